This design comes from an exercise in tuning for a short achievable clock period and few clock cycles on the open sky130 flow, not from production work.
RTL that was checked went through simulation tests only; none was proved equivalent to the original.
Order is by start time. A run may have started before the one above it ended, and the first run may already hold edits.
Some runs may be left out. An edit can pass the tests and still lose a function that they never use.
For run 3, only the layout was checked, not whether the RTL still works.
Power is estimated from default activity; no workload was simulated.

$ cat flow/design.v
module FA(
    output f,cout,
    input x,y,cin
);
    assign f= x ^ y ^ cin;
    assign cout= (x & y) | (x & cin) | (y & cin);
endmodule
/*verilator lint_off UNOPTFLAT*/
module CLU4(
    output [4:1] c,
    input [4:1] p,g,
    input c0
);
    assign c[1]=g[1] | (p[1] & c0);
    genvar i;
    generate
        for (i=2;i<=4;i=i+1) begin
            assign c[i]=g[i] | (p[i] & c[i-1]);
        end
    endgenerate
endmodule
/*verilator lint_off PINMISSING*/
/*verilator lint_off UNOPTFLAT*/
module CLA4(
    output [3:0] f,
    output cout,
    input [3:0] x,y,
    input cin
);
    wire [4:1] p,g;
    wire [4:1] c;
    assign p=x|y;
    assign g=x&y;
    CLU4 gen(
        .c0(cin),
        .p(p),
        .g(g),
        .c(c)
    );
    genvar i;
    FA adder(
        .x(x[0]),
        .y(y[0]),
        .cin(cin),
        .f(f[0])
    );
    generate
        for (i=1;i<=3;i=i+1) begin
            FA adder(
                .x(x[i]),
                .y(y[i]),
                .cin(c[i]),
                .f(f[i])
            );
        end
    endgenerate
    assign cout = c[4];
endmodule
/*verilator lint_off PINMISSING*/
module CLA8(
    output [7:0] f,
    output cout,
    input [7:0] x,y,
    input cin
);
    wire cin2;
    wire [3:0] p,g;
    assign p=x[3:0] | y[3:0];
    assign g=x[3:0] & y[3:0];
    assign cin2=g[3] | (p[3]&g[2]) | (p[3]&p[2]&g[1]) | (p[3]&p[2]&p[1]&g[0]) | (p[3]&p[2]&p[1]&p[0]&cin);
    CLA4 adder_low(
        .x(x[3:0]),
        .y(y[3:0]),
        .cin(cin),
        .f(f[3:0])
    );
    CLA4 adder_high(
        .x(x[7:4]),
        .y(y[7:4]),
        .cin(cin2),
        .f(f[7:4]),
        .cout(cout)
    );
endmodule
module Adder32(
    output [31:0] result,
    output cout,
    input [31:0] x,y,
    input sub
);
    parameter t=32;
    wire [3:0] Gg,Pg;
    wire [7:0] p[3:0],g[3:0];
    wire [4:0] c;
    wire [3:0] cout_temp;
    genvar i;
    generate
        for (i=0;i<=3;i=i+1) begin
            assign p[i]=x[i*8+7:i*8] | y[i*8+7:i*8];
            assign g[i]=x[i*8+7:i*8] & y[i*8+7:i*8];
            assign Pg[i] = (p[i]==8'hff ? 1 : 0);
            assign Gg[i] = g[i][7] | (p[i][7] & g[i][6]) | (p[i][7] & p[i][6] & g[i][5]) | (p[i][7] & p[i][6] & p[i][5] & g[i][4]) 
            | (p[i][7] & p[i][6] & p[i][5] & p[i][4] & g[i][3]) | (p[i][7] & p[i][6] & p[i][5] & p[i][4] & p[i][3] & g[i][2]) | 
            (p[i][7] & p[i][6] & p[i][5] & p[i][4] & p[i][3] & p[i][2] & g[i][1]) | (p[i][7] & p[i][6] & p[i][5] & p[i][4] & p[i][3] & p[i][2] & p[i][1] & p[i][0] & g[i][0]);
        end
    endgenerate
    CLU4 gen(
        .p(Pg),
        .g(Gg),
        .c0(sub),
        .c(c[4:1])
    );
    assign c[0]=sub;
    wire [7:0] ff[3:0];
    generate
        for (i=0;i<=3;i=i+1) begin
            CLA8 adder8(
                .x(x[i*8+7:i*8]),
                .y(y[i*8+7:i*8]),
                .cin(c[i]),
                .cout(cout_temp[i]),
                .f(ff[i])
            );
        end
    endgenerate
    assign result = {ff[3], ff[2], ff[1], ff[0]};
    assign cout = cout_temp[3];
endmodule
module Adder32_p(
    output [31:0] f,
    output OF,SF,CF,ZF,
    output cout,
    input [31:0] x,y,
    input sub
);
    wire [31:0] tmp;
    assign tmp = (sub ? ~y : y);
    Adder32 adder32(
        .x(x),
        .y(tmp),
        .sub(sub),
        .cout(cout),
        .result(f)
    );
    assign OF = (!x[31] & !tmp[31] & f[31]) | (x[31] & tmp[31] & !f[31]);
    assign SF = f[31];
    assign ZF = (f == 32'h00000000 ? 1 : 0);
    assign CF = cout ^ sub;
endmodule
module barrelshift(
    input [31:0] din,
    input [4:0] shamt,
    input AL,
    input LR,
    output reg [31:0] dout
);
    wire sgn; assign sgn = (AL == 1) ? din[31] : 0;
    integer i;
    always @(*) begin
        if (LR == 0) begin  
            for (i = 0; i <= 31; i = i + 1) begin
                if (i >= shamt) dout[i] = din[i - {27'b0, shamt}]; else dout[i] = 0;
            end
        end
        else begin  
            for (i = 0; i <= 31; i= i + 1) begin
                if (i >= 32 - {27'b0, shamt}) dout[i] = sgn; else dout[i] = din[i + {27'b0, shamt}];
            end
        end
    end
endmodule
module mux8(
    input [31:0] a0, a1, a2, a3, a4, a5, a6, a7,
    input [2:0] s,
    output reg [31:0] result
);
    always @(*) begin
        case (s)
            3'b000: result = a0;
            3'b001: result = a1;
            3'b010: result = a2;
            3'b011: result = a3;
            3'b100: result = a4;
            3'b101: result = a5;
            3'b110: result = a6;
            3'b111: result = a7;
        endcase 
    end
endmodule
/*verilator lint_off CASEINCOMPLETE*/
module ALU_signal(
    input [3:0] aluctr,
    output SUBctr,
    output SFTctr,
    output ALctr,
    output reg [2:0] OPctr,
    output SIGctr
);
    assign SUBctr = (aluctr == 4'b0000) ? 0 : 1;
    assign SFTctr = (aluctr == 4'b0001) ? 0 : 1;
    assign ALctr  = (aluctr == 4'b1101) ? 1 : 0;
    assign SIGctr = (aluctr == 4'b0011) ? 0 : 1;
    always @(*) begin
        case(aluctr)
            4'b0000: OPctr = 3'b000;
            4'b0001: OPctr = 3'b100;
            4'b0010: OPctr = 3'b110;
            4'b0011: OPctr = 3'b110;
            4'b0100: OPctr = 3'b011;
            4'b0101: OPctr = 3'b100;
            4'b0110: OPctr = 3'b010;
            4'b0111: OPctr = 3'b001;
            4'b1000: OPctr = 3'b000;
            4'b1101: OPctr = 3'b100;
            4'b1111: OPctr = 3'b101;
            default: OPctr = 3'b000;
        endcase
    end
endmodule
module ALU_RV32(
    input [31:0] da, db,
    input [3:0] aluctr,
    output zero,
    output [31:0] result
);
    wire SUBctr, SFTctr, ALctr, SIGctr; wire [2:0] OPctr;
    ALU_signal sig_generator(
        .aluctr(aluctr),
        .SUBctr(SUBctr),
        .SFTctr(SFTctr),
        .ALctr(ALctr),
        .OPctr(OPctr),
        .SIGctr(SIGctr)
    );
    wire CF, OF, SF, comF, cout;
    wire [31:0] input0, input1, input2, input3, input4, input5, input6, input7;
    Adder32_p adder (
        .sub(SUBctr),
        .x(da),
        .y(db),
        .OF(OF), .SF(SF), .CF(CF), .ZF(zero),
        .f(input0),
        .cout(cout)
    );
    assign input1 = da & db;
    assign input2 = da | db;
    assign input3 = da ^ db;
    barrelshift shift(
        .din(da),
        .shamt(db[4:0]),
        .AL(ALctr),
        .LR(SFTctr),
        .dout(input4)
    );
    assign input5 = db;
    assign comF = (SIGctr == 1) ? (OF ^ SF) : CF;
    assign input6 = (comF == 1) ? 32'h00000001 : 32'h00000000;
    assign input7 = 0;
    mux8 selector (
        .a0(input0), .a1(input1), .a2(input2), .a3(input3),
        .a4(input4), .a5(input5), .a6(input6), .a7(input7),
        .s(OPctr),
        .result(result)
    );
endmodule
/*verilator lint_off CASEINCOMPLETE*/
module CtrSignal(
    input [4:0] op,
    input [2:0] func3,
    input func7,
    input ban,
    output reg [2:0] ExtOp,
    output reg [2:0] Branch,
    output reg [1:0] ALUBSrc,
    output reg [3:0] ALUctr,
    output reg [2:0] MemOp,
    output reg RegWr, MemtoReg, ALUASrc, MemWr
);
    always @(*) begin
        if (ban) begin
            ExtOp = 3'b000;
            Branch = 3'b000;
            ALUBSrc = 2'b00;
            ALUctr = 4'b0000;
            MemOp = 3'b000;
            RegWr = 0;
            MemtoReg = 0;
            ALUASrc = 0;
            MemWr = 0;
        end
        else begin
            ExtOp = 3'b110;
            Branch = 3'b000;
            ALUBSrc = 2'b00;
            ALUctr = 4'b0000;
            MemOp = 3'b000;
            RegWr = 0;
            MemtoReg = 0;
            ALUASrc = 0;
            MemWr = 0;
            case (op)
                5'b01101: begin 
                    ExtOp = 3'b001; RegWr = 1; MemtoReg = 0; MemWr = 0; ALUASrc = 0; ALUBSrc = 2'b01; 
                    Branch = 3'b000; MemOp = 3'b000; ALUctr = 4'b1111;
                end
                5'b00101: begin 
                    ExtOp = 3'b001; RegWr = 1; MemtoReg = 0; MemWr = 0; ALUASrc = 1; ALUBSrc = 2'b01;
                    Branch = 3'b000; MemOp = 3'b000; ALUctr = 4'b0000;
                end
                5'b00100: begin 
                    ExtOp = 3'b000; RegWr = 1; MemtoReg = 0; MemWr = 0; ALUASrc = 0; ALUBSrc = 2'b01;
                    Branch = 3'b000; MemOp = 3'b000;
                    if (func3 != 3'b101) ALUctr = {1'b0, func3}; else ALUctr = {func7, func3};
                end
                5'b01100: begin
                    ExtOp = 3'b101; RegWr = 1; MemtoReg = 0; MemWr = 0; ALUASrc = 0; ALUBSrc = 2'b00;
                    Branch = 3'b000; MemOp = 3'b000; ALUctr = {func7, func3};
                end
                5'b11011: begin 
                    ExtOp = 3'b100; RegWr = 1; MemtoReg = 0; MemWr = 0; ALUASrc = 1; ALUBSrc = 2'b10;
                    Branch = 3'b001; MemOp = 3'b000; ALUctr = 4'b0000;
                end
                5'b11001: begin
                    ExtOp = 3'b000; RegWr = 1; MemtoReg = 0; MemWr = 0; ALUASrc = 1; ALUBSrc = 2'b10;
                    Branch = 3'b010; MemOp = 3'b000; ALUctr = 4'b0000;
                end
                5'b11000: begin
                    ExtOp = 3'b011; RegWr = 0; MemtoReg = 0; MemWr = 0; ALUASrc = 0; ALUBSrc = 2'b00;
                    case (func3)
                        3'b000: Branch = 3'b100;
                        3'b001: Branch = 3'b101;
                        3'b100: Branch = 3'b110;
                        3'b101: Branch = 3'b111;
                        3'b110: Branch = 3'b110;
                        3'b111: Branch = 3'b111;
                    endcase
                    MemOp = 3'b000;
                    if (func3 == 3'b110 || func3 == 3'b111) ALUctr = 4'b0011; else ALUctr = 4'b0010;
                end
                5'b00000: begin
                    ExtOp = 3'b000; RegWr = 1; MemtoReg = 1; MemWr = 0; ALUASrc = 0; ALUBSrc = 2'b01;
                    Branch = 3'b000;
                    case (func3)
                        3'b000: MemOp = 3'b001;
                        3'b001: MemOp = 3'b010;
                        3'b010: MemOp = 3'b000;
                        3'b100: MemOp = 3'b101;
                        3'b101: MemOp = 3'b110;
                    endcase
                    ALUctr = 4'b0000;
                end
                5'b01000: begin
                    ExtOp = 3'b010; RegWr = 0; MemtoReg = 0; MemWr = 1; ALUASrc = 0; ALUBSrc = 2'b01;
                    Branch = 3'b000;
                    case (func3)
                        3'b000: MemOp = 3'b001;
                        3'b001: MemOp = 3'b010;
                        3'b010: MemOp = 3'b000;
                    endcase
                    ALUctr = 4'b0000;
                end
            endcase
        end
    end
endmodule
module InstrToImm(
	input [31:0] instr,
    input [2:0] ExtOp,
    output reg [31:0] imm,
    output reg reada,
    output reg readb,
    output reg protect
);
	always @(*) begin
		case(ExtOp)
			0: begin  
				imm = {{20{instr[31]}}, instr[31:20]};                               
				reada = 1; readb = 0; protect = 1;
			end
			1: begin  
				imm = {instr[31:12], 12'b0};
				reada = 0; readb = 0; protect = 1;
			end
			2: begin  
				imm = {{20{instr[31]}}, instr[31:25], instr[11:7]};                  
				reada = 1; readb = 1; protect = 0;
			end
			3: begin  
				imm = {{20{instr[31]}}, instr[7], instr[30:25], instr[11:8],1'b0};   
				reada = 1; readb = 1; protect = 0;
			end
			4: begin  
				imm = {{12{instr[31]}}, instr[19:12], instr[20], instr[30:21],1'b0}; 
				reada = 0; readb = 0; protect = 0;
			end
			5: begin  
				imm = 0;
				reada = 1; readb = 1; protect = 1;
			end
			default: begin
				imm = 0;
				reada = 0; readb = 0; protect = 0;
			end
		endcase
	end
endmodule
module Regfiles(
    input clk, flush,
    input reada, readb,
    input [4:0] ra,
    input [4:0] rb,
    input we,
    input [4:0] rw,
    input [31:0] busw,
    input protect,
    input [4:0] protectw,
    output reg [31:0] busa,
    output reg [31:0] busb,
    output reg conflict,
    output [31:0] x0 , x1 , x2 , x3 , x4 , x5 , x6 ,  x7,
    output [31:0] x8 , x9 , x10, x11, x12, x13, x14, x15,
    output [31:0] x16, x17, x18, x19, x20, x21, x22, x23,
    output [31:0] x24, x25, x26, x27, x28, x29, x30, x31
);
    reg [31:0] registers[31:0]; integer i;
    reg reg_status[31:0];
    always @(*) begin
        busa = (ra == 5'b00000) ? 32'h00000000 : registers[ra];
        busb = (rb == 5'b00000) ? 32'h00000000 : registers[rb];
    end
    wire write;
    assign write = (we == 1'b1 && rw != 5'b00000);
    always @(posedge clk) begin
        if (write) begin registers[rw] <= busw; reg_status[rw] <= 0; end
        if (flush) begin
            for (i = 0; i <= 31; i = i + 1)
                if (!(write && rw == i[4:0])) reg_status[i] <= 0;
            conflict <= 0;
        end
        else begin
            if (protect && ((!reada || reg_status[ra] == 0) && (!readb || reg_status[rb] == 0)) && reg_status[protectw] == 0 && (!write || (write && protectw != rw)) && protectw != 0) begin
                reg_status[protectw] <= 1;
            end
            conflict <= ((reada && reg_status[ra] == 1) || (readb && reg_status[rb] == 1) || (protect && protectw != 0 && reg_status[protectw] == 1)) ? 1 : 0;
        end
    end
    assign x0 = 32'h00000000; assign x1 = registers[1]; assign x2 = registers[2]; assign x3 = registers[3];
    assign x4 = registers[4]; assign x5 = registers[5]; assign x6 = registers[6]; assign x7 = registers[7];
    assign x8 = registers[8]; assign x9 = registers[9]; assign x10 = registers[10]; assign x11 = registers[11];
    assign x12 = registers[12]; assign x13 = registers[13]; assign x14 = registers[14]; assign x15 = registers[15];
    assign x16 = registers[16]; assign x17 = registers[17]; assign x18 = registers[18]; assign x19 = registers[19];
    assign x20 = registers[20]; assign x21 = registers[21]; assign x22 = registers[22]; assign x23 = registers[23];
    assign x24 = registers[24]; assign x25 = registers[25]; assign x26 = registers[26]; assign x27 = registers[27];
    assign x28 = registers[28]; assign x29 = registers[29]; assign x30 = registers[30]; assign x31 = registers[31];
endmodule
module IF(
    input clk, rst, flush, block,
    input [31:0] inputPC,
    output [31:0] imemaddr,
    input [31:0] imemdataout,
    output [31:0] currentPC,
    output [31:0] snPC,
    output [31:0] currentInstr,
    input in_valid,
    input out_ready,
    output out_valid,
    output in_ready
);
    reg [31:0] PC;
    reg reg_valid_r;
    wire cout, receive_flag, send_flag;
    always @(negedge clk) begin
        reg_valid_r <= 1;
        if (receive_flag) begin
            PC <= inputPC;
        end
    end
    Adder32 snpc_gen (
        .sub(0),
        .x(PC), .y(32'h00000004),
        .result(snPC),
        .cout(cout)
    );
    assign imemaddr = PC;
    assign currentPC = PC;
    assign currentInstr = imemdataout;
    assign send_flag = out_valid & out_ready;
    assign receive_flag = in_valid & in_ready;
    assign out_valid = reg_valid_r & (~block) & (~flush) & (~rst);
    assign in_ready = 1;
endmodule
module ID(
    input clk, flush, block,
    input [31:0] in_instr,
    input [31:0] in_PC,
    input in_RegWr,
    input [31:0] in_busw,
    input [4:0] in_rw,
    output [31:0] currentPC,
    output [31:0] imm,
    output [2:0] Branch,
    output [1:0] ALUBSrc,
    output [3:0] ALUctr,
    output [2:0] MemOp,
    output RegWr, MemtoReg, ALUASrc, MemWr,
    output [31:0] busa, busb,
    output [4:0] rw,
    output blk,
    output done,
    output [31:0] reg00,
    output [31:0] reg01,
    output [31:0] reg02,
    output [31:0] reg03,
    output [31:0] reg04,
    output [31:0] reg05,
    output [31:0] reg06,
    output [31:0] reg07,
    output [31:0] reg08,
    output [31:0] reg09,
    output [31:0] reg10,
    output [31:0] reg11,
    output [31:0] reg12,
    output [31:0] reg13,
    output [31:0] reg14,
    output [31:0] reg15,
    output [31:0] reg16,
    output [31:0] reg17,
    output [31:0] reg18,
    output [31:0] reg19,
    output [31:0] reg20,
    output [31:0] reg21,
    output [31:0] reg22,
    output [31:0] reg23,
    output [31:0] reg24,
    output [31:0] reg25,
    output [31:0] reg26,
    output [31:0] reg27,
    output [31:0] reg28,
    output [31:0] reg29,
    output [31:0] reg30,
    output [31:0] reg31,
    input in_valid,
    input out_ready,
    output out_valid,
    output in_ready
);
    reg reg_valid_r;
    reg [31:0] reg_instr, reg_PC;
    wire receive_flag, send_flag;
    always @(negedge clk) begin
        if (flush) reg_valid_r <= 0;
        else reg_valid_r <= (receive_flag || (reg_valid_r && !send_flag)) ? 1 : 0;
        if (receive_flag) begin
            reg_instr   <= in_instr;
            reg_PC      <= in_PC;
        end
    end
    wire [2:0] ExtOp;
    wire reada, readb, protect;
    CtrSignal CtrSignal(
        .op(reg_instr[6:2]),
        .func3(reg_instr[14:12]),
        .func7(reg_instr[30]),
		.ban(flush),
        .ExtOp(ExtOp),
        .Branch(Branch),
        .ALUBSrc(ALUBSrc),
        .ALUctr(ALUctr),
        .RegWr(RegWr),
        .MemtoReg(MemtoReg),
        .MemOp(MemOp),
        .ALUASrc(ALUASrc),
        .MemWr(MemWr)
    );
    InstrToImm InstrToImm(
        .instr(reg_instr),
        .ExtOp(ExtOp),
        .imm(imm),
        .reada(reada),
        .readb(readb),
        .protect(protect)
    );
    Regfiles Regfiles(
        .clk(clk), .flush(flush),
        .reada(reada), .readb(readb),
        .ra(reg_instr[19:15]),
        .rb(reg_instr[24:20]),
        .we(in_RegWr),
        .busw(in_busw),
        .rw(in_rw),
        .protect(protect & reg_valid_r),
        .protectw(reg_instr[11:7]),
        .busa(busa), .busb(busb),
        .conflict(blk),
        .x0(reg00),
        .x1(reg01),
        .x2(reg02),
        .x3(reg03),
        .x4(reg04),
        .x5(reg05),
        .x6(reg06),
        .x7(reg07),
        .x8(reg08),
        .x9(reg09),
        .x10(reg10),
        .x11(reg11),
        .x12(reg12),
        .x13(reg13),
        .x14(reg14),
        .x15(reg15),
        .x16(reg16),
        .x17(reg17),
        .x18(reg18),
        .x19(reg19),
        .x20(reg20),
        .x21(reg21),
        .x22(reg22),
        .x23(reg23),
        .x24(reg24),
        .x25(reg25),
        .x26(reg26),
        .x27(reg27),
        .x28(reg28),
        .x29(reg29),
        .x30(reg30),
        .x31(reg31)
    );
    assign currentPC = reg_PC;
    assign rw = reg_instr[11:7];
    assign done = (reg_instr == 32'hdead10cc) ? 1 : 0;
    assign send_flag = out_valid & out_ready;
    assign receive_flag = in_valid & in_ready;
    assign out_valid = reg_valid_r & (~block) & (~flush);
    assign in_ready = !reg_valid_r || (reg_valid_r && send_flag);
endmodule
module EX (
    input clk, flush,
    input [31:0] in_busa, in_busb,
    input [4:0] in_rw,
    input [31:0] in_PC,
    input [31:0] in_imm,
    input [2:0] in_Branch,
    input [1:0] in_ALUBSrc,
    input [3:0] in_ALUctr,
    input [2:0] in_MemOp,
    input in_RegWr, in_MemtoReg, in_ALUASrc, in_MemWr,
    input in_done,
    output zero,
    output [31:0] result,
    output [31:0] currentPC,
    output [31:0] imm,
    output [31:0] busa, busb,
    output [4:0] rw,
    output [2:0] Branch,
    output [2:0] MemOp,
    output RegWr, MemtoReg, MemWr,
    output done,
    input in_valid,
    input out_ready,
    output out_valid,
    output in_ready
);
    reg reg_valid_r;
    reg [31:0] reg_PC, reg_imm, reg_busa, reg_busb;
    reg [4:0] reg_rw;
    reg [2:0] reg_Branch;
    reg [1:0] reg_ALUBSrc;
    reg [3:0] reg_ALUctr;
    reg [2:0] reg_MemOp;
    reg reg_RegWr, reg_MemtoReg, reg_ALUASrc, reg_MemWr;
    reg reg_done;
    wire receive_flag, send_flag;
    always @(negedge clk) begin
        if (flush) reg_valid_r <= 0;
        else reg_valid_r <= (receive_flag || (reg_valid_r && !send_flag)) ? 1 : 0;
        if (receive_flag) begin
            reg_PC          <= in_PC;
            reg_imm         <= in_imm;
            reg_busa        <= in_busa;
            reg_busb        <= in_busb;
            reg_rw          <= in_rw;
            reg_Branch      <= in_Branch;
            reg_ALUBSrc     <= in_ALUBSrc;
            reg_ALUctr      <= in_ALUctr;
            reg_MemOp       <= in_MemOp;
            reg_RegWr       <= in_RegWr;
            reg_MemtoReg    <= in_MemtoReg;
            reg_ALUASrc     <= in_ALUASrc;
            reg_MemWr       <= in_MemWr;
            reg_done        <= in_done;
        end
    end
    wire [31:0] ALUa, ALUb;
    assign ALUa = (reg_ALUASrc == 1 ? reg_PC : reg_busa);
    assign ALUb = (reg_ALUBSrc == 2'b00) ? reg_busb : ((reg_ALUBSrc == 2'b01) ? reg_imm : 32'h00000004);
    ALU_RV32 ALU(
        .da(ALUa),
        .db(ALUb),
        .aluctr(reg_ALUctr),
        .result(result),
        .zero(zero)
    );
    assign currentPC = reg_PC;
    assign Branch = reg_Branch;
    assign MemOp = reg_MemOp;
    assign RegWr = reg_RegWr;
    assign MemtoReg = reg_MemtoReg;
    assign MemWr = reg_MemWr;
    assign imm = reg_imm;
    assign busa = reg_busa;
    assign busb = reg_busb;
    assign rw = reg_rw;
    assign done = reg_done;
    assign send_flag = out_valid & out_ready;
    assign receive_flag = in_valid & in_ready;
    assign out_valid = reg_valid_r & (~flush);
    assign in_ready = !reg_valid_r || (reg_valid_r && send_flag);
endmodule
/*verilator lint_off CASEINCOMPLETE*/
module JumpCtr(
    input [2:0] Branch,
    input result0,
    input zero,
    output reg NxtASrc,
    output reg NxtBSrc
);
    always@(*)
        case(Branch)
            3'b000: begin NxtASrc = 0; NxtBSrc = 0; end
            3'b001: begin NxtASrc = 0; NxtBSrc = 1; end
            3'b010: begin NxtASrc = 1; NxtBSrc = 1; end
            3'b100: begin NxtASrc = 0; NxtBSrc = zero; end
            3'b101: begin NxtASrc = 0; NxtBSrc = ~zero; end
            3'b110: begin NxtASrc = 0; NxtBSrc = result0; end
            3'b111: begin NxtASrc = 0; NxtBSrc = zero | (~result0); end
            default: begin NxtASrc = 0; NxtBSrc = 0; end
       endcase
endmodule
/*verilator lint_off PINMISSING*/
module NextAddr(
    input zero,
    input rst,
    input result0,
    input [2:0] Branch,
    input [31:0] imm,
    input [31:0] currentPC,
    input [31:0] busa,
    output [31:0] nextPC
);
    wire NxtASrc, NxtBSrc;
    JumpCtr jumper (
        .zero(zero),
        .result0(result0),
        .Branch(Branch),
        .NxtASrc(NxtASrc),
        .NxtBSrc(NxtBSrc)
    );
    wire [31:0] da, db;
    assign db = (NxtBSrc == 1) ? imm : 32'h00000004;
    assign da = (NxtASrc == 1) ? busa : currentPC;
    Adder32_p adder_jump (
        .x(da),
        .y(db),
        .sub(1'b0),
        .f(nextPC)
    );
endmodule
module M(
    input clk,
    input rst,
    output reg flush,
    input MemWr,
    input [2:0] MemOp,
    input [2:0] Branch,
    input done, 
    input zero,
    input [31:0] Di,
    input [31:0] ALUout,
    input [31:0] imm,
    input [31:0] currentPC,
    input [31:0] busa,
    input MemtoReg,
    input RegWr,
    input [4:0] Rd,
    output reg MemtoReg_o,
    output reg RegWr_o,
    output reg [4:0] Rd_o,
    output reg [31:0] ALUout_o,
	output reg [2:0] Branch_o,
	output reg zero_o,
    output reg done_o,
    output reg [31:0] PC_o,
	output [31:0] dmemaddr,
	input [31:0] dmemdataout,
	output [31:0] dmemdatain,
	output [2:0] dmemop,
	output dmemwe,
    output [31:0] Do,
    input in_valid,
    input out_ready,
    output in_ready,
    output out_valid,
    output [31:0] nextPC
);
    reg reg_valid_r;
    wire send_flag, receive_flag;
    assign send_flag = out_valid & out_ready;
    assign receive_flag = in_valid & in_ready;
    assign out_valid = reg_valid_r & (~rst);
    assign in_ready = !reg_valid_r || (reg_valid_r && send_flag);
    reg we;
    reg [2:0] MemOp_i;
    reg [31:0] Di_i;
    reg [2:0] Branch_i;
    reg [31:0] addr;
    reg zero_i;
    reg [31:0] imm_i;
    reg [31:0] currentPC_i;
    reg [31:0] busa_i;
    always@(negedge clk) begin
        if (rst) reg_valid_r <= 0;
        else reg_valid_r <= (receive_flag || (reg_valid_r && !send_flag)) ? 1 : 0;
        if (receive_flag) begin
            reg_valid_r <= 1'b1;
            MemtoReg_o <= MemtoReg;
            RegWr_o <= RegWr;
            Rd_o <= Rd;
            ALUout_o <= ALUout;
			Branch_o <= Branch;
            we <= MemWr;
            MemOp_i <= MemOp;
            Di_i <= Di;
            Branch_i <= Branch;
            addr <= ALUout;
            zero_i <= zero;
			zero_o <= zero;
            imm_i <= imm;
            currentPC_i <= currentPC;
            busa_i <= busa;
            done_o <= done;
            PC_o <= currentPC;
        end
        else Branch_o <= 0;
        if (rst) begin
            addr <= 32'h00000000;
            MemOp_i <= 3'b000;
        end
        flush <= (receive_flag && Branch != 3'b0) ? 1 : 0;
    end
	assign dmemaddr = addr;
	assign Do = dmemdataout;
	assign dmemdatain = Di_i;
	assign dmemop = MemOp_i;
	assign dmemwe = we & reg_valid_r;
    wire result0 = addr[0];
    NextAddr NextAddr (
		.zero(zero_i),
		.rst(flush),
		.result0(result0),
		.Branch(Branch_i),
		.imm(imm_i),
		.currentPC(currentPC_i),
		.busa(busa_i),
		.nextPC(nextPC)
	);
endmodule
module WB(
    input clk, rst, flush,
    input MemtoReg,
    input RegWr,
    input done,
    input [4:0] Rd,
    input [31:0] Do,
    input [31:0] ALUout,
    input [31:0] currentPC,
    output reg [31:0] Di,
    output reg WE,
    output reg [4:0] Rw,
    output reg wb,
    output reg done_o,
    output reg [31:0] PC_o,
    input in_valid,
    output in_ready
);
    reg reg_valid_r;
    wire receive_flag, send_flag;
    assign send_flag = 1;
    assign receive_flag = in_valid & in_ready;
    assign in_ready = 1'b1;
    always @(negedge clk) begin
        if (rst) reg_valid_r <= 1'b0;
        else reg_valid_r <= (receive_flag || (reg_valid_r && !send_flag)) ? 1 : 0;
        if (receive_flag) begin
            reg_valid_r <= 1'b1;
            Di <= (MemtoReg) ? Do : ALUout;
            WE <= RegWr & (~done);
            Rw <= Rd;
            wb <= 1'b1;
            done_o <= done;
            PC_o <= currentPC;
        end
        else begin
            WE <= 1'b0;
            wb <= 1'b0;
        end
    end
endmodule
module rv32is(
    input 	clk,
	input 	rst,
	output [31:0] imemaddr,		 
	input  [31:0] imemdataout,	 
	output [31:0] dmemaddr,		 
	input  [31:0] dmemdataout,	 
	output [31:0] dmemdatain,	 
	output [2:0] dmemop,		 
	output	dmemwe,				 
	output reg [31:0] dbg_pc,	 
	output done,				 
	output wb,					 
	output [31:0] reg00, reg01, reg02, reg03, reg04, reg05, reg06, reg07,
				  reg08, reg09, reg10, reg11, reg12, reg13, reg14, reg15,
				  reg16, reg17, reg18, reg19, reg20, reg21, reg22, reg23,
				  reg24, reg25, reg26, reg27, reg28, reg29, reg30, reg31
);
	wire flush, block;
	assign flush = rst | M_flush;
	wire [31:0] IF_PC, IF_snPC, IF_instr, inputPC;
	wire IF_valid, IF_ready;
	IF IF(
		.clk(clk), .rst(rst), .flush(flush), .block(block),
		.inputPC(inputPC),
		.imemaddr(imemaddr), .imemdataout(imemdataout),
		.currentPC(IF_PC), .snPC(IF_snPC), .currentInstr(IF_instr),
		.in_valid(1'b1),
		.in_ready(IF_ready),
		.out_valid(IF_valid),
		.out_ready(ID_ready)
	);
	wire PCselect = (M_Branch != 3'b0);
	assign inputPC = (rst ? 32'h80000000 : (block ? IF_PC : (PCselect ? M_nextPC : IF_snPC)));
	wire ID_valid, ID_ready;
	wire [31:0] ID_PC, ID_imm;
	wire [2:0] ID_Branch;
	wire [1:0] ID_ALUBSrc;
	wire [3:0] ID_ALUctr;
	wire [2:0] ID_MemOp;
	wire ID_RegWr, ID_MemtoReg, ID_ALUASrc, ID_MemWr;
	wire [31:0] ID_busa, ID_busb;
	wire [4:0] ID_rw;
	wire ID_done;
	ID ID(
		.clk(clk), .flush(flush | rst), .block(block),
		.in_instr(IF_instr), .in_PC(IF_PC),
		.in_RegWr(W_RegWr), .in_busw(W_busw), .in_rw(W_rw),
		.currentPC(ID_PC),
		.imm(ID_imm),
		.Branch(ID_Branch),
		.ALUBSrc(ID_ALUBSrc),
		.ALUctr(ID_ALUctr),
		.MemOp(ID_MemOp),
		.RegWr(ID_RegWr),
		.MemtoReg(ID_MemtoReg),
		.ALUASrc(ID_ALUASrc),
		.MemWr(ID_MemWr),
		.busa(ID_busa),
		.busb(ID_busb),
		.rw(ID_rw),
		.done(ID_done),
		.blk(block),
		.in_valid(IF_valid),
		.in_ready(ID_ready),
		.out_valid(ID_valid),
		.out_ready(EX_ready),
		.reg00(reg00), .reg01(reg01), .reg02(reg02), .reg03(reg03), .reg04(reg04), .reg05(reg05), .reg06(reg06), .reg07(reg07),
		.reg08(reg08), .reg09(reg09), .reg10(reg10), .reg11(reg11), .reg12(reg12), .reg13(reg13), .reg14(reg14), .reg15(reg15),
		.reg16(reg16), .reg17(reg17), .reg18(reg18), .reg19(reg19), .reg20(reg20), .reg21(reg21), .reg22(reg22), .reg23(reg23),
		.reg24(reg24), .reg25(reg25), .reg26(reg26), .reg27(reg27), .reg28(reg28), .reg29(reg29), .reg30(reg30), .reg31(reg31)
	);
	wire EX_valid, EX_ready;
	wire EX_zero, EX_done;
	wire [31:0] EX_PC, EX_result, EX_imm, EX_busa, EX_busb;
	wire [4:0] EX_rw;
	wire [2:0] EX_Branch, EX_MemOp;
	wire EX_RegWr, EX_MemtoReg, EX_MemWr;
	EX EX(
		.clk(clk), .flush(flush | rst),
		.in_busa(ID_busa),
		.in_busb(ID_busb),
		.in_rw(ID_rw),
		.in_PC(ID_PC),
		.in_imm(ID_imm),
		.in_Branch(ID_Branch),
		.in_ALUBSrc(ID_ALUBSrc),
		.in_ALUctr(ID_ALUctr),
		.in_MemOp(ID_MemOp),
		.in_RegWr(ID_RegWr),
		.in_MemtoReg(ID_MemtoReg),
		.in_ALUASrc(ID_ALUASrc),
		.in_MemWr(ID_MemWr),
		.in_done(ID_done),
		.zero(EX_zero),
		.busa(EX_busa),
		.busb(EX_busb),
		.result(EX_result),
		.currentPC(EX_PC),
		.Branch(EX_Branch),
		.MemOp(EX_MemOp),
		.RegWr(EX_RegWr),
		.MemtoReg(EX_MemtoReg),
		.MemWr(EX_MemWr),
		.imm(EX_imm),
		.rw(EX_rw),
		.done(EX_done),
		.in_valid(ID_valid),
		.in_ready(EX_ready),
		.out_valid(EX_valid),
		.out_ready(M_ready)
	);
	wire M_flush, M_valid, M_ready, M_done;
	wire M_MemToReg, M_RegWr, M_zero;
	wire [31:0] M_result;
	wire [4:0] M_rw;
	wire [31:0] M_Do, M_nextPC, M_PC;
	wire [2:0] M_Branch;
	M M(
		.clk(clk), .rst(rst), .flush(M_flush),
		.MemWr(EX_MemWr),
		.MemOp(EX_MemOp),
		.Branch(EX_Branch),
		.zero(EX_zero),
		.Di(EX_busb),
		.ALUout(EX_result),
		.imm(EX_imm),
		.currentPC(EX_PC),
		.busa(EX_busa),
		.MemtoReg(EX_MemtoReg),
		.RegWr(EX_RegWr),
		.Rd(EX_rw),
		.done(EX_done),
		.MemtoReg_o(M_MemToReg),
		.RegWr_o(M_RegWr),
		.Branch_o(M_Branch),
		.Rd_o(M_rw),
		.ALUout_o(M_result),
		.zero_o(M_zero),
		.Do(M_Do),
		.nextPC(M_nextPC),
		.done_o(M_done),
		.PC_o(M_PC),
		.dmemaddr(dmemaddr),
		.dmemdataout(dmemdataout),
		.dmemdatain(dmemdatain),
		.dmemop(dmemop),
		.dmemwe(dmemwe),
		.in_valid(EX_valid),
		.in_ready(M_ready),
		.out_valid(M_valid),
		.out_ready(W_ready)
	);
	wire W_ready, W_RegWr;
	wire [31:0] W_busw;
	wire [4:0] W_rw;
	WB WB(
		.clk(clk), .rst(rst), .flush(flush),
		.currentPC(M_PC),	
		.MemtoReg(M_MemToReg),
		.RegWr(M_RegWr),
		.done(M_done),
		.Rd(M_rw),
		.Do(M_Do),
		.ALUout(M_result),
		.Di(W_busw),
		.WE(W_RegWr),
		.Rw(W_rw),
		.wb(wb),
		.done_o(done),
		.PC_o(dbg_pc),
		.in_valid(M_valid),
		.in_ready(W_ready)
	);
endmodule
$ cat flow/run.sh
#!/bin/bash
# synth_recipe.tcl (not shown) runs the flow's synth.tcl, then flattens the netlist and writes it again
# the make line also repeats each setting of config.mk as NAME=value (left out here)
make -C /OpenROAD-flow-scripts/flow DESIGN_CONFIG=/design/flow/config.mk WORK_HOME=/design/flow/orfs CLKGATE_MAP_FILE= SYNTH_SCRIPT=/design/flow/synth_recipe.tcl finish
$ cat flow/config.mk
export PLATFORM = sky130hd
export DESIGN_NAME = rv32is
export DESIGN_NICKNAME = rv32is
export VERILOG_FILES = /design/flow/design.v
export SDC_FILE = /design/flow/constraint.sdc
export NUM_CORES = 4
export LEC_CHECK = 0
export CAP_MARGIN = 20
export CORE_MARGIN = 2
export CORE_UTILIZATION = 40
export SLEW_MARGIN = 20
$ cat flow/constraint.sdc
create_clock -name core_clock -period 9.0 [get_ports {clk}]
set_input_delay 1.8000 -clock core_clock [delete_from_list [all_inputs] [get_ports {clk}]]
set_output_delay 1.8000 -clock core_clock [all_outputs]
set_load 0.01 [all_outputs]
==> impl_metrics.toml, run 1 <==
[worst_setup_path]
arrival_ns = 6.51
crit_chain = "clkdlybuf4s50_1"
crit_cells = 1
cp_slowest_stage_delay_ns = 0.83
cpMaxStageDelayCell = "clkdlybuf4s50_1"
cp-start-kind = "register"
r2r-end = "ID.Regfiles.reg_status[6]$_DFF_P_"
crit_family = "buffers and inverters"
reg2reg_slack_ns = 0.71
critPathKind = "register to output pin"
required_ns = 7.20
crit_fanout = 2
endpoint_kind = "output pin"
path_buf_inv = 1
reg2reg_depth = 7
reg2reg_from = "ID.reg_instr[21]$_DFFE_NP_"

[pwr]
powerDensity_nw_per_um2 = 183
total_power_mw = 19.4
p_int_mw = 13.7
power_frac_comb_pct = 13.3
clkPwrFrac_pct = 43.5
vdd_drop_max_mv = 0.199
leakagePower_nw = 38.7
p_sw_mw = 5.76
sequentialPowerShare_pct = 43.2
p_sw_share_pct = 29.7

[yosys]
synth_area_leaders = "edfxtp_1 54%, mux4_2 20%, ha_1 3.5%"
ys_types = 91
synth_edf_count = 1481
yosys_register_bits = 1593
avgSynthCellArea_um2 = 15.8
synth_warnings = 14
ys_async_sr_fraction_pct = 0
synth.top_cell.area_share_pct = 54.3
synthCells = 5194
syn_area_um2 = 81900
synth_top_area_cell = "edfxtp_1"
synth_flop_cell = "edfxtp_1"
ys_seq_area_share_pct = 57.0

[clocking]
clock_latency_ns = 0.86
clockBufferDepth = 3
cts_inserted_buffers = 179
cts_resized = 0
postCtsHoldBufs = 0
cts.sinks = 1593
clockRootBuffer = "clkbuf_16"
cts.clk_slew.worst_paths_ns = 0.04
cts_tree = "yes"
htree_levels = 4
postCtsSetupBuffers = 0

[floorplanning]
dieArea_um2 = 208000
num_rows = 166
die_height_um = 457
chipWidth_um = 457
io_pins = 1224
core_area_um2 = 204000
start_util_pct = 40.1

[drt]
drt-pass1-iter-count = 6
drc_errors = 0
vias = 62900
antenna_left = 0
wl_per_cell_um = 42.0
post_drt_via_cell_ratio = 6.41
drt_iter0_drc = 9282
wirelength_um = 413000

[status]
status = "no timing/DRC/antenna violations"

[finish]
nets = 7306
regArea_um2 = 46700
drive_above_1_share_pct = 19.6
fillCellCount = 17300
fin_cells = 9824
final_cell_mix = "1481 x edfxtp_1, 1191 x clkdlybuf4s50_1, 798 x inv_1"
final_common_cell = "edfxtp_1"
area_growth_pct = 29.2
multi_input_area_um2 = 33000

[worst_hold_path]
hold_end = "EX.reg_PC[20]$_DFFE_NP_"
min_path_cells = 0
hp-class = "register to register"
hp-start = "ID.reg_PC[20]$_DFFE_NP_"

[global_route]
grt_use_total_pct = 38.8
antenna_found_initial = 45
grt-ovfl-total = 0
grt_pass1_wl_um = 548000
grt_max_degree = 89
grt_pass1_vias = 60800

[timing]
fin_skew_ns = 0.0854
hold_viol_final = 0
rsz0062_at_grt = "false"
tns_ns = 0
worst_pin_slew_ns = 1.15
setup_viol = 0
setup_ws_ns = 0.691
max-slew-margin-rel_pct = 21.5
hold_ws_ns = 0.401
drv_slew = 0

[place]
numPortBuffers = 1191
gp_congestion = 1.04
dpl.cell_count = 8931
dpl.hpwl_um = 308000
dp_slack_ns = 0.00938

[job]
maxCapViolCount = 0
[Yosys cell counts, types with 7 or more instances]
master and number:
a211oi_1 34, a21o_1 37, a21oi_1 196, a221oi_1 8, a22oi_1 9, a31oi_1 31, and2_1 18, and3_1 22
buf_1 100, buf_2 22, buf_4 67, clkbuf_1 225, dfxtp_1 112, edfxtp_1 1481, fa_1 47, ha_1 231
inv_1 253, mux2_2 65, mux2i_1 164, mux4_1 10, mux4_2 741, nand2_1 292, nand2b_1 21, nand3_1 58
nand3b_1 13, nand4_1 26, nand4b_1 7, nor2_1 260, nor2b_1 10, nor3_1 51, nor4_1 16, o211ai_1 38
o21a_1 12, o21ai_0 194, o21bai_1 14, o22ai_1 55, o31ai_1 11, or2_2 10, or3_1 12, xnor2_1 59
xor2_1 14
[power groups by stage]
stage,registers [mW],logic [mW],clock network [mW]
floorplan,8.41,1.53,0.354
global placement,8.52,2.50,0.354
detailed placement,8.52,2.51,0.354
CTS,8.39,2.53,8.47
global route,8.39,2.67,8.97
finish,8.39,2.59,8.44
[metal layers]
metal | routed length [µm] | vias up | share of wire [%] | track usage [%]
met5 | 253 | - | 0.061 | 0
met4 | 30100 | 18 | 7.3 | 24.0
met3 | 51700 | 954 | 13 | 14.1
met2 | 180000 | 4888 | 44 | 56.4
met1 | 151000 | 32900 | 37 | 49.4
li1 | - | 24200 | - | -
[cell type report]
class	count	share of cell area, %
Antenna cell	28	0.0662
Clock buffer	220	4.62
Clock inverter	643	2.80
Inverter	261	0.942
Multi-Input combinational cell	2984	31.2
Sequential cell	1593	44.1
Tap cell	2688	3.18
Timing Repair Buffer	1407	13.1
[per-stage QoR]
step                util (%)  instance area [µm²]
floorplan                  -                82200
global placement        47.9                97800
detailed placement      48.0                97900
CTS                     51.8               106000
global route            51.9               106000
finish                  51.9               106000
[registers in the layout, summed over array words and instances (netlist names), 32 cells and up]
signal / count
ID.Regfiles.registers: 1024
ID.reg_PC: 32
WB.Di: 32
WB.PC_o: 32
M.imm_i: 32
M.ALUout_o: 32
M.currentPC_i: 32
EX.reg_PC: 32
M.Di_i: 32
ID.Regfiles.reg_status: 32
EX.reg_imm: 32
M.addr: 32
EX.reg_busa: 32
ID.reg_instr: 32
M.busa_i: 32
IF.PC: 32
EX.reg_busb: 32
[cells by family (layout without fill, tap and decap cells)]
kind of cell	Yosys count	count (layout)	share of synthesized area, %
mux	984	984	23.7
flops	1593	1593	57.0
simple gates	843	843	4.70
compound gates	742	742	5.66
other cells	1	92	0.00458
xor+xnor	73	73	0.780
fa+ha+maj	278	278	4.68
buf+inv	680	2531	3.51
[worst max path at each step]
| stage | from | to | slack [ns] |
|---|---|---|---|
| floorplan | rst | EX.ALU.selector.s[0]$_DFF_N_ | -2.70 |
| global placement | rst | EX.reg_imm[17]$_DFFE_NP_ | 0.13 |
| detailed placement | rst | EX.reg_imm[15]$_DFFE_NP_ | 0.009 |
| CTS | M.addr[26]$_SDFFE_NP0P_ | dmemaddr[26] | 0.68 |
| global route | ID.reg_instr[21]$_DFFE_NP_ | ID.Regfiles.reg_status[1]$_DFF_P_ | 0.47 |
| finish | M.addr[27]$_SDFFE_NP0P_ | dmemaddr[27] | 0.69 |
Testbench counts, summed over its fixed seeds: cycles 56,512.
==> inputs of run 2 (changes only) <==
--- a/flow/design.v
+++ b/flow/design.v
@@ -908,175 +908,193 @@
 module rv32is(
     input 	clk,
 	input 	rst,
-	output [31:0] imemaddr,		 
-	input  [31:0] imemdataout,	 
-	output [31:0] dmemaddr,		 
-	input  [31:0] dmemdataout,	 
-	output [31:0] dmemdatain,	 
-	output [2:0] dmemop,		 
-	output	dmemwe,				 
-	output reg [31:0] dbg_pc,	 
-	output done,				 
-	output wb,					 
+	output [31:0] imemaddr,
+	input  [31:0] imemdataout,
+	output [31:0] dmemaddr,
+	input  [31:0] dmemdataout,
+	output [31:0] dmemdatain,
+	output [2:0] dmemop,
+	output	dmemwe,
+	output reg [31:0] dbg_pc,
+	output reg done,
+	output reg wb,
 	output [31:0] reg00, reg01, reg02, reg03, reg04, reg05, reg06, reg07,
 				  reg08, reg09, reg10, reg11, reg12, reg13, reg14, reg15,
 				  reg16, reg17, reg18, reg19, reg20, reg21, reg22, reg23,
 				  reg24, reg25, reg26, reg27, reg28, reg29, reg30, reg31
 );
-	wire flush, block;
-	assign flush = rst | M_flush;
-	wire [31:0] IF_PC, IF_snPC, IF_instr, inputPC;
-	wire IF_valid, IF_ready;
-	IF IF(
-		.clk(clk), .rst(rst), .flush(flush), .block(block),
-		.inputPC(inputPC),
-		.imemaddr(imemaddr), .imemdataout(imemdataout),
-		.currentPC(IF_PC), .snPC(IF_snPC), .currentInstr(IF_instr),
-		.in_valid(1'b1),
-		.in_ready(IF_ready),
-		.out_valid(IF_valid),
-		.out_ready(ID_ready)
-	);
-	wire PCselect = (M_Branch != 3'b0);
-	assign inputPC = (rst ? 32'h80000000 : (block ? IF_PC : (PCselect ? M_nextPC : IF_snPC)));
-	wire ID_valid, ID_ready;
-	wire [31:0] ID_PC, ID_imm;
-	wire [2:0] ID_Branch;
-	wire [1:0] ID_ALUBSrc;
-	wire [3:0] ID_ALUctr;
-	wire [2:0] ID_MemOp;
-	wire ID_RegWr, ID_MemtoReg, ID_ALUASrc, ID_MemWr;
-	wire [31:0] ID_busa, ID_busb;
-	wire [4:0] ID_rw;
-	wire ID_done;
-	ID ID(
-		.clk(clk), .flush(flush | rst), .block(block),
-		.in_instr(IF_instr), .in_PC(IF_PC),
-		.in_RegWr(W_RegWr), .in_busw(W_busw), .in_rw(W_rw),
-		.currentPC(ID_PC),
-		.imm(ID_imm),
-		.Branch(ID_Branch),
-		.ALUBSrc(ID_ALUBSrc),
-		.ALUctr(ID_ALUctr),
-		.MemOp(ID_MemOp),
-		.RegWr(ID_RegWr),
-		.MemtoReg(ID_MemtoReg),
-		.ALUASrc(ID_ALUASrc),
-		.MemWr(ID_MemWr),
-		.busa(ID_busa),
-		.busb(ID_busb),
-		.rw(ID_rw),
-		.done(ID_done),
-		.blk(block),
-		.in_valid(IF_valid),
-		.in_ready(ID_ready),
-		.out_valid(ID_valid),
-		.out_ready(EX_ready),
-		.reg00(reg00), .reg01(reg01), .reg02(reg02), .reg03(reg03), .reg04(reg04), .reg05(reg05), .reg06(reg06), .reg07(reg07),
-		.reg08(reg08), .reg09(reg09), .reg10(reg10), .reg11(reg11), .reg12(reg12), .reg13(reg13), .reg14(reg14), .reg15(reg15),
-		.reg16(reg16), .reg17(reg17), .reg18(reg18), .reg19(reg19), .reg20(reg20), .reg21(reg21), .reg22(reg22), .reg23(reg23),
-		.reg24(reg24), .reg25(reg25), .reg26(reg26), .reg27(reg27), .reg28(reg28), .reg29(reg29), .reg30(reg30), .reg31(reg31)
-	);
-	wire EX_valid, EX_ready;
-	wire EX_zero, EX_done;
-	wire [31:0] EX_PC, EX_result, EX_imm, EX_busa, EX_busb;
-	wire [4:0] EX_rw;
-	wire [2:0] EX_Branch, EX_MemOp;
-	wire EX_RegWr, EX_MemtoReg, EX_MemWr;
-	EX EX(
-		.clk(clk), .flush(flush | rst),
-		.in_busa(ID_busa),
-		.in_busb(ID_busb),
-		.in_rw(ID_rw),
-		.in_PC(ID_PC),
-		.in_imm(ID_imm),
-		.in_Branch(ID_Branch),
-		.in_ALUBSrc(ID_ALUBSrc),
-		.in_ALUctr(ID_ALUctr),
-		.in_MemOp(ID_MemOp),
-		.in_RegWr(ID_RegWr),
-		.in_MemtoReg(ID_MemtoReg),
-		.in_ALUASrc(ID_ALUASrc),
-		.in_MemWr(ID_MemWr),
-		.in_done(ID_done),
-		.zero(EX_zero),
-		.busa(EX_busa),
-		.busb(EX_busb),
-		.result(EX_result),
-		.currentPC(EX_PC),
-		.Branch(EX_Branch),
-		.MemOp(EX_MemOp),
-		.RegWr(EX_RegWr),
-		.MemtoReg(EX_MemtoReg),
-		.MemWr(EX_MemWr),
-		.imm(EX_imm),
-		.rw(EX_rw),
-		.done(EX_done),
-		.in_valid(ID_valid),
-		.in_ready(EX_ready),
-		.out_valid(EX_valid),
-		.out_ready(M_ready)
-	);
-	wire M_flush, M_valid, M_ready, M_done;
-	wire M_MemToReg, M_RegWr, M_zero;
-	wire [31:0] M_result;
-	wire [4:0] M_rw;
-	wire [31:0] M_Do, M_nextPC, M_PC;
-	wire [2:0] M_Branch;
-	M M(
-		.clk(clk), .rst(rst), .flush(M_flush),
-		.MemWr(EX_MemWr),
-		.MemOp(EX_MemOp),
-		.Branch(EX_Branch),
-		.zero(EX_zero),
-		.Di(EX_busb),
-		.ALUout(EX_result),
-		.imm(EX_imm),
-		.currentPC(EX_PC),
-		.busa(EX_busa),
-		.MemtoReg(EX_MemtoReg),
-		.RegWr(EX_RegWr),
-		.Rd(EX_rw),
-		.done(EX_done),
-		.MemtoReg_o(M_MemToReg),
-		.RegWr_o(M_RegWr),
-		.Branch_o(M_Branch),
-		.Rd_o(M_rw),
-		.ALUout_o(M_result),
-		.zero_o(M_zero),
-		.Do(M_Do),
-		.nextPC(M_nextPC),
-		.done_o(M_done),
-		.PC_o(M_PC),
-		.dmemaddr(dmemaddr),
-		.dmemdataout(dmemdataout),
-		.dmemdatain(dmemdatain),
-		.dmemop(dmemop),
-		.dmemwe(dmemwe),
-		.in_valid(EX_valid),
-		.in_ready(M_ready),
-		.out_valid(M_valid),
-		.out_ready(W_ready)
-	);
-	wire W_ready, W_RegWr;
-	wire [31:0] W_busw;
-	wire [4:0] W_rw;
-	WB WB(
-		.clk(clk), .rst(rst), .flush(flush),
-		.currentPC(M_PC),	
-		.MemtoReg(M_MemToReg),
-		.RegWr(M_RegWr),
-		.done(M_done),
-		.Rd(M_rw),
-		.Do(M_Do),
-		.ALUout(M_result),
-		.Di(W_busw),
-		.WE(W_RegWr),
-		.Rw(W_rw),
-		.wb(wb),
-		.done_o(done),
-		.PC_o(dbg_pc),
-		.in_valid(M_valid),
-		.in_ready(W_ready)
-	);
+    reg [31:0] rf [1:31];
+    reg [31:0] bpc;         
+    reg [31:0] bpc4;        
+    reg        dhold;       
+    reg [31:0] hold_ins, hold_pc;
+    reg        e_valid;
+    reg [31:0] e_a, e_b, e_imm, e_target, e_pc, e_pcp4;
+    reg        e_fwda, e_fwdb;
+    reg [2:0]  e_f3;
+    reg        e_alt;       
+    reg        e_br, e_jal, e_jalr, e_ld, e_st, e_link, e_triv, e_halt;
+    reg        e_wen;
+    reg [4:0]  e_rd;
+    reg [2:0]  e_mop;
+    reg        m_valid, m_wen, m_ld, m_we, m_halt;
+    reg [4:0]  m_rd;
+    reg [31:0] m_result, m_addr, m_sdata, m_pc;
+    reg [2:0]  m_mop;
+    wire [31:0] d_ins = dhold ? hold_ins : imemdataout;
+    wire [31:0] d_pc  = dhold ? hold_pc  : bpc;
+    wire [6:0]  d_opc = d_ins[6:0];
+    wire [4:0]  d_rd  = d_ins[11:7];
+    wire [2:0]  d_f3  = d_ins[14:12];
+    wire [4:0]  d_rs1 = d_ins[19:15];
+    wire [4:0]  d_rs2 = d_ins[24:20];
+    wire op_lui   = d_opc == 7'b0110111;
+    wire op_auipc = d_opc == 7'b0010111;
+    wire op_jal   = d_opc == 7'b1101111;
+    wire op_jalr  = d_opc == 7'b1100111;
+    wire op_br    = d_opc == 7'b1100011;
+    wire op_ld    = d_opc == 7'b0000011;
+    wire op_st    = d_opc == 7'b0100011;
+    wire op_alui  = d_opc == 7'b0010011;
+    wire op_alur  = d_opc == 7'b0110011;
+    wire op_halt  = d_ins == 32'hdead10cc;
+    wire use1 = op_jalr | op_br | op_ld | op_st | op_alui | op_alur;
+    wire use2 = op_br | op_st | op_alur;
+    wire d_wen = (op_lui | op_auipc | op_jal | op_jalr | op_ld | op_alui | op_alur) & (d_rd != 5'd0);
+    wire [31:0] immI = {{20{d_ins[31]}}, d_ins[31:20]};
+    wire [31:0] immS = {{20{d_ins[31]}}, d_ins[31:25], d_ins[11:7]};
+    wire [31:0] immB = {{20{d_ins[31]}}, d_ins[7], d_ins[30:25], d_ins[11:8], 1'b0};
+    wire [31:0] immJ = {{12{d_ins[31]}}, d_ins[19:12], d_ins[20], d_ins[30:21], 1'b0};
+    wire [31:0] immU = {d_ins[31:12], 12'b0};
+    wire [31:0] m_wdata = m_ld ? dmemdataout : m_result;
+    wire        m_wr    = m_valid & m_wen;
+    wire [31:0] rf1 = (d_rs1 == 5'd0) ? 32'd0 : rf[d_rs1];
+    wire [31:0] rf2 = (d_rs2 == 5'd0) ? 32'd0 : rf[d_rs2];
+    wire [31:0] rv1 = (m_wr && m_rd == d_rs1) ? m_wdata : rf1;
+    wire [31:0] rv2 = (m_wr && m_rd == d_rs2) ? m_wdata : rf2;
+    wire e_prod  = e_valid & e_wen;
+    wire hit1    = e_prod & (e_rd == d_rs1);
+    wire hit2    = e_prod & (e_rd == d_rs2);
+    wire ld_use  = e_ld & ((use1 & hit1) | (use2 & hit2));
+    wire st_ld   = e_valid & e_st & op_ld;       
+    wire hazard  = ld_use | st_ld;
+    wire [31:0] A = e_fwda ? m_result : e_a;
+    wire [31:0] B = e_fwdb ? m_result : e_b;
+    wire [31:0] agu = A + e_imm;
+    wire        eq  = A == B;
+    wire        ltu = A < B;
+    wire        lt  = (A[31] ^ B[31]) ? A[31] : ltu;
+    wire signed [31:0] As = A;
+    wire [31:0] sra = As >>> B[4:0];
+    reg taken;
+    always @(*) begin
+        case (e_f3)
+            3'b000: taken = eq;
+            3'b001: taken = ~eq;
+            3'b100: taken = lt;
+            3'b101: taken = ~lt;
+            3'b110: taken = ltu;
+            default: taken = ~ltu;
+        endcase
+    end
+    reg [31:0] alu;
+    always @(*) begin
+        case (e_f3)
+            3'b000: alu = e_alt ? (A - B) : (A + B);
+            3'b001: alu = A << B[4:0];
+            3'b010: alu = {31'd0, lt};
+            3'b011: alu = {31'd0, ltu};
+            3'b100: alu = A ^ B;
+            3'b101: alu = e_alt ? sra : (A >> B[4:0]);
+            3'b110: alu = A | B;
+            default: alu = A & B;
+        endcase
+    end
+    wire redirect = e_valid & (e_jalr | ((e_jal | (e_br & taken)) & ~e_triv));
+    wire [31:0] target = e_jalr ? {agu[31:1], 1'b0} : e_target;
+    wire stall = hazard & ~redirect;
+    wire [31:0] npc = redirect ? target : (dhold ? bpc : bpc4);
+    assign imemaddr = rst ? 32'h80000000 : npc;
+    assign dmemaddr   = m_we ? m_addr : agu;
+    assign dmemop     = m_we ? m_mop  : e_mop;
+    assign dmemdatain = m_sdata;
+    assign dmemwe     = m_we;
+    always @(posedge clk) begin
+        if (rst) begin
+            bpc   <= 32'h80000000;
+            bpc4  <= 32'h80000004;
+            dhold <= 1'b0;
+        end else begin
+            bpc   <= npc;
+            bpc4  <= npc + 32'd4;
+            dhold <= stall;
+        end
+        if (stall) begin
+            hold_ins <= d_ins;
+            hold_pc  <= d_pc;
+        end
+    end
+    always @(posedge clk) begin
+        if (rst) e_valid <= 1'b0;
+        else     e_valid <= ~stall & ~redirect;
+        e_pc    <= d_pc;
+        e_pcp4  <= d_pc + 32'd4;
+        e_a     <= op_lui ? 32'd0 : (op_auipc ? d_pc : rv1);
+        e_b     <= (op_br | op_st | op_alur) ? rv2 :
+                   ((op_lui | op_auipc) ? immU : immI);
+        e_imm   <= op_st ? immS : immI;
+        e_target <= d_pc + (op_jal ? immJ : immB);
+        e_triv  <= op_jal ? (immJ == 32'd4) : (immB == 32'd4);
+        e_fwda  <= use1 & hit1;
+        e_fwdb  <= use2 & hit2;
+        e_f3    <= (op_alui | op_alur) ? d_f3 : (op_br ? d_f3 : 3'b000);
+        e_alt   <= (op_alur & d_ins[30] & (d_f3 == 3'b000 || d_f3 == 3'b101)) |
+                   (op_alui & d_ins[30] & (d_f3 == 3'b101));
+        e_br    <= op_br;
+        e_jal   <= op_jal;
+        e_jalr  <= op_jalr;
+        e_ld    <= op_ld;
+        e_st    <= op_st;
+        e_link  <= op_jal | op_jalr;
+        e_halt  <= op_halt;
+        e_wen   <= d_wen;
+        e_rd    <= d_rd;
+        e_mop   <= {op_ld & d_f3[2], (d_f3[1:0] == 2'b01), (d_f3[1:0] == 2'b00)};
+    end
+    always @(posedge clk) begin
+        if (rst) begin
+            m_valid <= 1'b0;
+            m_we    <= 1'b0;
+        end else begin
+            m_valid <= e_valid;
+            m_we    <= e_valid & e_st;
+        end
+        m_wen    <= e_wen;
+        m_ld     <= e_ld;
+        m_rd     <= e_rd;
+        m_halt   <= e_halt;
+        m_pc     <= e_pc;
+        m_result <= e_link ? e_pcp4 : alu;
+        m_addr   <= agu;
+        m_sdata  <= B;
+        m_mop    <= e_mop;
+    end
+    always @(posedge clk) begin
+        if (m_wr) rf[m_rd] <= m_wdata;
+    end
+    always @(posedge clk) begin
+        if (rst) wb <= 1'b0;
+        else     wb <= m_valid;
+        dbg_pc <= m_pc;
+        done   <= m_halt;
+    end
+    assign reg00 = 32'd0;
+    assign reg01 = rf[1];  assign reg02 = rf[2];  assign reg03 = rf[3];
+    assign reg04 = rf[4];  assign reg05 = rf[5];  assign reg06 = rf[6];  assign reg07 = rf[7];
+    assign reg08 = rf[8];  assign reg09 = rf[9];  assign reg10 = rf[10]; assign reg11 = rf[11];
+    assign reg12 = rf[12]; assign reg13 = rf[13]; assign reg14 = rf[14]; assign reg15 = rf[15];
+    assign reg16 = rf[16]; assign reg17 = rf[17]; assign reg18 = rf[18]; assign reg19 = rf[19];
+    assign reg20 = rf[20]; assign reg21 = rf[21]; assign reg22 = rf[22]; assign reg23 = rf[23];
+    assign reg24 = rf[24]; assign reg25 = rf[25]; assign reg26 = rf[26]; assign reg27 = rf[27];
+    assign reg28 = rf[28]; assign reg29 = rf[29]; assign reg30 = rf[30]; assign reg31 = rf[31];
 endmodule
==> run 2 against run 1 <==
Via count is 30% higher. Final cell count is 27% higher. Clock skew is 0.034 ns lower. Highest routed layer unchanged. Largest cell class unchanged. Critical path depth is 15 higher. Count of clock-buffer cells in the layout increased by 2. Flip-flop and latch count decreased by 72. Final area down 4.5%. Wire length increased by 24%. Register-to-register slack better by 1.1 ns. Non-clock buffer count is 9 higher. Global-route usage up 10 points.
==> impl_metrics.toml, run 2 <==
[yosys]
synth_common_cells = "2363 x nand2_1, 1088 x edfxtp_1, 1080 x nand3_1"
synthMostInstantiatedCell = "nand2_1"
ys_async_sr_fraction_pct = 0
synth_top_area_cell = "edfxtp_1"
syn_area_um2 = 79500
synth_area_leaders = "edfxtp_1 41%, nand2_1 11%, dfxtp_1 11%"
yosys_register_bits = 1521
ys_types = 95
synthCells = 8705
synth_edf_count = 1088
avgSynthCellArea_um2 = 9.14
synth.top_cell.area_share_pct = 41.1
synth_flop_cell = "edfxtp_1"
ys_seq_area_share_pct = 52.0
synth_warnings = 1

[status]
status = "no timing/DRC/antenna violations"

[pwr]
p_sw_share_pct = 32.8
power_frac_comb_pct = 21.7
powerDensity_nw_per_um2 = 199
leakagePower_nw = 37.5
sequentialPowerShare_pct = 41.3
clkPwrFrac_pct = 37.0
p_int_mw = 13.5
p_sw_mw = 6.62
vdd_drop_max_mv = 0.228

[place]
numPortBuffers = 1191
dpl.cell_count = 12100
gp_congestion = 1.06
dpl.hpwl_um = 377000

[clocking]
cts.clk_slew.worst_paths_ns = 0.06
cts_inserted_buffers = 175
cts_tree = "yes"
htree_levels = 4
clockRootBuffer = "clkbuf_16"
postCtsSetupBuffers = 0
clockBufferDepth = 3
cts.sinks = 1521
clock_latency_ns = 0.88

[timing]
tns_ns = 0
fin_skew_ns = 0.0519
setup_viol = 0
worst_pin_slew_ns = 1.34
fmax_mhz = 118
period_minus_slack_ns = 8.50
rsz0062_at_grt = "false"
hold_viol_final = 0
finalCritPeriodShare_pct = 94.4
max-slew-margin-rel_pct = 10.7
drv_slew = 0

[global_route]
grt_pass1_vias = 75100
grt-ovfl-total = 0
grt_use_total_pct = 49.1
grt_max_degree = 146
antenna_found_initial = 53
grt_pass1_wl_um = 681000

[finish]
final_cell_mix = "2363 x nand2_1, 1190 x clkdlybuf4s50_1, 1088 x edfxtp_1"
largest_register_ffs = 1024
drive_above_1_share_pct = 7.75
area_growth_pct = 27.2
fin_cells = 12400
nets = 9867
fillCellCount = 18200
regMostFlops = "rf"
final_common_cell = "nand2_1"

[job]
maxCapViolCount = 0

[drt]
wl_per_cell_um = 41.3
vias = 81700
drt_iter0_drc = 12900
antenna_left = 0
drt-pass1-iter-count = 7
wirelength_um = 513000
post_drt_via_cell_ratio = 6.57
drc_errors = 0

[worst_setup_path]
cp-start-kind = "register"
crit_fanout = 23
critPathKind = "register to output pin"
required_ns = 7.20
endpoint_kind = "output pin"
arrival_ns = 6.70

[floorplanning]
chipWidth_um = 450
die_height_um = 450
io_pins = 1224
dieArea_um2 = 202000
num_rows = 163
start_util_pct = 40.3
core_area_um2 = 197000

[worst_hold_path]
hp-class = "register to register"
[run 2: final timing paths]
| path | from | end | slack (ns) | depth (start not counted) |
|---|---|---|---|---|
| hold / removal | m_pc[5]$_DFF_P_ | dbg_pc[5]$_DFF_P_ | 0.32 | 0 |
| hold reg to reg | m_pc[5]$_DFF_P_ | dbg_pc[5]$_DFF_P_ | 0.32 | 0 |
| setup reg to reg | e_fwda$_DFF_P_ | bpc4[30]$_SDFF_PP0_ | 1.83 | 21 |
| setup / recovery | e_fwda$_DFF_P_ | imemaddr[4] | 0.50 | 16 |
[run 2: cells by family (layout without fill, tap and decap cells)]
logic type               Yosys count  after routing  share of synthesized area, %
AND/OR/NAND/NOR                 4195           4195                          22.8
flip-flops                      1521           1521                          52.0
AO/OA/AOI/OAI                   1501           1501                          12.9
buffers and inverters            903           1943                          4.51
multiplexers                     272            272                          3.56
adder cells (fa/ha/maj)          164            164                          2.62
XOR/XNOR                         148            148                          1.63
other                              1             58                       0.00472
[run 2: routing by layer]
layer	global-route usage [%]	vias to the layer above	routed length, µm
met5	0.0710	-	139
met4	49.5	20	65200
met3	15.5	1863	59500
met2	72.9	6854	220000
met1	54.5	39900	169000
li1	-	33100	-
[run 2: layout make-up]
type | instances | area, µm² | share of cell area, %
inverters | 211 | 826 | 0.816
clock buffers | 222 | 4780 | 4.73
well taps | 2640 | 3300 | 3.27
clock inverters | 94 | 1040 | 1.02
flip-flops and latches | 1521 | 41400 | 40.9
diodes | 26 | 65.1 | 0.0643
multi-input cells | 6312 | 35800 | 35.4
repair buffers | 1416 | 14000 | 13.8
[run 2: what timing repair did]
action,in CTS,in global routing
hold buffers,0,0
gates resized for setup,0,1
endpoints found under the setup margin,0,1
[run 2: worst max-delay path, cell delays in order, from the launching register on]
cell,delay [ns]
dfxtp_4,0.66
buf_4,0.36
mux2i_1,0.59
ha_1,0.42
nor4_1,0.12
and2_1,0.23
and3_1,0.21
nand3_1,0.23
a31oi_2,0.18
nor3_1,0.82
o32ai_4,0.18
buf_4,0.25
nand2_1,0.10
buf_4,0.28
mux2i_1,0.40
and2_1,0.22
clkdlybuf4s50_1,0.55
[run 2: power by group through the flow]
stage                     Clock, mW  Sequential [mW]  Combinational [mW]
after floorplan                   0             8.41                2.02
after global placement            0             8.47                4.12
after detailed placement          0             8.47                4.13
after CTS                      7.43             8.32                4.14
after global routing           7.71             8.34                4.42
final                          7.46             8.33                4.37
[run 2: through the flow]
stage / hold WS [ns] / setup WS, ns / cell area (µm²) / utilization [%] / power [mW]
4_1_cts: 0.320 / 0.372 / 101000 / 51.1 / 19.9
2_1_floorplan: 0.310 / 1.50 / 79600 / - / 10.4
5_1_grt: 0.329 / 0.246 / 101000 / 51.2 / 20.5
3_3_place_gp: 0.311 / 1.45 / 94900 / 48.1 / 12.6
6_report: 0.322 / 0.505 / 101000 / 51.2 / 20.2
3_5_place_dp: 0.312 / 1.30 / 95000 / 48.1 / 12.6
Testbench counts for the RTL of run 2, summed over its fixed seeds: cycles 27,972.
==> inputs of run 3 (changes only) <==
--- a/flow/design.v
+++ b/flow/design.v
@@ -924,25 +924,34 @@
 				  reg24, reg25, reg26, reg27, reg28, reg29, reg30, reg31
 );
     reg [31:0] rf [1:31];
+    reg [31:0] fa;          
     reg [31:0] bpc;         
-    reg [31:0] bpc4;        
+    reg        bvalid;      
+    reg        dspec;       
     reg        dhold;       
     reg [31:0] hold_ins, hold_pc;
     reg        e_valid;
     reg [31:0] e_a, e_b, e_imm, e_target, e_pc, e_pcp4;
-    reg        e_fwda, e_fwdb;
+    reg        e_lda, e_ldb;           
     reg [2:0]  e_f3;
-    reg        e_alt;       
-    reg        e_br, e_jal, e_jalr, e_ld, e_st, e_link, e_triv, e_halt;
-    reg        e_wen;
+    reg        e_alt;                  
+    reg        e_fb;                   
+    reg        e_brr;                  
+    reg        e_jalr, e_jale;         
+    reg        e_ld, e_st, e_link, e_halt, e_wen;
     reg [4:0]  e_rd;
     reg [2:0]  e_mop;
     reg        m_valid, m_wen, m_ld, m_we, m_halt;
     reg [4:0]  m_rd;
     reg [31:0] m_result, m_addr, m_sdata, m_pc;
     reg [2:0]  m_mop;
+    reg        w_valid, w_wen, w_ld, w_halt;
+    reg [4:0]  w_rd;
+    reg [31:0] w_result, w_pc;
     wire [31:0] d_ins = dhold ? hold_ins : imemdataout;
     wire [31:0] d_pc  = dhold ? hold_pc  : bpc;
+    wire        d_valid = dhold | bvalid;
+    wire        d_free  = dhold | ~dspec;      
     wire [6:0]  d_opc = d_ins[6:0];
     wire [4:0]  d_rd  = d_ins[11:7];
     wire [2:0]  d_f3  = d_ins[14:12];
@@ -966,20 +975,10 @@
     wire [31:0] immB = {{20{d_ins[31]}}, d_ins[7], d_ins[30:25], d_ins[11:8], 1'b0};
     wire [31:0] immJ = {{12{d_ins[31]}}, d_ins[19:12], d_ins[20], d_ins[30:21], 1'b0};
     wire [31:0] immU = {d_ins[31:12], 12'b0};
-    wire [31:0] m_wdata = m_ld ? dmemdataout : m_result;
-    wire        m_wr    = m_valid & m_wen;
-    wire [31:0] rf1 = (d_rs1 == 5'd0) ? 32'd0 : rf[d_rs1];
-    wire [31:0] rf2 = (d_rs2 == 5'd0) ? 32'd0 : rf[d_rs2];
-    wire [31:0] rv1 = (m_wr && m_rd == d_rs1) ? m_wdata : rf1;
-    wire [31:0] rv2 = (m_wr && m_rd == d_rs2) ? m_wdata : rf2;
-    wire e_prod  = e_valid & e_wen;
-    wire hit1    = e_prod & (e_rd == d_rs1);
-    wire hit2    = e_prod & (e_rd == d_rs2);
-    wire ld_use  = e_ld & ((use1 & hit1) | (use2 & hit2));
-    wire st_ld   = e_valid & e_st & op_ld;       
-    wire hazard  = ld_use | st_ld;
-    wire [31:0] A = e_fwda ? m_result : e_a;
-    wire [31:0] B = e_fwdb ? m_result : e_b;
+    wire triv     = op_jal ? (immJ == 32'd4) : (immB == 32'd4);
+    wire [31:0] d_target = d_pc + (op_jal ? immJ : immB);
+    wire [31:0] A = e_lda ? dmemdataout : e_a;
+    wire [31:0] B = e_ldb ? dmemdataout : e_b;
     wire [31:0] agu = A + e_imm;
     wire        eq  = A == B;
     wire        ltu = A < B;
@@ -1010,25 +1009,65 @@
             default: alu = A & B;
         endcase
     end
-    wire redirect = e_valid & (e_jalr | ((e_jal | (e_br & taken)) & ~e_triv));
-    wire [31:0] target = e_jalr ? {agu[31:1], 1'b0} : e_target;
-    wire stall = hazard & ~redirect;
-    wire [31:0] npc = redirect ? target : (dhold ? bpc : bpc4);
-    assign imemaddr = rst ? 32'h80000000 : npc;
-    assign dmemaddr   = m_we ? m_addr : agu;
-    assign dmemop     = m_we ? m_mop  : e_mop;
+    wire [31:0] e_res = e_link ? e_pcp4 : alu;
+    wire e_redir = e_valid & (e_jalr | e_jale | (e_brr & taken));
+    wire e_fbt   = e_valid & e_fb & taken;
+    wire e_fbn   = e_valid & e_fb & ~taken;
+    wire killd   = e_redir | e_fbt;
+    wire [31:0] e_rtarget = e_jalr ? {agu[31:1], 1'b0} : e_target;
+    wire [31:0] w_wdata = w_ld ? dmemdataout : w_result;
+    wire e_hit1 = e_valid & e_wen & (e_rd == d_rs1);
+    wire e_hit2 = e_valid & e_wen & (e_rd == d_rs2);
+    wire m_hit1 = m_valid & m_wen & (m_rd == d_rs1);
+    wire m_hit2 = m_valid & m_wen & (m_rd == d_rs2);
+    wire w_hit1 = w_valid & w_wen & (w_rd == d_rs1);
+    wire w_hit2 = w_valid & w_wen & (w_rd == d_rs2);
+    wire [31:0] rf1 = (d_rs1 == 5'd0) ? 32'd0 : rf[d_rs1];
+    wire [31:0] rf2 = (d_rs2 == 5'd0) ? 32'd0 : rf[d_rs2];
+    wire [31:0] rv1 = e_hit1 ? e_res : m_hit1 ? m_result : w_hit1 ? w_wdata : rf1;
+    wire [31:0] rv2 = e_hit2 ? e_res : m_hit2 ? m_result : w_hit2 ? w_wdata : rf2;
+    wire stall = d_valid & e_ld & ((use1 & e_hit1) | (use2 & e_hit2));
+    wire go    = d_valid & ~stall & ~killd;            
+    wire d_jal = op_jal & ~triv & d_free;              
+    wire d_fb  = op_br  & ~triv & d_free;              
+    reg [31:0] fa_n;
+    reg        bvalid_n, dspec_n;
+    always @(*) begin
+        dspec_n = 1'b0;
+        if (e_redir) begin
+            fa_n = e_rtarget; bvalid_n = 1'b0;
+        end else if (e_fbt) begin
+            fa_n = fa + 32'd4; bvalid_n = 1'b1;
+        end else if (e_fbn) begin
+            fa_n = bpc + 32'd4; bvalid_n = 1'b0;
+        end else if (stall) begin
+            fa_n = fa; bvalid_n = 1'b1;
+        end else if (d_valid & d_jal) begin
+            fa_n = d_target; bvalid_n = 1'b0;
+        end else if (d_valid & d_fb) begin
+            fa_n = d_target; bvalid_n = 1'b1; dspec_n = 1'b1;
+        end else begin
+            fa_n = fa + 32'd4; bvalid_n = 1'b1;
+        end
+    end
+    assign imemaddr = fa;
+    assign dmemaddr   = m_addr;
+    assign dmemop     = m_mop;
     assign dmemdatain = m_sdata;
     assign dmemwe     = m_we;
     always @(posedge clk) begin
         if (rst) begin
-            bpc   <= 32'h80000000;
-            bpc4  <= 32'h80000004;
-            dhold <= 1'b0;
+            fa     <= 32'h80000000;
+            bvalid <= 1'b0;
+            dspec  <= 1'b0;
+            dhold  <= 1'b0;
         end else begin
-            bpc   <= npc;
-            bpc4  <= npc + 32'd4;
-            dhold <= stall;
+            fa     <= fa_n;
+            bvalid <= bvalid_n;
+            dspec  <= dspec_n;
+            dhold  <= stall;
         end
+        bpc <= fa;
         if (stall) begin
             hold_ins <= d_ins;
             hold_pc  <= d_pc;
@@ -1036,23 +1075,22 @@
     end
     always @(posedge clk) begin
         if (rst) e_valid <= 1'b0;
-        else     e_valid <= ~stall & ~redirect;
+        else     e_valid <= go;
         e_pc    <= d_pc;
         e_pcp4  <= d_pc + 32'd4;
         e_a     <= op_lui ? 32'd0 : (op_auipc ? d_pc : rv1);
-        e_b     <= (op_br | op_st | op_alur) ? rv2 :
-                   ((op_lui | op_auipc) ? immU : immI);
+        e_b     <= use2 ? rv2 : ((op_lui | op_auipc) ? immU : immI);
+        e_lda   <= use1 & ~e_hit1 & m_hit1 & m_ld;
+        e_ldb   <= use2 & ~e_hit2 & m_hit2 & m_ld;
         e_imm   <= op_st ? immS : immI;
-        e_target <= d_pc + (op_jal ? immJ : immB);
-        e_triv  <= op_jal ? (immJ == 32'd4) : (immB == 32'd4);
-        e_fwda  <= use1 & hit1;
-        e_fwdb  <= use2 & hit2;
-        e_f3    <= (op_alui | op_alur) ? d_f3 : (op_br ? d_f3 : 3'b000);
+        e_target <= d_target;
+        e_f3    <= (op_alui | op_alur | op_br) ? d_f3 : 3'b000;
         e_alt   <= (op_alur & d_ins[30] & (d_f3 == 3'b000 || d_f3 == 3'b101)) |
                    (op_alui & d_ins[30] & (d_f3 == 3'b101));
-        e_br    <= op_br;
-        e_jal   <= op_jal;
+        e_fb    <= d_fb;
+        e_brr   <= op_br & ~triv & ~d_free;
         e_jalr  <= op_jalr;
+        e_jale  <= op_jal & ~triv & ~d_free;
         e_ld    <= op_ld;
         e_st    <= op_st;
         e_link  <= op_jal | op_jalr;
@@ -1065,28 +1103,40 @@
         if (rst) begin
             m_valid <= 1'b0;
             m_we    <= 1'b0;
+            m_addr  <= 32'd0;
+            m_mop   <= 3'b000;
         end else begin
             m_valid <= e_valid;
             m_we    <= e_valid & e_st;
+            m_addr  <= agu;
+            m_mop   <= e_mop;
         end
         m_wen    <= e_wen;
         m_ld     <= e_ld;
         m_rd     <= e_rd;
         m_halt   <= e_halt;
         m_pc     <= e_pc;
-        m_result <= e_link ? e_pcp4 : alu;
-        m_addr   <= agu;
+        m_result <= e_res;
         m_sdata  <= B;
-        m_mop    <= e_mop;
     end
     always @(posedge clk) begin
-        if (m_wr) rf[m_rd] <= m_wdata;
+        if (rst) w_valid <= 1'b0;
+        else     w_valid <= m_valid;
+        w_wen    <= m_wen;
+        w_ld     <= m_ld;
+        w_rd     <= m_rd;
+        w_halt   <= m_halt;
+        w_pc     <= m_pc;
+        w_result <= m_result;
+    end
+    always @(posedge clk) begin
+        if (w_valid & w_wen) rf[w_rd] <= w_wdata;
     end
     always @(posedge clk) begin
         if (rst) wb <= 1'b0;
-        else     wb <= m_valid;
-        dbg_pc <= m_pc;
-        done   <= m_halt;
+        else     wb <= w_valid;
+        dbg_pc <= w_pc;
+        done   <= w_halt;
     end
     assign reg00 = 32'd0;
     assign reg01 = rf[1];  assign reg02 = rf[2];  assign reg03 = rf[3];
--- a/flow/config.mk
+++ b/flow/config.mk
@@ -8,4 +8,6 @@
 export CAP_MARGIN = 20
 export CORE_MARGIN = 2
 export CORE_UTILIZATION = 40
+export SETUP_SLACK_MARGIN = 5
 export SLEW_MARGIN = 20
+export TNS_END_PERCENT = 100
==> run 3 against run 2 <==
Flip-flop and latch count up 75. Die area up 4.4%. Count of clock-buffer cells in the layout up 16. Synthesized cell count up 3.4%. Area after synthesis increased by 4.5%. Wire length grew 10%. Critical path type is now input port to register. Largest power group unchanged.
==> impl_metrics.toml, run 3 <==
[yosys]
ys_types = 106
yosys_register_bits = 1596
synth_area_leaders = "edfxtp_1 39%, dfxtp_1 12%, nand2_1 11%"
synth_warnings = 1
synthCells = 9005
synth.top_cell.area_share_pct = 39.3
synth_common_cells = "2382 x nand2_1, 1093 x nand3_1, 1088 x edfxtp_1"
synthMostInstantiatedCell = "nand2_1"
synth_top_area_cell = "edfxtp_1"
ys_seq_area_share_pct = 51.6
synth_edf_count = 1088
syn_area_um2 = 83100
avgSynthCellArea_um2 = 9.23
synth_flop_cell = "edfxtp_1"
ys_async_sr_fraction_pct = 0

[finish]
multi_input_area_um2 = 43400
nets = 10700
drive_above_1_share_pct = 19.3
fillCellCount = 17500
regMostFlops = "rf"
final_cell_mix = "2361 x nand2_1, 1124 x clkdlybuf4s50_1, 1088 x edfxtp_1"
regArea_um2 = 42900
finish.instance_area_um2 = 118000
area_growth_pct = 42.0
largest_register_ffs = 1024
final_common_cell = "nand2_1"

[worst_setup_path]
crit_chain = "buf_12 > mux2i_4 > buf_12 > ha_4 > inv_2 > fa_2 > nor2b_4 > o21ai_4 > a31oi_4 > o211ai_4 > a2111oi_4 > or4_4 > o211ai_4 > buf_6 > buf_12 > buf_8 > nor2_1 > o31ai_2 > a32o_1 > a41o_1"
critPathKind = "input port to register"
path_buf_inv = 6
cpMaxStageDelayCell = "or4_4"
arrival_ns = 5.67
cp-start-kind = "input port"
cp_slowest_stage_delay_ns = 0.54
crit_fanout = 5
crit_family = "compound AO/OA/AOI/OAI gates"
endpoint_kind = "register"
required_ns = 9.80
cp_common_cell = "buf_12"

[place]
dpl.hpwl_um = 378000
place_area_um2 = 98700
dp_slack_ns = 1.79
numPortBuffers = 1191
gp_congestion = 1.09

[floorplanning]
dieArea_um2 = 211000
core_area_um2 = 207000
start_util_pct = 40.2
chipWidth_um = 460
die_height_um = 460
num_rows = 167
io_pins = 1224

[drt]
drc_errors = 0
post_drt_via_cell_ratio = 6.85
drt_iter0_drc = 16800
drt-pass1-iter-count = 9
wirelength_um = 567000
vias = 91300
wl_per_cell_um = 42.5
antenna_left = 0

[global_route]
grt_max_degree = 107
antenna_found_initial = 59
grt_use_total_pct = 51.3
grt_pass1_wl_um = 742000
grt-ovfl-total = 0
grt_pass1_vias = 81900

[timing]
hold_viol_final = 0
fmax_mhz = 205
drv_slew = 0
fin_skew_ns = 0.0335
worst_pin_slew_ns = 1.37
tns_ns = 0
setup_ws_ns = 4.13
setup_viol = 0
finalCritPeriodShare_pct = 54.1
rsz0062_at_grt = "true"
period_minus_slack_ns = 4.87
max-slew-margin-rel_pct = 8.24

[clocking]
clock_latency_ns = 0.89
cts_tree = "yes"
clockBufferDepth = 3
cts.sinks = 1596
cts.clk_slew.worst_paths_ns = 0.07
htree_levels = 4
cts_inserted_buffers = 178
clockRootBuffer = "clkbuf_16"
postCtsHoldBufs = 0

[pwr]
powerDensity_nw_per_um2 = 186
vdd_drop_max_mv = 0.254
leakagePower_nw = 43.8

[status]
status = "no timing/DRC/antenna violations"

[worst_hold_path]
hp-class = "register to register"

[job]
maxCapViolCount = 0
-- run 3: changes by cell type in the layout (fill, tap and decap cells not counted), moves of 66 or more --
cell / delta
buf_4: +225
a21oi_1: -155
buf_6: +107
o21ai_0: -107
a21oi_2: +92
ha_1: -77
dfxtp_1: +76
mux2i_4: +68
clkdlybuf4s50_1: -66
-- run 3: cell families (layout without fill, tap and decap cells) --
kind of cell | after synthesis | after routing | share of synthesized area [%]
AND/OR/NAND/NOR | 4309 | 4311 | 22.6
flip-flops | 1596 | 1596 | 51.6
AO/OA/AOI/OAI | 1586 | 1586 | 13.7
buffers and inverters | 906 | 2468 | 4.44
multiplexers | 271 | 271 | 3.36
XOR/XNOR | 171 | 171 | 1.80
adder cells (fa/ha/maj) | 165 | 165 | 2.52
other | 1 | 69 | 0.00451
-- run 3: per-layer routing --
metal	share of wire [%]	up-vias	GRT usage, %
li1	-	35600	-
met1	34	44400	62.3
met2	40	9009	72.4
met3	15	2337	18.5
met4	11	26	42.8
met5	0.056	-	0.436
-- run 3: path summary, 6_finish.rpt --
| kind | startpoint | endpoint | slack (ns) | cells past startpoint |
|---|---|---|---|---|
| setup reg to reg | e_lda$_DFF_P_ | fa[11]$_SDFFE_PP0P_ | 4.21 | 20 |
| hold / removal | w_pc[25]$_DFF_P_ | dbg_pc[25]$_DFF_P_ | 0.32 | 0 |
| hold reg to reg | w_pc[25]$_DFF_P_ | dbg_pc[25]$_DFF_P_ | 0.32 | 0 |
| setup / recovery | dmemdataout[0] | fa[11]$_SDFFE_PP0P_ | 4.13 | 20 |
-- run 3: repair_timing --
item	4_1_cts	5_1_grt
setup buffers	335	93
endpoints found under the setup margin	260	238
gates resized for setup	1268	301
gates cloned	76	15
pin swaps	275	237
-- run 3: layout make-up --
class	instances	area share, %
Multi-Input combinational cell	6536	36.8
Sequential cell	1596	36.3
Timing Repair Buffer	1922	18.1
Clock buffer	238	4.27
Tap cell	2704	2.87
Inverter	213	0.835
Clock inverter	85	0.639
Antenna cell	37	0.0785
Timing Repair inverter	10	0.0764
-- run 3: through the flow --
| step | cells | power, mW | utilization, % | hold WS (ns) |
|---|---|---|---|---|
| 3_5_place_dp | 12500 | 13.0 | 47.7 | 0.312 |
| 3_3_place_gp | 12500 | 13.0 | 47.7 | 0.310 |
| 6_report | 13300 | 21.9 | 57.0 | 0.320 |
| 5_1_grt | 13300 | 22.2 | 57.0 | 0.325 |
| 2_1_floorplan | 9036 | 10.9 | - | 0.310 |
| 4_1_cts | 13200 | 21.2 | 55.7 | 0.324 |
-- run 3: where the power goes --
part | internal, mW | switching, mW
Combinational | 1.76 | 3.84
Clock | 4.19 | 3.30
Sequential | 8.59 | 0.252
==> inputs of run 4 (changes only) <==
--- a/flow/design.v
+++ b/flow/design.v
@@ -928,17 +928,19 @@
     reg [31:0] bpc;         
     reg        bvalid;      
     reg        dspec;       
-    reg        dhold;       
-    reg [31:0] hold_ins, hold_pc;
+    reg        bpred;       
+    reg        btb_v;
+    reg [31:0] btb_pc, btb_tgt;
     reg        e_valid;
-    reg [31:0] e_a, e_b, e_imm, e_target, e_pc, e_pcp4;
-    reg        e_lda, e_ldb;           
+    reg [31:0] e_a, e_b, e_imm, e_target, e_pc, e_pcp4, e_eval;
     reg [2:0]  e_f3;
     reg        e_alt;                  
-    reg        e_fb;                   
-    reg        e_brr;                  
-    reg        e_jalr, e_jale;         
-    reg        e_ld, e_st, e_link, e_halt, e_wen;
+    reg        k_fb;                   
+    reg        k_brr;                  
+    reg        k_jalr, k_jale;         
+    reg        k_bp;                   
+    reg        e_back;                 
+    reg        e_ld, e_st, e_link, e_halt, e_wen, e_early;
     reg [4:0]  e_rd;
     reg [2:0]  e_mop;
     reg        m_valid, m_wen, m_ld, m_we, m_halt;
@@ -948,10 +950,10 @@
     reg        w_valid, w_wen, w_ld, w_halt;
     reg [4:0]  w_rd;
     reg [31:0] w_result, w_pc;
-    wire [31:0] d_ins = dhold ? hold_ins : imemdataout;
-    wire [31:0] d_pc  = dhold ? hold_pc  : bpc;
-    wire        d_valid = dhold | bvalid;
-    wire        d_free  = dhold | ~dspec;      
+    wire [31:0] d_ins = imemdataout;
+    wire [31:0] d_pc  = bpc;
+    wire        d_valid = bvalid;
+    wire        d_free  = ~dspec;                  
     wire [6:0]  d_opc = d_ins[6:0];
     wire [4:0]  d_rd  = d_ins[11:7];
     wire [2:0]  d_f3  = d_ins[14:12];
@@ -976,9 +978,12 @@
     wire [31:0] immJ = {{12{d_ins[31]}}, d_ins[19:12], d_ins[20], d_ins[30:21], 1'b0};
     wire [31:0] immU = {d_ins[31:12], 12'b0};
     wire triv     = op_jal ? (immJ == 32'd4) : (immB == 32'd4);
-    wire [31:0] d_target = d_pc + (op_jal ? immJ : immB);
-    wire [31:0] A = e_lda ? dmemdataout : e_a;
-    wire [31:0] B = e_ldb ? dmemdataout : e_b;
+    wire [31:0] d_target = d_pc + (op_jal ? immJ : op_br ? immB : immU);
+    wire        j_early  = (d_rs1 == 5'd0) | (e_valid & e_wen & e_early & (e_rd == d_rs1));
+    wire [31:0] j_base   = (d_rs1 == 5'd0) ? 32'd0 : e_eval;
+    wire [31:0] j_target = j_base + immI;
+    wire [31:0] A = e_a;
+    wire [31:0] B = e_b;
     wire [31:0] agu = A + e_imm;
     wire        eq  = A == B;
     wire        ltu = A < B;
@@ -1010,11 +1015,6 @@
         endcase
     end
     wire [31:0] e_res = e_link ? e_pcp4 : alu;
-    wire e_redir = e_valid & (e_jalr | e_jale | (e_brr & taken));
-    wire e_fbt   = e_valid & e_fb & taken;
-    wire e_fbn   = e_valid & e_fb & ~taken;
-    wire killd   = e_redir | e_fbt;
-    wire [31:0] e_rtarget = e_jalr ? {agu[31:1], 1'b0} : e_target;
     wire [31:0] w_wdata = w_ld ? dmemdataout : w_result;
     wire e_hit1 = e_valid & e_wen & (e_rd == d_rs1);
     wire e_hit2 = e_valid & e_wen & (e_rd == d_rs2);
@@ -1026,30 +1026,41 @@
     wire [31:0] rf2 = (d_rs2 == 5'd0) ? 32'd0 : rf[d_rs2];
     wire [31:0] rv1 = e_hit1 ? e_res : m_hit1 ? m_result : w_hit1 ? w_wdata : rf1;
     wire [31:0] rv2 = e_hit2 ? e_res : m_hit2 ? m_result : w_hit2 ? w_wdata : rf2;
-    wire stall = d_valid & e_ld & ((use1 & e_hit1) | (use2 & e_hit2));
-    wire go    = d_valid & ~stall & ~killd;            
-    wire d_jal = op_jal & ~triv & d_free;              
-    wire d_fb  = op_br  & ~triv & d_free;              
-    reg [31:0] fa_n;
-    reg        bvalid_n, dspec_n;
+    wire stall = d_valid & ((use1 & ((e_hit1 & e_ld) | (m_hit1 & m_ld))) |
+                            (use2 & ((e_hit2 & e_ld) | (m_hit2 & m_ld))));
+    wire d_jal = d_valid & op_jal & ~triv & d_free;               
+    wire d_jr  = d_valid & op_jalr & j_early & d_free;            
+    wire d_bp  = d_valid & op_br  & ~triv & d_free & bpred;       
+    wire d_fb  = d_valid & op_br  & ~triv & d_free & ~bpred;      
+    wire kill_nt = k_jalr | k_jale;                      
+    wire kill_t  = kill_nt | k_brr | k_fb;               
+    wire        bhit   = btb_v & (btb_pc == fa);
+    wire [31:0] fa_seq = bhit ? btb_tgt : fa + 32'd4;
+    wire [31:0] bpc4   = bpc + 32'd4;
+    reg [31:0] fa_d; reg bv_d, ds_d, bp_d;
     always @(*) begin
-        dspec_n = 1'b0;
-        if (e_redir) begin
-            fa_n = e_rtarget; bvalid_n = 1'b0;
-        end else if (e_fbt) begin
-            fa_n = fa + 32'd4; bvalid_n = 1'b1;
-        end else if (e_fbn) begin
-            fa_n = bpc + 32'd4; bvalid_n = 1'b0;
-        end else if (stall) begin
-            fa_n = fa; bvalid_n = 1'b1;
-        end else if (d_valid & d_jal) begin
-            fa_n = d_target; bvalid_n = 1'b0;
-        end else if (d_valid & d_fb) begin
-            fa_n = d_target; bvalid_n = 1'b1; dspec_n = 1'b1;
-        end else begin
-            fa_n = fa + 32'd4; bvalid_n = 1'b1;
-        end
+        ds_d = 1'b0; bp_d = 1'b0;
+        if (stall)      begin fa_d = bpc;                      bv_d = 1'b0; end
+        else if (d_jal) begin fa_d = d_target;                 bv_d = 1'b0; end
+        else if (d_jr)  begin fa_d = {j_target[31:1], 1'b0};   bv_d = 1'b0; end
+        else if (d_fb)  begin fa_d = d_target;                 bv_d = 1'b1; ds_d = 1'b1; end
+        else            begin fa_d = fa_seq;                   bv_d = 1'b1; bp_d = bhit; end
     end
+    wire [31:0] fa_e = k_jalr ? {agu[31:1], 1'b0} : e_target;    
+    wire [31:0] fa_t = (kill_nt | k_brr) ? fa_e : k_fb ? fa_seq : fa_d;
+    wire        bv_t = (kill_nt | k_brr) ? 1'b0 : k_fb ? 1'b1 : bv_d;
+    wire        ds_t = kill_t ? 1'b0 : ds_d;
+    wire        bp_t = (kill_nt | k_brr) ? 1'b0 : k_fb ? bhit : bp_d;
+    wire [31:0] fa_nt = kill_nt ? fa_e : k_fb ? (stall ? bpc : bpc4) : k_bp ? e_pcp4 : fa_d;
+    wire        bv_nt = (kill_nt | k_fb | k_bp) ? 1'b0 : bv_d;
+    wire        ds_nt = (kill_nt | k_fb | k_bp) ? 1'b0 : ds_d;
+    wire        bp_nt = (kill_nt | k_fb | k_bp) ? 1'b0 : bp_d;
+    wire [31:0] fa_n   = taken ? fa_t : fa_nt;
+    wire        bv_n   = taken ? bv_t : bv_nt;
+    wire        ds_n   = taken ? ds_t : ds_nt;
+    wire        bp_n   = taken ? bp_t : bp_nt;
+    wire        killd  = taken ? kill_t : (kill_nt | k_bp);
+    wire        go     = d_valid & ~stall & ~killd;       
     assign imemaddr = fa;
     assign dmemaddr   = m_addr;
     assign dmemop     = m_mop;
@@ -1060,37 +1071,46 @@
             fa     <= 32'h80000000;
             bvalid <= 1'b0;
             dspec  <= 1'b0;
-            dhold  <= 1'b0;
+            bpred  <= 1'b0;
+            btb_v  <= 1'b0;
         end else begin
+            bpred  <= bp_n;
+            if ((k_fb | k_brr) & taken & e_back) begin
+                btb_v   <= 1'b1;
+                btb_pc  <= e_pc;
+                btb_tgt <= e_target;
+            end
             fa     <= fa_n;
-            bvalid <= bvalid_n;
-            dspec  <= dspec_n;
-            dhold  <= stall;
+            bvalid <= bv_n;
+            dspec  <= ds_n;
         end
         bpc <= fa;
-        if (stall) begin
-            hold_ins <= d_ins;
-            hold_pc  <= d_pc;
-        end
     end
     always @(posedge clk) begin
-        if (rst) e_valid <= 1'b0;
-        else     e_valid <= go;
+        if (rst) begin
+            e_valid <= 1'b0;
+            k_fb    <= 1'b0;
+            k_brr   <= 1'b0;
+            k_jalr  <= 1'b0;
+            k_jale  <= 1'b0;
+            k_bp    <= 1'b0;
+        end else begin
+            k_bp    <= go & d_bp;
+            e_valid <= go;
+            k_fb    <= go & d_fb;
+            k_brr   <= go & op_br & ~triv & ~d_free;
+            k_jalr  <= go & op_jalr & ~d_jr;
+            k_jale  <= go & op_jal & ~triv & ~d_free;
+        end
         e_pc    <= d_pc;
         e_pcp4  <= d_pc + 32'd4;
         e_a     <= op_lui ? 32'd0 : (op_auipc ? d_pc : rv1);
         e_b     <= use2 ? rv2 : ((op_lui | op_auipc) ? immU : immI);
-        e_lda   <= use1 & ~e_hit1 & m_hit1 & m_ld;
-        e_ldb   <= use2 & ~e_hit2 & m_hit2 & m_ld;
         e_imm   <= op_st ? immS : immI;
         e_target <= d_target;
         e_f3    <= (op_alui | op_alur | op_br) ? d_f3 : 3'b000;
         e_alt   <= (op_alur & d_ins[30] & (d_f3 == 3'b000 || d_f3 == 3'b101)) |
                    (op_alui & d_ins[30] & (d_f3 == 3'b101));
-        e_fb    <= d_fb;
-        e_brr   <= op_br & ~triv & ~d_free;
-        e_jalr  <= op_jalr;
-        e_jale  <= op_jal & ~triv & ~d_free;
         e_ld    <= op_ld;
         e_st    <= op_st;
         e_link  <= op_jal | op_jalr;
@@ -1098,6 +1118,9 @@
         e_wen   <= d_wen;
         e_rd    <= d_rd;
         e_mop   <= {op_ld & d_f3[2], (d_f3[1:0] == 2'b01), (d_f3[1:0] == 2'b00)};
+        e_early <= op_lui | op_auipc;
+        e_eval  <= op_lui ? immU : d_target;
+        e_back  <= immB[31];
     end
     always @(posedge clk) begin
         if (rst) begin
==> run 4 against run 3 <==
Still clean on timing, DRC and antenna. Worst setup slack improved by 0.16 ns. Flip-flop and latch count increased by 32. Non-clock buffer count decreased by 223. First-iteration DRC count down 27%. Global-route usage is 7.2 points lower. Via count decreased by 19%. Worst hold slack improved by 0.0045 ns. Core utilization down 3.2 points. Maximum frequency grew 3.3%. Synthesized cell count shrank 27%. Critical path depth decreased by 9. Power up 4.1%. Critical endpoint is now fa[28]$_SDFF_PP0_. Highest routed layer unchanged.
==> impl_metrics.toml, run 4 <==
[timing]
period_minus_slack_ns = 4.71
max-slew-margin-rel_pct = 14.0
fmax_mhz = 212
setup_viol = 0
hold_viol_final = 0
worst_pin_slew_ns = 1.28
rsz0062_at_grt = "true"
tns_ns = 0
finalCritPeriodShare_pct = 52.4
fin_skew_ns = 0.0858
drv_slew = 0
hold_ws_ns = 0.324

[worst_setup_path]
required_ns = 9.75
path_buf_inv = 0
cp-start-kind = "register"
crit_fanout = 7
crit_family = "simple AND/OR/NAND/NOR gates"
critPathKind = "register to register"
crit_chain = "ha_1 > nand3_1 > nor4_1 > and3_1 > nand3_1 > or2_2 > o21ai_0 > nand2_1 > a21oi_1 > o21ai_0 > a32o_1"
cpMaxStageDelayCell = "dfxtp_1"
cp_slowest_stage_delay_ns = 0.86
endpoint_kind = "register"
arrival_ns = 5.46

[global_route]
use_met3_pct = 14.7
grt_pass1_wl_um = 646000
use_met2_pct = 64.5
grt-ovfl-total = 0
grt_use_total_pct = 44.1
antenna_found_initial = 64
grt_pass1_vias = 68800
grt_max_degree = 78
grt.busiest_layer = "met2"
grt_util_met1_pct = 55.7

[floorplanning]
core_area_um2 = 212000
dieArea_um2 = 216000
chipWidth_um = 465
die_height_um = 465
num_rows = 169
io_pins = 1224
start_util_pct = 40.2

[yosys]
ys_async_sr_fraction_pct = 0
synth_warnings = 1
ys_types = 96
synth_edf_count = 1087
ys_seq_area_share_pct = 51.1
synth_area_leaders = "edfxtp_1 38%, mux4_2 19%, dfxtp_1 13%"
syn_area_um2 = 85000
synth_top_area_cell = "edfxtp_1"
synth_flop_cell = "edfxtp_1"
synth_common_cells = "1087 x edfxtp_1, 702 x mux4_2, 541 x dfxtp_1"
synthCells = 6542
avgSynthCellArea_um2 = 13.0
synthMostInstantiatedCell = "edfxtp_1"
synth.top_cell.area_share_pct = 38.4
yosys_register_bits = 1628

[clocking]
cts.sinks = 1628
clockBufferDepth = 3
cts_tree = "yes"
cts_inserted_buffers = 180
clockRootBuffer = "clkbuf_16"
postCtsHoldBufs = 0
htree_levels = 4
clock_latency_ns = 0.91
cts.clk_slew.worst_paths_ns = 0.07

[finish]
final_cell_mix = "1138 x clkdlybuf4s50_1, 1087 x edfxtp_1, 702 x mux4_2"
final_common_cell = "clkdlybuf4s50_1"
finish.instance_area_um2 = 114000
largest_register_ffs = 1024
fin_cells = 11000
postLayoutCoreUtil_pct = 53.8
fillCellCount = 17700
nets = 8229
drive_above_1_share_pct = 26.6
area_growth_pct = 34.0
regMostFlops = "rf"

[pwr]
leakagePower_nw = 40.5
vdd_drop_max_mv = 0.212
powerDensity_nw_per_um2 = 200

[drt]
antenna_left = 0
drt-pass1-iter-count = 6
drt_iter0_drc = 12200
vias = 74300
wl_per_cell_um = 45.3
drc_errors = 0
post_drt_via_cell_ratio = 6.76
wirelength_um = 497000

[status]
status = "no timing/DRC/antenna violations"

[job]
maxCapViolCount = 0

[worst_hold_path]
hp-class = "register to register"

[place]
place_area_um2 = 101000
gp_congestion = 1.04
dpl.cell_count = 10300
numPortBuffers = 1191
dpl.hpwl_um = 348000
## run 4: cell types whose count changed after synthesis, moves of 73 or more
cell,before,now
nand2_1,2382,384
nor2_1,365,440
nand3_1,1093,131
mux4_2,0,702
o21ai_0,182,290
and3_1,160,31
buf_2,100,26
clkbuf_1,416,343
a311oi_1,319,12
## run 4: power breakdown
| group | switching (mW) | internal, mW |
|---|---|---|
| Combinational | 3.86 | 2.13 |
| Clock | 3.41 | 4.10 |
| Sequential | 0.404 | 8.95 |
## run 4: logic make-up (layout without fill, tap and decap cells)
| family | count (synthesis) | after routing | share of synthesized area [%] |
|---|---|---|---|
| AOI/OAI and AO/OA | 1356 | 1357 | 10.4 |
| xor gates and xnor gates | 228 | 228 | 2.35 |
| adders and majority gates | 198 | 198 | 2.96 |
| buffers and inverters | 710 | 2240 | 3.35 |
| DFF | 1628 | 1628 | 51.1 |
| muxes | 920 | 920 | 21.3 |
| other | 1 | 77 | 0.00441 |
| and+or+nand+nor | 1501 | 1511 | 8.49 |
## run 4: metrics by stage
step	power, mW	setup WS, ns
4_1_cts	22.3	4.40
6_report	22.8	4.29
3_5_place_dp	14.4	2.31
2_1_floorplan	12.1	3.61
3_3_place_gp	14.4	2.31
5_1_grt	23.3	4.26
## run 4: path summary, 6_finish.rpt
check	startpoint	slack, ns	end	cells past startpoint
max	bpc[2]$_DFF_P_	4.29	fa[28]$_SDFF_PP0_	11
min	w_pc[22]$_DFF_P_	0.32	dbg_pc[22]$_DFF_P_	0
max reg2reg	bpc[2]$_DFF_P_	4.29	fa[28]$_SDFF_PP0_	11
min reg2reg	w_pc[22]$_DFF_P_	0.32	dbg_pc[22]$_DFF_P_	0
## run 4: per-layer routing
layer  routed length, µm  up-vias
met5                 115        -
met4               41400       16
met3               66400     1387
met2              213000     6263
met1              176000    38100
li1                    -    28400
## run 4: repair_timing
item | CTS | global route
gates resized for setup | 618 | 264
cloned | 32 | 15
endpoints found under the setup margin | 278 | 203
setup buffers | 191 | 93
pin swaps | 146 | 113
## run 4: area by class of cell
type	count	area, µm²	share of cell area [%]
clock buffers	239	4880	4.29
clock inverters	92	988	0.868
well taps	2821	3530	3.10
flip-flops and latches	1628	43600	38.3
multi-input cells	4246	42400	37.2
inverters	210	842	0.739
repair buffers	1699	17600	15.4
diodes	45	113	0.0988
Testbench counts for the RTL of run 4, summed over its fixed seeds: cycles 28,977.
==> inputs of run 5 (changes only) <==
==> flow/flow/run.sh (new file) <==
#!/bin/bash
set -euo pipefail
MARGIN=$(cat flow/margin.txt)
sed -e "s|\"\${@:-finish}\"|SETUP_SLACK_MARGIN=${MARGIN} \"\${@:-finish}\"|" standard.sh > standard_margin.sh
bash standard_margin.sh > flow_make.log 2>&1
==> flow/flow/margin.txt (new file) <==
6
==> flow/standard.sh (new file) <==
#!/bin/bash
# synth_recipe.tcl (not shown) runs the flow's synth.tcl, then flattens the netlist and writes it again
# the make line also repeats each setting of config.mk as NAME=value (left out here)
make -C /OpenROAD-flow-scripts/flow DESIGN_CONFIG=/design/flow/config.mk WORK_HOME=/design/flow/orfs CLKGATE_MAP_FILE= SYNTH_SCRIPT=/design/flow/synth_recipe.tcl "${@:-finish}"
--- a/flow/config.mk
+++ b/flow/config.mk
@@ -8,6 +8,5 @@
 export CAP_MARGIN = 20
 export CORE_MARGIN = 2
 export CORE_UTILIZATION = 40
-export SETUP_SLACK_MARGIN = 5
 export SLEW_MARGIN = 20
 export TNS_END_PERCENT = 100
removed: flow/run.sh
==> run 5 against run 4 <==
Sequential power increased by 0.5%. Clock power is 4.8% higher. Wire length increased by 4.7%. Flip-flop and latch count stayed put. Synthesized cell count did not move. Worst hold slack worse by 0.010 ns. Die area unchanged. Critical path type is now input port to register. Sequential share of layout area down 4.2 points. Still clean on timing, DRC and antenna. Via count increased by 9.4%. Worst setup slack improved by 0.072 ns.
==> impl_metrics.toml, run 5 <==
[timing]
tns_ns = 0
hold_ws_ns = 0.314
fmax_mhz = 215
max-slew-margin-rel_pct = 13.3
drv_slew = 0
fin_skew_ns = 0.0971
setup_viol = 0
period_minus_slack_ns = 4.64
finalCritPeriodShare_pct = 51.6
rsz0062_at_grt = "true"
hold_viol_final = 0
worst_pin_slew_ns = 1.30

[pwr]
p_sw_mw = 8.11
power_frac_comb_pct = 28.4
powerDensity_nw_per_um2 = 188
p_int_mw = 16.0
clkPwrFrac_pct = 32.6
vdd_drop_max_mv = 0.232
leakagePower_nw = 50.2
p_sw_share_pct = 33.6
sequentialPowerShare_pct = 39.0
total_power_mw = 24.1

[worst_setup_path]
crit_fanout = 8
critPathKind = "input port to register"
cp-start-kind = "input port"
arrival_ns = 5.39
cp_slowest_stage_delay_ns = 0.46
endpoint_kind = "register"
cpMaxStageDelayCell = "or3_4"
required_ns = 9.75
crit_chain = "buf_16 > or3_4 > or2_4 > and2_1 > ha_2 > a21o_1 > o21bai_1 > a21o_1 > a211oi_2 > o21bai_2 > a31o_2 > mux2i_2 > a221oi_2 > buf_4 > o21bai_1 > a32o_1"

[global_route]
grt_pass1_wl_um = 672000
grt-ovfl-total = 0
grt_pass1_vias = 75000
grt_use_total_pct = 45.8
antenna_found_initial = 53
grt_max_degree = 61

[yosys]
synth_common_cells = "1087 x edfxtp_1, 702 x mux4_2, 541 x dfxtp_1"
synth_warnings = 1
ys_types = 96
synth_compound_area_share_pct = 10.4
synth.top_cell.area_share_pct = 38.4
ys_seq_area_share_pct = 51.1
synth.area.mux_share_pct = 21.3
yosys.area_share.adder_pct = 2.96
syn_area_um2 = 85000
synthSimpleGateAreaFrac_pct = 8.49
synth_area_leaders = "edfxtp_1 38%, mux4_2 19%, dfxtp_1 13%"
synth_flop_cell = "edfxtp_1"
yosys_register_bits = 1628
ys_async_sr_fraction_pct = 0
synthCells = 6542
synth-xor-area-share_pct = 2.35
synth_edf_count = 1087
avgSynthCellArea_um2 = 13.0
synth_top_area_cell = "edfxtp_1"
synthMostInstantiatedCell = "edfxtp_1"
synth_top_family_by_area = "multiplexers"

[floorplanning]
io_pins = 1224
num_rows = 169
start_util_pct = 40.2
core_area_um2 = 212000
chipWidth_um = 465
dieArea_um2 = 216000
die_height_um = 465

[finish]
nets = 9609
final_cell_mix = "1510 x buf_4, 1087 x edfxtp_1, 848 x buf_6"
largest_register_ffs = 1024
regMostFlops = "rf"
final_common_cell = "buf_4"
postLayoutCoreUtil_pct = 60.8
area_growth_pct = 51.3
drive_above_1_share_pct = 53.8

[clocking]
cts_tree = "yes"
cts_inserted_buffers = 182
cts.sinks = 1628
cts.clk_slew.worst_paths_ns = 0.06
postCtsHoldBufs = 0
htree_levels = 4
clock_latency_ns = 0.90
clockRootBuffer = "clkbuf_16"
clockBufferDepth = 3

[place]
numPortBuffers = 1191
gp_congestion = 1.06
dpl.hpwl_um = 343000

[drt]
drc_errors = 0
drt_iter0_drc = 12300
post_drt_via_cell_ratio = 6.57
vias = 81200
wl_per_cell_um = 42.1
met3_length_um = 74100
wirelength_um = 520000
drt-pass1-iter-count = 7
antenna_left = 0
wl_met1_um = 171000
top_layer = "met5"
routed-wl-met2_um = 218000

[status]
status = "no timing/DRC/antenna violations"

[job]
maxCapViolCount = 0

[worst_hold_path]
hp-class = "register to register"
run 5: logic make-up (layout without fill, tap and decap cells):
group | after synthesis | count (layout)
other | 1 | 68
XOR/XNOR | 228 | 228
AO/OA/AOI/OAI | 1356 | 1357
adder cells (fa/ha/maj) | 198 | 198
AND/OR/NAND/NOR | 1501 | 1510
buffers and inverters | 710 | 3626
multiplexers | 920 | 920
flip-flops | 1628 | 1628
run 5: critical path, delay by kind of cell:
family / cells / cell delay (ns)
buf+inv: 2 / 0.28
fa+ha+maj: 1 / 0.33
mux: 1 / 0.18
compound gates: 9 / 1.78
simple gates: 3 / 1.02
run 5: area by class of cell:
| cell class | count | area (µm²) |
|---|---|---|
| clock inverters | 106 | 1170 |
| flip-flops and latches | 1628 | 43800 |
| repair buffers | 3076 | 29000 |
| clock buffers | 232 | 5040 |
| well taps | 2821 | 3530 |
| fillers | 16600 | 83100 |
| inverters | 210 | 845 |
| diodes | 36 | 90.1 |
| repair inverters | 2 | 17.5 |
| multi-input cells | 4245 | 45100 |
run 5: final timing paths:
kind / cells past startpoint / slack, ns / start / endpoint
hold / removal: 0 / 0.31 / m_pc[0]$_DFF_P_ / w_pc[0]$_DFF_P_
setup / recovery: 16 / 4.36 / imemdataout[16] / fa[28]$_SDFF_PP0_
setup reg to reg: 14 / 4.81 / e_b[18]$_DFF_P_ / fa[26]$_SDFF_PP0_
hold reg to reg: 0 / 0.31 / m_pc[0]$_DFF_P_ / w_pc[0]$_DFF_P_
run 5: power groups by stage:
stage                     logic, mW  clock network, mW  registers, mW
after global routing           6.99               8.13           9.41
after global placement         4.76                  0           9.57
after CTS                      6.02               7.82           9.36
after floorplan                2.86                  0           9.32
after detailed placement       4.79                  0           9.57
final                          6.85               7.86           9.40
run 5: metrics by stage:
stage	area, µm²	setup slack (ns)	std cells
detailed placement	101000	2.34	10300
global route	129000	4.32	12300
global placement	101000	2.44	10300
finish	129000	4.36	12400
CTS	121000	4.47	11800
floorplan	87100	3.61	6573
run 5: what timing repair did:
action | CTS | global route
pin swaps | 232 | 246
resized for setup | 6946 | 745
endpoints found under the setup margin | 1676 | 1420
buffers inserted | 1115 | 509
cloned | 77 | 23
endpoints found under the hold margin | 0 | 0
run 5: layer usage:
metal / track usage [%] / vias to the layer above
met5: 0.0659 / -
met4: 36.9 / 16
met1: 54.4 / 40700
met3: 16.9 / 2083
met2: 66.8 / 7220
li1: - / 31200
==> inputs of run 6 (changes only) <==
--- a/flow/design.v
+++ b/flow/design.v
@@ -931,10 +931,12 @@
     reg        bpred;       
     reg        btb_v;
     reg [31:0] btb_pc, btb_tgt;
+    reg        bi_v;                
+    reg [31:0] bi_pc, bi_tgt;
     reg        e_valid;
     reg [31:0] e_a, e_b, e_imm, e_target, e_pc, e_pcp4, e_eval;
-    reg [2:0]  e_f3;
-    reg        e_alt;                  
+    reg        s_add, s_sub, s_sll, s_slt, s_sltu, s_xor, s_srl, s_sra, s_or, s_and;
+    reg        c_eq, c_ne, c_lt, c_ge, c_ltu, c_geu;
     reg        k_fb;                   
     reg        k_brr;                  
     reg        k_jalr, k_jale;         
@@ -978,10 +980,22 @@
     wire [31:0] immJ = {{12{d_ins[31]}}, d_ins[19:12], d_ins[20], d_ins[30:21], 1'b0};
     wire [31:0] immU = {d_ins[31:12], 12'b0};
     wire triv     = op_jal ? (immJ == 32'd4) : (immB == 32'd4);
-    wire [31:0] d_target = d_pc + (op_jal ? immJ : op_br ? immB : immU);
-    wire        j_early  = (d_rs1 == 5'd0) | (e_valid & e_wen & e_early & (e_rd == d_rs1));
-    wire [31:0] j_base   = (d_rs1 == 5'd0) ? 32'd0 : e_eval;
-    wire [31:0] j_target = j_base + immI;
+    wire [19:0] pc_hi   = d_pc[31:12];
+    wire [19:0] pc_hip  = d_pc[31:12] + 20'd1;
+    wire [19:0] pc_him  = d_pc[31:12] - 20'd1;
+    wire [12:0] tb_lo   = {1'b0, d_pc[11:0]} + {1'b0, immB[11:0]};
+    wire [31:0] tgtB    = {immB[31] ? (tb_lo[12] ? pc_hi : pc_him) : (tb_lo[12] ? pc_hip : pc_hi), tb_lo[11:0]};
+    wire [11:0] pc_hjp  = d_pc[31:20] + 12'd1;
+    wire [11:0] pc_hjm  = d_pc[31:20] - 12'd1;
+    wire [20:0] tj_lo   = {1'b0, d_pc[19:0]} + {1'b0, immJ[19:0]};
+    wire [31:0] tgtJ    = {immJ[31] ? (tj_lo[20] ? d_pc[31:20] : pc_hjm) : (tj_lo[20] ? pc_hjp : d_pc[31:20]), tj_lo[19:0]};
+    wire [31:0] tgtU    = {d_pc[31:12] + d_ins[31:12], d_pc[11:0]};
+    wire [31:0] d_target = op_jal ? tgtJ : tgtB;
+    wire        j_early  = e_valid & e_wen & e_early & (e_rd == d_rs1);
+    wire [19:0] ev_hip   = e_eval[31:12] + 20'd1;
+    wire [19:0] ev_him   = e_eval[31:12] - 20'd1;
+    wire [12:0] tr_lo    = {1'b0, e_eval[11:0]} + {1'b0, immI[11:0]};
+    wire [31:0] j_target = {immI[31] ? (tr_lo[12] ? e_eval[31:12] : ev_him) : (tr_lo[12] ? ev_hip : e_eval[31:12]), tr_lo[11:0]};
     wire [31:0] A = e_a;
     wire [31:0] B = e_b;
     wire [31:0] agu = A + e_imm;
@@ -990,31 +1004,19 @@
     wire        lt  = (A[31] ^ B[31]) ? A[31] : ltu;
     wire signed [31:0] As = A;
     wire [31:0] sra = As >>> B[4:0];
-    reg taken;
-    always @(*) begin
-        case (e_f3)
-            3'b000: taken = eq;
-            3'b001: taken = ~eq;
-            3'b100: taken = lt;
-            3'b101: taken = ~lt;
-            3'b110: taken = ltu;
-            default: taken = ~ltu;
-        endcase
-    end
-    reg [31:0] alu;
-    always @(*) begin
-        case (e_f3)
-            3'b000: alu = e_alt ? (A - B) : (A + B);
-            3'b001: alu = A << B[4:0];
-            3'b010: alu = {31'd0, lt};
-            3'b011: alu = {31'd0, ltu};
-            3'b100: alu = A ^ B;
-            3'b101: alu = e_alt ? sra : (A >> B[4:0]);
-            3'b110: alu = A | B;
-            default: alu = A & B;
-        endcase
-    end
-    wire [31:0] e_res = e_link ? e_pcp4 : alu;
+    wire taken = (c_eq & eq) | (c_ne & ~eq) | (c_lt & lt) | (c_ge & ~lt) |
+                 (c_ltu & ltu) | (c_geu & ~ltu);
+    wire [31:0] e_res = ({32{s_add}}  & (A + B)) |
+                        ({32{s_sub}}  & (A - B)) |
+                        ({32{s_sll}}  & (A << B[4:0])) |
+                        ({32{s_slt}}  & {31'd0, lt}) |
+                        ({32{s_sltu}} & {31'd0, ltu}) |
+                        ({32{s_xor}}  & (A ^ B)) |
+                        ({32{s_srl}}  & (A >> B[4:0])) |
+                        ({32{s_sra}}  & sra) |
+                        ({32{s_or}}   & (A | B)) |
+                        ({32{s_and}}  & (A & B)) |
+                        ({32{e_link}} & e_pcp4);
     wire [31:0] w_wdata = w_ld ? dmemdataout : w_result;
     wire e_hit1 = e_valid & e_wen & (e_rd == d_rs1);
     wire e_hit2 = e_valid & e_wen & (e_rd == d_rs2);
@@ -1024,8 +1026,10 @@
     wire w_hit2 = w_valid & w_wen & (w_rd == d_rs2);
     wire [31:0] rf1 = (d_rs1 == 5'd0) ? 32'd0 : rf[d_rs1];
     wire [31:0] rf2 = (d_rs2 == 5'd0) ? 32'd0 : rf[d_rs2];
-    wire [31:0] rv1 = e_hit1 ? e_res : m_hit1 ? m_result : w_hit1 ? w_wdata : rf1;
-    wire [31:0] rv2 = e_hit2 ? e_res : m_hit2 ? m_result : w_hit2 ? w_wdata : rf2;
+    wire [31:0] ro1 = m_hit1 ? m_result : w_hit1 ? w_wdata : rf1;
+    wire [31:0] ro2 = m_hit2 ? m_result : w_hit2 ? w_wdata : rf2;
+    wire [31:0] a_other = op_lui ? 32'd0 : (op_auipc ? d_pc : ro1);
+    wire [31:0] b_other = use2 ? ro2 : ((op_lui | op_auipc) ? immU : immI);
     wire stall = d_valid & ((use1 & ((e_hit1 & e_ld) | (m_hit1 & m_ld))) |
                             (use2 & ((e_hit2 & e_ld) | (m_hit2 & m_ld))));
     wire d_jal = d_valid & op_jal & ~triv & d_free;               
@@ -1041,9 +1045,9 @@
     always @(*) begin
         ds_d = 1'b0; bp_d = 1'b0;
         if (stall)      begin fa_d = bpc;                      bv_d = 1'b0; end
-        else if (d_jal) begin fa_d = d_target;                 bv_d = 1'b0; end
+        else if (d_jal) begin fa_d = tgtJ;                     bv_d = 1'b0; end
         else if (d_jr)  begin fa_d = {j_target[31:1], 1'b0};   bv_d = 1'b0; end
-        else if (d_fb)  begin fa_d = d_target;                 bv_d = 1'b1; ds_d = 1'b1; end
+        else if (d_fb)  begin fa_d = tgtB;                     bv_d = 1'b1; ds_d = 1'b1; end
         else            begin fa_d = fa_seq;                   bv_d = 1'b1; bp_d = bhit; end
     end
     wire [31:0] fa_e = k_jalr ? {agu[31:1], 1'b0} : e_target;    
@@ -1073,18 +1077,22 @@
             dspec  <= 1'b0;
             bpred  <= 1'b0;
             btb_v  <= 1'b0;
+            bi_v   <= 1'b0;
         end else begin
             bpred  <= bp_n;
-            if ((k_fb | k_brr) & taken & e_back) begin
+            bi_v   <= (k_fb | k_brr) & taken & e_back;
+            if (bi_v) begin
                 btb_v   <= 1'b1;
-                btb_pc  <= e_pc;
-                btb_tgt <= e_target;
+                btb_pc  <= bi_pc;
+                btb_tgt <= bi_tgt;
             end
             fa     <= fa_n;
             bvalid <= bv_n;
             dspec  <= ds_n;
         end
         bpc <= fa;
+        bi_pc  <= e_pc;
+        bi_tgt <= e_target;
     end
     always @(posedge clk) begin
         if (rst) begin
@@ -1104,13 +1112,26 @@
         end
         e_pc    <= d_pc;
         e_pcp4  <= d_pc + 32'd4;
-        e_a     <= op_lui ? 32'd0 : (op_auipc ? d_pc : rv1);
-        e_b     <= use2 ? rv2 : ((op_lui | op_auipc) ? immU : immI);
+        e_a     <= (use1 & e_hit1) ? e_res : a_other;
+        e_b     <= (use2 & e_hit2) ? e_res : b_other;
         e_imm   <= op_st ? immS : immI;
         e_target <= d_target;
-        e_f3    <= (op_alui | op_alur | op_br) ? d_f3 : 3'b000;
-        e_alt   <= (op_alur & d_ins[30] & (d_f3 == 3'b000 || d_f3 == 3'b101)) |
-                   (op_alui & d_ins[30] & (d_f3 == 3'b101));
+        s_add   <= op_lui | op_auipc | ((op_alui | op_alur) & (d_f3 == 3'b000) & ~(op_alur & d_ins[30]));
+        s_sub   <= op_alur & (d_f3 == 3'b000) & d_ins[30];
+        s_sll   <= (op_alui | op_alur) & (d_f3 == 3'b001);
+        s_slt   <= (op_alui | op_alur) & (d_f3 == 3'b010);
+        s_sltu  <= (op_alui | op_alur) & (d_f3 == 3'b011);
+        s_xor   <= (op_alui | op_alur) & (d_f3 == 3'b100);
+        s_srl   <= (op_alui | op_alur) & (d_f3 == 3'b101) & ~d_ins[30];
+        s_sra   <= (op_alui | op_alur) & (d_f3 == 3'b101) & d_ins[30];
+        s_or    <= (op_alui | op_alur) & (d_f3 == 3'b110);
+        s_and   <= (op_alui | op_alur) & (d_f3 == 3'b111);
+        c_eq    <= op_br & (d_f3 == 3'b000);
+        c_ne    <= op_br & (d_f3 == 3'b001);
+        c_lt    <= op_br & (d_f3 == 3'b100);
+        c_ge    <= op_br & (d_f3 == 3'b101);
+        c_ltu   <= op_br & (d_f3 == 3'b110);
+        c_geu   <= op_br & (d_f3 == 3'b111);
         e_ld    <= op_ld;
         e_st    <= op_st;
         e_link  <= op_jal | op_jalr;
@@ -1119,7 +1140,7 @@
         e_rd    <= d_rd;
         e_mop   <= {op_ld & d_f3[2], (d_f3[1:0] == 2'b01), (d_f3[1:0] == 2'b00)};
         e_early <= op_lui | op_auipc;
-        e_eval  <= op_lui ? immU : d_target;
+        e_eval  <= op_lui ? immU : tgtU;
         e_back  <= immB[31];
     end
     always @(posedge clk) begin
==> flow/flow/run.sh (replaced) <==
#!/bin/bash
set -euo pipefail
export SETUP_SLACK_MARGIN=$(cat flow/margin.txt)
export BUFFER_PORTS_ARGS="-buffer_cell sky130_fd_sc_hd__buf_4"
bash standard.sh > flow_make.log 2>&1
==> run 6 against run 5 <==
Still clean on timing, DRC and antenna. Worst hold slack improved by 0.0077 ns. Area after synthesis rose by 0.91%. Via count rose by 5.7%. Register-to-register slack improved by 0.17 ns. Largest power group unchanged. Highest routed layer unchanged.
==> impl_metrics.toml, run 6 <==
[yosys]
synth_area_leaders = "edfxtp_1 38%, mux4_2 16%, dfxtp_1 14%"
avgSynthCellArea_um2 = 12.8
yosys_register_bits = 1672
synth_common_cells = "1087 x edfxtp_1, 598 x mux4_2, 585 x dfxtp_1"
ys_types = 99
syn_area_um2 = 85800
synth.top_cell.area_share_pct = 38.1
ys_seq_area_share_pct = 51.7
synth_edf_count = 1087
synth_warnings = 1
synth_flop_cell = "edfxtp_1"
synth_top_area_cell = "edfxtp_1"
synthCells = 6726
synthMostInstantiatedCell = "edfxtp_1"
ys_async_sr_fraction_pct = 0

[drt]
post_drt_via_cell_ratio = 6.76
vias = 85800
wirelength_um = 563000
drc_errors = 0
drt_iter0_drc = 14700
wl_per_cell_um = 44.4
antenna_left = 0
drt-pass1-iter-count = 10

[global_route]
grt_pass1_vias = 78000
antenna_found_initial = 76
grt-ovfl-total = 0
grt_use_total_pct = 49.2
grt_max_degree = 53
grt_pass1_wl_um = 722000

[floorplanning]
core_area_um2 = 213000
io_pins = 1224
num_rows = 169
die_height_um = 467
chipWidth_um = 467
start_util_pct = 40.3
dieArea_um2 = 218000

[clocking]
clock_latency_ns = 0.90
cts_tree = "yes"
cts.clk_slew.worst_paths_ns = 0.06
postCtsHoldBufs = 0
clockBufferDepth = 3
clockRootBuffer = "clkbuf_16"
cts.sinks = 1672
cts_inserted_buffers = 184
htree_levels = 4

[timing]
drv_slew = 0
period_minus_slack_ns = 4.11
rsz0062_at_grt = "true"
max-slew-margin-rel_pct = 11.9
tns_ns = 0
finalCritPeriodShare_pct = 45.6
fmax_mhz = 243
worst_pin_slew_ns = 1.32
fin_skew_ns = 0.0634
setup_viol = 0
setup_ws_ns = 4.89
hold_viol_final = 0

[worst_setup_path]
critPathKind = "input port to register"
arrival_ns = 4.92
endpoint_kind = "register"
cpMaxStageDelayCell = "a221o_1"
required_ns = 9.82
cp_slowest_stage_delay_ns = 0.40
cp-start-kind = "input port"
crit_fanout = 10
crit_chain = "buf_12 > ha_2 > and4_4 > a221oi_4 > nand2_4 > a21o_4 > mux2i_1 > xor2_1 > nor2_2 > o31ai_2 > o21ai_1 > a221o_1 > a21oi_2"

[place]
dp_slack_ns = 2.69
dpl.hpwl_um = 365000
numPortBuffers = 1191
dpl.cell_count = 10400
gp_congestion = 1.03

[status]
status = "no timing/DRC/antenna violations"

[finish]
final_common_cell = "buf_4"
area_growth_pct = 56.6
fin_cells = 12700
regMostFlops = "rf"
nets = 9940
final_cell_mix = "1686 x buf_4, 1276 x buf_6, 1087 x edfxtp_1"
largest_register_ffs = 1024
drive_above_1_share_pct = 53.6

[pwr]
power_frac_comb_pct = 21.1
sequentialPowerShare_pct = 41.1
vdd_drop_max_mv = 0.229
clkPwrFrac_pct = 37.8
leakagePower_nw = 52.6
powerDensity_nw_per_um2 = 160
p_sw_share_pct = 30.3
p_int_mw = 14.9
p_sw_mw = 6.50

[worst_hold_path]
hp-class = "register to register"

[job]
maxCapViolCount = 0
-- run 6: cell types whose count changed after synthesis, moves of 21 or more --
cell / previous run / this run
a211oi_1: 62 / 106
dfxtp_1: 541 / 585
o221ai_1: 44 / 65
o21ai_0: 290 / 265
a221oi_1: 33 / 76
a21o_1: 96 / 53
mux2i_1: 156 / 219
and2_1: 69 / 43
mux4_2: 702 / 598
buf_2: 26 / 63
a311oi_1: 12 / 34
xnor2_1: 120 / 192
o211ai_1: 64 / 100
or3_1: 55 / 31
-- run 6: routing by layer --
metal / part of all wire, % / wire length [µm] / global-route usage [%]
met5: 0.061 / 346 / 0
met2: 40 / 225000 / 68.1
met1: 32 / 183000 / 58.0
met4: 12 / 66100 / 42.2
met3: 16 / 89000 / 21.6
-- run 6: kinds of logic after synthesis --
group / Yosys count / synth area share, %
adders and majority gates: 189 / 2.82
DFF: 1672 / 51.7
other: 1 / 0.00437
buffers and inverters: 728 / 3.50
AOI/OAI and AO/OA: 1477 / 11.6
and+or+nand+nor: 1490 / 8.30
muxes: 883 / 19.1
xor gates and xnor gates: 286 / 2.92
-- run 6: path summary, 6_finish.rpt --
path                         start            endpoint  slack [ns]  cells after the start
setup / recovery   imemdataout[30]   fa[25]$_SDFF_PP0_        4.89                     13
hold / removal    w_pc[30]$_DFF_P_  dbg_pc[30]$_DFF_P_        0.32                      0
setup reg to reg   e_a[20]$_DFF_P_   fa[19]$_SDFF_PP0_        4.98                     16
hold reg to reg   w_pc[30]$_DFF_P_  dbg_pc[30]$_DFF_P_        0.32                      0
-- run 6: critical path, delay by kind of cell --
kind	cells	cell delay (ns)
and+or+nand+nor	3	0.54
xor gates and xnor gates	1	0.37
buffers and inverters	1	0.16
muxes	1	0.18
AOI/OAI and AO/OA	6	1.48
adders and majority gates	1	0.35
-- run 6: metrics by stage --
step | cell area (µm²) | hold WS, ns | utilization, % | total power [mW]
after global routing | 134000 | 0.323 | 63.1 | 21.7
after CTS | 128000 | 0.322 | 60.0 | 20.8
after floorplan | 88100 | 0.310 | - | 10.7
after global placement | 99100 | 0.311 | 46.6 | 12.0
after detailed placement | 99100 | 0.312 | 46.6 | 12.1
final | 134000 | 0.322 | 63.2 | 21.4
-- run 6: power groups by stage --
| stage | sequential (mW) | clock [mW] | combinational [mW] |
|---|---|---|---|
| after floorplan | 8.83 | 0 | 1.89 |
| after global placement | 8.97 | 0 | 3.06 |
| after detailed placement | 8.97 | 0 | 3.08 |
| after CTS | 8.79 | 8.02 | 4.01 |
| after global routing | 8.82 | 8.34 | 4.57 |
| final | 8.82 | 8.09 | 4.52 |
-- run 6: area by class of cell --
| type | instances | area [µm²] |
|---|---|---|
| antenna | 34 | 85.1 |
| tap | 2821 | 3530 |
| multi-input combinational | 4369 | 45000 |
| clock inverter | 83 | 1040 |
| timing repair inverter | 1 | 8.76 |
| timing repair buffer | 3251 | 33700 |
| fill | 16100 | 78400 |
| inverter | 206 | 861 |
| sequential | 1672 | 44800 |
| clock buffer | 258 | 5310 |
-- run 6: timing repair --
| action | in CTS | in global routing |
|---|---|---|
| setup buffers | 1238 | 556 |
| cloned | 88 | 9 |
| resized for setup | 2382 | 474 |
| endpoints found under the setup margin | 1840 | 1593 |
| pin swaps | 344 | 334 |
Testbench counts for the RTL of run 6, summed over its fixed seeds: cycles 28,977.
==> inputs of run 7 (changes only) <==
==> flow/flow/margin.txt (replaced) <==
7
==> run 7 against run 6 <==
Maximum frequency fell by 2.8%. Worst hold slack improved by 0.0025 ns. Sequential share of layout area fell by 0.78 points. Core utilization rose by 1.6 points. Die area did not move. Largest cell class unchanged. Area after synthesis did not move. Still clean on timing, DRC and antenna. Final area rose by 2.6%. First-iteration DRC count fell by 1.5%. Global-route usage rose by 0.30 points.
==> impl_metrics.toml, run 7 <==
[status]
status = "no timing/DRC/antenna violations"

[floorplanning]
die_height_um = 467
num_rows = 169
core_area_um2 = 213000
start_util_pct = 40.3
chipWidth_um = 467
dieArea_um2 = 218000
io_pins = 1224

[timing]
hold_viol_final = 0
fmax_mhz = 237
worst_pin_slew_ns = 1.36
tns_ns = 0
drv_slew = 0
rsz0062_at_grt = "true"
setup_viol = 0
period_minus_slack_ns = 4.23
max-slew-margin-rel_pct = 8.29
hold_ws_ns = 0.324
fin_skew_ns = 0.108
finalCritPeriodShare_pct = 47.0

[pwr]
powerDensity_nw_per_um2 = 157
leakagePower_nw = 53.6
vdd_drop_max_mv = 0.224

[finish]
area_growth_pct = 60.7
largest_register_ffs = 1024
postLayoutCoreUtil_pct = 64.8
final_cell_mix = "1664 x buf_4, 1286 x buf_6, 1087 x edfxtp_1"
regMostFlops = "rf"
final_common_cell = "buf_4"
nets = 10000
fillCellCount = 15400
drive_above_1_share_pct = 56.4
finish.instance_area_um2 = 138000

[place]
place_area_um2 = 100000
numPortBuffers = 1191
gp_congestion = 1.06
dpl.hpwl_um = 361000

[worst_setup_path]
cpMaxStageDelayCell = "fa_2"
required_ns = 9.84
endpoint_kind = "register"
reg2reg_slack_ns = 4.93
cp_common_cell = "o31a_1"
critPathKind = "input port to register"
r2r-end = "k_jale$_SDFF_PP0_"
reg2reg_from = "e_a[11]$_DFF_P_"
crit_fanout = 5
cp-start-kind = "input port"
arrival_ns = 5.06
crit_chain = "buf_16 > nand2_4 > fa_2 > nor2b_4 > o31a_1 > o41a_1 > buf_6 > a21o_4 > buf_4 > nand2_1 > o31a_1 > xnor2_2 > a211oi_2 > or3_1 > a311o_1 > a21oi_1"
reg2reg_depth = 16
cp_slowest_stage_delay_ns = 0.41

[yosys]
synth_warnings = 1
synth_flop_cell = "edfxtp_1"
yosys.area_share.adder_pct = 2.82
ys_seq_area_share_pct = 51.7
synthSimpleGateAreaFrac_pct = 8.30
synth-xor-area-share_pct = 2.92
synth_area_leaders = "edfxtp_1 38%, mux4_2 16%, dfxtp_1 14%"
yosys_register_bits = 1672
synth_top_area_cell = "edfxtp_1"
ys_async_sr_fraction_pct = 0
synth.top_cell.area_share_pct = 38.1
avgSynthCellArea_um2 = 12.8
synthMostInstantiatedCell = "edfxtp_1"
synth.area.mux_share_pct = 19.1
synthCells = 6726
synth_top_family_by_area = "multiplexers"
synth_common_cells = "1087 x edfxtp_1, 598 x mux4_2, 585 x dfxtp_1"
syn_area_um2 = 85800
ys_types = 99
synth_compound_area_share_pct = 11.6
synth_edf_count = 1087

[global_route]
grt_max_degree = 69
grt_pass1_vias = 78600
grt-ovfl-total = 0
antenna_found_initial = 78
grt_pass1_wl_um = 725000
grt_use_total_pct = 49.5

[drt]
antenna_left = 0
drt_iter0_drc = 14500
drt-pass1-iter-count = 10
post_drt_via_cell_ratio = 6.79
vias = 86800
wl_per_cell_um = 44.6
drc_errors = 0
wirelength_um = 570000

[job]
maxCapViolCount = 0

[clocking]
cts_inserted_buffers = 184
clockRootBuffer = "clkbuf_16"
clock_latency_ns = 0.91
cts.clk_slew.worst_paths_ns = 0.08
clockBufferDepth = 3
cts_tree = "yes"
htree_levels = 4
cts.sinks = 1672
postCtsHoldBufs = 0

[worst_hold_path]
hp-class = "register to register"
hp-start = "w_pc[6]$_DFF_P_"
hold_end = "dbg_pc[6]$_DFF_P_"
min_path_cells = 0
==> run 7: power by group <==
group	internal (mW)	total (mW)	switching, mW
Sequential	8.54	8.82	0.276
Clock	4.39	7.94	3.55
Combinational	1.98	4.84	2.86
==> run 7: cells by family after synthesis <==
| kind of cell | Yosys count |
|---|---|
| xor gates and xnor gates | 286 |
| other | 1 |
| DFF | 1672 |
| adders and majority gates | 189 |
| muxes | 883 |
| and+or+nand+nor | 1490 |
| buffers and inverters | 728 |
| AOI/OAI and AO/OA | 1477 |
==> run 7: what timing repair did <==
item                       4_1_cts  5_1_grt
hold endpoints to repair         0        0
gates cloned                   119       17
setup buffers                 1239      602
resized for setup             2449      545
pin swaps                      422      369
setup endpoints to repair     2697     1797
==> run 7: cell type report <==
cell class              instances  area (µm²)  share of cell area, %
repair buffers               3305       35100                   25.5
diodes                         48         120                 0.0872
flip-flops and latches       1672       44800                   32.5
clock buffers                 239        5150                   3.74
inverters                     206         921                  0.668
repair inverters                6         104                 0.0754
clock inverters               103        1080                  0.787
multi-input cells            4378       47000                   34.1
well taps                    2821        3530                   2.56
==> run 7: critical path: cells and delay by family <==
kind                       cells  cell delay (ns)
AOI/OAI and AO/OA              7             1.42
and+or+nand+nor                4             0.58
adders and majority gates      1             0.41
xor gates and xnor gates       1             0.38
buffers and inverters          3             0.44
==> run 7: layer usage <==
metal / up-vias / share of wire (%) / GRT usage (%)
li1: 32400 / - / -
met1: 42900 / 32 / 56.9
met2: 8589 / 40 / 68.5
met3: 2754 / 16 / 22.8
met4: 56 / 12 / 44.6
met5: - / 0.14 / 0.176
==> run 7: worst max-delay path by stage <==
stage / start / to / slack [ns] / cells past startpoint
global route: imemdataout[20] / fa[20]$_SDFF_PP0_ / 4.81 / 16
floorplan: imemdataout[20] / fa[28]$_SDFF_PP0_ / 3.98 / 18
finish: imemdataout[20] / fa[20]$_SDFF_PP0_ / 4.77 / 16
detailed placement: imemdataout[22] / fa[0]$_SDFF_PP0_ / 2.57 / 14
global placement: imemdataout[21] / fa[13]$_SDFF_PP0_ / 2.64 / 13
CTS: imemdataout[22] / fa[20]$_SDFF_PP0_ / 4.94 / 13
==> run 7: per-stage QoR <==
| step | setup WS (ns) | power [mW] | instances |
|---|---|---|---|
| after global routing | 4.81 | 21.9 | 12800 |
| after CTS | 4.94 | 20.9 | 12100 |
| after floorplan | 3.98 | 10.8 | 6757 |
| final | 4.77 | 21.6 | 12800 |
| after detailed placement | 2.57 | 12.1 | 10400 |
| after global placement | 2.64 | 12.1 | 10400 |
==> inputs of run 8 (changes only) <==
--- a/flow/design.v
+++ b/flow/design.v
@@ -942,6 +942,9 @@
     reg        k_jalr, k_jale;         
     reg        k_bp;                   
     reg        e_back;                 
+    reg        e_zaddi;                
+    reg [31:0] e_nimm;
+    reg        k_ebi;                  
     reg        e_ld, e_st, e_link, e_halt, e_wen, e_early;
     reg [4:0]  e_rd;
     reg [2:0]  e_mop;
@@ -1024,18 +1027,42 @@
     wire m_hit2 = m_valid & m_wen & (m_rd == d_rs2);
     wire w_hit1 = w_valid & w_wen & (w_rd == d_rs1);
     wire w_hit2 = w_valid & w_wen & (w_rd == d_rs2);
-    wire [31:0] rf1 = (d_rs1 == 5'd0) ? 32'd0 : rf[d_rs1];
-    wire [31:0] rf2 = (d_rs2 == 5'd0) ? 32'd0 : rf[d_rs2];
-    wire [31:0] ro1 = m_hit1 ? m_result : w_hit1 ? w_wdata : rf1;
-    wire [31:0] ro2 = m_hit2 ? m_result : w_hit2 ? w_wdata : rf2;
-    wire [31:0] a_other = op_lui ? 32'd0 : (op_auipc ? d_pc : ro1);
-    wire [31:0] b_other = use2 ? ro2 : ((op_lui | op_auipc) ? immU : immI);
+    wire [1023:0] rfv;
+    assign rfv[31:0] = 32'd0;
+    genvar gi;
+    generate for (gi = 1; gi < 32; gi = gi + 1) begin : rfr
+        assign rfv[gi*32 +: 32] = rf[gi];
+    end endgenerate
+    wire [31:0] rf1 = rfv[d_rs1*32 +: 32];
+    wire [31:0] rf2 = rfv[d_rs2*32 +: 32];
+    wire sa_e = use1 & e_hit1;
+    wire sa_m = use1 & ~e_hit1 & m_hit1;
+    wire sa_w = use1 & ~e_hit1 & ~m_hit1 & w_hit1;
+    wire sa_r = use1 & ~e_hit1 & ~m_hit1 & ~w_hit1;
+    wire sa_p = op_auipc;
+    wire sb_e = use2 & e_hit2;
+    wire sb_m = use2 & ~e_hit2 & m_hit2;
+    wire sb_w = use2 & ~e_hit2 & ~m_hit2 & w_hit2;
+    wire sb_r = use2 & ~e_hit2 & ~m_hit2 & ~w_hit2;
+    wire sb_u = op_lui | op_auipc;
+    wire sb_i = ~use2 & ~sb_u;
+    wire [31:0] a_next = ({32{sa_e}} & e_res) | ({32{sa_m}} & m_result) | ({32{sa_w}} & w_wdata) |
+                         ({32{sa_r}} & rf1)   | ({32{sa_p}} & d_pc);
+    wire [31:0] b_next = ({32{sb_e}} & e_res) | ({32{sb_m}} & m_result) | ({32{sb_w}} & w_wdata) |
+                         ({32{sb_r}} & rf2)   | ({32{sb_u}} & immU)     | ({32{sb_i}} & immI);
     wire stall = d_valid & ((use1 & ((e_hit1 & e_ld) | (m_hit1 & m_ld))) |
                             (use2 & ((e_hit2 & e_ld) | (m_hit2 & m_ld))));
     wire d_jal = d_valid & op_jal & ~triv & d_free;               
     wire d_jr  = d_valid & op_jalr & j_early & d_free;            
-    wire d_bp  = d_valid & op_br  & ~triv & d_free & bpred;       
-    wire d_fb  = d_valid & op_br  & ~triv & d_free & ~bpred;      
+    wire e_zero = e_a == e_nimm;
+    wire eb_c   = op_br & (d_f3[2:1] == 2'b00) & e_valid & e_wen & e_zaddi &
+                  (((d_rs2 == 5'd0) & (d_rs1 == e_rd)) | ((d_rs1 == 5'd0) & (d_rs2 == e_rd)));
+    wire eb_tk  = d_f3[0] ? ~e_zero : e_zero;
+    wire d_eb   = d_valid & op_br & ~triv & d_free & eb_c;
+    wire d_ebt  = d_eb & eb_tk & ~bpred;                           
+    wire d_ebn  = d_eb & ~eb_tk & bpred;                           
+    wire d_bp  = d_valid & op_br  & ~triv & d_free & bpred & ~eb_c;    
+    wire d_fb  = d_valid & op_br  & ~triv & d_free & ~bpred & ~eb_c;   
     wire kill_nt = k_jalr | k_jale;                      
     wire kill_t  = kill_nt | k_brr | k_fb;               
     wire        bhit   = btb_v & (btb_pc == fa);
@@ -1047,6 +1074,8 @@
         if (stall)      begin fa_d = bpc;                      bv_d = 1'b0; end
         else if (d_jal) begin fa_d = tgtJ;                     bv_d = 1'b0; end
         else if (d_jr)  begin fa_d = {j_target[31:1], 1'b0};   bv_d = 1'b0; end
+        else if (d_ebt) begin fa_d = tgtB;                     bv_d = 1'b0; end
+        else if (d_ebn) begin fa_d = bpc4;                     bv_d = 1'b0; end
         else if (d_fb)  begin fa_d = tgtB;                     bv_d = 1'b1; ds_d = 1'b1; end
         else            begin fa_d = fa_seq;                   bv_d = 1'b1; bp_d = bhit; end
     end
@@ -1080,7 +1109,7 @@
             bi_v   <= 1'b0;
         end else begin
             bpred  <= bp_n;
-            bi_v   <= (k_fb | k_brr) & taken & e_back;
+            bi_v   <= ((k_fb | k_brr) & taken & e_back) | k_ebi;
             if (bi_v) begin
                 btb_v   <= 1'b1;
                 btb_pc  <= bi_pc;
@@ -1102,7 +1131,9 @@
             k_jalr  <= 1'b0;
             k_jale  <= 1'b0;
             k_bp    <= 1'b0;
+            k_ebi   <= 1'b0;
         end else begin
+            k_ebi   <= go & d_eb & eb_tk & immB[31];
             k_bp    <= go & d_bp;
             e_valid <= go;
             k_fb    <= go & d_fb;
@@ -1112,8 +1143,8 @@
         end
         e_pc    <= d_pc;
         e_pcp4  <= d_pc + 32'd4;
-        e_a     <= (use1 & e_hit1) ? e_res : a_other;
-        e_b     <= (use2 & e_hit2) ? e_res : b_other;
+        e_a     <= a_next;
+        e_b     <= b_next;
         e_imm   <= op_st ? immS : immI;
         e_target <= d_target;
         s_add   <= op_lui | op_auipc | ((op_alui | op_alur) & (d_f3 == 3'b000) & ~(op_alur & d_ins[30]));
@@ -1142,6 +1173,8 @@
         e_early <= op_lui | op_auipc;
         e_eval  <= op_lui ? immU : tgtU;
         e_back  <= immB[31];
+        e_zaddi <= op_alui & (d_f3 == 3'b000);
+        e_nimm  <= 32'd0 - immI;
     end
     always @(posedge clk) begin
         if (rst) begin
==> flow/flow/margin.txt (replaced) <==
6
==> run 8 against run 7 <==
Still clean. Maximum frequency rose by 2.0%. Combinational power is 45% lower. Sequential share of layout area increased by 0.95 points. Synthesized cell count shrank 0.74%. Clock skew down 0.040 ns. Largest power group unchanged.
==> impl_metrics.toml, run 8 <==
[finish]
fin_cells = 12600
area_growth_pct = 55.2
nets = 9822
fillCellCount = 15800
regMostFlops = "rf"
final_common_cell = "buf_4"
final_cell_mix = "1662 x buf_4, 1271 x buf_6, 1055 x edfxtp_1"
largest_register_ffs = 992
drive_above_1_share_pct = 53.3
finish.instance_area_um2 = 132000

[yosys]
yosys_register_bits = 1655
synth_top_area_cell = "edfxtp_1"
synth_common_cells = "1055 x edfxtp_1, 623 x mux4_2, 600 x dfxtp_1"
synthMostInstantiatedCell = "edfxtp_1"
avgSynthCellArea_um2 = 12.7
synthCells = 6676
ys_seq_area_share_pct = 51.6
synth_area_leaders = "edfxtp_1 37%, mux4_2 17%, dfxtp_1 14%"
synth_edf_count = 1055
ys_types = 94
syn_area_um2 = 84700
synth.top_cell.area_share_pct = 37.4
ys_async_sr_fraction_pct = 0
synth_warnings = 1
synth_flop_cell = "edfxtp_1"

[timing]
rsz0062_at_grt = "true"
hold_ws_ns = 0.321
period_minus_slack_ns = 4.14
worst_pin_slew_ns = 1.29
fin_skew_ns = 0.0679
setup_viol = 0
drv_slew = 0
fmax_mhz = 241
hold_viol_final = 0
finalCritPeriodShare_pct = 46.0
max-slew-margin-rel_pct = 13.9
tns_ns = 0

[place]
dpl.cell_count = 10400
numPortBuffers = 1191
place_area_um2 = 98400
dpl.hpwl_um = 383000
gp_congestion = 1.04

[clocking]
postCtsHoldBufs = 0
clockBufferDepth = 3
htree_levels = 4
clockRootBuffer = "clkbuf_16"
cts.sinks = 1655
clock_latency_ns = 0.92
cts_tree = "yes"
cts.clk_slew.worst_paths_ns = 0.06
cts_inserted_buffers = 183

[pwr]
p_sw_mw = 5.36
power_frac_comb_pct = 14.0
p_sw_share_pct = 28.1
sequentialPowerShare_pct = 44.0
p_int_mw = 13.7
clkPwrFrac_pct = 42.0
leakagePower_nw = 51.6
powerDensity_nw_per_um2 = 145
vdd_drop_max_mv = 0.258

[worst_setup_path]
endpoint_kind = "register"
required_ns = 9.79
cp-start-kind = "register"
crit_fanout = 14
arrival_ns = 4.93
reg2reg_depth = 19
critPathKind = "register to register"

[floorplanning]
num_rows = 168
dieArea_um2 = 216000
io_pins = 1224
die_height_um = 464
start_util_pct = 40.4
chipWidth_um = 464
core_area_um2 = 210000

[drt]
wl_per_cell_um = 45.4
post_drt_via_cell_ratio = 6.82
drt-pass1-iter-count = 8
drc_errors = 0
drt_iter0_drc = 14700
wirelength_um = 571000
antenna_left = 0
vias = 85700

[global_route]
grt_use_total_pct = 50.4
grt_pass1_wl_um = 729000
grt_max_degree = 64
grt_pass1_vias = 77200
antenna_found_initial = 74
grt-ovfl-total = 0

[worst_hold_path]
hp-class = "register to register"
min_path_cells = 0

[status]
status = "no timing/DRC/antenna violations"

[job]
maxCapViolCount = 0
==> run 8: changes by cell type in the layout (fill, tap and decap cells not counted), moves of 30 or more <==
cell      delta
dfxtp_4     -30
a21oi_1     +39
mux2i_4     -41
nand2_1     +64
buf_12      -81
o21ai_0     +63
a222oi_1    +44
dfxtp_1     +64
edfxtp_1    -32
a21oi_2     -44
o211ai_1    -65
==> run 8: worst max-delay path, stage by stage, from the launching register on <==
cell	delay (ns)
dfxtp_1	0.37
buf_12	0.18
inv_1	0.09
ha_4	0.32
nor4_4	0.39
nand4_1	0.29
nor4_4	0.40
mux2i_1	0.29
buf_4	0.18
nand2_8	0.06
mux2i_4	0.20
buf_12	0.18
buf_6	0.11
buf_8	0.13
buf_8	0.14
nor2_4	0.04
o22ai_2	0.16
a31oi_1	0.07
a221o_1	0.39
o31ai_1	0.07
==> run 8: repair_timing <==
action / in CTS / in global routing
resized for setup: 2294 / 470
buffers inserted: 1233 / 450
endpoints found under the setup margin: 1568 / 1427
pin swaps: 248 / 227
gates cloned: 81 / 8
==> run 8: worst paths after layout <==
check,start,endpoint,slack [ns]
worst max register to register,e_a[25]$_DFF_P_,fa[28]$_SDFF_PP0_,4.86
worst max-delay path,e_a[25]$_DFF_P_,fa[28]$_SDFF_PP0_,4.86
worst min register to register,e_pc[13]$_DFF_P_,m_pc[13]$_DFF_P_,0.32
worst min-delay path,e_pc[13]$_DFF_P_,m_pc[13]$_DFF_P_,0.32
==> run 8: cell families (layout without fill, tap and decap cells) <==
group	after synthesis	in the layout	share of synthesized area, %
AOI/OAI and AO/OA	1424	1424	11.1
xor gates and xnor gates	293	293	3.03
adders and majority gates	202	202	3.04
buffers and inverters	687	3693	3.24
DFF	1655	1655	51.6
muxes	861	863	19.5
other	1	75	0.00442
and+or+nand+nor	1553	1555	8.54
==> run 8: cell type report <==
cell class / instances / area [µm²] / share of cell area [%]
repair buffers: 3160 / 32200 / 24.5
clock inverters: 111 / 1290 / 0.984
clock buffers: 237 / 4980 / 3.79
multi-input cells: 4369 / 44600 / 33.9
repair inverters: 2 / 17.5 / 0.0133
flip-flops and latches: 1655 / 44000 / 33.5
inverters: 183 / 782 / 0.595
diodes: 43 / 108 / 0.0818
well taps: 2805 / 3510 / 2.67
==> run 8: metal layers <==
metal  GRT usage (%)  routed length, µm
met5           0.111                266
met4            44.7              68600
met3            24.0              93900
met2            68.2             223000
met1            59.1             185000
==> run 8: through the flow <==
stage	util (%)	worst slack [ns]	power, mW
after floorplan	-	4.42	9.67
after global placement	46.8	3.12	10.4
after detailed placement	46.9	3.12	10.4
after CTS	59.8	5.04	18.7
after global routing	62.6	4.85	19.3
final	62.6	4.86	19.1
==> run 8: power by group through the flow <==
stage	Combinational, mW	Clock, mW	Sequential, mW
2_1_floorplan	1.18	0	8.48
3_3_place_gp	1.86	0	8.56
3_5_place_dp	1.87	0	8.56
4_1_cts	2.41	7.94	8.39
5_1_grt	2.69	8.25	8.41
6_report	2.68	8.02	8.41
Testbench counts for the RTL of run 8, summed over its fixed seeds: cycles 28,424.
==> inputs of run 9 (changes only) <==
--- a/flow/config.mk
+++ b/flow/config.mk
@@ -7,6 +7,6 @@
 export LEC_CHECK = 0
 export CAP_MARGIN = 20
 export CORE_MARGIN = 2
-export CORE_UTILIZATION = 40
+export CORE_UTILIZATION = 50
 export SLEW_MARGIN = 20
 export TNS_END_PERCENT = 100
==> run 9 against run 8 <==
The run now fails in global routing. Synthesized cell count did not move. Area after synthesis is the same.
==> impl_metrics.toml, run 9 <==
[floorplanning]
chipWidth_um = 416
num_rows = 151
io_pins = 1224
start_util_pct = 50.2
die_height_um = 416

[clocking]
htree_levels = 4
cts_inserted_buffers = 175
clockRootBuffer = "clkbuf_16"
cts.sinks = 1655
clockBufferDepth = 3
postCtsHoldBufs = 0

[place]
numPortBuffers = 1191
dpl.hpwl_um = 385000
gp_congestion = 1.16

[yosys]
synth_warnings = 1
synth_top_area_cell = "edfxtp_1"
avgSynthCellArea_um2 = 12.7
ys_types = 94
ys_seq_area_share_pct = 51.6
synthCells = 6676
synth_flop_cell = "edfxtp_1"
yosys_register_bits = 1655
synth_area_leaders = "edfxtp_1 37%, mux4_2 17%, dfxtp_1 14%"
synth.area.mux_share_pct = 19.5
yosys.area_share.adder_pct = 3.04
synthMostInstantiatedCell = "edfxtp_1"
ys_async_sr_fraction_pct = 0
synth.top_cell.area_share_pct = 37.4
synth_compound_area_share_pct = 11.1
synth_top_family_by_area = "multiplexers"
synth_common_cells = "1055 x edfxtp_1, 623 x mux4_2, 600 x dfxtp_1"
syn_area_um2 = 84700
synthSimpleGateAreaFrac_pct = 8.54
synth-xor-area-share_pct = 3.03
synth_edf_count = 1055

[status]
status = "stopped before the end"
error_line = "[ERROR GRT-0232] Routing congestion too high. Check the congestion heatmap in the GUI."
lastStage = "global routing"

[global_route]
grt_use_total_pct = 79.5
grt-ovfl-total = 177
grt_max_degree = 56
run 9: timing repair:
action	CTS
endpoints found under the setup margin	1506
resized for setup	2346
setup buffers	1312
pin swaps	252
gates cloned	84
run 9: logic make-up after synthesis:
family,after synthesis
xor gates and xnor gates,293
muxes,861
other,1
and+or+nand+nor,1553
buffers and inverters,687
AOI/OAI and AO/OA,1424
DFF,1655
adders and majority gates,202
run 9: stage by stage:
stage | instance area (µm²) | std cells | power, mW | utilization [%] | setup slack [ns]
2_1_floorplan | 87300 | 6707 | 9.67 | - | 4.42
3_3_place_gp | 97700 | 9829 | 10.4 | 57.8 | 2.84
3_5_place_dp | 97700 | 9831 | 10.4 | 57.8 | 2.86
4_1_cts | 125000 | 11600 | 18.4 | 74.3 | 5.06
run 9: metal layers:
layer | GRT usage [%] | GRT overflow
met5 | 41.4 | 1
met4 | 75.3 | 78
met3 | 69.7 | 10
met2 | 91.4 | 80
met1 | 80.8 | 8
run 9: worst max-delay path by stage:
stage | cells after the start | endpoint | slack, ns | from
4_1_cts | 14 | fa[6]$_SDFF_PP0_ | 5.06 | e_a[1]$_DFF_P_
3_5_place_dp | 8 | e_a[10]$_DFF_P_ | 2.86 | imemdataout[15]
3_3_place_gp | 8 | e_a[10]$_DFF_P_ | 2.84 | imemdataout[15]
2_1_floorplan | 17 | fa[28]$_SDFF_PP0_ | 4.42 | imemdataout[20]
run 9: power groups by stage:
stage | clock network, mW | logic (mW) | registers, mW
floorplan | 0 | 1.18 | 8.48
global placement | 0 | 1.86 | 8.56
detailed placement | 0 | 1.88 | 8.57
CTS | 7.60 | 2.41 | 8.40
==> inputs of run 10 (changes only) <==
--- a/flow/config.mk
+++ b/flow/config.mk
@@ -7,6 +7,6 @@
 export LEC_CHECK = 0
 export CAP_MARGIN = 20
 export CORE_MARGIN = 2
-export CORE_UTILIZATION = 50
+export CORE_UTILIZATION = 33
 export SLEW_MARGIN = 20
 export TNS_END_PERCENT = 100
==> run 10 against run 9 <==
The run now finishes clean. Area after synthesis is the same. Synthesized cell count is the same.
==> impl_metrics.toml, run 10 <==
[worst_setup_path]
cp-start-kind = "register"
crit_chain = "buf_12 > buf_6 > ha_4 > or3_4 > a211o_4 > a311oi_4 > o21ai_2 > a2111o_2 > mux2i_4 > buf_6 > buf_4 > buf_6 > buf_8 > buf_16 > a21o_1 > a32oi_1 > o211ai_1"
cpMaxStageDelayCell = "a2111o_2"
reg2reg_from = "e_a[4]$_DFF_P_"
required_ns = 9.71
crit_fanout = 8
crit_family = "compound AO/OA/AOI/OAI gates"
crit_cells = 17
reg2reg_depth = 17
r2r-end = "fa[23]$_SDFF_PP0_"
arrival_ns = 4.83
critPathKind = "register to register"
crit_path_end = "fa[23]$_SDFF_PP0_"
crit_path_start = "e_a[4]$_DFF_P_"
reg2reg_slack_ns = 4.88
path_buf_inv = 7
endpoint_kind = "register"
cp_common_cell = "buf_6"
cp_slowest_stage_delay_ns = 0.56

[pwr]
total_power_mw = 19.2
p_sw_share_pct = 27.7
sequentialPowerShare_pct = 43.8
p_sw_mw = 5.32
p_int_mw = 13.9
clkPwrFrac_pct = 42.4
power_frac_comb_pct = 13.7
leakagePower_nw = 51.5
vdd_drop_max_mv = 0.218
powerDensity_nw_per_um2 = 146

[finish]
final_cell_mix = "1615 x buf_4, 1255 x buf_6, 1055 x edfxtp_1"
final_common_cell = "buf_4"
regMostFlops = "rf"
finish.instance_area_um2 = 132000
nets = 9773
drive_above_1_share_pct = 52.7
largest_register_ffs = 992
area_growth_pct = 55.6
postLayoutCoreUtil_pct = 51.5

[clocking]
cts_inserted_buffers = 186
cts.clk_slew.worst_paths_ns = 0.06
clock_latency_ns = 0.93
clockRootBuffer = "clkbuf_16"
clockBufferDepth = 3
cts_tree = "yes"
postCtsHoldBufs = 0
cts.sinks = 1655
htree_levels = 4

[timing]
hold_viol_final = 0
hold_ws_ns = 0.288
fin_skew_ns = 0.116
worst_pin_slew_ns = 1.34
max-slew-margin-rel_pct = 10.4
drv_slew = 0
rsz0062_at_grt = "true"
finalCritPeriodShare_pct = 45.8
period_minus_slack_ns = 4.12
fmax_mhz = 243
setup_viol = 0
tns_ns = 0

[place]
dpl.hpwl_um = 373000
numPortBuffers = 1191
place_area_um2 = 99000
gp_congestion = 1.05

[yosys]
ys_types = 94
syn_area_um2 = 84700
synth.top_cell.area_share_pct = 37.4
ys_async_sr_fraction_pct = 0
synth_warnings = 1
synthMostInstantiatedCell = "edfxtp_1"
ys_seq_area_share_pct = 51.6
synthCells = 6676
synth_flop_cell = "edfxtp_1"
synth_top_area_cell = "edfxtp_1"
synth_edf_count = 1055
yosys_register_bits = 1655
synth_common_cells = "1055 x edfxtp_1, 623 x mux4_2, 600 x dfxtp_1"
avgSynthCellArea_um2 = 12.7
synth_area_leaders = "edfxtp_1 37%, mux4_2 17%, dfxtp_1 14%"

[floorplanning]
num_rows = 186
io_pins = 1224
chipWidth_um = 511
die_height_um = 511
dieArea_um2 = 261000
start_util_pct = 33.1
core_area_um2 = 256000

[global_route]
grt_max_degree = 73
antenna_found_initial = 72
grt-ovfl-total = 0
grt_pass1_vias = 76700
grt_use_total_pct = 40.5
grt_pass1_wl_um = 715000

[drt]
post_drt_via_cell_ratio = 6.36
drt_iter0_drc = 13800
wirelength_um = 554000
antenna_left = 0
wl_per_cell_um = 42.3
drt-pass1-iter-count = 10
drc_errors = 0
vias = 83400

[job]
maxCapViolCount = 0

[status]
status = "no timing/DRC/antenna violations"

[worst_hold_path]
hp-class = "register to register"
## run 10: cell counts after synthesis
Identical to the previous run, type by type.
## run 10: how the worst min path moves through the flow
stage,startpoint,end,slack [ns],depth (start not counted)
floorplan,w_pc[0]$_DFF_P_,dbg_pc[0]$_DFF_P_,0.31,0
global placement,e_pc[27]$_DFF_P_,m_pc[27]$_DFF_P_,0.31,0
detailed placement,w_pc[26]$_DFF_P_,dbg_pc[26]$_DFF_P_,0.31,0
CTS,e_target[5]$_DFF_P_,bi_tgt[5]$_DFF_P_,0.28,0
global route,e_target[6]$_DFF_P_,bi_tgt[6]$_DFF_P_,0.30,0
finish,e_target[5]$_DFF_P_,bi_tgt[5]$_DFF_P_,0.29,0
## run 10: timing repair
item                       4_1_cts  5_1_grt
pin swaps                      234      249
gates resized for setup       2341      434
setup buffers                 1174      454
gates cloned                    86        7
setup endpoints to repair     1596     1323
## run 10: routing by layer
metal,GRT usage [%],up-vias,part of all wire [%]
met5,0,-,0.028
met4,37.4,26,12
met3,16.4,2276,14
met2,57.9,8029,41
met1,46.0,41400,32
li1,-,31700,-
## run 10: worst register-to-register path, delay by kind of cell, from the launching register on
kind                     cells  cell delay [ns]
AO/OA/AOI/OAI                7             1.92
adder cells (fa/ha/maj)      1             0.16
flip-flops                   1             0.33
buffers and inverters        7             0.95
multiplexers                 1             0.25
AND/OR/NAND/NOR              1             0.36
## run 10: cells by family (layout without fill, tap and decap cells)
group	Yosys count	count (layout)	share of synthesized area, %
buffers and inverters	687	3642	3.24
AND/OR/NAND/NOR	1553	1554	8.54
flip-flops	1655	1655	51.6
XOR/XNOR	293	293	3.03
other	1	94	0.00442
adder cells (fa/ha/maj)	202	202	3.04
AO/OA/AOI/OAI	1424	1424	11.1
multiplexers	861	862	19.5
## run 10: power groups by stage
| stage | logic, mW | registers (mW) | clock network, mW |
|---|---|---|---|
| after global placement | 1.87 | 8.57 | 0 |
| after global routing | 2.66 | 8.42 | 8.45 |
| after CTS | 2.40 | 8.41 | 8.13 |
| after detailed placement | 1.88 | 8.57 | 0 |
| final | 2.64 | 8.42 | 8.16 |
| after floorplan | 1.18 | 8.48 | 0 |
## run 10: final cells by class
| cell class | instances | area (µm²) |
|---|---|---|
| multi-input combinational | 4367 | 44200 |
| tap | 3384 | 4230 |
| inverter | 183 | 768 |
| clock buffer | 231 | 4940 |
| timing repair inverter | 1 | 8.76 |
| clock inverter | 116 | 1490 |
| antenna | 62 | 155 |
| sequential | 1655 | 44000 |
| timing repair buffer | 3111 | 32100 |
| fill | 21500 | 124000 |
## run 10: through the flow
step | instances | setup WS, ns
final | 13100 | 4.88
after global routing | 13100 | 4.88
after CTS | 12600 | 4.98
after detailed placement | 11000 | 2.75
after global placement | 11000 | 2.83
after floorplan | 6707 | 4.42
==> inputs of run 11 (changes only) <==
--- a/flow/design.v
+++ b/flow/design.v
@@ -924,27 +924,34 @@
 				  reg24, reg25, reg26, reg27, reg28, reg29, reg30, reg31
 );
     reg [31:0] rf [1:31];
-    reg [31:0] fa;          
+    reg        tk_r;
+    reg [31:0] fa_tr, fa_ntr;
+    reg        bv_tr, bv_ntr, ds_tr, ds_ntr, bp_tr, bp_ntr;
+    wire [31:0] fa = tk_r ? fa_tr : fa_ntr;    
     reg [31:0] bpc;         
-    reg        bvalid;      
-    reg        dspec;       
-    reg        bpred;       
+    wire       bvalid = tk_r ? bv_tr : bv_ntr;   
+    wire       dspec  = tk_r ? ds_tr : ds_ntr;   
+    wire       bpred  = tk_r ? bp_tr : bp_ntr;   
     reg        btb_v;
     reg [31:0] btb_pc, btb_tgt;
     reg        bi_v;                
     reg [31:0] bi_pc, bi_tgt;
-    reg        e_valid;
+    reg        e_vp, e_kl;             
+    wire       e_valid = e_vp & ~e_kl;
     reg [31:0] e_a, e_b, e_imm, e_target, e_pc, e_pcp4, e_eval;
     reg        s_add, s_sub, s_sll, s_slt, s_sltu, s_xor, s_srl, s_sra, s_or, s_and;
     reg        c_eq, c_ne, c_lt, c_ge, c_ltu, c_geu;
-    reg        k_fb;                   
-    reg        k_brr;                  
-    reg        k_jalr, k_jale;         
-    reg        k_bp;                   
+    reg        kp_fb, kp_brr, kp_jalr, kp_jale, kp_bp;
+    wire       k_fb   = kp_fb   & ~e_kl;   
+    wire       k_brr  = kp_brr  & ~e_kl;   
+    wire       k_jalr = kp_jalr & ~e_kl;   
+    wire       k_jale = kp_jale & ~e_kl;   
+    wire       k_bp   = kp_bp   & ~e_kl;   
     reg        e_back;                 
     reg        e_zaddi;                
     reg [31:0] e_nimm;
-    reg        k_ebi;                  
+    reg        kp_ebi;
+    wire       k_ebi  = kp_ebi  & ~e_kl;   
     reg        e_ld, e_st, e_link, e_halt, e_wen, e_early;
     reg [4:0]  e_rd;
     reg [2:0]  e_mop;
@@ -1088,12 +1095,8 @@
     wire        bv_nt = (kill_nt | k_fb | k_bp) ? 1'b0 : bv_d;
     wire        ds_nt = (kill_nt | k_fb | k_bp) ? 1'b0 : ds_d;
     wire        bp_nt = (kill_nt | k_fb | k_bp) ? 1'b0 : bp_d;
-    wire [31:0] fa_n   = taken ? fa_t : fa_nt;
-    wire        bv_n   = taken ? bv_t : bv_nt;
-    wire        ds_n   = taken ? ds_t : ds_nt;
-    wire        bp_n   = taken ? bp_t : bp_nt;
     wire        killd  = taken ? kill_t : (kill_nt | k_bp);
-    wire        go     = d_valid & ~stall & ~killd;       
+    wire        dgo    = d_valid & ~stall;                
     assign imemaddr = fa;
     assign dmemaddr   = m_addr;
     assign dmemop     = m_mop;
@@ -1101,23 +1104,33 @@
     assign dmemwe     = m_we;
     always @(posedge clk) begin
         if (rst) begin
-            fa     <= 32'h80000000;
-            bvalid <= 1'b0;
-            dspec  <= 1'b0;
-            bpred  <= 1'b0;
+            tk_r   <= 1'b0;
+            fa_tr  <= 32'h80000000;
+            fa_ntr <= 32'h80000000;
+            bv_tr  <= 1'b0;
+            bv_ntr <= 1'b0;
+            ds_tr  <= 1'b0;
+            ds_ntr <= 1'b0;
+            bp_tr  <= 1'b0;
+            bp_ntr <= 1'b0;
             btb_v  <= 1'b0;
             bi_v   <= 1'b0;
         end else begin
-            bpred  <= bp_n;
+            tk_r   <= taken;
+            fa_tr  <= fa_t;
+            fa_ntr <= fa_nt;
+            bv_tr  <= bv_t;
+            bv_ntr <= bv_nt;
+            ds_tr  <= ds_t;
+            ds_ntr <= ds_nt;
+            bp_tr  <= bp_t;
+            bp_ntr <= bp_nt;
             bi_v   <= ((k_fb | k_brr) & taken & e_back) | k_ebi;
             if (bi_v) begin
                 btb_v   <= 1'b1;
                 btb_pc  <= bi_pc;
                 btb_tgt <= bi_tgt;
             end
-            fa     <= fa_n;
-            bvalid <= bv_n;
-            dspec  <= ds_n;
         end
         bpc <= fa;
         bi_pc  <= e_pc;
@@ -1125,21 +1138,23 @@
     end
     always @(posedge clk) begin
         if (rst) begin
-            e_valid <= 1'b0;
-            k_fb    <= 1'b0;
-            k_brr   <= 1'b0;
-            k_jalr  <= 1'b0;
-            k_jale  <= 1'b0;
-            k_bp    <= 1'b0;
-            k_ebi   <= 1'b0;
+            e_vp    <= 1'b0;
+            e_kl    <= 1'b0;
+            kp_fb   <= 1'b0;
+            kp_brr  <= 1'b0;
+            kp_jalr <= 1'b0;
+            kp_jale <= 1'b0;
+            kp_bp   <= 1'b0;
+            kp_ebi  <= 1'b0;
         end else begin
-            k_ebi   <= go & d_eb & eb_tk & immB[31];
-            k_bp    <= go & d_bp;
-            e_valid <= go;
-            k_fb    <= go & d_fb;
-            k_brr   <= go & op_br & ~triv & ~d_free;
-            k_jalr  <= go & op_jalr & ~d_jr;
-            k_jale  <= go & op_jal & ~triv & ~d_free;
+            e_vp    <= dgo;
+            e_kl    <= killd;
+            kp_ebi  <= dgo & d_eb & eb_tk & immB[31];
+            kp_bp   <= dgo & d_bp;
+            kp_fb   <= dgo & d_fb;
+            kp_brr  <= dgo & op_br & ~triv & ~d_free;
+            kp_jalr <= dgo & op_jalr & ~d_jr;
+            kp_jale <= dgo & op_jal & ~triv & ~d_free;
         end
         e_pc    <= d_pc;
         e_pcp4  <= d_pc + 32'd4;
--- a/flow/config.mk
+++ b/flow/config.mk
@@ -7,6 +7,6 @@
 export LEC_CHECK = 0
 export CAP_MARGIN = 20
 export CORE_MARGIN = 2
-export CORE_UTILIZATION = 33
+export CORE_UTILIZATION = 40
 export SLEW_MARGIN = 20
 export TNS_END_PERCENT = 100
==> run 11 against run 10 <==
Still clean on timing, DRC and antenna. Power rose by 2.0%. Wire length rose by 6.2%. Worst hold slack improved by 0.032 ns. First-iteration DRC count rose by 15%. Count of clock-buffer cells in the layout fell by 8. Synthesized cell count rose by 1.6%. Die area fell by 16%. Final area rose by 2.9%. Worst setup slack improved by 0.061 ns. Via count rose by 4.2%. Final cell count fell by 1.8%. Largest power group unchanged. Highest routed layer unchanged.
==> impl_metrics.toml, run 11 <==
[status]
status = "no timing/DRC/antenna violations"

[floorplanning]
core_area_um2 = 214000
start_util_pct = 40.2
dieArea_um2 = 219000
io_pins = 1224
chipWidth_um = 468
num_rows = 170
die_height_um = 468

[global_route]
grt-ovfl-total = 0
grt_use_total_pct = 51.6
grt_max_degree = 64
antenna_found_initial = 79
grt_pass1_vias = 79000
grt_pass1_wl_um = 750000

[timing]
tns_ns = 0
setup_viol = 0
drv_slew = 0
worst_pin_slew_ns = 1.33
hold_ws_ns = 0.320
hold_viol_final = 0
rsz0062_at_grt = "true"
period_minus_slack_ns = 4.06
fmax_mhz = 246
max-slew-margin-rel_pct = 11.1
fin_skew_ns = 0.118
finalCritPeriodShare_pct = 45.1

[worst_hold_path]
min_path_cells = 0
hold_end = "m_pc[18]$_DFF_P_"
hp-start = "e_pc[18]$_DFF_P_"
hp-class = "register to register"

[yosys]
avgSynthCellArea_um2 = 12.7
syn_area_um2 = 86100
synth_edf_count = 1055
synthMostInstantiatedCell = "edfxtp_1"
synth_flop_cell = "edfxtp_1"
synth_top_area_cell = "edfxtp_1"
yosys_register_bits = 1692
ys_seq_area_share_pct = 51.6
ys_async_sr_fraction_pct = 0
synth_area_leaders = "edfxtp_1 37%, mux4_2 16%, dfxtp_1 15%"
synthCells = 6783
synth_common_cells = "1055 x edfxtp_1, 637 x dfxtp_1, 615 x mux4_2"
synth_warnings = 1
synth.top_cell.area_share_pct = 36.8
ys_types = 109

[worst_setup_path]
crit_family = "simple AND/OR/NAND/NOR gates"
endpoint_kind = "register"
path_buf_inv = 1
critPathKind = "register to register"
reg2reg_from = "bpc[11]$_DFF_P_"
cp_slowest_stage_delay_ns = 1.02
cp-start-kind = "register"
required_ns = 9.81
arrival_ns = 4.87
reg2reg_slack_ns = 4.94
crit_chain = "and3_1 > nand3_1 > nor2_1 > nand2_1 > xnor2_1 > o21a_1 > a31oi_4 > a221oi_2 > buf_4 > nor2_2 > o31ai_2"
crit_fanout = 7
cpMaxStageDelayCell = "dfxtp_1"
reg2reg_depth = 11
r2r-end = "fa_ntr[31]$_SDFF_PP1_"

[finish]
final_cell_mix = "1733 x buf_4, 1309 x buf_6, 1055 x edfxtp_1"
final_common_cell = "buf_4"
drive_above_1_share_pct = 54.8
postLayoutCoreUtil_pct = 63.4
area_growth_pct = 57.7
nets = 10100
largest_register_ffs = 992
regMostFlops = "rf"

[clocking]
cts.sinks = 1692
postCtsHoldBufs = 0
clockRootBuffer = "clkbuf_16"
cts_tree = "yes"
clock_latency_ns = 0.93
cts.clk_slew.worst_paths_ns = 0.06
htree_levels = 4
clockBufferDepth = 3
cts_inserted_buffers = 185

[drt]
antenna_left = 0
wirelength_um = 589000
post_drt_via_cell_ratio = 6.76
wl_per_cell_um = 45.8
drt_iter0_drc = 15900
vias = 86900
drc_errors = 0
drt-pass1-iter-count = 9

[place]
gp_congestion = 1.06
dpl.hpwl_um = 397000
numPortBuffers = 1191

[pwr]
vdd_drop_max_mv = 0.220
total_power_mw = 19.6
powerDensity_nw_per_um2 = 144
leakagePower_nw = 53.6

[job]
maxCapViolCount = 0
## run 11: cell types whose count changed after synthesis, sizes merged, moves of 13 or more
cell	change
nor2	-51
nor3	-13
inv	+29
o21a	-14
o211ai	+18
nand3	+16
a222oi	-13
mux2i	+43
nand4	-13
nor2b	-15
a22o	+18
dfxtp	+37
nand2	+53
## run 11: cells by family after synthesis
group,after synthesis,synth area share [%]
simple gates,1561,8.49
flops,1692,51.6
xor+xnor,300,3.05
compound gates,1436,11.1
other cells,1,0.00436
fa+ha+maj,193,2.87
buf+inv,704,3.38
mux,896,19.5
## run 11: metal layers
| metal | GRT usage (%) | wire, µm | part of all wire, % |
|---|---|---|---|
| met2 | 71.7 | 236000 | 40 |
| met3 | 23.3 | 89500 | 15 |
| met1 | 60.3 | 194000 | 33 |
| met5 | 0.285 | 518 | 0.088 |
| met4 | 44.1 | 68600 | 12 |
## run 11: timing repair
action,4_1_cts,5_1_grt
endpoints found under the setup margin,1615,1352
cloned,102,7
pin swaps,425,287
resized for setup,2532,408
setup buffers,1313,519
## run 11: cell type report
class	count	area [µm²]
tap	2838	3550
clock inverter	125	1530
antenna	51	128
sequential	1692	44700
fill	16000	78400
clock buffer	223	4970
timing repair buffer	3310	34200
inverter	207	858
timing repair inverter	2	17.5
multi-input combinational	4423	45800
## run 11: per-stage QoR
stage / setup slack, ns / cell area [µm²] / std cells
final: 4.94 / 136000 / 12900
after global routing: 4.86 / 136000 / 12800
after CTS: 4.95 / 130000 / 12300
after detailed placement: 2.98 / 99600 / 10500
after global placement: 3.05 / 99600 / 10500
after floorplan: 4.41 / 88800 / 6814
## run 11: power by group
| part | internal (mW) | leakage, nW | switching [mW] | total, mW |
|---|---|---|---|---|
| Combinational | 1.10 | 35.5 | 1.68 | 2.79 |
| Clock | 4.70 | 3.16 | 3.59 | 8.29 |
| Sequential | 8.37 | 14.9 | 0.151 | 8.52 |
| Total | 14.2 | 53.6 | 5.42 | 19.6 |
## run 11: worst max path at each step
stage,start,slack (ns),endpoint,depth (start not counted)
floorplan,imemdataout[20],4.41,fa_ntr[19]$_SDFF_PP0_,16
global placement,imemdataout[20],3.05,fa_ntr[29]$_SDFF_PP0_,12
detailed placement,imemdataout[20],2.98,e_b[4]$_DFF_P_,9
CTS,tk_r$_SDFF_PP0_,4.95,imemaddr[11],5
global route,imemdataout[21],4.86,fa_ntr[31]$_SDFF_PP1_,16
finish,bpc[11]$_DFF_P_,4.94,fa_ntr[31]$_SDFF_PP1_,11
Testbench counts for the RTL of run 11, summed over its fixed seeds: cycles 28,424.
==> inputs of run 12 (changes only) <==
--- a/flow/design.v
+++ b/flow/design.v
@@ -925,6 +925,7 @@
 );
     reg [31:0] rf [1:31];
     reg        tk_r;
+    reg        tk_o;           
     reg [31:0] fa_tr, fa_ntr;
     reg        bv_tr, bv_ntr, ds_tr, ds_ntr, bp_tr, bp_ntr;
     wire [31:0] fa = tk_r ? fa_tr : fa_ntr;    
@@ -1097,7 +1098,7 @@
     wire        bp_nt = (kill_nt | k_fb | k_bp) ? 1'b0 : bp_d;
     wire        killd  = taken ? kill_t : (kill_nt | k_bp);
     wire        dgo    = d_valid & ~stall;                
-    assign imemaddr = fa;
+    assign imemaddr = tk_o ? fa_tr : fa_ntr;
     assign dmemaddr   = m_addr;
     assign dmemop     = m_mop;
     assign dmemdatain = m_sdata;
@@ -1133,6 +1134,7 @@
             end
         end
         bpc <= fa;
+        tk_o <= taken;             
         bi_pc  <= e_pc;
         bi_tgt <= e_target;
     end
--- a/flow/config.mk
+++ b/flow/config.mk
@@ -7,6 +7,6 @@
 export LEC_CHECK = 0
 export CAP_MARGIN = 20
 export CORE_MARGIN = 2
-export CORE_UTILIZATION = 40
+export CORE_UTILIZATION = 33
 export SLEW_MARGIN = 20
 export TNS_END_PERCENT = 100
==> run 12 against run 11 <==
Global-route usage decreased by 9.4 points. Die area is 22% higher. Clock power rose by 0.8%. Clock skew rose by 0.0066 ns. Non-clock buffer count shrank 65. Area after synthesis rose by 0.64%. Core utilization fell by 11 points. Worst setup slack got worse by 0.15 ns. Maximum frequency is 3.6% lower. Largest cell class unchanged. Critical path depth increased by 1. First-iteration DRC count decreased by 8.1%. Wire length grew 0.10%. Highest routed layer unchanged.
==> impl_metrics.toml, run 12 <==
[status]
status = "no timing/DRC/antenna violations"

[global_route]
grt_pass1_wl_um = 749000
grt_max_degree = 67
grt-ovfl-total = 0
antenna_found_initial = 61
grt_pass1_vias = 78300
grt_use_total_pct = 42.2

[worst_hold_path]
hp-class = "register to register"
hold_end = "bi_tgt[13]$_DFF_P_"
hp-start = "e_target[13]$_DFF_P_"
min_path_cells = 0

[pwr]
powerDensity_nw_per_um2 = 144
leakagePower_nw = 52.8
vdd_drop_max_mv = 0.198

[floorplanning]
core_area_um2 = 262000
io_pins = 1224
num_rows = 188
die_height_um = 516
start_util_pct = 33.1
dieArea_um2 = 267000
chipWidth_um = 516

[worst_setup_path]
reg2reg_depth = 17
endpoint_kind = "register"
reg2reg_slack_ns = 4.95
crit_family = "compound AO/OA/AOI/OAI gates"
cp-start-kind = "input port"
cpMaxStageDelayCell = "a222oi_1"
arrival_ns = 4.84
crit_fanout = 6
cp_slowest_stage_delay_ns = 1.05
reg2reg_from = "tk_r$_SDFF_PP0_"
crit_chain = "buf_16 > buf_6 > buf_6 > buf_6 > xnor2_2 > nand4_1 > or2_4 > nor3b_4 > and2_4 > buf_12 > a222oi_1 > o221ai_1"
r2r-end = "fa_ntr[22]$_SDFF_PP0_"
required_ns = 9.63
critPathKind = "input port to register"
cp_common_cell = "buf_6"
path_buf_inv = 5

[finish]
multi_input_area_um2 = 46100
regMostFlops = "rf"
nets = 10100
fin_cells = 13500
fillCellCount = 21900
final_cell_mix = "1669 x buf_4, 1294 x buf_6, 1055 x edfxtp_1"
postLayoutCoreUtil_pct = 52.1
final_common_cell = "buf_4"
regArea_um2 = 44700
drive_above_1_share_pct = 53.7
largest_register_ffs = 992
area_growth_pct = 57.5

[yosys]
synth_edf_count = 1055
synthMostInstantiatedCell = "edfxtp_1"
avgSynthCellArea_um2 = 12.6
ys_types = 96
synth_area_leaders = "edfxtp_1 37%, mux4_2 16%, dfxtp_1 15%"
ys_seq_area_share_pct = 51.3
syn_area_um2 = 86600
synth_flop_cell = "edfxtp_1"
yosys_register_bits = 1693
synthCells = 6851
synth_top_area_cell = "edfxtp_1"
synth_warnings = 1
ys_async_sr_fraction_pct = 0
synth.top_cell.area_share_pct = 36.6
synth_common_cells = "1055 x edfxtp_1, 638 x dfxtp_1, 616 x mux4_2"

[timing]
hold_ws_ns = 0.311
worst_pin_slew_ns = 1.33
fmax_mhz = 237
rsz0062_at_grt = "true"
fin_skew_ns = 0.125
setup_viol = 0
drv_slew = 0
finalCritPeriodShare_pct = 46.8
max-slew-margin-rel_pct = 11.6
tns_ns = 0
hold_viol_final = 0
period_minus_slack_ns = 4.21

[place]
dpl.hpwl_um = 403000
gp_congestion = 1.06
dpl.cell_count = 11300
numPortBuffers = 1191

[drt]
wl_per_cell_um = 43.6
drt_iter0_drc = 14600
antenna_left = 0
drc_errors = 0
post_drt_via_cell_ratio = 6.38
vias = 86300
wirelength_um = 590000
drt-pass1-iter-count = 9

[clocking]
cts.sinks = 1693
clock_latency_ns = 0.97
cts_tree = "yes"
cts.clk_slew.worst_paths_ns = 0.06
cts_inserted_buffers = 189
clockBufferDepth = 3
htree_levels = 4
clockRootBuffer = "clkbuf_16"

[job]
maxCapViolCount = 0
run 12: cell families (layout without fill, tap and decap cells):
| logic type | Yosys count | in the layout | synth area share [%] |
|---|---|---|---|
| buffers and inverters | 728 | 3805 | 3.44 |
| adder cells (fa/ha/maj) | 193 | 193 | 2.85 |
| other | 1 | 77 | 0.00433 |
| XOR/XNOR | 315 | 315 | 3.18 |
| AO/OA/AOI/OAI | 1429 | 1429 | 10.7 |
| flip-flops | 1693 | 1693 | 51.3 |
| multiplexers | 944 | 944 | 20.0 |
| AND/OR/NAND/NOR | 1548 | 1550 | 8.45 |
run 12: worst max path at each step:
stage	from	to	slack (ns)	cells after the start
floorplan	imemdataout[20]	fa_ntr[22]$_SDFF_PP0_	4.33	16
global placement	imemdataout[23]	fa_ntr[23]$_SDFF_PP0_	2.45	12
detailed placement	imemdataout[23]	fa_ntr[14]$_SDFF_PP0_	3.02	12
CTS	imemdataout[21]	fa_ntr[24]$_SDFF_PP0_	4.95	16
global route	imemdataout[20]	fa_ntr[24]$_SDFF_PP0_	4.85	16
finish	imemdataout[20]	e_b[8]$_DFF_P_	4.79	12
run 12: power by group:
part / switching (mW) / leakage, nW / internal [mW] / total (mW)
clock network: 3.66 / 3.16 / 4.70 / 8.36
registers: 0.165 / 14.8 / 8.37 / 8.54
logic: 1.67 / 34.8 / 1.11 / 2.78
total: 5.49 / 52.8 / 14.2 / 19.7
run 12: layer usage:
metal	GRT usage (%)	up-vias	wire length (µm)
met5	0.270	-	327
met4	40.0	32	72000
met3	15.1	2343	80900
met2	60.3	8356	243000
met1	48.9	43000	194000
li1	-	32500	-
run 12: area by class of cell:
type / instances / share of cell area [%]
antenna: 45 / 0.0826
clock buffer: 243 / 3.80
clock inverter: 114 / 1.07
inverter: 201 / 0.620
multi-input combinational: 4463 / 33.8
sequential: 1693 / 32.8
tap: 3515 / 3.22
timing repair buffer: 3245 / 24.6
timing repair inverter: 2 / 0.0128
run 12: what timing repair did:
| item | CTS | global route |
|---|---|---|
| pin swaps | 358 | 302 |
| setup buffers | 1261 | 497 |
| hold buffers | 0 | 0 |
| endpoints found under the hold margin | 0 | 0 |
| gates resized for setup | 2485 | 479 |
| cloned | 89 | 11 |
| setup endpoints to repair | 1401 | 1425 |
run 12: per-stage QoR:
stage	setup slack, ns	area, µm²	power [mW]
final	4.79	136000	19.7
after global routing	4.85	136000	20.0
after CTS	4.95	130000	19.3
after detailed placement	3.02	101000	10.6
after global placement	2.45	101000	10.6
after floorplan	4.33	89000	9.75
run 12: worst register-to-register path, cell delays in order, from the launching register on:
cell and delay [ns]:
dfxtp_4 0.36, buf_16 0.17, mux2i_4 0.25, inv_1 0.13, ha_1 0.22, nand4b_1 0.23
a22oi_2 0.27, nand4_1 0.10, buf_4 0.19, buf_4 0.16, a21oi_1 0.15, xnor2_1 0.14
nor2_1 0.40, nor4_4 0.09, o31ai_2 0.27, a221oi_2 0.11, or3_1 0.37, a221oi_2 0.26
Testbench counts for the RTL of run 12, summed over its fixed seeds: cycles 28,424.
==> inputs of run 13 (changes only) <==
--- a/flow/config.mk
+++ b/flow/config.mk
@@ -7,6 +7,6 @@
 export LEC_CHECK = 0
 export CAP_MARGIN = 20
 export CORE_MARGIN = 2
-export CORE_UTILIZATION = 33
+export CORE_UTILIZATION = 40
 export SLEW_MARGIN = 20
 export TNS_END_PERCENT = 100
==> run 13 against run 12 <==
Still clean on timing, DRC and antenna. Count of clock-buffer cells in the layout decreased by 14. Sequential share of layout area increased by 0.49 points. Worst hold slack improved by 0.0068 ns. Combinational power decreased by 3%. Clock skew decreased by 0.043 ns. Global-route usage increased by 8.9 points. Largest power group unchanged.
==> impl_metrics.toml, run 13 <==
[worst_setup_path]
critPathKind = "input port to register"
reg2reg_from = "e_a[13]$_DFF_P_"
cp-start-kind = "input port"
endpoint_kind = "register"
arrival_ns = 4.94
crit_path_start = "imemdataout[21]"
required_ns = 9.77
crit_fanout = 4

[place]
dp_slack_ns = 2.73
dpl.hpwl_um = 411000
dpl.cell_count = 10600
numPortBuffers = 1191
gp_congestion = 1.07

[drt]
vias = 87700
post_drt_via_cell_ratio = 6.85
drt_iter0_drc = 15200
antenna_left = 0
drc_errors = 0
wirelength_um = 598000
drt-pass1-iter-count = 10
wl_per_cell_um = 46.7

[pwr]
vdd_drop_max_mv = 0.231
powerDensity_nw_per_um2 = 146
total_power_mw = 19.6
leakagePower_nw = 52.4

[finish]
fin_cells = 12800
regMostFlops = "rf"
final_common_cell = "buf_4"
drive_above_1_share_pct = 53.4
largest_register_ffs = 992
nets = 10000
area_growth_pct = 55.2
final_cell_mix = "1659 x buf_4, 1311 x buf_6, 1055 x edfxtp_1"

[clocking]
cts_inserted_buffers = 183
cts.clk_slew.worst_paths_ns = 0.06
cts_tree = "yes"
htree_levels = 4
clock_latency_ns = 0.92
clockBufferDepth = 3
cts.sinks = 1693
clockRootBuffer = "clkbuf_16"
postCtsHoldBufs = 0

[timing]
rsz0062_at_grt = "true"
period_minus_slack_ns = 4.17
worst_pin_slew_ns = 1.21
hold_ws_ns = 0.318
drv_slew = 0
setup_viol = 0
finalCritPeriodShare_pct = 46.3
max-slew-margin-rel_pct = 19.1
tns_ns = 0
fmax_mhz = 240
fin_skew_ns = 0.0824
hold_viol_final = 0
setup_ws_ns = 4.83

[yosys]
avgSynthCellArea_um2 = 12.6
synth_top_area_cell = "edfxtp_1"
ys_async_sr_fraction_pct = 0
synthMostInstantiatedCell = "edfxtp_1"
ys_seq_area_share_pct = 51.3
synth_warnings = 1
ys_types = 96
synth_common_cells = "1055 x edfxtp_1, 638 x dfxtp_1, 616 x mux4_2"
synth_edf_count = 1055
synth_area_leaders = "edfxtp_1 37%, mux4_2 16%, dfxtp_1 15%"
synth.top_cell.area_share_pct = 36.6
yosys_register_bits = 1693
syn_area_um2 = 86600
synth_flop_cell = "edfxtp_1"
synthCells = 6851

[global_route]
grt-ovfl-total = 0
grt_use_total_pct = 51.1
antenna_found_initial = 78
grt_max_degree = 71
grt_pass1_vias = 78000
grt_pass1_wl_um = 752000

[floorplanning]
num_rows = 170
core_area_um2 = 215000
start_util_pct = 40.3
io_pins = 1224
die_height_um = 469
dieArea_um2 = 220000
chipWidth_um = 469

[worst_hold_path]
hp-class = "register to register"
hp-start = "w_pc[20]$_DFF_P_"

[job]
maxCapViolCount = 0

[status]
status = "no timing/DRC/antenna violations"
-- run 13: logic make-up (layout without fill, tap and decap cells) --
logic type | count (synthesis) | after routing | synth area share [%]
multiplexers | 944 | 944 | 20.0
AO/OA/AOI/OAI | 1429 | 1431 | 10.7
other | 1 | 69 | 0.00433
buffers and inverters | 728 | 3768 | 3.44
flip-flops | 1693 | 1693 | 51.3
AND/OR/NAND/NOR | 1548 | 1551 | 8.45
XOR/XNOR | 315 | 315 | 3.18
adder cells (fa/ha/maj) | 193 | 193 | 2.85
-- run 13: critical path, cell delays in order --
cell and delay, ns:
buf_16 0.11, clkinvlp_4 0.11, fa_2 0.41, nand2b_4 0.18
a21oi_4 0.14, o211ai_1 0.09, buf_4 0.17, o21a_4 0.24
buf_6 0.12, nor3_2 0.24, a41oi_2 0.19, xor2_2 0.25
o221a_2 0.30, o21ai_2 0.20, o21ai_0 0.12, a211oi_1 0.23
-- run 13: timing repair --
action | in CTS | in global routing
gates cloned | 67 | 22
resized for setup | 2372 | 522
setup buffers | 1233 | 514
setup endpoints to repair | 1514 | 1365
pin swaps | 298 | 255
-- run 13: cell type report --
cell class,instances,area (µm²)
inverter,201,872
timing repair buffer,3217,32900
fill,16400,80600
timing repair inverter,3,48.8
clock buffer,229,4940
sequential,1693,44700
antenna,37,92.6
multi-input combinational,4466,45800
tap,2838,3550
clock inverter,118,1500
-- run 13: final timing paths --
check | end | slack [ns] | cells past startpoint
max | fa_ntr[21]$_SDFF_PP0_ | 4.83 | 16
min | dbg_pc[20]$_DFF_P_ | 0.32 | 0
max reg2reg | fa_tr[28]$_SDFF_PP0_ | 4.97 | 13
min reg2reg | dbg_pc[20]$_DFF_P_ | 0.32 | 0
-- run 13: metrics by stage --
step	area (µm²)	util, %
after floorplan	89000	-
after global placement	99800	46.4
after detailed placement	99800	46.4
after CTS	127000	59.2
after global routing	134000	62.5
final	134000	62.5
-- run 13: routing by layer --
metal | up-vias | share of wire (%) | GRT usage (%)
li1 | 32500 | - | -
met1 | 43900 | 33 | 61.2
met2 | 8772 | 40 | 71.1
met3 | 2468 | 15 | 19.5
met4 | 48 | 12 | 45.9
met5 | - | 0.068 | 0
-- run 13: where the power goes --
group / internal [mW] / switching [mW] / total, mW / leakage (nW)
clock: 4.73 / 3.59 / 8.32 / 3.15
sequential: 8.37 / 0.175 / 8.55 / 14.8
combinational: 1.07 / 1.64 / 2.71 / 34.4
total: 14.2 / 5.40 / 19.6 / 52.4
==> inputs of run 14 (changes only) <==
--- a/flow/design.v
+++ b/flow/design.v
@@ -935,7 +935,7 @@
     wire       bpred  = tk_r ? bp_tr : bp_ntr;   
     reg        btb_v;
     reg [31:0] btb_pc, btb_tgt;
-    reg        bi_v;                
+    reg        bi_v, bi_b, bi_tk;   
     reg [31:0] bi_pc, bi_tgt;
     reg        e_vp, e_kl;             
     wire       e_valid = e_vp & ~e_kl;
@@ -992,12 +992,11 @@
     wire [31:0] immU = {d_ins[31:12], 12'b0};
     wire triv     = op_jal ? (immJ == 32'd4) : (immB == 32'd4);
     wire [19:0] pc_hi   = d_pc[31:12];
-    wire [19:0] pc_hip  = d_pc[31:12] + 20'd1;
-    wire [19:0] pc_him  = d_pc[31:12] - 20'd1;
+    reg  [19:0] pc_hip, pc_him;
+    reg  [11:0] pc_hjp, pc_hjm;
+    reg  [31:0] bpc4;
     wire [12:0] tb_lo   = {1'b0, d_pc[11:0]} + {1'b0, immB[11:0]};
     wire [31:0] tgtB    = {immB[31] ? (tb_lo[12] ? pc_hi : pc_him) : (tb_lo[12] ? pc_hip : pc_hi), tb_lo[11:0]};
-    wire [11:0] pc_hjp  = d_pc[31:20] + 12'd1;
-    wire [11:0] pc_hjm  = d_pc[31:20] - 12'd1;
     wire [20:0] tj_lo   = {1'b0, d_pc[19:0]} + {1'b0, immJ[19:0]};
     wire [31:0] tgtJ    = {immJ[31] ? (tj_lo[20] ? d_pc[31:20] : pc_hjm) : (tj_lo[20] ? pc_hjp : d_pc[31:20]), tj_lo[19:0]};
     wire [31:0] tgtU    = {d_pc[31:12] + d_ins[31:12], d_pc[11:0]};
@@ -1073,9 +1072,12 @@
     wire d_fb  = d_valid & op_br  & ~triv & d_free & ~bpred & ~eb_c;   
     wire kill_nt = k_jalr | k_jale;                      
     wire kill_t  = kill_nt | k_brr | k_fb;               
-    wire        bhit   = btb_v & (btb_pc == fa);
-    wire [31:0] fa_seq = bhit ? btb_tgt : fa + 32'd4;
-    wire [31:0] bpc4   = bpc + 32'd4;
+    wire        bhit_t  = btb_v & (btb_pc == fa_tr);
+    wire        bhit_nt = btb_v & (btb_pc == fa_ntr);
+    wire [31:0] seq_t   = bhit_t  ? btb_tgt : fa_tr  + 32'd4;
+    wire [31:0] seq_nt  = bhit_nt ? btb_tgt : fa_ntr + 32'd4;
+    wire        bhit   = tk_r ? bhit_t : bhit_nt;
+    wire [31:0] fa_seq = tk_r ? seq_t : seq_nt;
     reg [31:0] fa_d; reg bv_d, ds_d, bp_d;
     always @(*) begin
         ds_d = 1'b0; bp_d = 1'b0;
@@ -1116,6 +1118,7 @@
             bp_ntr <= 1'b0;
             btb_v  <= 1'b0;
             bi_v   <= 1'b0;
+            bi_b   <= 1'b0;
         end else begin
             tk_r   <= taken;
             fa_tr  <= fa_t;
@@ -1126,15 +1129,22 @@
             ds_ntr <= ds_nt;
             bp_tr  <= bp_t;
             bp_ntr <= bp_nt;
-            bi_v   <= ((k_fb | k_brr) & taken & e_back) | k_ebi;
-            if (bi_v) begin
+            bi_b   <= (k_fb | k_brr) & e_back;
+            bi_v   <= k_ebi;
+            if (bi_v | (bi_b & bi_tk)) begin
                 btb_v   <= 1'b1;
                 btb_pc  <= bi_pc;
                 btb_tgt <= bi_tgt;
             end
         end
         bpc <= fa;
+        bpc4   <= fa + 32'd4;
+        pc_hip <= fa[31:12] + 20'd1;
+        pc_him <= fa[31:12] - 20'd1;
+        pc_hjp <= fa[31:20] + 12'd1;
+        pc_hjm <= fa[31:20] - 12'd1;
         tk_o <= taken;             
+        bi_tk  <= taken;
         bi_pc  <= e_pc;
         bi_tgt <= e_target;
     end
@@ -1159,7 +1169,7 @@
             kp_jale <= dgo & op_jal & ~triv & ~d_free;
         end
         e_pc    <= d_pc;
-        e_pcp4  <= d_pc + 32'd4;
+        e_pcp4  <= bpc4;
         e_a     <= a_next;
         e_b     <= b_next;
         e_imm   <= op_st ? immS : immI;
==> run 14 against run 13 <==
Clock power rose by 3.0%. Die area up 4.1%. Area after synthesis rose by 4.2%. Sequential power rose by 5.0%. Non-clock buffer count increased by 93. Wire length increased by 2.8%. Combinational power is essentially flat. Worst hold slack better by 0.0084 ns. Via count up 3.6%. Synthesized cell count is 4.1% higher. Clock skew up 0.041 ns. Register-to-register slack got worse by 0.05 ns. Critical path type unchanged. Critical endpoint is now fa_tr[25]$_SDFF_PP0_.
==> impl_metrics.toml, run 14 <==
[status]
status = "no timing/DRC/antenna violations"

[floorplanning]
dieArea_um2 = 229000
chipWidth_um = 479
core_area_um2 = 224000
die_height_um = 479
start_util_pct = 40.2
num_rows = 174
io_pins = 1224

[drt]
wl_per_cell_um = 45.9
drt_iter0_drc = 15300
drc_errors = 0
routed-wl-met2_um = 243000
post_drt_via_cell_ratio = 6.78
drt-pass1-iter-count = 11
antenna_left = 0
wirelength_um = 614000
met3_length_um = 99700
wl_met1_um = 198000
top_layer = "met5"
vias = 90800

[finish]
fillCellCount = 17200
nets = 10400
final_cell_mix = "1719 x buf_4, 1314 x buf_6, 1055 x edfxtp_1"
drive_above_1_share_pct = 53.0
fin_cells = 13400
regMostFlops = "rf"
area_growth_pct = 55.0
largest_register_ffs = 992
final_common_cell = "buf_4"

[global_route]
antenna_found_initial = 102
grt_pass1_wl_um = 774000
grt_max_degree = 64
grt_use_total_pct = 50.7
grt_pass1_vias = 81600
grt-ovfl-total = 0

[worst_setup_path]
cpMaxStageDelayCell = "a2111oi_4"
reg2reg_from = "bpc[4]$_DFF_P_"
cp-start-kind = "input port"
crit_fanout = 7
crit_family = "compound AO/OA/AOI/OAI gates"
required_ns = 9.80
crit_path_start = "imemdataout[22]"
endpoint_kind = "register"
crit_chain = "buf_16 > buf_12 > ha_4 > nor2b_4 > o31a_1 > o311ai_4 > buf_4 > nand2_2 > nor3b_2 > a41oi_2 > xor2_4 > a211oi_2 > a2111oi_4 > a21oi_1 > a21o_1"
critPathKind = "input port to register"
path_buf_inv = 3
cp_slowest_stage_delay_ns = 0.42
arrival_ns = 4.93

[timing]
period_minus_slack_ns = 4.13
fmax_mhz = 242
setup_viol = 0
hold_viol_final = 0
fin_skew_ns = 0.123
tns_ns = 0
worst_pin_slew_ns = 1.40
max-slew-margin-rel_pct = 6.75
finalCritPeriodShare_pct = 45.9
hold_ws_ns = 0.326
rsz0062_at_grt = "true"
drv_slew = 0

[yosys]
synth_common_cells = "1055 x edfxtp_1, 731 x dfxtp_1, 603 x mux4_2"
synth_flop_cell = "edfxtp_1"
synthCells = 7129
syn_area_um2 = 90200
synth_warnings = 1
avgSynthCellArea_um2 = 12.7
synth.top_cell.area_share_pct = 35.1
yosys_register_bits = 1786
synthMostInstantiatedCell = "edfxtp_1"
ys_seq_area_share_pct = 51.3
ys_async_sr_fraction_pct = 0
synth_area_leaders = "edfxtp_1 35%, dfxtp_1 16%, mux4_2 15%"
ys_types = 125
synth_edf_count = 1055
synth_top_area_cell = "edfxtp_1"

[worst_hold_path]
hp-class = "register to register"
hp-start = "w_pc[20]$_DFF_P_"

[job]
maxCapViolCount = 0

[pwr]
sequentialPowerShare_pct = 44.3
clkPwrFrac_pct = 42.3
p_sw_share_pct = 27.8
p_int_mw = 14.6
p_sw_mw = 5.64
vdd_drop_max_mv = 0.198
total_power_mw = 20.3
powerDensity_nw_per_um2 = 145
leakagePower_nw = 56.3
power_frac_comb_pct = 13.4

[clocking]
htree_levels = 4
cts_inserted_buffers = 195
cts_tree = "yes"
postCtsHoldBufs = 0
cts.clk_slew.worst_paths_ns = 0.06
clockRootBuffer = "clkbuf_16"
clock_latency_ns = 0.95
clockBufferDepth = 3
cts.sinks = 1786

[place]
dpl.hpwl_um = 414000
numPortBuffers = 1191
gp_congestion = 1.04
dpl.cell_count = 11000
-- run 14: power groups by stage --
stage | clock [mW] | combinational [mW] | sequential (mW)
2_1_floorplan | 0 | 1.16 | 9.03
3_3_place_gp | 0 | 1.85 | 9.13
3_5_place_dp | 0 | 1.85 | 9.13
4_1_cts | 8.48 | 2.39 | 8.96
5_1_grt | 8.84 | 2.70 | 8.97
6_report | 8.57 | 2.71 | 8.98
-- run 14: kinds of logic (layout without fill, tap and decap cells) --
family	count (synthesis)	after routing	synth area share, %
AND/OR/NAND/NOR	1632	1634	8.49
adder cells (fa/ha/maj)	194	194	2.75
XOR/XNOR	365	365	3.54
other	1	98	0.00416
flip-flops	1786	1786	51.3
AO/OA/AOI/OAI	1394	1399	10.4
multiplexers	1025	1025	19.9
buffers and inverters	732	3893	3.56
-- run 14: final cells by class --
cell class | count | area, µm² | area share (%)
inverter | 212 | 903 | 0.646
tap | 2992 | 3740 | 2.68
antenna | 66 | 165 | 0.118
timing repair inverter | 3 | 26.3 | 0.0188
sequential | 1786 | 46600 | 33.3
clock buffer | 243 | 5340 | 3.82
timing repair buffer | 3310 | 34400 | 24.6
multi-input combinational | 4649 | 47300 | 33.8
clock inverter | 125 | 1440 | 1.03
-- run 14: worst paths after layout --
kind,end,slack [ns],cells past startpoint
max reg2reg,fa_ntr[21]$_SDFF_PP0_,4.92,15
min,dbg_pc[20]$_DFF_P_,0.33,0
max,fa_tr[25]$_SDFF_PP0_,4.87,15
min reg2reg,dbg_pc[20]$_DFF_P_,0.33,0
-- run 14: worst reg2reg max path: stages, from the launching register on --
cell      delay [ns]
dfxtp_1         0.97
ha_1            0.45
o21ai_2         0.12
nor2_4          0.08
o311ai_4        0.33
a311oi_4        0.15
buf_6           0.16
a41oi_4         0.23
buf_12          0.19
buf_12          0.17
mux2i_1         0.24
nor2_1          0.07
a21oi_1         0.12
nand3_1         0.12
or3_1           0.35
a22o_1          0.21
-- run 14: layer usage --
metal	vias up	global-route usage (%)
met2	9220	70.0
li1	33700	-
met1	45100	57.9
met3	2785	25.1
met5	-	0.559
met4	66	43.9
-- run 14: metrics by stage --
step / cell area (µm²) / setup WS [ns] / util, %
final: 140000 / 4.87 / 62.3
after global routing: 140000 / 4.85 / 62.3
after global placement: 104000 / 2.81 / 46.2
after CTS: 133000 / 4.99 / 59.0
after detailed placement: 104000 / 2.85 / 46.2
after floorplan: 92900 / 4.34 / -
-- run 14: what timing repair did --
action,CTS,global route
pin swaps,351,282
setup buffers,1237,566
endpoints found under the hold margin,0,0
cloned,96,21
setup endpoints to repair,1487,1419
resized for setup,2347,501
Testbench counts for the RTL of run 14, summed over its fixed seeds: cycles 28,424.
==> inputs of run 15 (changes only) <==
--- a/flow/config.mk
+++ b/flow/config.mk
@@ -7,6 +7,6 @@
 export LEC_CHECK = 0
 export CAP_MARGIN = 20
 export CORE_MARGIN = 2
-export CORE_UTILIZATION = 40
+export CORE_UTILIZATION = 33
 export SLEW_MARGIN = 20
 export TNS_END_PERCENT = 100
==> run 15 against run 14 <==
Global-route usage decreased by 5.7 points. Clock skew increased by 0.023 ns. Non-clock buffer count decreased by 113. Synthesized cell count unchanged. Largest power group unchanged. Highest routed layer unchanged.
==> impl_metrics.toml, run 15 <==
[status]
status = "no timing/DRC/antenna violations"

[drt]
wirelength_um = 655000
drt_iter0_drc = 15200
post_drt_via_cell_ratio = 6.50
vias = 90000
drc_errors = 0
drt-pass1-iter-count = 10
wl_per_cell_um = 47.3
antenna_left = 0

[place]
numPortBuffers = 1191
gp_congestion = 1.05
dpl.hpwl_um = 448000
dp_slack_ns = 2.25

[global_route]
grt_max_degree = 63
grt-ovfl-total = 0
use_met2_pct = 64.4
grt_pass1_vias = 81400
grt_use_total_pct = 45.0
grt_pass1_wl_um = 825000
grt.busiest_layer = "met2"
grt_util_met1_pct = 52.0
use_met3_pct = 17.0
antenna_found_initial = 97

[pwr]
leakagePower_nw = 55.8
p_int_mw = 14.8
clkPwrFrac_pct = 42.5
p_sw_share_pct = 27.7
powerDensity_nw_per_um2 = 147
vdd_drop_max_mv = 0.195
p_sw_mw = 5.68
power_frac_comb_pct = 13.8
sequentialPowerShare_pct = 43.7

[worst_setup_path]
endpoint_kind = "register"
crit_path_start = "imemdataout[29]"
cp-start-kind = "input port"
required_ns = 9.75
crit_fanout = 11
reg2reg_from = "bpc[2]$_DFF_P_"
arrival_ns = 4.93
critPathKind = "input port to register"

[timing]
rsz0062_at_grt = "true"
fmax_mhz = 239
fin_skew_ns = 0.146
setup_ws_ns = 4.82
tns_ns = 0
period_minus_slack_ns = 4.18
max-slew-margin-rel_pct = 8.11
setup_viol = 0
finalCritPeriodShare_pct = 46.4
worst_pin_slew_ns = 1.38
drv_slew = 0
hold_viol_final = 0

[yosys]
synth_warnings = 1
synthCells = 7129
synth_compound_area_share_pct = 10.4
synth.area.mux_share_pct = 19.9
synth.top_cell.area_share_pct = 35.1
synthMostInstantiatedCell = "edfxtp_1"
synthSimpleGateAreaFrac_pct = 8.49
syn_area_um2 = 90200
yosys_register_bits = 1786
synth_area_leaders = "edfxtp_1 35%, dfxtp_1 16%, mux4_2 15%"
avgSynthCellArea_um2 = 12.7
ys_types = 125
synth_common_cells = "1055 x edfxtp_1, 731 x dfxtp_1, 603 x mux4_2"
yosys.area_share.adder_pct = 2.75
synth_top_family_by_area = "multiplexers"
synth-xor-area-share_pct = 3.54
synth_edf_count = 1055
synth_flop_cell = "edfxtp_1"
synth_top_area_cell = "edfxtp_1"
ys_seq_area_share_pct = 51.3
ys_async_sr_fraction_pct = 0

[finish]
regArea_um2 = 46600
drive_above_1_share_pct = 52.1
area_growth_pct = 54.9
final_cell_mix = "1616 x buf_4, 1302 x buf_6, 1055 x edfxtp_1"
fillCellCount = 23200
final_common_cell = "buf_4"
largest_register_ffs = 992
multi_input_area_um2 = 47400
regMostFlops = "rf"
nets = 10300

[clocking]
cts_tree = "yes"
clockRootBuffer = "clkbuf_16"
cts_inserted_buffers = 205
clock_latency_ns = 0.98
cts.clk_slew.worst_paths_ns = 0.06
postCtsHoldBufs = 0
clockBufferDepth = 4
htree_levels = 4
cts.sinks = 1786

[floorplanning]
chipWidth_um = 527
num_rows = 191
dieArea_um2 = 278000
io_pins = 1224
die_height_um = 527
start_util_pct = 33.2
core_area_um2 = 271000

[worst_hold_path]
hp-class = "register to register"
hp-start = "e_pc[20]$_DFF_P_"

[job]
maxCapViolCount = 0
-- run 15: worst max-delay path, stage by stage --
cell     delay (ns)
buf_16         0.15
ha_4           0.23
a21o_1         0.21
or3_4          0.35
a31oi_4        0.23
or2_4          0.21
buf_12         0.15
buf_6          0.11
mux2i_4        0.24
mux2i_4        0.12
a221o_1        0.40
o22ai_2        0.21
nor2_4         0.08
nor4b_4        0.25
o22ai_1        0.12
-- run 15: logic make-up after synthesis --
kind of cell / after synthesis
DFF: 1786
and+or+nand+nor: 1632
AOI/OAI and AO/OA: 1394
muxes: 1025
buffers and inverters: 732
xor gates and xnor gates: 365
adders and majority gates: 194
other: 1
-- run 15: final cells by class --
cell class | instances | area share, %
multi-input cells | 4647 | 33.9
flip-flops and latches | 1786 | 33.3
repair buffers | 3197 | 24.0
clock buffers | 270 | 4.05
well taps | 3570 | 3.20
clock inverters | 100 | 0.786
inverters | 212 | 0.633
diodes | 66 | 0.118
repair inverters | 3 | 0.0188
-- run 15: metal layers --
layer	share of wire, %	wire length, µm
met5	0.050	328
met4	12	76900
met3	14	90400
met2	41	269000
met1	33	219000
-- run 15: final timing paths --
| check | to | cells after the start | slack (ns) |
|---|---|---|---|
| worst max-delay path | fa_ntr[30]$_SDFF_PP0_ | 15 | 4.82 |
| worst min register to register | m_pc[20]$_DFF_P_ | 0 | 0.29 |
| worst min-delay path | m_pc[20]$_DFF_P_ | 0 | 0.29 |
| worst max register to register | fa_ntr[30]$_SDFF_PP0_ | 14 | 5.02 |
-- run 15: timing repair --
action                                  in CTS  in global routing
endpoints found under the setup margin    1508               1368
buffers inserted                          1228                476
gates resized for setup                   2428                437
cloned                                     107                  6
pin swaps                                  327                296
-- run 15: stage by stage --
step           hold slack, ns  util (%)  instance area, µm²  total power, mW  std cells
2_1_floorplan           0.310         -               92900             10.2       7160
3_3_place_gp            0.310      38.4              104000             11.1      11600
3_5_place_dp            0.312      38.4              104000             11.1      11600
4_1_cts                 0.296      49.3              134000             20.2      13300
5_1_grt                 0.314      51.4              140000             20.8      13800
6_report                0.293      51.5              140000             20.5      13900
-- run 15: power groups by stage --
| stage | logic (mW) | clock network (mW) | registers [mW] |
|---|---|---|---|
| 2_1_floorplan | 1.16 | 0 | 9.03 |
| 3_3_place_gp | 1.93 | 0 | 9.14 |
| 3_5_place_dp | 1.93 | 0 | 9.14 |
| 4_1_cts | 2.55 | 8.68 | 8.96 |
| 5_1_grt | 2.81 | 8.99 | 8.96 |
| 6_report | 2.83 | 8.72 | 8.97 |
==> inputs of run 16 (changes only) <==
==> flow/flow/margin.txt (replaced) <==
5.5
--- a/flow/config.mk
+++ b/flow/config.mk
@@ -7,6 +7,6 @@
 export LEC_CHECK = 0
 export CAP_MARGIN = 20
 export CORE_MARGIN = 2
-export CORE_UTILIZATION = 33
+export CORE_UTILIZATION = 40
 export SLEW_MARGIN = 20
 export TNS_END_PERCENT = 100
==> run 16 against run 15 <==
Sequential share of layout area grew 4.4 points. Global-route usage up 2.9 points. Worst hold slack improved by 0.031 ns. Non-clock buffer count is 1229 lower. Combinational power down 14%. Via count is 8.6% lower. First-iteration DRC count shrank 9.2%. Worst setup slack improved by 0.16 ns.
==> impl_metrics.toml, run 16 <==
[clocking]
clock_latency_ns = 0.93
postCtsHoldBufs = 0
cts.sinks = 1786
clockRootBuffer = "clkbuf_16"
cts_inserted_buffers = 195
htree_levels = 4
clockBufferDepth = 3
cts.clk_slew.worst_paths_ns = 0.06
cts_tree = "yes"

[timing]
worst_pin_slew_ns = 1.32
tns_ns = 0
finalCritPeriodShare_pct = 44.7
fin_skew_ns = 0.0776
fmax_mhz = 249
setup_viol = 0
period_minus_slack_ns = 4.02
rsz0062_at_grt = "true"
hold_ws_ns = 0.324
max-slew-margin-rel_pct = 11.7
drv_slew = 0
hold_viol_final = 0
setup_ws_ns = 4.98

[worst_hold_path]
hold_end = "m_pc[2]$_DFF_P_"
hp-start = "e_pc[2]$_DFF_P_"
hp-class = "register to register"
min_path_cells = 0

[yosys]
synth_common_cells = "1055 x edfxtp_1, 731 x dfxtp_1, 603 x mux4_2"
ys_async_sr_fraction_pct = 0
ys_seq_area_share_pct = 51.3
synth_top_area_cell = "edfxtp_1"
synth_flop_cell = "edfxtp_1"
avgSynthCellArea_um2 = 12.7
syn_area_um2 = 90200
synth_area_leaders = "edfxtp_1 35%, dfxtp_1 16%, mux4_2 15%"
ys_types = 125
synth_edf_count = 1055
synth_warnings = 1
yosys_register_bits = 1786
synthCells = 7129
synthMostInstantiatedCell = "edfxtp_1"
synth.top_cell.area_share_pct = 35.1

[global_route]
grt_pass1_vias = 75300
grt_use_total_pct = 48.0
grt_pass1_wl_um = 733000
grt-ovfl-total = 0
antenna_found_initial = 81
grt_max_degree = 71

[drt]
vias = 82200
drt-pass1-iter-count = 10
drc_errors = 0
antenna_left = 0
wirelength_um = 573000
post_drt_via_cell_ratio = 6.84
wl_per_cell_um = 47.7
drt_iter0_drc = 13800

[floorplanning]
die_height_um = 479
dieArea_um2 = 229000
io_pins = 1224
chipWidth_um = 479
start_util_pct = 40.2
num_rows = 174
core_area_um2 = 224000

[place]
dpl.cell_count = 11000
dpl.hpwl_um = 405000
numPortBuffers = 1191
place_area_um2 = 103000
dp_slack_ns = 2.86
gp_congestion = 1.06

[finish]
largest_register_ffs = 992
fin_cells = 12000
drive_above_1_share_pct = 42.7
nets = 9077
final_common_cell = "buf_4"
area_growth_pct = 36.4
fillCellCount = 18800
finish.instance_area_um2 = 123000
final_cell_mix = "1599 x buf_4, 1055 x edfxtp_1, 693 x dfxtp_1"
regMostFlops = "rf"

[worst_setup_path]
required_ns = 9.78
arrival_ns = 4.80
cp-start-kind = "input port"
reg2reg_slack_ns = 5.00
crit_fanout = 5
endpoint_kind = "register"
reg2reg_from = "bpc[3]$_DFF_P_"
critPathKind = "input port to register"
reg2reg_depth = 14
r2r-end = "fa_tr[29]$_SDFF_PP0_"

[pwr]
leakagePower_nw = 47.7
vdd_drop_max_mv = 0.241
powerDensity_nw_per_um2 = 164

[status]
status = "no timing/DRC/antenna violations"

[job]
maxCapViolCount = 0
## run 16: cell type report
class | count | area (µm²) | share of cell area, %
flip-flops and latches | 1786 | 46400 | 37.7
multi-input cells | 4651 | 46200 | 37.5
repair buffers | 1968 | 18900 | 15.3
clock buffers | 232 | 5190 | 4.22
well taps | 2992 | 3740 | 3.04
clock inverters | 132 | 1710 | 1.39
inverters | 212 | 880 | 0.715
diodes | 36 | 90.1 | 0.0732
repair inverters | 3 | 26.3 | 0.0213
## run 16: cell families (layout without fill, tap and decap cells)
kind of cell | after synthesis | in the layout | share of synthesized area [%]
adders and majority gates | 194 | 194 | 2.75
xor gates and xnor gates | 365 | 365 | 3.54
and+or+nand+nor | 1632 | 1636 | 8.49
other | 1 | 68 | 0.00416
muxes | 1025 | 1025 | 19.9
DFF | 1786 | 1786 | 51.3
buffers and inverters | 732 | 2547 | 3.56
AOI/OAI and AO/OA | 1394 | 1399 | 10.4
## run 16: per-layer routing
| layer | vias up | GRT usage [%] | part of all wire, % |
|---|---|---|---|
| met5 | - | 0 | 0.065 |
| met3 | 2010 | 21.0 | 15 |
| met2 | 7676 | 66.9 | 41 |
| met1 | 41500 | 57.0 | 33 |
| met4 | 48 | 39.3 | 11 |
| li1 | 31000 | - | - |
## run 16: per-stage QoR
| stage | power [mW] | util (%) |
|---|---|---|
| 2_1_floorplan | 10.2 | - |
| 3_3_place_gp | 10.9 | 46.0 |
| 3_5_place_dp | 11.0 | 46.1 |
| 4_1_cts | 19.9 | 53.2 |
| 5_1_grt | 20.5 | 54.8 |
| 6_report | 20.2 | 54.8 |
## run 16: power by group
| group | internal [mW] | total [mW] | switching [mW] |
|---|---|---|---|
| combinational | 0.930 | 2.43 | 1.50 |
| sequential | 8.79 | 8.96 | 0.164 |
| clock | 5.00 | 8.77 | 3.77 |
| total | 14.7 | 20.2 | 5.44 |
## run 16: worst max path at each step
stage / startpoint / endpoint / slack [ns] / cells after the start
floorplan: imemdataout[16] / fa_ntr[21]$_SDFF_PP0_ / 4.34 / 14
finish: imemdataout[21] / fa_ntr[29]$_SDFF_PP0_ / 4.98 / 17
global route: imemdataout[27] / fa_ntr[30]$_SDFF_PP0_ / 4.95 / 15
CTS: tk_o$_DFF_P_ / imemaddr[7] / 4.99 / 3
global placement: imemdataout[22] / fa_ntr[7]$_SDFF_PP0_ / 2.94 / 15
detailed placement: imemdataout[22] / fa_ntr[7]$_SDFF_PP0_ / 2.86 / 15
## run 16: critical path: stages
cell and delay [ns]:
buf_16 0.14, inv_12 0.07, fa_2 0.23, nor2b_4 0.05, o31a_1 0.28, o311ai_4 0.32
buf_6 0.17, buf_6 0.10, a21oi_4 0.06, a32oi_2 0.24, mux2i_4 0.47, o21ai_4 0.11
a2111oi_4 0.33, nor3b_4 0.09, buf_4 0.15, o21ai_2 0.10, nand2_1 0.06
## run 16: repair_timing
item | 4_1_cts | 5_1_grt
pin swaps | 264 | 231
gates cloned | 69 | 16
gates resized for setup | 908 | 413
buffers inserted | 348 | 146
setup endpoints to repair | 324 | 227
==> inputs of run 17 (changes only) <==
==> flow/design.v: back to that of run 11 <==
==> flow/flow/margin.txt (replaced) <==
6
--- a/flow/config.mk
+++ b/flow/config.mk
@@ -5,8 +5,8 @@
 export SDC_FILE = /design/flow/constraint.sdc
 export NUM_CORES = 4
 export LEC_CHECK = 0
-export CAP_MARGIN = 20
+export CAP_MARGIN = 40
 export CORE_MARGIN = 2
 export CORE_UTILIZATION = 40
-export SLEW_MARGIN = 20
+export SLEW_MARGIN = 40
 export TNS_END_PERCENT = 100
==> run 17 against run 16 <==
Clock power decreased by 8.4%. Worst setup slack got worse by 0.18 ns. Flip-flop and latch count decreased by 94. Synthesized cell count decreased by 4.9%. Combinational power increased by 14%. Sequential power decreased by 4.9%. First-iteration DRC count increased by 12%. Die area decreased by 4.6%. Largest power group unchanged. Highest routed layer unchanged.
==> impl_metrics.toml, run 17 <==
[yosys]
ys_types = 109
synth_area_leaders = "edfxtp_1 37%, mux4_2 16%, dfxtp_1 15%"
synthCells = 6783
yosys_register_bits = 1692
ys_seq_area_share_pct = 51.6
yosys.area_share.adder_pct = 2.87
avgSynthCellArea_um2 = 12.7
synth_common_cells = "1055 x edfxtp_1, 637 x dfxtp_1, 615 x mux4_2"
synth-xor-area-share_pct = 3.05
synth_top_family_by_area = "multiplexers"
synth.top_cell.area_share_pct = 36.8
synth_compound_area_share_pct = 11.1
synthSimpleGateAreaFrac_pct = 8.49
synthMostInstantiatedCell = "edfxtp_1"
synth_warnings = 1
synth_edf_count = 1055
synth.area.mux_share_pct = 19.5
synth_flop_cell = "edfxtp_1"
ys_async_sr_fraction_pct = 0
synth_top_area_cell = "edfxtp_1"
syn_area_um2 = 86100

[place]
gp_congestion = 1.06
dpl.hpwl_um = 398000
numPortBuffers = 1191

[worst_setup_path]
path_buf_inv = 5
required_ns = 9.78
arrival_ns = 4.98
endpoint_kind = "register"
crit_family = "compound AO/OA/AOI/OAI gates"
cp-start-kind = "input port"
critPathKind = "input port to register"
crit_fanout = 12
crit_chain = "buf_16 > or4_4 > or3_4 > a21oi_4 > buf_6 > buf_6 > a211oi_4 > and3_4 > a21oi_4 > buf_12 > buf_12 > a211o_1 > a21oi_2 > a211oi_2 > o31ai_1 > a221o_1"
reg2reg_slack_ns = 4.83
cpMaxStageDelayCell = "or4_4"
cp_slowest_stage_delay_ns = 0.52

[drt]
drt-pass1-iter-count = 10
drc_errors = 0
wl_per_cell_um = 45.8
post_drt_via_cell_ratio = 6.76
antenna_left = 0
vias = 86400
drt_iter0_drc = 15400
wirelength_um = 586000

[finish]
final_common_cell = "buf_4"
regMostFlops = "rf"
nets = 10000
final_cell_mix = "1636 x buf_4, 1312 x buf_6, 1055 x edfxtp_1"
largest_register_ffs = 992
area_growth_pct = 56.6
drive_above_1_share_pct = 53.9

[status]
status = "no timing/DRC/antenna violations"

[global_route]
grt_pass1_wl_um = 742000
grt_pass1_vias = 78100
grt-ovfl-total = 0
antenna_found_initial = 78
grt_max_degree = 64
grt_use_total_pct = 51.0

[pwr]
leakagePower_nw = 53.1
p_int_mw = 13.9
powerDensity_nw_per_um2 = 143
p_sw_mw = 5.37
vdd_drop_max_mv = 0.225
power_frac_comb_pct = 14.3
p_sw_share_pct = 27.8
clkPwrFrac_pct = 41.6
sequentialPowerShare_pct = 44.1

[timing]
tns_ns = 0
hold_ws_ns = 0.326
rsz0062_at_grt = "true"
fmax_mhz = 238
period_minus_slack_ns = 4.21
finalCritPeriodShare_pct = 46.7
worst_pin_slew_ns = 1.01
fin_skew_ns = 0.0795
drv_slew = 0
setup_viol = 0
max-slew-margin-rel_pct = 32.5
hold_viol_final = 0

[job]
maxCapViolCount = 0

[floorplanning]
chipWidth_um = 468
dieArea_um2 = 219000
num_rows = 170
core_area_um2 = 214000
start_util_pct = 40.2
die_height_um = 468
io_pins = 1224

[clocking]
clock_latency_ns = 0.92
htree_levels = 4
cts.sinks = 1692
clockRootBuffer = "clkbuf_16"
cts_inserted_buffers = 185
postCtsHoldBufs = 0
cts.clk_slew.worst_paths_ns = 0.06
cts_tree = "yes"
clockBufferDepth = 3

[worst_hold_path]
hp-class = "register to register"
-- run 17: worst register-to-register path, cell delays in order, from the launching register on --
cell,delay (ns)
dfxtp_4,0.45
buf_12,0.17
buf_12,0.14
buf_8,0.12
mux2i_4,0.23
buf_4,0.15
xnor2_1,0.19
nor4_1,0.38
and4_4,0.36
buf_4,0.14
and2_4,0.30
mux2i_1,0.67
nand2_2,0.11
o211ai_1,0.11
o21bai_1,0.15
o31ai_1,0.26
o22ai_1,0.10
-- run 17: per-layer routing --
metal,routed length [µm],track usage (%)
met1,194000,60.8
met5,294,0.0220
met4,68400,43.4
met2,235000,71.3
met3,88600,20.8
-- run 17: final timing paths --
path / startpoint / end / depth (start not counted)
min reg2reg: w_pc[23]$_DFF_P_ / dbg_pc[23]$_DFF_P_ / 0
min: w_pc[23]$_DFF_P_ / dbg_pc[23]$_DFF_P_ / 0
max: imemdataout[27] / fa_ntr[9]$_SDFF_PP0_ / 16
max reg2reg: tk_r$_SDFF_PP0_ / fa_tr[11]$_SDFF_PP0_ / 16
-- run 17: stage by stage --
step / power, mW / setup slack (ns) / area [µm²] / utilization (%) / cells
after global routing: 19.5 / 4.78 / 135000 / 62.9 / 12800
after CTS: 18.9 / 4.95 / 128000 / 60.0 / 12200
after detailed placement: 10.6 / 2.97 / 100000 / 46.7 / 10500
final: 19.3 / 4.79 / 135000 / 62.9 / 12800
after global placement: 10.6 / 3.05 / 99600 / 46.5 / 10500
after floorplan: 9.77 / 4.41 / 88800 / - / 6814
-- run 17: final cells by class --
cell class / instances / area [µm²]
inverters: 207 / 841
multi-input cells: 4421 / 45500
fillers: 16100 / 79400
clock buffers: 244 / 5080
well taps: 2838 / 3550
repair buffers: 3234 / 33900
diodes: 51 / 128
clock inverters: 102 / 1150
flip-flops and latches: 1692 / 44700
-- run 17: timing repair --
action,in CTS,in global routing
endpoints found under the setup margin,1369,1381
pin swaps,371,270
setup buffers,1243,504
gates resized for setup,2440,445
cloned,92,15
-- run 17: cell families (layout without fill, tap and decap cells) --
group,after synthesis,count (layout)
flops,1692,1692
simple gates,1561,1563
compound gates,1436,1437
mux,896,896
buf+inv,704,3787
xor+xnor,300,300
fa+ha+maj,193,193
other cells,1,83
-- run 17: power groups by stage --
stage,sequential (mW),combinational [mW],clock (mW)
finish,8.52,2.77,8.03
global route,8.52,2.77,8.26
CTS,8.51,2.48,7.93
detailed placement,8.67,1.93,0
global placement,8.67,1.91,0
floorplan,8.60,1.17,0
Testbench counts for the RTL of run 17, summed over its fixed seeds: cycles 28,424.
==> inputs of run 18 (changes only) <==
==> flow/design.v: back to that of run 14 <==
==> flow/flow/margin.txt (replaced) <==
5
--- a/flow/config.mk
+++ b/flow/config.mk
@@ -5,8 +5,8 @@
 export SDC_FILE = /design/flow/constraint.sdc
 export NUM_CORES = 4
 export LEC_CHECK = 0
-export CAP_MARGIN = 40
+export CAP_MARGIN = 20
 export CORE_MARGIN = 2
 export CORE_UTILIZATION = 40
-export SLEW_MARGIN = 40
+export SLEW_MARGIN = 20
 export TNS_END_PERCENT = 100
==> run 18 against run 17 <==
Maximum frequency fell by 0.31%. Clock skew hardly changed. Worst hold slack worse by 0.0030 ns. Worst setup slack got worse by 0.013 ns. Largest power group unchanged.
==> impl_metrics.toml, run 18 <==
[yosys]
synth_top_area_cell = "edfxtp_1"
synth_common_cells = "1055 x edfxtp_1, 731 x dfxtp_1, 603 x mux4_2"
avgSynthCellArea_um2 = 12.7
ys_types = 125
synth_edf_count = 1055
synth_warnings = 1
synth_flop_cell = "edfxtp_1"
synthMostInstantiatedCell = "edfxtp_1"
synth.top_cell.area_share_pct = 35.1
ys_async_sr_fraction_pct = 0
syn_area_um2 = 90200
synth_area_leaders = "edfxtp_1 35%, dfxtp_1 16%, mux4_2 15%"
synthCells = 7129
ys_seq_area_share_pct = 51.3
yosys_register_bits = 1786

[finish]
fin_cells = 11700
finish.instance_area_um2 = 115000
regMostFlops = "rf"
regArea_um2 = 46400
nets = 8736
area_growth_pct = 27.6
final_cell_mix = "1515 x buf_4, 1055 x edfxtp_1, 698 x dfxtp_1"
drive_above_1_share_pct = 36.4
multi_input_area_um2 = 43400
final_common_cell = "buf_4"
largest_register_ffs = 992
fillCellCount = 19500

[global_route]
grt.busiest_layer = "met2"
grt_util_met1_pct = 57.3
grt_max_degree = 147
grt_pass1_wl_um = 715000
antenna_found_initial = 78
use_met3_pct = 18.4
grt_pass1_vias = 73200
grt_use_total_pct = 46.7
use_met2_pct = 65.4
grt-ovfl-total = 0

[worst_setup_path]
endpoint_kind = "register"
crit_chain = "buf_16 > buf_16 > or4_4 > nor4_4 > nand4_1 > and4_4 > buf_6 > and2_4 > buf_4 > buf_6 > a221oi_2 > a211oi_2 > a2111oi_4 > a221oi_2 > a21o_1"
critPathKind = "input port to register"
cpMaxStageDelayCell = "or4_4"
cp_slowest_stage_delay_ns = 0.55
path_buf_inv = 5
crit_cells = 15
crit_path_start = "imemdataout[19]"
crit_fanout = 5
reg2reg_from = "e_imm[11]$_DFF_P_"
crit_family = "simple AND/OR/NAND/NOR gates"
crit_path_end = "fa_ntr[25]$_SDFF_PP0_"
reg2reg_depth = 12
reg2reg_slack_ns = 4.94
arrival_ns = 5.00
required_ns = 9.78
cp-start-kind = "input port"
r2r-end = "fa_ntr[31]$_SDFF_PP1_"

[clocking]
cts.clk_slew.worst_paths_ns = 0.06
cts_inserted_buffers = 196
postCtsHoldBufs = 0
clockRootBuffer = "clkbuf_16"
clockBufferDepth = 3
htree_levels = 4
cts.sinks = 1786
cts_tree = "yes"
clock_latency_ns = 0.90

[floorplanning]
die_height_um = 479
start_util_pct = 40.2
chipWidth_um = 479
core_area_um2 = 224000
num_rows = 174
io_pins = 1224
dieArea_um2 = 229000

[timing]
tns_ns = 0
setup_ws_ns = 4.78
period_minus_slack_ns = 4.22
setup_viol = 0
max-slew-margin-rel_pct = 17.8
drv_slew = 0
fin_skew_ns = 0.0800
hold_viol_final = 0
rsz0062_at_grt = "true"
finalCritPeriodShare_pct = 46.9
worst_pin_slew_ns = 1.22
fmax_mhz = 237

[place]
dpl.hpwl_um = 409000
dp_slack_ns = 2.64
dpl.cell_count = 11000
place_area_um2 = 103000
numPortBuffers = 1191
gp_congestion = 1.08

[drt]
vias = 79800
wl_per_cell_um = 47.6
drc_errors = 0
drt_iter0_drc = 14600
antenna_left = 0
drt-pass1-iter-count = 11
post_drt_via_cell_ratio = 6.83
wirelength_um = 555000

[worst_hold_path]
hp-class = "register to register"
hp-start = "e_halt$_DFF_P_"

[pwr]
leakagePower_nw = 44.5
vdd_drop_max_mv = 0.174
total_power_mw = 19.7
powerDensity_nw_per_um2 = 171

[status]
status = "no timing/DRC/antenna violations"

[job]
maxCapViolCount = 0
[run 18: logic make-up after synthesis]
kind of cell / share of synthesized area, %
flops: 51.3
mux: 19.9
other cells: 0.00416
xor+xnor: 3.54
compound gates: 10.4
simple gates: 8.49
fa+ha+maj: 2.75
buf+inv: 3.56
[run 18: power by group]
| group | total, mW | switching, mW | leakage [nW] | internal (mW) |
|---|---|---|---|---|
| clock | 8.63 | 3.73 | 3.30 | 4.89 |
| sequential | 8.96 | 0.163 | 15.9 | 8.79 |
| combinational | 2.13 | 1.36 | 25.4 | 0.764 |
[run 18: routing by layer]
| metal | wire length (µm) | vias to the layer above |
|---|---|---|
| met4 | 55300 | 36 |
| met5 | 244 | - |
| met3 | 78600 | 1647 |
| met1 | 194000 | 40700 |
| li1 | - | 30200 |
| met2 | 227000 | 7149 |
[run 18: timing repair]
item,CTS,global route
pin swaps,63,126
endpoints found under the setup margin,250,124
buffers inserted,106,103
gates resized for setup,318,201
gates cloned,29,5
[run 18: how the worst min path moves through the flow]
stage	endpoint	slack [ns]	cells after the start
final	m_halt$_DFF_P_	0.32	0
after global routing	m_pc[21]$_DFF_P_	0.33	0
after CTS	m_pc[29]$_DFF_P_	0.32	0
after floorplan	dbg_pc[0]$_DFF_P_	0.31	0
after detailed placement	dbg_pc[9]$_DFF_P_	0.31	0
after global placement	m_pc[16]$_DFF_P_	0.31	0
[run 18: stage by stage]
step           utilization, %  hold WS [ns]
2_1_floorplan               -         0.310
3_3_place_gp             45.9         0.311
3_5_place_dp             45.9         0.312
4_1_cts                  50.4         0.321
5_1_grt                  51.3         0.329
6_report                 51.3         0.323
[run 18: final cells by class]
cell class                 count  share of cell area, %
antenna                       34                 0.0739
clock buffer                 255                   4.70
clock inverter               112                   1.21
inverter                     212                  0.743
multi-input combinational   4650                   37.7
sequential                  1786                   40.3
tap                         2992                   3.25
timing repair buffer        1630                   12.0
Testbench counts for the RTL of run 18, summed over its fixed seeds: cycles 28,424.

[static timing again, ports no longer ideal]
In the flow no input, the clock included, has a driving cell. The finished layouts below were timed again as built, in two steps.
Step 1 (the two cells are an assumption about what drives the block):
set clk [get_ports {clk}]
set_driving_cell -lib_cell sky130_fd_sc_hd__clkbuf_16 $clk
set_driving_cell -lib_cell sky130_fd_sc_hd__buf_2 [delete_from_list [all_inputs] $clk]
Step 2 moves the port delays by t, midway between the first and last clock arrival at a register: inputs arrive t later, outputs are due t later. That takes back most of the time a late clock gives input paths.
Three values: no drivers, after step 1, after step 2; two values: the first two.
| run | shift t [ns] | setup WS [ns] | worst setup path at the end | latest minus earliest clock arrival (ns) | worst data-port slew with drivers (ns) |
|---|---|---|---|---|---|
| run 2 | 0.946 | 0.505 / 0.410 / 1.299 | input to register | 0.053 / 0.052 | 0.28 |
| run 3 | 0.976 | 4.129 / 3.991 / 3.015 | input to register | 0.041 / 0.041 | 0.30 |
| run 4 | 0.969 | 4.287 / 4.262 / 3.294 | input to register | 0.088 / 0.087 | 0.44 |
| run 5 | 0.968 | 4.359 / 4.204 / 3.236 | input to register | 0.106 / 0.105 | 0.53 |
| run 6 | 0.978 | 4.892 / 4.588 / 3.611 | input to register | 0.065 / 0.065 | 0.63 |
| run 7 | 0.965 | 4.773 / 4.534 / 3.569 | input to register | 0.116 / 0.115 | 0.52 |
| run 8 | 0.998 | 4.856 / 4.668 / 3.670 | input to register | 0.070 / 0.070 | 0.57 |
| run 10 | 0.977 | 4.879 / 4.733 / 3.756 | input to register | 0.134 / 0.134 | 0.48 |
| run 11 | 0.977 | 4.939 / 4.628 / 3.651 | input to register | 0.124 / 0.124 | 0.53 |
| run 12 | 1.016 | 4.786 / 4.531 / 3.515 | input to register | 0.148 / 0.148 | 0.62 |
| run 13 | 0.991 | 4.835 / 4.523 / 3.532 | input to register | 0.088 / 0.088 | 0.48 |
| run 14 | 1.020 | 4.872 / 4.663 / 3.642 | input to register | 0.153 / 0.153 | 0.39 |
| run 15 | 1.003 | 4.820 / 4.621 / 3.618 | input to register | 0.167 / 0.166 | 0.48 |
| run 16 | 0.998 | 4.979 / 4.841 / 3.843 | input to register | 0.098 / 0.098 | 0.41 |
| run 17 | 0.991 | 4.795 / 4.590 / 3.599 | input to register | 0.090 / 0.091 | 0.63 |
| run 18 | 0.976 | 4.782 / 4.560 / 3.584 | input to register | 0.085 / 0.085 | 0.40 |
After both steps setup and hold are still met in every run listed. The setup slack of run 13, which loses most, moves by -0.312 ns with the drivers and by -1.303 ns with both steps.
